From an optimization exercise on the open Yosys and OpenROAD flow, aimed at a short achievable clock period and few clock cycles; shortcuts taken in it are not production practice.
Function was checked by simulation only, so behaviour that the tests miss may differ from the original.
The runs stand in the order in which they began. Some may have run side by side, so a run need not build on the results above it, and the first need not be the original design.
Some runs may be left out. An edit can pass the tests and still lose a function that they never use.
Power is estimated from default activity; no workload was simulated.

File: flow/design.v
`timescale 1ns / 1ps
`default_nettype none
module Nbit_reg #(parameter n=1, r=0)
   (input  wire [n-1:0] in,
    output wire [n-1:0] out,
    input  wire         clk,
    input  wire         we,
    input  wire         gwe,
    input  wire         rst
    );
   reg [n-1:0] state;
   assign out = state;
   always @(posedge clk) 
     begin 
       if (gwe & rst) 
         state <= r;
       else if (gwe & we) 
         state <= in; 
     end
endmodule
module gp1(input wire a, b,
           output wire g, p);
   assign g = a & b;
   assign p = a | b;
endmodule
module gp4(input wire [3:0] gin, pin,
           input wire cin,
           output wire gout, pout,
           output wire [2:0] cout);
  assign pout = (&  pin [3:0]);
  assign gout = (gin[0] & pin[1] & pin[2] & pin[3]) |(gin[1] & pin[2] & pin[3])| (gin[2] & pin[3]) | gin[3];
  assign cout[0] = (gin[0] | pin[0] & cin); 
  assign cout[1] = (gin[1] | pin[1] & cout[0]);
  assign cout[2] = (gin[2] | pin[2] & cout[1]);
endmodule
module cla16
  (input wire [15:0]  a, b,
   input wire         cin,
   output wire [15:0] sum);
  wire [15:0] gin, pin;
  genvar i;
  for(i = 0; i < 16; i=i+1) begin
    gp1 g(.a(a[i]), .b(b[i]), .g(gin[i]), .p(pin[i]));
  end
  wire [15:0] cout;
  wire g30_1, p30_1;
  gpn #(4) gf1(.gin(gin[3:0]), .pin(pin[3:0]), .cin(cin), .gout(g30_1), .pout(p30_1), .cout(cout[2:0]));
  assign cout[3] = (cin & p30_1) | g30_1;
  wire g30_2, p30_2;
  gp4 gf2(.gin(gin[7:4]), .pin(pin[7:4]), .cin(cout[3]), .gout(g30_2), .pout(p30_2), .cout(cout[6:4]));
  assign cout[7] = (cout[3] & p30_2) | g30_2;
  wire g30_3, p30_3;
  gp4 gf3(.gin(gin[11:8]), .pin(pin[11:8]), .cin(cout[7]), .gout(g30_3), .pout(p30_3), .cout(cout[10:8]));
  assign cout[11] = (cout[7] & p30_3) | g30_3;
  wire g30_4, p30_4;
  gp4 gf4(.gin(gin[15:12]), .pin(pin[15:12]), .cin(cout[11]), .gout(g30_4), .pout(p30_4), .cout(cout[14:12]));
  assign cout[15] = (cout[11] & p30_4) | g30_4;
  assign sum[0] = a[0] ^ b[0] ^ cin;
  for(i = 1; i < 16; i = i + 1) begin
    assign sum[i] = a[i] ^ b[i] ^ cout[i - 1];
  end
endmodule
module gpn
  #(parameter N = 4)
  (input wire [N-1:0] gin, pin,
   input wire  cin,
   output wire gout, pout,
   output wire [N-2:0] cout);
  assign pout = (&  pin [N - 1:0]);
  wire [N-2: 0] temp;
  genvar i;
  for (i = 0; i < N-1; i = i + 1) begin
    assign temp[i] = gin[i] & (& pin[N-1:i+1]);
  end
  assign gout = (| temp [N-2:0]) | gin[N-1];
  assign cout[0] = (gin[0] | pin[0] & cin); 
  for(i = 0; i < N - 2; i = i + 1) begin
    assign cout[i + 1] = (gin[i + 1] | pin[i + 1] & cout[i]);
  end
endmodule
`timescale 1ns / 1ps
`default_nettype none
module lc4_divider(input  wire [15:0] i_dividend,
                   input  wire [15:0] i_divisor,
                   output wire [15:0] o_remainder,
                   output wire [15:0] o_quotient);
      wire [15:0] temp_rem [16:0];
      wire [15:0] temp_quot [16:0];
      wire [15:0] temp_div [16:0];
      assign temp_rem[0] = 16'b0;
      assign temp_quot[0] = 16'b0;
      assign temp_div[0] = i_dividend;
      genvar i;
      for (i = 0; i < 16; i = i + 1) begin
            lc4_divider_one_iter div_one_iter(.i_dividend(temp_div[i]),
                              .i_divisor(i_divisor),
                              .i_remainder(temp_rem[i]),
                              .i_quotient(temp_quot[i]),
                              .o_dividend(temp_div[i + 1]),
                              .o_remainder(temp_rem[i + 1]),
                              .o_quotient(temp_quot[i + 1]));
      end
      wire divisor_zero_check = (i_divisor == 16'b0);
      assign o_quotient = divisor_zero_check ? 16'b0 : temp_quot[16];
      assign o_remainder = divisor_zero_check ? 16'b0 : temp_rem[16];
endmodule  
module lc4_divider_one_iter(input  wire [15:0] i_dividend,
                            input  wire [15:0] i_divisor,
                            input  wire [15:0] i_remainder,
                            input  wire [15:0] i_quotient,
                            output wire [15:0] o_dividend,
                            output wire [15:0] o_remainder,
                            output wire [15:0] o_quotient);
      wire zerocheck = 0 == i_divisor;
      assign o_dividend = i_dividend << 1;
      wire [15:0] div_shift_t, a_comp_t, prequot, preremainder, tempquot, remshift;
      assign remshift = i_remainder << 1;
      assign div_shift_t = (i_dividend >> 15) & 1'b1;
      assign a_comp_t =  div_shift_t | remshift;
      wire select_t = a_comp_t < i_divisor;
      assign preremainder = (select_t ? a_comp_t : (a_comp_t - i_divisor));
      assign o_remainder = zerocheck ? 16'b0 : preremainder;
      assign tempquot = i_quotient << 1;
      assign prequot = (select_t ? tempquot : tempquot | 1'b1);
      assign o_quotient = zerocheck ? 16'b0 : prequot;
endmodule
`timescale 1ns / 1ps
`default_nettype none
module cla_input_rs (  
      input wire [15:0] insn,
      input wire [15:0] pc,
      input wire [15:0] r1,
      output wire [15:0] rs
);
      assign rs = (insn[15:12] == 4'd1) | (insn[15:12] == 4'd6) | (insn[15:12] == 4'd7) ? r1 : pc;
endmodule
module cla_input_rt (  
      input wire [15:0] insn,
      input wire [15:0] r2,
      input wire [15:0] imm11,
      input wire [15:0] imm5,
      input wire [15:0] uimm7,
      input wire [15:0] imm9,
      input wire [15:0] imm6,
      output wire [15:0] rt
);
      wire [15:0] mux1, mux2;
      assign mux1 = (insn[5:4] == 2'b00) ? r2 : ((insn[5:4] == 2'b01) ? ~r2 : imm5);
      assign mux2 = imm9;
      assign rt = (insn[15:12] == 4'b1100) ? imm11 : 
                  ((insn[15:12] == 4'b0001) ? mux1 : 
                   (insn[15:12] == 4'b0010) ? uimm7 :
                   (insn[15:12] == 4'b0000) ? mux2 :
                   (insn[15:12] == 4'b0110 | insn[15:12] == 4'b0111) ? imm6:
                   16'b0
                  );
endmodule
module cla_input_ci (
      input wire [15:0] insn,
      output wire cin
);
      wire mux_top = (insn[5:3] == 3'b010) ? ((insn[15:12] == 4'b0001) ? 1 : 0) : 0;
      wire mux_bot = (insn[15:12] == 4'b0000 | insn[15:12] == 4'b0100 | insn[15:12] == 4'b1100 | insn[15:12] == 4'b1111) ? 1 : 0;
      assign cin = mux_top | mux_bot;
endmodule
module comparators (
      input wire [15:0] insn,
      input wire [15:0] r1,
      input wire [15:0] r2,
      input wire [15:0] imm7,
      input wire [15:0] uimm7,
      output wire [15:0] comp_out
);
      wire [15:0] mux_rs = (insn[8:7] == 2'b00 | insn[8:7] == 2'b10) ? $signed(r1) : r1; 
      wire [15:0] mux_rt = (insn[8:7] == 2'b00) ? $signed(r2) : 
                        (insn[8:7] == 2'b01) ? r2 :
                        (insn[8:7] == 2'b10) ? imm7 :
                        uimm7;
      wire signed [15:0] signed_comp_out = ($signed(mux_rs) > $signed(mux_rt)) ? 16'b1 : ($signed(mux_rs) == $signed(mux_rt)) ? 16'b0 : 16'hFFFF;
      wire [15:0] unsigned_comp_out = (mux_rs > mux_rt) ? 16'b1 : (mux_rs == mux_rt) ? 16'b0 : 16'hFFFF;
      assign comp_out = (insn[8:7] == 2'b00 | insn[8:7] == 2'b10) ? signed_comp_out : unsigned_comp_out;
endmodule
module lc4_alu(input  wire [15:0] i_insn,
               input wire [15:0]  i_pc,
               input wire [15:0]  i_r1data,
               input wire [15:0]  i_r2data,
               output wire [15:0] o_result);
      wire [15:0] imm5, imm6, imm7, imm9, imm11, uimm4, uimm7, uimm8;
      assign uimm4 = {12'b0, i_insn[3:0]};
      assign uimm7 = {9'b0, i_insn[6:0]};
      assign uimm8 = {8'b0, i_insn[7:0]};
      assign imm5 = {{12{i_insn[4]}}, i_insn[3:0]};
      assign imm6 = {{11{i_insn[5]}}, i_insn[4:0]};
      assign imm7 = {{10{i_insn[6]}}, i_insn[5:0]};
      assign imm9 = {{8{i_insn[8]}}, i_insn[7:0]};
      assign imm11 = {{6{i_insn[10]}}, i_insn[9:0]};
      wire cla_cin;
      wire [15:0] cla_rt, cla_rs;
      cla_input_ci get_cin(.insn(i_insn), .cin(cla_cin));
      cla_input_rs get_rs(.insn(i_insn), .pc(i_pc), .r1(i_r1data), .rs(cla_rs));
      cla_input_rt get_rt(.insn(i_insn), .r2(i_r2data), .imm11(imm11), .imm5(imm5), .uimm7(uimm7), .imm9(imm9), .imm6(imm6), .rt(cla_rt));
      wire [15:0] cla_output;
      cla16 get_cla_out(.a(cla_rs), .b(cla_rt), .cin(cla_cin), .sum(cla_output));
      wire [15:0] mult_out = i_r1data * i_r2data;
      wire [15:0] div_out, mod_out;
      lc4_divider div(.i_dividend(i_r1data), .i_divisor(i_r2data), .o_remainder(mod_out), .o_quotient(div_out));
      wire [15:0] math_mux = (i_insn[5:3] == 3'b011) ? div_out : (i_insn[5:3] == 3'b001) ? mult_out : cla_output;
      wire [15:0] comp_result;
      comparators get_comp(.insn(i_insn), .r1(i_r1data), .r2(i_r2data), .imm7(imm7), .uimm7(uimm7), .comp_out(comp_result));
      wire signed [15:0] sra_temp = $signed(i_r1data) >>> uimm4;
      wire [15:0] shift_result = (i_insn[5:4] == 2'b00) ? (i_r1data << uimm4) : 
                              (i_insn[5:4] == 2'b01) ? sra_temp : 
                              (i_insn[5:4] == 2'b10) ? (i_r1data >> uimm4) : 
                              mod_out;
      wire [15:0] hiconst = (i_r1data & 8'hFF) | (uimm8 << 8);
      wire [15:0] trap = 16'h8000 | uimm8;
      wire [15:0] basic_log = (i_insn[5:3] == 3'b000) ? i_r1data & i_r2data :
                              (i_insn[5:3] == 3'b001) ? ~i_r1data :
                              (i_insn[5:3] == 3'b010) ? i_r1data | i_r2data :
                              (i_insn[5:3] == 3'b011) ? i_r1data ^ i_r2data :
                              i_r1data & imm5;
      wire [15:0] jsr_out =  (i_insn[11] == 1) ? ((i_pc & 16'h8000) | (i_insn[10:0] << 4)) : i_r1data;
      wire [15:0] jmp_out = (i_insn[11] == 1) ? cla_output : i_r1data;
      assign o_result =  (i_insn[15:12] == 4'b0100) ? jsr_out : 
                        (i_insn[15:12] == 4'b0101) ? basic_log : 
                        (i_insn[15:12] == 4'b1101) ? hiconst : 
                        (i_insn[15:12] == 4'b1111) ? trap :  
                        (i_insn[15:12] == 4'b1001) ? imm9 : 
                        (i_insn[15:12] == 4'b1010) ? shift_result : 
                        (i_insn[15:12] == 4'b0010) ? comp_result : 
                        (i_insn[15:12] == 4'b0001) ? math_mux : 
                        (i_insn[15:12] == 4'b1100) ? jmp_out : 
                        (i_insn[15:12] == 4'b0000) ? cla_output : 
                        (i_insn[15:12] == 4'b0110) ? cla_output : 
                        (i_insn[15:12] == 4'b0111) ? cla_output :
                        (i_insn[15:12] == 4'b1000) ? i_r1data : 
                        16'b0;
endmodule
`timescale 1ns / 1ps
`default_nettype none
module lc4_decoder(input  wire [15:0] insn,                
                   output wire [ 2:0] r1sel,               
                   output wire        r1re,                
                   output wire [ 2:0] r2sel,               
                   output wire        r2re,                
                   output wire [ 2:0] wsel,                
                   output wire        regfile_we,          
                   output wire        nzp_we,              
                   output wire        select_pc_plus_one,  
                   output wire        is_load,             
                   output wire        is_store,            
                   output wire        is_branch,           
                   output wire        is_control_insn      
                   );
   wire [3:0] opcode = insn[15:12];
   assign     is_branch = (opcode == 4'b0000 & insn != 0);
   wire       is_arith = (opcode == 4'b0001);
   wire       is_add = (is_arith & (insn[5:3] == 3'b000));
   wire       is_mul = (is_arith & (insn[5:3] == 3'b001));
   wire       is_sub = (is_arith & (insn[5:3] == 3'b010));
   wire       is_div = (is_arith & (insn[5:3] == 3'b011));
   wire       is_addi = (is_arith & insn[5]);
   wire       is_compare = (opcode == 4'b0010);
   wire       is_cmp = (is_compare & (insn[8:7] == 2'b00));
   wire       is_cmpu = (is_compare & (insn[8:7] == 2'b01));
   wire       is_cmpi = (is_compare & (insn[8:7] == 2'b10));
   wire       is_cmpiu = (is_compare & (insn[8:7] == 2'b11));
   wire       is_jsr = (insn[15:11] == 5'b01001);
   wire       is_jsrr = (insn[15:11] == 5'b01000);
   wire       is_logic = (opcode == 4'b0101);
   wire       is_and = (is_logic & (insn[5:3] == 3'b000));
   wire       is_not = (is_logic & (insn[5:3] == 3'b001));
   wire       is_or = (is_logic & (insn[5:3] == 3'b010));
   wire       is_xor = (is_logic & (insn[5:3] == 3'b011));
   wire       is_andi = (is_logic & insn[5]);
   wire       is_ldr = (opcode == 4'b0110);
   wire       is_str = (opcode == 4'b0111);
   wire       is_rti = (opcode == 4'b1000);
   wire       is_const = (opcode == 4'b1001);
   wire       is_shift = (opcode == 4'b1010);
   wire       is_sll = (is_shift & (insn[5:4] == 2'b00));
   wire       is_sra = (is_shift & (insn[5:4] == 2'b01));
   wire       is_srl = (is_shift & (insn[5:4] == 2'b10));
   wire       is_mod = (is_shift & (insn[5:4] == 2'b11));
   wire       is_jmpr = (insn[15:11] == 5'b11000);
   wire       is_jmp = (insn[15:11] == 5'b11001);
   wire       is_hiconst = (opcode == 4'b1101);
   wire       is_trap = (opcode == 4'b1111);
   assign r1sel = (is_compare | is_hiconst) ? insn[11:9] :   
                  (is_rti) ? 3'd7 : insn[8:6];
   assign r1re = is_arith | 
                 is_compare | 
                 is_jsrr | 
                 is_logic | 
                 is_ldr | 
                 is_str | 
                 is_rti | 
                 is_shift | 
                 is_jmpr |
                 is_hiconst
                 ;
   assign r2sel = (is_str) ? insn[11:9] : insn[2:0];  
   assign r2re = is_add | is_mul |  is_sub | is_div |
                 is_cmp | is_cmpu |
                 is_and | is_or | is_xor |
                 is_str |
                 is_mod;
   assign wsel = (is_jsr | is_jsrr | is_trap) ? 3'd7 : insn[11:9];   
   assign regfile_we = is_arith | is_jsr | is_jsrr | is_logic | is_ldr | is_const | is_shift | is_hiconst | is_trap;
   assign nzp_we = regfile_we | is_compare;
   assign select_pc_plus_one = is_trap | is_jsrr | is_jsr;
   assign is_load = is_ldr;
   assign is_store = is_str;
   assign is_control_insn =  is_jsr | is_jsrr | is_rti | is_jmpr | is_jmp | is_trap;
endmodule
`timescale 1ns / 1ps
`default_nettype none
module lc4_regfile #(parameter n = 16)
   (input  wire         clk,
    input  wire         gwe,
    input  wire         rst,
    input  wire [  2:0] i_rs,       
    output wire [n-1:0] o_rs_data,  
    input  wire [  2:0] i_rt,       
    output wire [n-1:0] o_rt_data,  
    input  wire [  2:0] i_rd,       
    input  wire [n-1:0] i_wdata,    
    input  wire         i_rd_we     
    );
    wire [8:0] registers_write_q;
    wire [16:0] o_data_temp [8:0];
    genvar i;
    for (i = 0; i < 8; i=i+1) begin
        assign registers_write_q[i] = (i_rd == i) & i_rd_we;
        Nbit_reg #(16, 0) thing_register(.in(i_wdata), .out(o_data_temp[i]), .clk(clk), .we(registers_write_q[i]), .gwe(gwe), .rst(rst));
    end
    assign o_rs_data = i_rs == 0 ? o_data_temp[0] :
                       i_rs == 1 ? o_data_temp[1] :
                       i_rs == 2 ? o_data_temp[2] :
                       i_rs == 3 ? o_data_temp[3] :
                       i_rs == 4 ? o_data_temp[4] :
                       i_rs == 5 ? o_data_temp[5] :
                       i_rs == 6 ? o_data_temp[6] :
                       o_data_temp[7];
    assign o_rt_data = i_rt == 0 ? o_data_temp[0] :
                       i_rt == 1 ? o_data_temp[1] :
                       i_rt == 2 ? o_data_temp[2] :
                       i_rt == 3 ? o_data_temp[3] :
                       i_rt == 4 ? o_data_temp[4] :
                       i_rt == 5 ? o_data_temp[5] :
                       i_rt == 6 ? o_data_temp[6] :
                       o_data_temp[7];
endmodule
`timescale 1ns / 1ps
`default_nettype none
module lc4_processor
   (input  wire        clk,                 
    input wire         rst,  
    input wire         gwe,  
    output wire [15:0] o_cur_pc,  
    input wire [15:0]  i_cur_insn,  
    output wire [15:0] o_dmem_addr,  
    input wire [15:0]  i_cur_dmem_data,  
    output wire        o_dmem_we,  
    output wire [15:0] o_dmem_towrite,  
    output wire [1:0]  test_stall,  
    output wire [15:0] test_cur_pc,  
    output wire [15:0] test_cur_insn,  
    output wire        test_regfile_we,  
    output wire [2:0]  test_regfile_wsel,  
    output wire [15:0] test_regfile_data,  
    output wire        test_nzp_we,  
    output wire [2:0]  test_nzp_new_bits,  
    output wire        test_dmem_we,  
    output wire [15:0] test_dmem_addr,  
    output wire [15:0] test_dmem_data,  
    input wire [7:0]   switch_data,  
    output wire [7:0]  led_data  
    );
   wire [15:0]   pc;       
   wire [15:0]   next_pc;  
   wire stall_load = is_load_X && ((r1sel_D_pre == wsel_X && r1re_D_pre) ||
                     ((r2sel_D_pre == wsel_X && r2re_D_pre) && ~is_store_D_pre));
   wire not_stall_q = ~stall_load && (~is_load_X || ~is_branch_D_pre);
   wire branched_q = (is_control_insn_X) || (is_branch_X & nzp_correct);
   wire [15:0] i_cur_insn_F = branched_q ? 16'b0 : i_cur_insn;
   wire [15:0] pc_F = branched_q ? 16'b0 : pc;
   wire [1:0] stall_F = branched_q ? 2'd2 : (not_stall_q ? 2'd0 : 2'd3);
   Nbit_reg #(16, 16'h8200) pc_reg (.in(next_pc), .out(pc), .clk(clk), .we(not_stall_q), .gwe(gwe), .rst(rst));
   wire [15:0] pc_D_pre, i_cur_insn_D_pre;
   Nbit_reg #(16, 16'h8200) pc_reg_D (.in(pc_F), .out(pc_D_pre), .clk(clk), .we(not_stall_q), .gwe(gwe), .rst(rst));
   Nbit_reg #(16, 16'b0) i_cur_insn_reg_D (.in(i_cur_insn_F), .out(i_cur_insn_D_pre), .clk(clk), .we(not_stall_q), .gwe(gwe), .rst(rst));
   wire [1:0] stall_D_pre;
   Nbit_reg #(2, 2'b10) stall_reg_D(.in(stall_F), .out(stall_D_pre), .clk(clk), .we(not_stall_q), .gwe(gwe), .rst(rst));
   wire [2:0] r1sel_D_pre, r2sel_D_pre, wsel_D_pre;
   wire r1re_D_pre, r2re_D_pre, regfile_we_D_pre, nzp_we_D_pre, select_pc_plus_one_D_pre, is_load_D_pre, is_store_D_pre, is_branch_D_pre, is_control_insn_D_pre;
   lc4_decoder decodermain(.insn(i_cur_insn_D_pre),  .r1sel(r1sel_D_pre), .r1re(r1re_D_pre), .r2sel(r2sel_D_pre), .r2re(r2re_D_pre), .wsel(wsel_D_pre), .regfile_we(regfile_we_D_pre), .nzp_we(nzp_we_D_pre), .select_pc_plus_one(select_pc_plus_one_D_pre), .is_load(is_load_D_pre), .is_store(is_store_D_pre), .is_branch(is_branch_D_pre), .is_control_insn(is_control_insn_D_pre));
   wire [15:0] o_rs_data1, o_rt_data1;
   lc4_regfile #(16) theregisterfile(.clk(clk), .gwe(gwe), .rst(rst),
    .i_rs(r1sel_D_pre),       
    .o_rs_data(o_rs_data1),  
    .i_rt(r2sel_D_pre),       
    .o_rt_data(o_rt_data1),  
    .i_rd_we(regfile_we_W),     
    .i_rd(wsel_W),       
    .i_wdata(i_wdata)    
    );
   wire[15:0] o_rs_data = (r1sel_D_pre == wsel_W) && regfile_we_W && r1re_D_pre ? i_wdata : o_rs_data1;
   wire[15:0] o_rt_data = (r2sel_D_pre == wsel_W) && regfile_we_W && r2re_D_pre ? i_wdata : o_rt_data1;
   wire [15:0] pc_plus_1, pc_plus_1_D;
   cla16 cla_one(.a(pc), .b(0), .cin(1), .sum(pc_plus_1));
   Nbit_reg #(16, 16'b0) pc_plus_one_reg_D(.in(pc_plus_1), .out(pc_plus_1_D), .clk(clk), .we(not_stall_q), .gwe(gwe), .rst(rst));
   wire r1re_D, r2re_D, regfile_we_D, nzp_we_D, select_pc_plus_one_D, is_load_D, is_store_D, is_branch_D, is_control_insn_D;
   wire nop_question = branched_q || ~not_stall_q;
   wire [15:0] pc_D = nop_question ? 16'b0 :  pc_D_pre;
   wire[15:0] i_cur_insn_D = nop_question ? 16'b0 :  i_cur_insn_D_pre;
   wire [2:0] r1sel_D,r2sel_D, wsel_D;
   assign r1sel_D = nop_question ? 3'b0 :  r1sel_D_pre;
   assign r2sel_D = nop_question ? 3'b0 :  r2sel_D_pre;
   assign wsel_D = nop_question ? 3'b0 :  wsel_D_pre;
   assign r1re_D = nop_question ? 1'b0 :  r1re_D_pre;
   assign r2re_D = nop_question ? 1'b0 :  r2re_D_pre;
   assign regfile_we_D = nop_question ? 1'b0 :  regfile_we_D_pre;
   assign select_pc_plus_one_D = nop_question ? 1'b0 :  select_pc_plus_one_D_pre;
   assign is_load_D = nop_question ? 1'b0 : is_load_D_pre;
   assign is_store_D = nop_question ? 1'b0 :  is_store_D_pre;
   assign is_branch_D = nop_question ? 1'b0 :  is_branch_D_pre;
   assign is_control_insn_D = nop_question ? 1'b0 :  is_control_insn_D_pre;
   assign nzp_we_D = nop_question ? 1'b0 :  nzp_we_D_pre;
   wire [1:0] stall_D = branched_q ? 2'b10 : (not_stall_q ? stall_D_pre : 2'b11);
   wire [1:0] stall_X;
   wire [2:0] r1sel_X,r2sel_X, wsel_X;
   wire r1re_X, r2re_X, regfile_we_X, nzp_we_X, select_pc_plus_one_X, is_load_X, is_store_X, is_branch_X, is_control_insn_X;
   wire [15:0] pc_X, o_rs_data_X, o_rt_data_X, i_cur_insn_X, pc_plus_1_X;
   Nbit_reg #(2, 2'b10) stall_reg_X(.in(stall_D), .out(stall_X), .clk(clk), .we(1'b1), .gwe(gwe), .rst(rst));
   Nbit_reg #(16, 16'h8200) pc_reg_X (.in(pc_D), .out(pc_X), .clk(clk), .we(1'b1), .gwe(gwe), .rst(rst));
   Nbit_reg #(16, 0) reg_rs_X (.in(o_rs_data), .out(o_rs_data_X), .clk(clk), .we(1'b1), .gwe(gwe), .rst(rst));
   Nbit_reg #(16, 0) reg_rt_X (.in(o_rt_data), .out(o_rt_data_X), .clk(clk), .we(1'b1), .gwe(gwe), .rst(rst));
   Nbit_reg #(16, 16'b0) pc_plus_one_reg_X(.in(pc_plus_1_D), .out(pc_plus_1_X), .clk(clk), .we(1'b1), .gwe(gwe), .rst(rst));
   Nbit_reg #(3, 0) r1sel_reg_X (.in(r1sel_D), .out(r1sel_X), .clk(clk), .we(1'b1), .gwe(gwe), .rst(rst));
   Nbit_reg #(3, 0) r2sel_reg_X (.in(r2sel_D), .out(r2sel_X), .clk(clk), .we(1'b1), .gwe(gwe), .rst(rst));
   Nbit_reg #(3, 0) wsel_reg_X (.in(wsel_D), .out(wsel_X), .clk(clk), .we(1'b1), .gwe(gwe), .rst(rst));
   Nbit_reg #(1, 0) r1re_reg_X (.in(r1re_D), .out(r1re_X), .clk(clk), .we(1'b1), .gwe(gwe), .rst(rst));
   Nbit_reg #(1, 0) r2re_reg_X (.in(r2re_D), .out(r2re_X), .clk(clk), .we(1'b1), .gwe(gwe), .rst(rst));
   Nbit_reg #(1, 0) regfile_we_reg_X (.in(regfile_we_D), .out(regfile_we_X), .clk(clk), .we(1'b1), .gwe(gwe), .rst(rst));
   Nbit_reg #(1, 0) nzp_we_reg_X (.in(nzp_we_D), .out(nzp_we_X), .clk(clk), .we(1'b1), .gwe(gwe), .rst(rst));
   Nbit_reg #(1, 0) select_pc_plus_one_reg_X (.in(select_pc_plus_one_D), .out(select_pc_plus_one_X), .clk(clk), .we(1'b1), .gwe(gwe), .rst(rst));
   Nbit_reg #(1, 0) is_load_reg_X (.in(is_load_D), .out(is_load_X), .clk(clk), .we(1'b1), .gwe(gwe), .rst(rst));
   Nbit_reg #(1, 0) is_store_reg_X (.in(is_store_D), .out(is_store_X), .clk(clk), .we(1'b1), .gwe(gwe), .rst(rst));
   Nbit_reg #(1, 0) is_branch_reg_X (.in(is_branch_D), .out(is_branch_X), .clk(clk), .we(1'b1), .gwe(gwe), .rst(rst));
   Nbit_reg #(1, 0) is_control_insn_reg_X (.in(is_control_insn_D), .out(is_control_insn_X), .clk(clk), .we(1'b1), .gwe(gwe), .rst(rst));
   Nbit_reg #(16, 0) i_cur_insn_reg_X (.in(i_cur_insn_D), .out(i_cur_insn_X), .clk(clk), .we(1'b1), .gwe(gwe), .rst(rst));
   wire [15:0] bypass_r1_1 = (r1sel_X == wsel_W) && regfile_we_W ? i_wdata : o_rs_data_X;
   wire [15:0] bypass_r2_1 = (r2sel_X == wsel_W) && regfile_we_W ? i_wdata : o_rt_data_X;
   wire [15:0] bypass_r1_full = (r1sel_X == wsel_M) && regfile_we_M ? alu_result_M : bypass_r1_1;
   wire [15:0] bypass_r2_full = (r2sel_X == wsel_M) && regfile_we_M ? alu_result_M : bypass_r2_1;
   wire [15:0] alu_result;
   lc4_alu alu_main(.i_insn(i_cur_insn_X), .i_pc(pc_X), .i_r1data(bypass_r1_full), .i_r2data(bypass_r2_full),
               .o_result(alu_result));
   wire [1:0] stall_M;
   Nbit_reg #(2, 2'b10) stall_reg_M(.in(stall_X), .out(stall_M), .clk(clk), .we(1'b1), .gwe(gwe), .rst(rst));
   wire [15:0] pc_M;
   Nbit_reg #(16, 16'h8200) pc_reg_M (.in(pc_X), .out(pc_M), .clk(clk), .we(1'b1), .gwe(gwe), .rst(rst));
   wire [15:0] o_rs_data_M;
   wire [15:0] o_rt_data_M_1;
   wire [15:0] alu_result_M;
   Nbit_reg #(16, 0) reg_rs_M (.in(bypass_r1_full), .out(o_rs_data_M), .clk(clk), .we(1'b1), .gwe(gwe), .rst(rst));
   Nbit_reg #(16, 0) reg_rt_M (.in(bypass_r2_full), .out(o_rt_data_M_1), .clk(clk), .we(1'b1), .gwe(gwe), .rst(rst));
   Nbit_reg #(16, 0) alu_result_reg_M (.in(alu_result), .out(alu_result_M), .clk(clk), .we(1'b1), .gwe(gwe), .rst(rst));
   wire[15:0] pc_plus_1_M;
   Nbit_reg #(16, 16'b0) pc_plus_one_reg_M(.in(pc_plus_1_X), .out(pc_plus_1_M), .clk(clk), .we(1'b1), .gwe(gwe), .rst(rst));
   wire [15:0] i_cur_insn_M;
   wire [2:0] r1sel_M, r2sel_M, wsel_M;
   wire r1re_M, r2re_M, regfile_we_M, nzp_we_M, select_pc_plus_one_M, is_load_M, is_store_M, is_branch_M, is_control_insn_M;
   Nbit_reg #(3, 0) r1sel_reg_M (.in(r1sel_X), .out(r1sel_M), .clk(clk), .we(1'b1), .gwe(gwe), .rst(rst));
   Nbit_reg #(3, 0) r2sel_reg_M (.in(r2sel_X), .out(r2sel_M), .clk(clk), .we(1'b1), .gwe(gwe), .rst(rst));
   Nbit_reg #(3, 0) wsel_reg_M (.in(wsel_X), .out(wsel_M), .clk(clk), .we(1'b1), .gwe(gwe), .rst(rst));
   Nbit_reg #(1, 0) r1re_reg_M (.in(r1re_X), .out(r1re_M), .clk(clk), .we(1'b1), .gwe(gwe), .rst(rst));
   Nbit_reg #(1, 0) r2re_reg_M (.in(r2re_X), .out(r2re_M), .clk(clk), .we(1'b1), .gwe(gwe), .rst(rst));
   Nbit_reg #(1, 0) regfile_we_reg_M (.in(regfile_we_X), .out(regfile_we_M), .clk(clk), .we(1'b1), .gwe(gwe), .rst(rst));
   Nbit_reg #(1, 0) nzp_we_reg_M (.in(nzp_we_X), .out(nzp_we_M), .clk(clk), .we(1'b1), .gwe(gwe), .rst(rst));
   Nbit_reg #(1, 0) select_pc_plus_one_reg_M (.in(select_pc_plus_one_X), .out(select_pc_plus_one_M), .clk(clk), .we(1'b1), .gwe(gwe), .rst(rst));
   Nbit_reg #(1, 0) is_load_reg_M (.in(is_load_X), .out(is_load_M), .clk(clk), .we(1'b1), .gwe(gwe), .rst(rst));
   Nbit_reg #(1, 0) is_store_reg_M (.in(is_store_X), .out(is_store_M), .clk(clk), .we(1'b1), .gwe(gwe), .rst(rst));
   Nbit_reg #(1, 0) is_branch_reg_M (.in(is_branch_X), .out(is_branch_M), .clk(clk), .we(1'b1), .gwe(gwe), .rst(rst));
   Nbit_reg #(1, 0) is_control_insn_reg_M (.in(is_control_insn_X), .out(is_control_insn_M), .clk(clk), .we(1'b1), .gwe(gwe), .rst(rst));
   Nbit_reg #(16, 0) i_cur_insn_reg_M (.in(i_cur_insn_X), .out(i_cur_insn_M), .clk(clk), .we(1'b1), .gwe(gwe), .rst(rst));
   wire [15:0] o_rt_data_M =  regfile_we_W && is_store_M && r2sel_M == wsel_W ? i_wdata : o_rt_data_M_1;
   wire [15:0] o_dmem_towrite_M = is_store_M ? o_rt_data_M : 16'b0;
   wire o_dmem_we_M = is_store_M;
   wire [15:0] o_dmem_addr_M = (is_load_M | is_store_M) ? alu_result_M : 16'b0;
   assign o_dmem_we = o_dmem_we_M;
   assign o_dmem_addr = o_dmem_addr_M;
   assign o_dmem_towrite = o_dmem_towrite_M;
   wire [15:0] i_cur_dmem_data_M = i_cur_dmem_data;
   Nbit_reg #(2, 2'b10) stall_reg_W(.in(stall_M), .out(test_stall), .clk(clk), .we(1'b1), .gwe(gwe), .rst(rst));
   wire [15:0] o_dmem_addr_W, o_dmem_towrite_W, i_cur_dmem_data_W;
   wire o_dmem_we_W;
   Nbit_reg #(16, 0) o_dem_addr_reg_W (.in(o_dmem_addr_M), .out(o_dmem_addr_W), .clk(clk), .we(1'b1), .gwe(gwe), .rst(rst));
   Nbit_reg #(16, 0) o_dem_towrite_reg_W (.in(o_dmem_towrite_M), .out(o_dmem_towrite_W), .clk(clk), .we(1'b1), .gwe(gwe), .rst(rst));
   Nbit_reg #(1, 0) o_dem_we_reg_W (.in(o_dmem_we_M), .out(o_dmem_we_W), .clk(clk), .we(1'b1), .gwe(gwe), .rst(rst));
   Nbit_reg #(16, 0) i_cur_dmem_data_reg_W (.in(i_cur_dmem_data_M), .out(i_cur_dmem_data_W), .clk(clk), .we(1'b1), .gwe(gwe), .rst(rst));
   wire[15:0] pc_plus_1_W;
   Nbit_reg #(16, 16'b0) pc_plus_one_reg_W(.in(pc_plus_1_M), .out(pc_plus_1_W), .clk(clk), .we(1'b1), .gwe(gwe), .rst(rst));
   wire [15:0] pc_W;
   Nbit_reg #(16, 16'h8200) pc_reg_W (.in(pc_M), .out(pc_W), .clk(clk), .we(1'b1), .gwe(gwe), .rst(rst));
   wire [15:0] o_rs_data_W;
   wire [15:0] o_rt_data_W;
   wire [15:0] alu_result_W;
   Nbit_reg #(16, 0) reg_rs_W (.in(o_rs_data_M), .out(o_rs_data_W), .clk(clk), .we(1'b1), .gwe(gwe), .rst(rst));
   Nbit_reg #(16, 0) reg_rt_W (.in(o_rt_data_M), .out(o_rt_data_W), .clk(clk), .we(1'b1), .gwe(gwe), .rst(rst));
   Nbit_reg #(16, 0) alu_result_reg_W (.in(alu_result_M), .out(alu_result_W), .clk(clk), .we(1'b1), .gwe(gwe), .rst(rst));
   wire [15:0] i_cur_insn_W;
   wire [2:0] r1sel_W, r2sel_W, wsel_W;
   wire r1re_W, r2re_W, regfile_we_W, nzp_we_W, select_pc_plus_one_W, is_load_W, is_store_W, is_branch_W, is_control_insn_W;
   Nbit_reg #(3, 0) r1sel_reg_W (.in(r1sel_M), .out(r1sel_W), .clk(clk), .we(1'b1), .gwe(gwe), .rst(rst));
   Nbit_reg #(3, 0) r2sel_reg_W (.in(r2sel_M), .out(r2sel_W), .clk(clk), .we(1'b1), .gwe(gwe), .rst(rst));
   Nbit_reg #(3, 0) wsel_reg_W (.in(wsel_M), .out(wsel_W), .clk(clk), .we(1'b1), .gwe(gwe), .rst(rst));
   Nbit_reg #(1, 0) r1re_reg_W (.in(r1re_M), .out(r1re_W), .clk(clk), .we(1'b1), .gwe(gwe), .rst(rst));
   Nbit_reg #(1, 0) r2re_reg_W (.in(r2re_M), .out(r2re_W), .clk(clk), .we(1'b1), .gwe(gwe), .rst(rst));
   Nbit_reg #(1, 0) regfile_we_reg_W (.in(regfile_we_M), .out(regfile_we_W), .clk(clk), .we(1'b1), .gwe(gwe), .rst(rst));
   Nbit_reg #(1, 0) nzp_we_reg_W (.in(nzp_we_M), .out(nzp_we_W), .clk(clk), .we(1'b1), .gwe(gwe), .rst(rst));
   Nbit_reg #(1, 0) select_pc_plus_one_reg_W (.in(select_pc_plus_one_M), .out(select_pc_plus_one_W), .clk(clk), .we(1'b1), .gwe(gwe), .rst(rst));
   Nbit_reg #(1, 0) is_load_reg_W (.in(is_load_M), .out(is_load_W), .clk(clk), .we(1'b1), .gwe(gwe), .rst(rst));
   Nbit_reg #(1, 0) is_store_reg_W (.in(is_store_M), .out(is_store_W), .clk(clk), .we(1'b1), .gwe(gwe), .rst(rst));
   Nbit_reg #(1, 0) is_branch_reg_W (.in(is_branch_M), .out(is_branch_W), .clk(clk), .we(1'b1), .gwe(gwe), .rst(rst));
   Nbit_reg #(1, 0) is_control_insn_reg_W (.in(is_control_insn_M), .out(is_control_insn_W), .clk(clk), .we(1'b1), .gwe(gwe), .rst(rst));
   Nbit_reg #(16, 0) i_cur_insn_reg_W (.in(i_cur_insn_M), .out(i_cur_insn_W), .clk(clk), .we(1'b1), .gwe(gwe), .rst(rst));
   wire [15:0] nzp_new_bits_input = is_control_insn_X ? pc_plus_1_X : alu_result;
   wire [2:0] nzp_new_bits = ($signed(nzp_new_bits_input) == 0) ? 3'b010 : 
                        ($signed(nzp_new_bits_input) > 0) ? 3'b001 :
                        3'b100;
   wire nzp_from_load = is_load_M && ~(nzp_we_X && ~is_load_X);
   wire [2:0] nzp_load_bits = ($signed(i_cur_dmem_data) == 0) ? 3'b010 :
                              ($signed(i_cur_dmem_data) > 0) ? 3'b001 :
                              3'b100;
   wire [2:0] nzp_reg_in = nzp_from_load ? nzp_load_bits : nzp_new_bits;
   wire [2:0] nzp_new_bits_M;
   Nbit_reg #(3, 0) nzp_reg_M (.in(nzp_new_bits), .out(nzp_new_bits_M), .clk(clk), .we(1'b1), .gwe(gwe), .rst(rst));
   wire [2:0] nzp_new_bits_W;
   Nbit_reg #(3, 0) nzp_reg_W (.in(nzp_new_bits_M), .out(nzp_new_bits_W), .clk(clk), .we(1'b1), .gwe(gwe), .rst(rst));
   wire nzp_correct = i_cur_insn_X[11] == 1 & nzp_old_bits == 3'b100 | 
                     i_cur_insn_X[10] == 1 & nzp_old_bits == 3'b010 |
                     i_cur_insn_X[9] == 1 & nzp_old_bits == 3'b001;
   wire [2:0] nzp_old_bits;
   Nbit_reg #(3, 0) nzp_reg (.in(nzp_reg_in), .out(nzp_old_bits), .clk(clk), .we(nzp_we_X | is_load_M), .gwe(gwe), .rst(rst));
   assign next_pc = (branched_q) ? alu_result : pc_plus_1;
   wire [15:0] alu_datamem_output = is_load_W ? i_cur_dmem_data_W : alu_result_W;
   wire [15:0] i_wdata = (select_pc_plus_one_W ? pc_plus_1_W : alu_datamem_output);
   assign test_cur_pc = pc_W;
   assign test_cur_insn = i_cur_insn_W;
   assign test_regfile_wsel = wsel_W;
   assign test_regfile_data = regfile_we_W ? i_wdata : 16'b0;
   assign test_nzp_we = nzp_we_W;
   assign test_dmem_we = is_store_W;
   assign test_nzp_new_bits = is_load_W ? ($signed(i_cur_dmem_data_W) == 0) ? 3'b010 : 
                        ($signed(i_cur_dmem_data_W) > 0) ? 3'b001 :
                        3'b100 : nzp_new_bits_W;
   assign test_dmem_addr = o_dmem_addr_W;
   assign test_dmem_data = is_store_W ? o_dmem_towrite_W : (is_load_W ? i_cur_dmem_data_W : 16'b0);
   assign test_regfile_we = regfile_we_W;
   assign o_cur_pc = pc;
endmodule
`timescale 1ns / 1ps
`default_nettype none
module lc4_core
   (input  wire        clk,
    input  wire        rst,
    output wire [15:0] o_cur_pc,
    input  wire [15:0] i_cur_insn,
    output wire [15:0] o_dmem_addr,
    input  wire [15:0] i_cur_dmem_data,
    output wire        o_dmem_we,
    output wire [15:0] o_dmem_towrite,
    output wire [1:0]  test_stall,
    output wire [15:0] test_cur_pc,
    output wire [15:0] test_cur_insn,
    output wire        test_regfile_we,
    output wire [2:0]  test_regfile_wsel,
    output wire [15:0] test_regfile_data,
    output wire        test_nzp_we,
    output wire [2:0]  test_nzp_new_bits,
    output wire        test_dmem_we,
    output wire [15:0] test_dmem_addr,
    output wire [15:0] test_dmem_data
    );
   wire [7:0] led_unused;
   lc4_processor proc (.clk(clk), .rst(rst), .gwe(1'b1),
                       .o_cur_pc(o_cur_pc), .i_cur_insn(i_cur_insn),
                       .o_dmem_addr(o_dmem_addr), .i_cur_dmem_data(i_cur_dmem_data),
                       .o_dmem_we(o_dmem_we), .o_dmem_towrite(o_dmem_towrite),
                       .test_stall(test_stall), .test_cur_pc(test_cur_pc),
                       .test_cur_insn(test_cur_insn), .test_regfile_we(test_regfile_we),
                       .test_regfile_wsel(test_regfile_wsel), .test_regfile_data(test_regfile_data),
                       .test_nzp_we(test_nzp_we), .test_nzp_new_bits(test_nzp_new_bits),
                       .test_dmem_we(test_dmem_we), .test_dmem_addr(test_dmem_addr),
                       .test_dmem_data(test_dmem_data),
                       .switch_data(8'd0), .led_data(led_unused));
endmodule
File: flow/run.sh
#!/bin/bash
# synth_recipe.tcl (not shown) runs the flow's synth.tcl, then flattens the netlist and writes it again
# the make line also repeats each setting of config.mk as NAME=value (left out here)
make -C /OpenROAD-flow-scripts/flow DESIGN_CONFIG=/design/flow/config.mk WORK_HOME=/design/flow/orfs CLKGATE_MAP_FILE= SYNTH_SCRIPT=/design/flow/synth_recipe.tcl finish
File: flow/config.mk
export PLATFORM = sky130hd
export DESIGN_NAME = lc4_core
export DESIGN_NICKNAME = lc4_core
export VERILOG_FILES = /design/flow/design.v
export SDC_FILE = /design/flow/constraint.sdc
export NUM_CORES = 4
export LEC_CHECK = 0
export CAP_MARGIN = 20
export CORE_MARGIN = 2
export CORE_UTILIZATION = 40
export SLEW_MARGIN = 20
File: flow/constraint.sdc
create_clock -name core_clock -period 40.0 [get_ports {clk}]
set_input_delay 8.0000 -clock core_clock [delete_from_list [all_inputs] [get_ports {clk}]]
set_output_delay 8.0000 -clock core_clock [all_outputs]
set_load 0.01 [all_outputs]
==> summary.md, run 1 <==
| Metric | Value |
|---|---|
| Result of the run | complete, no violations |
| Via total after detailed routing | 48,322 |
| Die height | 344 um |
| Filler instances | 11,552 |
| Hold buffer count at cts | 0 |
| Row count | 124 |
| Setup Skew | 0.0559 ns |
| Antenna violations before repair | 7 |
| Pre-antenna DRT Iters | 6 |
| Ys async rst share | 0% |
| TritonCTS sink count | a little over 500 |
| Number of flip-flops in the largest register | 128 |
| Dpl hpwl | 150,000 um |
| Number of different library cells in the post-synthesis netlist | 97 |
| Port bufs | around 170 |
| Summed instance area of the synthesized netlist | 46,300 um^2 |
| Worst Path Arrival | 38.16 ns |
| Final net count | ~6,900 |
| Required time worst endpoint | roughly 40 ns |
| Adder-Cell Fraction of Synth Area | 15.1% |
| Tightest slew margin relative to the limit | 11.4% |
| Setup tns final | 0 ns |
| I/O Pins | 174 |
| Area of the core | 115,000 um^2 |
| Maximum buffer depth of the clock tree | 3 |
| Number of H-tree levels | 2 |
| Layout Cell Area excl Fill | 53,100 um^2 |
| Sequential cell area fraction in the yosys report | 22.2% |
| Vias in the first global route | 45,725 |
| GR Util All Layers | 33.4% |
| Worst reg2reg endpoint | proc.nzp_reg.state[1] |
| Cell taking the most area after synthesis | sky130_fd_sc_hd__dfxtp_1 |
| Largest cells by area after synthesis | sky130_fd_sc_hd__dfxtp_1, sky130_fd_sc_hd__ha_1, sky130_fd_sc_hd__nand2_1 |
| Number of max-cap violations | 0 |
| HP Class | flop to flop |
| R2R setup slack | between 2 and 2.5 ns |
| CP endpoint | proc.nzp_reg.state[1] |
| Pin count of the biggest net entering global routing | 105 |
| Cts bufs inserted | 55 |
| Final count of hold timing violations | 0 |
| Minimum clock period | 37.61 ns |
| Flops & latches, synth | 515 |
| List of most frequent post-synthesis cells | sky130_fd_sc_hd__nand2_1, sky130_fd_sc_hd__nor2_1, sky130_fd_sc_hd__a21oi_1 |
| Least-Margin Pin Slew | 1.31 ns |
| Remaining number of nets flagged by the antenna check after routing | 0 |
| Highest net fanout along the worst path | 14 |
| Number of cell instances on the worst register-to-register path | between 150 and 200 |
| Synth Area in XOR/XNOR | 4.57% |
| Compound-Gate Fraction of Synth Area | 25.0% |
| Setup WS pre-CTS | -0.280 ns |
| Largest Register | proc.theregisterfile.genblk1.thing_register.state |
| Weighted congestion at the end of routability-driven global placement | ~1.1 |
| Syn Inst Count | 6,206 |
| Routed wire length per instance | 25.9 um |
| Cell type of the slowest stage on the worst timing path | sky130_fd_sc_hd__o21ai_1 |
| Post-CTS clock slew at the launch and capture registers of the worst setup and hold paths | 0.06 ns |
| Area of the die | 119,000 um^2 |
| Fraction of post-synthesis cell area in the top cell type by area | 22.2% |
| Most frequently used flop master after synthesis | sky130_fd_sc_hd__dfxtp_1 |
| Layout cell share with drive strength beyond 1 | a little under a tenth |
| CTS tree | built |
| First-pass GRT wire length | ~300,000 um |
| Post-route DRC violation count | 0 |
| Final Max Tran Viols | 0 |
| Final setup violating endpoints | 0 |
| Insertion delay to the later sink of the worst-skew pair | approximately 0.65 ns |
| Synth-to-Final Area Change | 14.5% |
| Post-Place Cell Area | 50,800 um^2 |
| Total detailed-routing wirelength | 205,000 um |
| Setup CP Type | flop to flop |
| Endpoint class of the critical path | flop |
| GRT overflow | 0 |
| Yosys warning total | 10 |
| Simple-gate portion of the synthesized area | between 20% and 30% |
| Most repeated cell in the gate-level netlist after synthesis | sky130_fd_sc_hd__nand2_1 |
| Worst-case setup margin in the final layout | 2.39 ns |
| Hold Startpoint | proc.stall_reg_M.state[1] |
| Combinational family with the most area after synthesis | compound AO/OA/AOI/OAI gates |
| Achievable frequency | 0.0266 GHz |
| Proportion of synthesized area in mux cells | approximately 4.2% |
| Critical path's most frequent cell | sky130_fd_sc_hd__o21ai_0 |
| Startpoint of the worst-slack reg-to-reg timing path | proc.is_load_reg_W.state |
| Number of enable flip-flop cells after synthesis | 0 |
| Startpoint kind of the worst setup timing path | flop |
| Root cell of the clock tree | sky130_fd_sc_hd__clkbuf_16 |
| Crit path largest cell delay | approximately 0.53 ns |
| Worst hold slack after final layout | around 0.40 ns |
| Die X-Extent | around 340 um |
| Mean instance size in the synthesized netlist | 7.47 um^2 |
| Effective utilization at floorplan | about two fifths |
| Fraction of the cycle the final worst path needs | 94.0% |
| Iteration-0 DRC count of the detailed router | 5,315 |
| Critical path origin | proc.is_load_reg_W.state |
| Avg Vias per Cell | 6.10 |
==> final cells by class <==
| class | count | area, um^2 | share of cell area, % |
|---|---|---|---|
| Clock buffer | 75 | 1590 | 3.00 |
| Sequential cell | 515 | 10300 | 19.4 |
| Clock inverter | 27 | 302 | 0.568 |
| Inverter | 298 | 1120 | 2.11 |
| Antenna cell | 6 | 15.0 | 0.0283 |
| Tap cell | 1512 | 1890 | 3.56 |
| Multi-Input combinational cell | 5002 | 33800 | 63.6 |
| Timing Repair Buffer | 484 | 4090 | 7.71 |
==> metrics by stage <==
stage / std cells / util, %
6_report: 7919 / 46.3
5_1_grt: 7913 / 46.3
4_1_cts: 7901 / 46.0
3_5_place_dp: 7799 / 44.3
3_3_place_gp: 7799 / 44.3
2_1_floorplan: 6212 / -
==> critical path: cells and delay by family (launching register included) <==
kind,cells,cell delay (ns)
xor gates and xnor gates,2,0.26
and+or+nand+nor,41,7.62
AOI/OAI and AO/OA,90,21.06
buffers and inverters,15,2.72
adders and majority gates,15,4.97
DFF,1,0.48
muxes,2,0.36
==> routing by layer <==
layer | share of wire [%] | vias to the layer above | global-route usage [%]
met5 | 0.033 | - | 0
met4 | 5.4 | 12 | 16.0
met3 | 8.5 | 532 | 5.93
met2 | 44 | 2309 | 53.0
met1 | 42 | 23278 | 43.8
li1 | - | 22191 | -
==> cells in the final DEF, fill, tap and decap left out, types with 81 or more instances in the layout <==
master | synthesis | layout
sky130_fd_sc_hd__a211oi_1 | 106 | 100
sky130_fd_sc_hd__a21o_1 | 86 | 85
sky130_fd_sc_hd__a21oi_1 | 527 | 523
sky130_fd_sc_hd__and2_1 | 92 | 91
sky130_fd_sc_hd__buf_4 | 20 | 308
sky130_fd_sc_hd__clkdlybuf4s50_1 | 0 | 172
sky130_fd_sc_hd__dfxtp_1 | 515 | 511
sky130_fd_sc_hd__fa_1 | 107 | 107
sky130_fd_sc_hd__ha_1 | 389 | 389
sky130_fd_sc_hd__inv_1 | 286 | 286
sky130_fd_sc_hd__mux2i_1 | 128 | 124
sky130_fd_sc_hd__nand2_1 | 822 | 821
sky130_fd_sc_hd__nand3_1 | 106 | 105
sky130_fd_sc_hd__nor2_1 | 660 | 658
sky130_fd_sc_hd__nor2b_1 | 240 | 238
sky130_fd_sc_hd__nor3_1 | 95 | 92
sky130_fd_sc_hd__o21a_1 | 81 | 81
sky130_fd_sc_hd__o21ai_0 | 359 | 346
sky130_fd_sc_hd__xnor2_1 | 162 | 158
==> worst min-delay path by stage <==
stage,cells after the start,endpoint,slack [ns]
final,1,proc.stall_reg_W.state[1],0.40
after global routing,1,proc.stall_reg_W.state[1],0.43
after CTS,1,proc.stall_reg_W.state[1],0.41
after detailed placement,1,proc.stall_reg_W.state[1],0.40
after global placement,1,proc.stall_reg_W.state[1],0.39
after floorplan,1,proc.pc_reg_W.state[15],0.39
==> cells by family (layout without fill, tap and decap cells) <==
kind of cell	count (synthesis)	count (layout)
AOI/OAI and AO/OA	1788	1789
xor gates and xnor gates	234	234
adders and majority gates	496	496
buffers and inverters	697	884
DFF	515	515
muxes	171	171
other	1	13
and+or+nand+nor	2304	2305
==> what timing repair did <==
item | CTS | global route
cloned | 0 | 2
gates resized for setup | 4 | 64
endpoints found under the setup margin | 4 | 38
pin swaps | 0 | 7
setup buffers | 0 | 10
Testbench counts, summed over its fixed seeds: cycles 62,933.
Power of run 1 is not shown: default switching activity piles up to over one toggle a cycle in this logic, so the estimate is an artifact.
==> run 2: changes to the inputs <==
--- a/flow/design.v
+++ b/flow/design.v
@@ -584,16 +584,296 @@
     output wire [15:0] test_dmem_addr,
     output wire [15:0] test_dmem_data
     );
-   wire [7:0] led_unused;
-   lc4_processor proc (.clk(clk), .rst(rst), .gwe(1'b1),
-                       .o_cur_pc(o_cur_pc), .i_cur_insn(i_cur_insn),
-                       .o_dmem_addr(o_dmem_addr), .i_cur_dmem_data(i_cur_dmem_data),
-                       .o_dmem_we(o_dmem_we), .o_dmem_towrite(o_dmem_towrite),
-                       .test_stall(test_stall), .test_cur_pc(test_cur_pc),
-                       .test_cur_insn(test_cur_insn), .test_regfile_we(test_regfile_we),
-                       .test_regfile_wsel(test_regfile_wsel), .test_regfile_data(test_regfile_data),
-                       .test_nzp_we(test_nzp_we), .test_nzp_new_bits(test_nzp_new_bits),
-                       .test_dmem_we(test_dmem_we), .test_dmem_addr(test_dmem_addr),
-                       .test_dmem_data(test_dmem_data),
-                       .switch_data(8'd0), .led_data(led_unused));
+   function [2:0] nzp_of(input [15:0] v);
+      nzp_of = v[15] ? 3'b100 : ((v == 16'd0) ? 3'b010 : 3'b001);
+   endfunction
+   reg        rst_q;
+   reg [15:0] pc_f;
+   reg [15:0] ir_raw, pc_raw;
+   reg        v_raw;
+   reg        sel_skid;
+   reg [15:0] skid_insn, skid_pc;
+   reg        skid_v;
+   reg        x_v;
+   reg [15:0] x_insn, x_pc, x_a, x_b;
+   reg        x_byp_a, x_byp_b;
+   reg [2:0]  x_dst;
+   reg        x_we, x_nzpw, x_ld, x_st, x_mul, x_div, x_mod;
+   reg [15:0] x_addr, x_sdata;
+   reg        mem_we;
+   reg        w_v;
+   reg [15:0] w_pc, w_insn, w_res, w_ld, w_addr, w_sdata;
+   reg [2:0]  w_dst;
+   reg        w_we, w_nzpw, w_isld, w_isst;
+   reg        t_v;
+   reg [15:0] t_pc, t_insn, t_data, t_daddr, t_ddata;
+   reg        t_we, t_nzpw, t_dwe;
+   reg [2:0]  t_wsel, t_nzp;
+   reg [15:0] rf0, rf1, rf2, rf3, rf4, rf5, rf6, rf7;
+   reg [2:0]  nzp_r;
+   reg        div_busy;
+   reg [2:0]  div_cnt;
+   reg [15:0] div_rem, div_dq;
+   wire [15:0] w_val = w_isld ? w_ld : w_res;
+   wire [2:0]  w_nzp = nzp_of(w_val);
+   wire [15:0] insn_d = sel_skid ? skid_insn : ir_raw;
+   wire [15:0] pc_d   = sel_skid ? skid_pc   : pc_raw;
+   wire        v_d    = sel_skid ? skid_v    : v_raw;
+   wire [3:0] op_d = insn_d[15:12];
+   wire d_br    = (op_d == 4'd0);
+   wire d_arith = (op_d == 4'd1);
+   wire d_cmp   = (op_d == 4'd2);
+   wire d_jsrx  = (op_d == 4'd4);
+   wire d_jsr   = d_jsrx & insn_d[11];
+   wire d_jsrr  = d_jsrx & ~insn_d[11];
+   wire d_logic = (op_d == 4'd5);
+   wire d_ldr   = (op_d == 4'd6);
+   wire d_str   = (op_d == 4'd7);
+   wire d_rti   = (op_d == 4'd8);
+   wire d_const = (op_d == 4'd9);
+   wire d_shift = (op_d == 4'd10);
+   wire d_jmpx  = (op_d == 4'd12);
+   wire d_jmp   = d_jmpx & insn_d[11];
+   wire d_jmpr  = d_jmpx & ~insn_d[11];
+   wire d_hic   = (op_d == 4'd13);
+   wire d_trap  = (op_d == 4'd15);
+   wire d_mul = d_arith & ~insn_d[5] & (insn_d[4:3] == 2'b01);
+   wire d_div = d_arith & ~insn_d[5] & (insn_d[4:3] == 2'b11);
+   wire d_mod = d_shift & (insn_d[5:4] == 2'b11);
+   wire [2:0] rs_d = (d_cmp | d_hic) ? insn_d[11:9] : (d_rti ? 3'd7 : insn_d[8:6]);
+   wire [2:0] rt_d = d_str ? insn_d[11:9] : insn_d[2:0];
+   wire [2:0] dst_d = (d_jsrx | d_trap) ? 3'd7 : insn_d[11:9];
+   wire we_d   = d_arith | d_logic | d_ldr | d_const | d_shift | d_hic | d_jsrx | d_trap;
+   wire nzpw_d = we_d | d_cmp;
+   reg [15:0] rf_rs, rf_rt;
+   always @(*) begin
+      case (rs_d)
+        3'd0: rf_rs = rf0; 3'd1: rf_rs = rf1; 3'd2: rf_rs = rf2; 3'd3: rf_rs = rf3;
+        3'd4: rf_rs = rf4; 3'd5: rf_rs = rf5; 3'd6: rf_rs = rf6; default: rf_rs = rf7;
+      endcase
+      case (rt_d)
+        3'd0: rf_rt = rf0; 3'd1: rf_rt = rf1; 3'd2: rf_rt = rf2; 3'd3: rf_rt = rf3;
+        3'd4: rf_rt = rf4; 3'd5: rf_rt = rf5; 3'd6: rf_rt = rf6; default: rf_rt = rf7;
+      endcase
+   end
+   wire x_fast = ~(x_ld | x_mul | x_div | x_mod);
+   wire x_wr   = x_v & x_we;
+   wire w_wr   = w_v & w_we;
+   wire rs_x = x_wr & (x_dst == rs_d);
+   wire rt_x = x_wr & (x_dst == rt_d);
+   wire rs_w = w_wr & (w_dst == rs_d);
+   wire rt_w = w_wr & (w_dst == rt_d);
+   wire [15:0] x_res_fast;    
+   wire [15:0] a_for_x = rs_w ? w_val : rf_rs;
+   wire [15:0] b_for_x = rt_w ? w_val : rf_rt;
+   wire [15:0] rsv_d = rs_x ? x_res_fast : a_for_x;
+   wire [15:0] rtv_d = rt_x ? x_res_fast : b_for_x;
+   wire x_nzp_src = x_v & x_nzpw;
+   wire [2:0] nzp_d = x_nzp_src ? nzp_of(x_res_fast) :
+                      ((w_v & w_nzpw) ? w_nzp : nzp_r);
+   wire need_rs_d = d_ldr | d_str | d_jsrr | d_jmpr | d_rti;
+   wire use_nzp_d = d_br & (insn_d[11:9] != 3'b000);
+   wire haz_d = (need_rs_d & rs_x & ~x_fast) |
+                (d_str & rt_x & ~x_fast) |
+                (use_nzp_d & x_nzp_src & ~x_fast);
+   wire x_stall;
+   wire stall_d = v_d & (haz_d | x_stall);
+   wire adv_d   = v_d & ~stall_d;
+   wire [15:0] pc1_d = pc_d + 16'd1;
+   wire [15:0] br_tgt  = pc1_d + {{7{insn_d[8]}}, insn_d[8:0]};
+   wire [15:0] jmp_tgt = pc1_d + {{5{insn_d[10]}}, insn_d[10:0]};
+   wire [15:0] jsr_tgt = {pc_d[15], insn_d[10:0], 4'b0000};
+   wire [15:0] trap_tgt = {8'h80, insn_d[7:0]};
+   wire br_taken = d_br & ((insn_d[11:9] & nzp_d) != 3'b000);
+   wire [15:0] target_d = d_br ? br_tgt :
+                          d_jmp ? jmp_tgt :
+                          d_jsr ? jsr_tgt :
+                          d_trap ? trap_tgt : rsv_d;
+   wire taken_d = br_taken | d_jsrx | d_rti | d_jmpx | d_trap;
+   wire redirect = adv_d & taken_d;
+   wire [15:0] addr_d = rsv_d + {{10{insn_d[5]}}, insn_d[5:0]};
+   wire [15:0] A = x_byp_a ? w_val : x_a;
+   wire [15:0] B = x_byp_b ? w_val : x_b;
+   wire [3:0]  op_x = x_insn[15:12];
+   wire [15:0] imm5 = {{11{x_insn[4]}}, x_insn[4:0]};
+   wire [15:0] sum  = A + (x_insn[5] ? imm5 : B);
+   wire [15:0] diff = A - B;
+   reg  [15:0] arith_r;
+   always @(*) begin
+      if (x_insn[5]) arith_r = sum;
+      else case (x_insn[4:3])
+             2'b00: arith_r = sum;
+             2'b10: arith_r = diff;
+             default: arith_r = sum;
+           endcase
+   end
+   wire [15:0] cmp_b = x_insn[8] ? (x_insn[7] ? {9'd0, x_insn[6:0]} : {{9{x_insn[6]}}, x_insn[6:0]}) : B;
+   wire        cmp_uns = x_insn[7];
+   wire        cmp_eq = (A == cmp_b);
+   wire        cmp_lt = cmp_uns ? (A < cmp_b) : ($signed(A) < $signed(cmp_b));
+   wire [15:0] cmp_r = cmp_eq ? 16'd0 : (cmp_lt ? 16'hFFFF : 16'd1);
+   reg  [15:0] logic_r;
+   always @(*) begin
+      if (x_insn[5]) logic_r = A & imm5;
+      else case (x_insn[4:3])
+             2'b00: logic_r = A & B;
+             2'b01: logic_r = ~A;
+             2'b10: logic_r = A | B;
+             default: logic_r = A ^ B;
+           endcase
+   end
+   wire [3:0] sh = x_insn[3:0];
+   reg  [15:0] shift_r;
+   always @(*) begin
+      case (x_insn[5:4])
+        2'b00: shift_r = A << sh;
+        2'b01: shift_r = $signed(A) >>> sh;
+        default: shift_r = A >> sh;
+      endcase
+   end
+   wire [15:0] pc1_x = x_pc + 16'd1;
+   reg [15:0] fast_r;
+   always @(*) begin
+      case (op_x)
+        4'd1:  fast_r = arith_r;
+        4'd2:  fast_r = cmp_r;
+        4'd5:  fast_r = logic_r;
+        4'd9:  fast_r = {{7{x_insn[8]}}, x_insn[8:0]};
+        4'd10: fast_r = shift_r;
+        4'd13: fast_r = {x_insn[7:0], A[7:0]};
+        default: fast_r = pc1_x;    
+      endcase
+   end
+   assign x_res_fast = fast_r;
+   wire [15:0] prod = A * B;
+   wire div_zero = (B == 16'd0);
+   wire div_small = B[15] | ({1'b0, A} < {B, 1'b0});
+   wire div_fast = div_zero | div_small;
+   wire        ge1 = (A >= B);
+   wire [15:0] q_fast = div_zero ? 16'd0 : {15'd0, ge1};
+   wire [15:0] r_fast = div_zero ? 16'd0 : (ge1 ? (A - B) : A);
+   wire [15:0] s_rem0 = div_busy ? div_rem : 16'd0;
+   wire [15:0] s_dq0  = div_busy ? div_dq  : A;
+   wire [16:0] t1 = {s_rem0, s_dq0[15]};
+   wire        b1 = (t1 >= {1'b0, B});
+   wire [15:0] rem1 = b1 ? (t1[15:0] - B) : t1[15:0];
+   wire [15:0] dq1 = {s_dq0[14:0], b1};
+   wire [16:0] t2 = {rem1, dq1[15]};
+   wire        b2 = (t2 >= {1'b0, B});
+   wire [15:0] rem2 = b2 ? (t2[15:0] - B) : t2[15:0];
+   wire [15:0] dq2 = {dq1[14:0], b2};
+   wire x_dm = x_div | x_mod;
+   wire div_last = div_busy & (div_cnt == 3'd7);
+   assign x_stall = x_v & x_dm & ~div_fast & ~div_last;
+   wire [15:0] q_val = div_fast ? q_fast : dq2;
+   wire [15:0] r_val = div_fast ? r_fast : rem2;
+   wire [15:0] x_result = x_mul ? prod : (x_div ? q_val : (x_mod ? r_val : fast_r));
+   always @(posedge clk) begin
+      rst_q <= rst;
+      if (rst)
+        pc_f <= 16'h8200;
+      else if (redirect)
+        pc_f <= target_d;
+      else if (!stall_d)
+        pc_f <= pc_f + 16'd1;
+      ir_raw <= i_cur_insn;
+      pc_raw <= pc_f;
+      v_raw  <= ~rst & ~redirect;
+      skid_insn <= insn_d;
+      skid_pc   <= pc_d;
+      skid_v    <= v_d;
+      sel_skid  <= ~rst & stall_d;
+      if (rst) begin
+         x_v <= 1'b0;
+         mem_we <= 1'b0;
+      end else if (!x_stall) begin
+         x_v <= adv_d;
+         mem_we <= adv_d & d_str;
+      end else begin
+         mem_we <= 1'b0;
+      end
+      if (!x_stall) begin
+         x_insn  <= insn_d;
+         x_pc    <= pc_d;
+         x_a     <= a_for_x;
+         x_b     <= b_for_x;
+         x_byp_a <= rs_x;
+         x_byp_b <= rt_x;
+         x_dst   <= dst_d;
+         x_we    <= we_d;
+         x_nzpw  <= nzpw_d;
+         x_ld    <= d_ldr;
+         x_st    <= d_str;
+         x_mul   <= d_mul;
+         x_div   <= d_div;
+         x_mod   <= d_mod;
+         x_addr  <= addr_d;
+         x_sdata <= rtv_d;
+      end else begin
+         x_a <= A;
+         x_b <= B;
+         x_byp_a <= 1'b0;
+         x_byp_b <= 1'b0;
+      end
+      if (rst | ~x_stall) begin
+         div_busy <= 1'b0;
+         div_cnt  <= 3'd0;
+      end else begin
+         div_busy <= 1'b1;
+         div_cnt  <= div_busy ? div_cnt + 3'd1 : 3'd1;
+      end
+      div_rem <= rem2;
+      div_dq  <= dq2;
+      w_v    <= ~rst & x_v & ~x_stall;
+      w_pc   <= x_pc;
+      w_insn <= x_insn;
+      w_res  <= x_result;
+      w_ld   <= i_cur_dmem_data;
+      w_dst  <= x_dst;
+      w_we   <= x_we;
+      w_nzpw <= x_nzpw;
+      w_isld <= x_ld;
+      w_isst <= x_st;
+      w_addr <= x_addr;
+      w_sdata <= x_sdata;
+      if (rst_q) begin
+         rf0 <= 16'd0; rf1 <= 16'd0; rf2 <= 16'd0; rf3 <= 16'd0;
+         rf4 <= 16'd0; rf5 <= 16'd0; rf6 <= 16'd0; rf7 <= 16'd0;
+         nzp_r <= 3'b000;
+      end else begin
+         if (w_wr) begin
+            case (w_dst)
+              3'd0: rf0 <= w_val; 3'd1: rf1 <= w_val; 3'd2: rf2 <= w_val; 3'd3: rf3 <= w_val;
+              3'd4: rf4 <= w_val; 3'd5: rf5 <= w_val; 3'd6: rf6 <= w_val; default: rf7 <= w_val;
+            endcase
+         end
+         if (w_v & w_nzpw) nzp_r <= w_nzp;
+      end
+      t_v     <= ~rst & w_v;
+      t_pc    <= w_pc;
+      t_insn  <= w_insn;
+      t_we    <= w_we;
+      t_wsel  <= w_dst;
+      t_data  <= w_we ? w_val : 16'd0;
+      t_nzpw  <= w_nzpw;
+      t_nzp   <= w_nzp;
+      t_dwe   <= w_isst;
+      t_daddr <= (w_isld | w_isst) ? w_addr : 16'd0;
+      t_ddata <= w_isst ? w_sdata : (w_isld ? w_ld : 16'd0);
+   end
+   assign o_cur_pc       = pc_f;
+   assign o_dmem_addr    = x_addr;
+   assign o_dmem_we      = mem_we;
+   assign o_dmem_towrite = x_sdata;
+   assign test_stall        = {1'b0, ~t_v};
+   assign test_cur_pc       = t_pc;
+   assign test_cur_insn     = t_insn;
+   assign test_regfile_we   = t_we;
+   assign test_regfile_wsel = t_wsel;
+   assign test_regfile_data = t_data;
+   assign test_nzp_we       = t_nzpw;
+   assign test_nzp_new_bits = t_nzp;
+   assign test_dmem_we      = t_dwe;
+   assign test_dmem_addr    = t_daddr;
+   assign test_dmem_data    = t_ddata;
 endmodule
==> run 2 against run 1 <==
  * Still clean
  * First-iteration DRC count down 28%
  * Flip-flop and latch count grew 40
  * Setup slack better by 28 ns
  * Utilization is 0.13 points higher
  * Via count down 34%
  * Global-route usage is 4.1 points lower
  * Area after synthesis is 24% lower
  * Non-clock buffer count shrank 203
  * Clock skew down 0.0046 ns
  * Wire length decreased by 34%
  * Critical path type is now flop to output port
  * Critical endpoint is now o_cur_pc[5]
  * Largest cell class unchanged
==> summary.md, run 2 <==
| Metric | Value |
|---|---|
| Port bufs | 172 (-0.58%) |
| Avg Vias per Cell | 6.02 (-1.4%) |
| Root cell of the clock tree | sky130_fd_sc_hd__clkbuf_16 |
| Weighted congestion at the end of routability-driven global placement | 0.993 (-6.8%) |
| Post-CTS clock slew at the launch and capture registers of the worst setup and hold paths | 0.06 ns (about the same) |
| Least-Margin Pin Slew | 1.14 ns (-0.174 ns) |
| Result of the run | complete, no violations |
| Worst ir drop on vdd | 0.0000394 V |
| Setup tns final | 0 ns (unchanged) |
| Flops & latches, synth | 555 (+7.8%) |
| Required time worst endpoint | 32.00 ns (-8.56 ns) |
| CTS tree | built |
| Die X-Extent | 300 um (-13%) |
| Total detailed-routing wirelength | 135,000 um (-34%) |
| Dpl hpwl | 96,400 um (-36%) |
| R2R setup slack | 31.06 ns (+28.67 ns) |
| Highest net fanout along the worst path | 7 (-7) |
| Ys async rst share | 0% (unchanged) |
| Setup Skew | 0.0513 ns (-0.00461 ns) |
| Insertion delay to the later sink of the worst-skew pair | 0.68 ns (+0.03 ns) |
| Setup repair after global routing missed its margin | no |
| CTS-repair resized insts | 0 (-4) |
| Static leakage power | approximately 0.016 uW |
| Fraction of the cycle the final worst path needs | 24.3% (-70 points) |
| Number of max-cap violations | 0 (unchanged) |
| Crit path largest cell delay | 0.63 ns (+0.10 ns) |
| Iteration-0 DRC count of the detailed router | 3,852 (-28%) |
| Number of enable flip-flop cells after synthesis | 74 (+74) |
| Layout cell share with drive strength beyond 1 | 9.47% (+0.27 points) |
| Area of the die | 90,200 um^2 (-24%) |
| Startpoint kind of the worst setup timing path | flop |
| Antenna violations before repair | 4 (-3) |
| Area of the core | 86,900 um^2 (-24%) |
| Cell taking the most area after synthesis | sky130_fd_sc_hd__dfxtp_1 |
| Final Max Tran Viols | 0 (unchanged) |
| Final count of hold timing violations | 0 (unchanged) |
| Largest delay share family, worst path | buffers and inverters |
| TritonCTS sink count | 555 (+7.8%) |
| Worst-case setup margin in the final layout | 30.27 ns (+27.88 ns) |
| Vias in the first global route | 30,188 (-34%) |
| HP Class | flop to flop |
| Effective utilization at floorplan | 40.4% (about the same) |
| Sequential Area | 11,900 um^2 (+15%) |
| Hold Startpoint | w_insn[10] |
| Final net count | 4,462 (-35%) |
| Setup CP Type | flop to output port |
| Filler instances | 8,417 (-27%) |
| Minimum clock period | 9.73 ns (-27.88 ns) |
| Sequential cell area fraction in the yosys report | 33.7% (+11 points) |
| First-pass GRT wire length | 201,000 um (-33%) |
| Cell Pwr Density | 46.6 nW/um^2 |
| Most frequently used flop master after synthesis | sky130_fd_sc_hd__dfxtp_1 |
| Remaining number of nets flagged by the antenna check after routing | 0 (unchanged) |
| GRT overflow | 0 (unchanged) |
| Yosys warning total | 1 (-9) |
| Tightest slew margin relative to the limit | 24.0% (+13 points) |
| Commonest non-fill, non-tap cell in the layout | sky130_fd_sc_hd__dfxtp_1 |
| Final setup violating endpoints | 0 (unchanged) |
| Pre-antenna DRT Iters | 7 (+1) |
| Commonest cells after routing, fill and taps aside | sky130_fd_sc_hd__dfxtp_1, sky130_fd_sc_hd__nor2_1, sky130_fd_sc_hd__nand2_1 |
| Number of H-tree levels | 2 (unchanged) |
| Worst Path Arrival | 1.73 ns (-36.43 ns) |
| Setup Buffers After CTS | 0 (unchanged) |
| Synth-to-Final Area Change | 14.8% |
| Syn Inst Count | 4,035 (-35%) |
| Routed wire length per instance | 25.4 um (-1.9%) |
| Hold buffer count at cts | 0 (unchanged) |
| Most repeated cell in the gate-level netlist after synthesis | sky130_fd_sc_hd__dfxtp_1 |
| Post-route DRC violation count | 0 (unchanged) |
| Largest cells by area after synthesis | sky130_fd_sc_hd__dfxtp_1, sky130_fd_sc_hd__ha_1, sky130_fd_sc_hd__edfxtp_1 |
| Cell type of the slowest stage on the worst timing path | sky130_fd_sc_hd__clkdlybuf4s50_1 |
| Maximum buffer depth of the clock tree | 3 (unchanged) |
| Die height | 300 um (-13%) |
| Pin count of the biggest net entering global routing | 87 (-17%) |
| Via total after detailed routing | 32,050 (-34%) |
| Startpoint of the worst-slack reg-to-reg timing path | w_isld |
| Number of cell instances on the worst register-to-register path | 34 (-79%) |
| Area occupied by multi-input gates | 21,400 um^2 (-37%) |
| Summed instance area of the synthesized netlist | 35,100 um^2 (-24%) |
| Endpoint class of the critical path | output port |
| Crit path buffers/inverters | 1 (-14) |
| Fraction of post-synthesis cell area in the top cell type by area | 27.4% (+5.2 points) |
| Row count | 108 (-13%) |
| Hold Path Sink | t_insn[10] |
| GR Util All Layers | 29.3% (-4.1 points) |
| List of most frequent post-synthesis cells | sky130_fd_sc_hd__dfxtp_1, sky130_fd_sc_hd__nor2_1, sky130_fd_sc_hd__nand2_1 |
| Post-layout instance count excluding filler cells | 5,328 (-33%) |
| Number of different library cells in the post-synthesis netlist | 99 (+2.1%) |
| Setup WS pre-CTS | 29.86 ns (+30.14 ns) |
| Depth of the critical timing path with buffers and inverters included | 1 (-99%) |
| Achievable frequency | 0.103 GHz (+290%) |
| Cts bufs inserted | 60 (+9.1%) |
| Worst reg2reg endpoint | w_res[4] |
| Number of placed instances, taps included | 5,212 (-33%) |
| Worst hold slack after final layout | 0.327 ns (-0.0760 ns) |
| Worst Hold Depth | 0 (-1) |
| Worst path cell trace | clkdlybuf4s50_1 |
| Mean instance size in the synthesized netlist | 8.71 um^2 (+17%) |
| I/O Pins | 174 (unchanged) |
==> run 2: kinds of logic (layout without fill, tap and decap cells) <==
group / Yosys count / count (layout) / share of synthesized area [%]
xor+xnor: 156 / 156 / 3.89
flops: 555 / 555 / 33.7
mux: 227 / 227 / 8.09
fa+ha+maj: 308 / 308 / 12.8
other cells: 1 / 2 / 0.0107
buf+inv: 509 / 646 / 5.70
compound gates: 1046 / 1046 / 19.9
simple gates: 1233 / 1233 / 15.9
==> run 2: worst max-delay path by stage <==
stage               slack (ns)     endpoint    start
floorplan                31.00      pc_f[2]      rst
global placement         29.87     pc_f[10]      rst
detailed placement       29.86     pc_f[10]      rst
CTS                      30.24  o_cur_pc[5]  pc_f[5]
global route             30.20  o_cur_pc[5]  pc_f[5]
finish                   30.27  o_cur_pc[5]  pc_f[5]
==> run 2: layer usage <==
metal / wire, um / vias up / global-route usage (%)
li1: - / 14578 / -
met5: 25 / - / 0
met1: 56000 / 15384 / 39.7
met4: 6570 / 4 / 12.8
met3: 13100 / 351 / 5.66
met2: 59600 / 1733 / 45.5
==> run 2: final cells by class <==
cell class              instances  area share, %
diodes                          1        0.00620
clock buffers                  83           4.36
clock inverters                31          0.912
inverters                     251           2.34
multi-input cells            2971           53.1
flip-flops and latches        555           29.4
well taps                    1155           3.58
repair buffers                281           6.31
==> run 2: report_power, final <==
group / total [uW] / internal [uW] / switching [uW]
registers: 643 / 617 / 25.5
logic: 646 / 228 / 418
clock network: 590 / 343 / 247
==> run 2: stage by stage <==
step | util [%] | power (uW) | cell area [um^2]
6_report | 46.4 | 1880 | 40300
5_1_grt | 46.4 | 1950 | 40300
4_1_cts | 46.4 | 1870 | 40300
3_5_place_dp | 44.0 | 1280 | 38200
3_3_place_gp | 44.0 | 1280 | 38200
2_1_floorplan | - | 1030 | 35100
Testbench counts for the RTL of run 2, summed over its fixed seeds: cycles 57,862.
==> run 3: changes to the inputs <==
==> flow/flow/run.sh (new file) <==
#!/bin/bash
set -euo pipefail
bash standard.sh SETUP_SLACK_MARGIN=30.6 SKIP_GATE_CLONING=1 finish > flow_make.log 2>&1
==> flow/standard.sh (new file) <==
#!/bin/bash
# synth_recipe.tcl (not shown) runs the flow's synth.tcl, then flattens the netlist and writes it again
# the make line also repeats each setting of config.mk as NAME=value (left out here)
make -C /OpenROAD-flow-scripts/flow DESIGN_CONFIG=/design/flow/config.mk WORK_HOME=/design/flow/orfs CLKGATE_MAP_FILE= SYNTH_SCRIPT=/design/flow/synth_recipe.tcl "${@:-finish}"
removed: flow/run.sh
==> run 3 against run 2 <==
  * Largest cell class unchanged
  * Wire length decreased by 0.14%
  * Register-to-register slack gained 0.25 ns
  * Still clean on timing, DRC and antenna
  * Highest routed layer unchanged
  * Clock power is essentially flat
  * Global-route usage barely moved
  * Critical path depth did not move
==> summary.md, run 3 <==
| Metric | Value |
|---|---|
| Final setup violating endpoints | 0 (unchanged) |
| Tightest slew margin relative to the limit | 26.0% (+2.0 points) |
| Port bufs | 172 (unchanged) |
| Commonest cells after routing, fill and taps aside | sky130_fd_sc_hd__dfxtp_1, sky130_fd_sc_hd__nor2_1, sky130_fd_sc_hd__nand2_1 |
| Switching part of the total | 36.9% (+0.16 points) |
| Met1 WL | 56,200 um (+0.27%) |
| Least-Margin Pin Slew | 1.11 ns (-0.0294 ns) |
| Clock group share of total power | 31.6% (+0.2 points) |
| Summed instance area of the synthesized netlist | 35,100 um^2 (unchanged) |
| Area of the core | 86,900 um^2 (unchanged) |
| Area of the die | 90,200 um^2 (unchanged) |
| Flops & latches, synth | 555 (unchanged) |
| Setup repair after global routing missed its margin | no |
| Highest net fanout along the worst path | 2 (-5) |
| Cts bufs inserted | 60 (unchanged) |
| Crit path buffers/inverters | 1 (unchanged) |
| Routed wire length per instance | 25.4 um (-0.16%) |
| Endpoint class of the critical path | output port |
| Yosys warning total | 1 (unchanged) |
| Post-CTS clock slew at the launch and capture registers of the worst setup and hold paths | 0.06 ns (about the same) |
| TritonCTS sink count | 555 (unchanged) |
| Number of different library cells in the post-synthesis netlist | 99 (unchanged) |
| Power spent charging and discharging nets | 690 uW (-0.12%) |
| Die height | 300 um (unchanged) |
| Required time worst endpoint | 32.00 ns (about the same) |
| Post-layout util | 46.3% (-0.14 points) |
| Internal power contribution | 1180 uW (-0.82%) |
| GRT overflow | 0 (unchanged) |
| Maximum buffer depth of the clock tree | 3 (unchanged) |
| Worst ir drop on vdd | 0.0000385 V (-2.3%) |
| Vias in the first global route | 30,154 (-0.11%) |
| Die X-Extent | 300 um (unchanged) |
| Highest metal layer with signal wires | met5 |
| Fraction of post-synthesis cell area in the top cell type by area | 27.4% (unchanged) |
| Dpl hpwl | 96,400 um (unchanged) |
| Wire length on met3 | 12,800 um (-1.8%) |
| Pin count of the biggest net entering global routing | 87 (unchanged) |
| Antenna violations before repair | 4 (unchanged) |
| Achievable frequency | 0.107 GHz (+3.8%) |
| I/O Pins | 174 (unchanged) |
| Cell type of the slowest stage on the worst timing path | sky130_fd_sc_hd__edfxtp_1 |
| Pre-antenna DRT Iters | 6 (-1) |
| Root cell of the clock tree | sky130_fd_sc_hd__clkbuf_16 |
| Layout cell share with drive strength beyond 1 | 9.85% (+0.38 points) |
| Combinational share of power | 34.1% (-0.3 points) |
| Crit path largest cell delay | 0.38 ns (-0.25 ns) |
| Commonest non-fill, non-tap cell in the layout | sky130_fd_sc_hd__dfxtp_1 |
| Minimum clock period | 9.37 ns (-0.355 ns) |
| Row count | 108 (unchanged) |
| Iteration-0 DRC count of the detailed router | 3,519 (-8.6%) |
| Mean instance size in the synthesized netlist | 8.71 um^2 (unchanged) |
| Cell taking the most area after synthesis | sky130_fd_sc_hd__dfxtp_1 |
| Final count of hold timing violations | 0 (unchanged) |
| Effective utilization at floorplan | 40.4% (unchanged) |
| Number of H-tree levels | 2 (unchanged) |
| Static leakage power | 0.0167 uW (+2.5%) |
| Flop pwr share | 34.4% (+0.2 points) |
| Final net count | 4,462 (unchanged) |
| Syn Inst Count | 4,035 (unchanged) |
| HP Class | flop to flop |
| Number of max-cap violations | 0 (unchanged) |
| Avg Vias per Cell | 6.01 (-0.17%) |
| CTS tree | built |
| Worst path cell trace | dlygate4sd2_1 |
| Total detailed-routing wirelength | 135,000 um (-0.14%) |
| Setup tns final | 0 ns (unchanged) |
| List of most frequent post-synthesis cells | sky130_fd_sc_hd__dfxtp_1, sky130_fd_sc_hd__nor2_1, sky130_fd_sc_hd__nand2_1 |
| Remaining number of nets flagged by the antenna check after routing | 0 (unchanged) |
| Largest cells by area after synthesis | sky130_fd_sc_hd__dfxtp_1, sky130_fd_sc_hd__ha_1, sky130_fd_sc_hd__edfxtp_1 |
| Synth-to-Final Area Change | 14.5% |
| Startpoint kind of the worst setup timing path | flop |
| Largest delay share family, worst path | flip-flops |
| Post-route DRC violation count | 0 (unchanged) |
| Worst Path Arrival | 1.37 ns (-0.36 ns) |
| Fraction of the cycle the final worst path needs | 23.4% (-0.89 points) |
| Final Max Tran Viols | 0 (unchanged) |
| Most frequently used flop master after synthesis | sky130_fd_sc_hd__dfxtp_1 |
| Number of enable flip-flop cells after synthesis | 74 (unchanged) |
| Setup Skew | 0.0517 ns (+0.000441 ns) |
| Result of the run | complete, no violations |
| Via total after detailed routing | 32,001 (-0.15%) |
| Sequential cell area fraction in the yosys report | 33.7% (unchanged) |
| Insertion delay to the later sink of the worst-skew pair | 0.68 ns (about the same) |
| Weighted congestion at the end of routability-driven global placement | 0.993 (unchanged) |
| First-pass GRT wire length | 201,000 um (about the same) |
| Ys async rst share | 0% (unchanged) |
| Most repeated cell in the gate-level netlist after synthesis | sky130_fd_sc_hd__dfxtp_1 |
| Setup CP Type | flop to output port |
| Met2 wire length | 59,600 um (about the same) |
| GR Util All Layers | 29.3% (about the same) |
| Cell Pwr Density | 46.5 nW/um^2 (-0.27%) |
-- run 3: changes by cell type in the layout (fill, tap and decap cells not counted), sizes merged --
| cell | previous run | this run |
|---|---|---|
| dlygate4sd2 | 0 | 124 |
| clkdlybuf4s50 | 172 | 33 |
| clkbuf | 84 | 85 |
| clkdlybuf4s15 | 0 | 14 |
| diode | 1 | 2 |
-- run 3: layer usage --
metal,vias to the layer above,track usage (%)
met5,-,0
met4,4,12.8
met3,348,5.66
met2,1684,45.5
met1,15388,39.7
li1,14577,-
-- run 3: path summary, 6_finish.rpt --
kind / start / end / slack [ns] / cells after the start
worst max register to register: w_isld / x_addr[15] / 31.31 / 28
worst max-delay path: x_sdata[10] / o_dmem_towrite[10] / 30.63 / 1
worst min-delay path: w_insn[10] / t_insn[10] / 0.33 / 0
worst min register to register: w_insn[10] / t_insn[10] / 0.33 / 0
-- run 3: cell families (layout without fill, tap and decap cells) --
kind of cell	after synthesis	count (layout)	share of synthesized area [%]
simple gates	1233	1233	15.9
compound gates	1046	1046	19.9
flops	555	555	33.7
buf+inv	509	646	5.70
fa+ha+maj	308	308	12.8
mux	227	227	8.09
xor+xnor	156	156	3.89
other cells	1	3	0.0107
-- run 3: metrics by stage --
| stage | power, uW | instances | cell area [um^2] | hold WS (ns) | worst slack, ns |
|---|---|---|---|---|---|
| after global routing | 1940 | 5327 | 40200 | 0.335 | 30.61 |
| after floorplan | 1030 | 4035 | 35100 | 0.310 | 31.00 |
| final | 1870 | 5329 | 40200 | 0.327 | 30.63 |
| after global placement | 1280 | 5211 | 38200 | 0.311 | 29.87 |
| after CTS | 1860 | 5326 | 40200 | 0.333 | 30.53 |
| after detailed placement | 1280 | 5212 | 38200 | 0.312 | 29.86 |
-- run 3: area by class of cell --
class	count	area, um^2
antenna	2	5.00
inverter	251	946
sequential	555	11900
clock buffer	83	1760
tap	1155	1450
timing repair buffer	281	2390
clock inverter	31	368
multi-input combinational	2971	21400
fill	8480	46700
-- run 3: power groups by stage --
stage	sequential, uW	combinational, uW	clock [uW]
floorplan	652	378	0
global placement	653	625	0
detailed placement	654	626	0
CTS	642	620	599
global route	647	676	621
finish	642	637	590
-- run 3: timing repair --
action                                  4_1_cts  5_1_grt
endpoints found under the setup margin      142       23
buffers inserted                              0        0
resized for setup                           154       18
pin swaps                                     0        0
hold buffers                                  0        0
==> run 4: changes to the inputs <==
--- a/flow/design.v
+++ b/flow/design.v
@@ -591,9 +591,25 @@
    reg [15:0] pc_f;
    reg [15:0] ir_raw, pc_raw;
    reg        v_raw;
+   reg [15:0] pnext_raw;
+   reg        phit_raw;
+   reg [1:0]  pctr_raw;
    reg        sel_skid;
-   reg [15:0] skid_insn, skid_pc;
-   reg        skid_v;
+   reg [15:0] skid_insn, skid_pc, skid_pnext;
+   reg        skid_v, skid_phit;
+   reg [1:0]  skid_pctr;
+   localparam BL = 4;
+   localparam BN = 1 << BL;
+   reg [15:0] btb_tgt [0:BN-1];
+   reg [BL-1:0] btb_tag [0:BN-1];
+   reg [1:0]  btb_ctr [0:BN-1];
+   reg [BN-1:0] btb_ret;
+   reg [BN-1:0] btb_val;
+   reg          u_wr, u_cwr, u_inv, u_ret;
+   reg [BL-1:0] u_idx, u_tag;
+   reg [15:0]   u_tgt;
+   reg [1:0]    u_ctr;
+   reg [15:0] ras0, ras1;
    reg        x_v;
    reg [15:0] x_insn, x_pc, x_a, x_b;
    reg        x_byp_a, x_byp_b;
@@ -612,13 +628,16 @@
    reg [15:0] rf0, rf1, rf2, rf3, rf4, rf5, rf6, rf7;
    reg [2:0]  nzp_r;
    reg        div_busy;
-   reg [2:0]  div_cnt;
+   reg [3:0]  div_cnt;
    reg [15:0] div_rem, div_dq;
    wire [15:0] w_val = w_isld ? w_ld : w_res;
    wire [2:0]  w_nzp = nzp_of(w_val);
    wire [15:0] insn_d = sel_skid ? skid_insn : ir_raw;
    wire [15:0] pc_d   = sel_skid ? skid_pc   : pc_raw;
    wire        v_d    = sel_skid ? skid_v    : v_raw;
+   wire [15:0] pnext_d = sel_skid ? skid_pnext : pnext_raw;
+   wire        phit_d  = sel_skid ? skid_phit  : phit_raw;
+   wire [1:0]  pctr_d  = sel_skid ? skid_pctr  : pctr_raw;
    wire [3:0] op_d = insn_d[15:12];
    wire d_br    = (op_d == 4'd0);
    wire d_arith = (op_d == 4'd1);
@@ -689,8 +708,34 @@
                           d_jmp ? jmp_tgt :
                           d_jsr ? jsr_tgt :
                           d_trap ? trap_tgt : rsv_d;
-   wire taken_d = br_taken | d_jsrx | d_rti | d_jmpx | d_trap;
-   wire redirect = adv_d & taken_d;
+   wire jump_d  = d_jsrx | d_rti | d_jmpx | d_trap;
+   wire taken_d = br_taken | jump_d;
+   wire ctrl_d  = use_nzp_d | jump_d;
+   wire ret_d   = (d_jmpr & (insn_d[8:6] == 3'd7)) | d_rti;
+   wire mis_t = (pnext_d != target_d);
+   wire mis_n = (pnext_d != pc1_d);
+   wire redirect = adv_d & (taken_d ? mis_t : mis_n);
+   wire [15:0] npc_d = taken_d ? target_d : pc1_d;
+   reg  [BL-1:0] idx_f;    
+   function [BL-1:0] hash(input [15:0] p);
+      hash = p[BL-1:0] ^ p[2*BL-1:BL];
+   endfunction
+   wire [BL-1:0] tag_f = pc_f[2*BL-1:BL];
+   wire [15:0]   e_tgt = btb_tgt[idx_f];
+   wire [BL-1:0] e_tag = btb_tag[idx_f];
+   wire [1:0]    e_ctr = btb_ctr[idx_f];
+   wire          e_ret = btb_ret[idx_f];
+   wire hit_f = btb_val[idx_f] & (e_tag == tag_f);
+   wire ptaken_f = hit_f & (e_ret | e_ctr[1]);
+   wire [15:0] pc1_f = pc_f + 16'd1;
+   wire [15:0] pred_f = ptaken_f ? (e_ret ? ras0 : e_tgt) : pc1_f;
+   wire [BL-1:0] idx_d = pc_d[BL-1:0] ^ pc_d[2*BL-1:BL];
+   wire [BL-1:0] tag_d = pc_d[2*BL-1:BL];
+   wire btb_wr  = adv_d & ctrl_d & taken_d;
+   wire btb_cwr = adv_d & ctrl_d & (taken_d | phit_d);
+   wire [1:0] ctr_new = taken_d ? (phit_d ? (pctr_d == 2'b11 ? 2'b11 : pctr_d + 2'd1) : 2'b10)
+                                : (pctr_d == 2'b00 ? 2'b00 : pctr_d - 2'd1);
+   wire btb_inv = adv_d & ~ctrl_d & phit_d;
    wire [15:0] addr_d = rsv_d + {{10{insn_d[5]}}, insn_d[5:0]};
    wire [15:0] A = x_byp_a ? w_val : x_a;
    wire [15:0] B = x_byp_b ? w_val : x_b;
@@ -752,46 +797,89 @@
    wire        ge1 = (A >= B);
    wire [15:0] q_fast = div_zero ? 16'd0 : {15'd0, ge1};
    wire [15:0] r_fast = div_zero ? 16'd0 : (ge1 ? (A - B) : A);
-   wire [15:0] s_rem0 = div_busy ? div_rem : 16'd0;
-   wire [15:0] s_dq0  = div_busy ? div_dq  : A;
-   wire [16:0] t1 = {s_rem0, s_dq0[15]};
+   wire lt12 = ({4'd0, A[15:4]} < B);
+   wire lt8  = ({8'd0, A[15:8]} < B);
+   wire lt4  = ({12'd0, A[15:12]} < B);
+   wire [15:0] init_rem = lt12 ? {4'd0, A[15:4]} : lt8 ? {8'd0, A[15:8]} : lt4 ? {12'd0, A[15:12]} : 16'd0;
+   wire [15:0] init_dq  = lt12 ? {A[3:0], 12'd0} : lt8 ? {A[7:0], 8'd0} : lt4 ? {A[11:0], 4'd0} : A;
+   wire [3:0]  init_cnt = lt12 ? 4'd2 : lt8 ? 4'd4 : lt4 ? 4'd6 : 4'd8;
+   wire [16:0] t1 = {div_rem, div_dq[15]};
    wire        b1 = (t1 >= {1'b0, B});
    wire [15:0] rem1 = b1 ? (t1[15:0] - B) : t1[15:0];
-   wire [15:0] dq1 = {s_dq0[14:0], b1};
+   wire [15:0] dq1 = {div_dq[14:0], b1};
    wire [16:0] t2 = {rem1, dq1[15]};
    wire        b2 = (t2 >= {1'b0, B});
    wire [15:0] rem2 = b2 ? (t2[15:0] - B) : t2[15:0];
    wire [15:0] dq2 = {dq1[14:0], b2};
    wire x_dm = x_div | x_mod;
-   wire div_last = div_busy & (div_cnt == 3'd7);
+   wire div_last = div_busy & (div_cnt == 4'd1);
    assign x_stall = x_v & x_dm & ~div_fast & ~div_last;
    wire [15:0] q_val = div_fast ? q_fast : dq2;
    wire [15:0] r_val = div_fast ? r_fast : rem2;
    wire [15:0] x_result = x_mul ? prod : (x_div ? q_val : (x_mod ? r_val : fast_r));
    always @(posedge clk) begin
       rst_q <= rst;
-      if (rst)
-        pc_f <= 16'h8200;
-      else if (redirect)
-        pc_f <= target_d;
-      else if (!stall_d)
-        pc_f <= pc_f + 16'd1;
-      ir_raw <= i_cur_insn;
-      pc_raw <= pc_f;
-      v_raw  <= ~rst & ~redirect;
-      skid_insn <= insn_d;
-      skid_pc   <= pc_d;
-      skid_v    <= v_d;
-      sel_skid  <= ~rst & stall_d;
-      if (rst) begin
+      if (rst_q) begin
+         pc_f  <= 16'h8200;
+         idx_f <= hash(16'h8200);
+      end else if (redirect) begin
+         pc_f  <= npc_d;
+         idx_f <= hash(npc_d);
+      end else if (!stall_d) begin
+         pc_f  <= pred_f;
+         idx_f <= hash(pred_f);
+      end
+      ir_raw    <= i_cur_insn;
+      pc_raw    <= pc_f;
+      v_raw     <= ~rst_q & ~redirect;
+      pnext_raw <= pred_f;
+      phit_raw  <= hit_f;
+      pctr_raw  <= e_ctr;
+      skid_insn  <= insn_d;
+      skid_pc    <= pc_d;
+      skid_v     <= v_d;
+      skid_pnext <= pnext_d;
+      skid_phit  <= phit_d;
+      skid_pctr  <= pctr_d;
+      sel_skid   <= ~rst_q & stall_d;
+      u_wr  <= btb_wr;
+      u_cwr <= btb_cwr;
+      u_inv <= btb_inv;
+      u_idx <= idx_d;
+      u_tag <= tag_d;
+      u_tgt <= target_d;
+      u_ctr <= ctr_new;
+      u_ret <= ret_d;
+      if (u_wr) begin
+         btb_tgt[u_idx] <= u_tgt;
+         btb_tag[u_idx] <= u_tag;
+      end
+      if (u_cwr)
+         btb_ctr[u_idx] <= u_ctr;
+      if (u_wr)
+         btb_ret[u_idx] <= u_ret;
+      if (rst_q)
+         btb_val <= {BN{1'b0}};
+      else if (u_wr)
+         btb_val[u_idx] <= 1'b1;
+      else if (u_inv)
+         btb_val[u_idx] <= 1'b0;
+      if (rst_q) begin
+         ras0 <= 16'd0;
+         ras1 <= 16'd0;
+      end else if (adv_d & (d_jsrx | d_trap)) begin
+         ras0 <= pc1_d;
+         ras1 <= ras0;
+      end else if (adv_d & ret_d) begin
+         ras0 <= ras1;
+      end
+      if (rst_q)
          x_v <= 1'b0;
-         mem_we <= 1'b0;
-      end else if (!x_stall) begin
+      else if (!x_stall)
          x_v <= adv_d;
-         mem_we <= adv_d & d_str;
-      end else begin
-         mem_we <= 1'b0;
-      end
+      mem_we <= ~rst & ~rst_q & adv_d & d_str;
+      x_addr  <= addr_d;
+      x_sdata <= rtv_d;
       if (!x_stall) begin
          x_insn  <= insn_d;
          x_pc    <= pc_d;
@@ -807,24 +895,27 @@
          x_mul   <= d_mul;
          x_div   <= d_div;
          x_mod   <= d_mod;
-         x_addr  <= addr_d;
-         x_sdata <= rtv_d;
       end else begin
          x_a <= A;
          x_b <= B;
          x_byp_a <= 1'b0;
          x_byp_b <= 1'b0;
       end
-      if (rst | ~x_stall) begin
+      if (rst_q | ~x_stall) begin
          div_busy <= 1'b0;
-         div_cnt  <= 3'd0;
       end else begin
          div_busy <= 1'b1;
-         div_cnt  <= div_busy ? div_cnt + 3'd1 : 3'd1;
       end
-      div_rem <= rem2;
-      div_dq  <= dq2;
-      w_v    <= ~rst & x_v & ~x_stall;
+      if (div_busy) begin
+         div_cnt <= div_cnt - 4'd1;
+         div_rem <= rem2;
+         div_dq  <= dq2;
+      end else begin
+         div_cnt <= init_cnt;
+         div_rem <= init_rem;
+         div_dq  <= init_dq;
+      end
+      w_v    <= ~rst_q & x_v & ~x_stall;
       w_pc   <= x_pc;
       w_insn <= x_insn;
       w_res  <= x_result;
@@ -849,7 +940,7 @@
          end
          if (w_v & w_nzpw) nzp_r <= w_nzp;
       end
-      t_v     <= ~rst & w_v;
+      t_v     <= ~rst & ~rst_q & w_v;
       t_pc    <= w_pc;
       t_insn  <= w_insn;
       t_we    <= w_we;
==> flow/flow/run.sh (replaced) <==
#!/bin/bash
set -euo pipefail
bash standard.sh SETUP_SLACK_MARGIN=30.8 SKIP_GATE_CLONING=1 MATCH_CELL_FOOTPRINT=0 finish > flow_make.log 2>&1
==> run 4 against run 3 <==
  * Power increased by 81%
  * Via count grew 44%
  * Register-to-register slack lost 0.25 ns
  * Clock power up 83%
  * Flip-flop and latch count grew 489
  * Sequential share of layout area grew 9.8 points
  * Maximum frequency is 1.4% higher
  * Setup slack better by 0.13 ns
  * Sequential power grew 96%
  * Critical path type unchanged
  * Critical endpoint is now o_cur_pc[11]
  * Largest power group unchanged
==> summary.md, run 4 <==
| Metric | Value |
|---|---|
| Result of the run | complete, no violations |
| Required time worst endpoint | 32.00 ns (about the same) |
| Total detailed-routing wirelength | 216,000 um (+60%) |
| Pin count of the biggest net entering global routing | 99 (+14%) |
| Yosys warning total | 1 (unchanged) |
| Met3 usage | 5.89% (+0.23 points) |
| Tightest slew margin relative to the limit | 16.3% (-9.7 points) |
| Crit path buffers/inverters | 1 (unchanged) |
| Most frequently used flop master after synthesis | sky130_fd_sc_hd__dfxtp_1 |
| Maximum buffer depth of the clock tree | 3 (unchanged) |
| Iteration-0 DRC count of the detailed router | 6,006 (+71%) |
| Worst Path Arrival | 1.25 ns (-0.12 ns) |
| Port bufs | 172 (unchanged) |
| CTS tree | built |
| Setup tns final | 0 ns (unchanged) |
| TritonCTS sink count | 1,044 (+88%) |
| Final Max Tran Viols | 0 (unchanged) |
| Weighted congestion at the end of routability-driven global placement | 0.981 (-1.2%) |
| Fraction of met2 tracks used by global routing | 45.0% (-0.48 points) |
| Vias in the first global route | 43,348 (+44%) |
| Antenna violations before repair | 19 (+15) |
| Number of enable flip-flop cells after synthesis | 410 (+450%) |
| Commonest non-fill, non-tap cell in the layout | sky130_fd_sc_hd__dfxtp_1 |
| Number of different library cells in the post-synthesis netlist | 96 (-3.0%) |
| Post-Place Cell Area | 60,000 um^2 (+57%) |
| Crit path largest cell delay | 0.37 ns (about the same) |
| Achievable frequency | 0.108 GHz (+1.4%) |
| Ys async rst share | 0% (unchanged) |
| Commonest cells after routing, fill and taps aside | sky130_fd_sc_hd__dfxtp_1, sky130_fd_sc_hd__nand2_1, sky130_fd_sc_hd__nor2_1 |
| Met1 track demand over resource | 40.2% (+0.52 points) |
| Cell taking the most area after synthesis | sky130_fd_sc_hd__dfxtp_1 |
| Fraction of the cycle the final worst path needs | 23.1% (-0.32 points) |
| First-pass GRT wire length | 307,000 um (+53%) |
| I/O Pins | 174 (unchanged) |
| Gr busiest metal | met2 |
| Effective utilization at floorplan | 40.1% (-0.33 points) |
| GRT overflow | 0 (unchanged) |
| Startpoint kind of the worst setup timing path | flop |
| Highest net fanout along the worst path | 3 (+1) |
| Flops & latches, synth | 1,044 (+88%) |
| List of most frequent post-synthesis cells | sky130_fd_sc_hd__dfxtp_1, sky130_fd_sc_hd__nor2_1, sky130_fd_sc_hd__nand2_1 |
| Filler instances | 12,927 (+52%) |
| Insertion delay to the later sink of the worst-skew pair | 0.78 ns (+0.10 ns) |
| Layout cell share with drive strength beyond 1 | 16.4% (+6.5 points) |
| Worst ir drop on vdd | 0.0000444 V (+15%) |
| Via total after detailed routing | 46,030 (+44%) |
| Syn Inst Count | 5,462 (+35%) |
| Die X-Extent | 377 um (+26%) |
| Summed instance area of the synthesized netlist | 55,800 um^2 (+59%) |
| Mean instance size in the synthesized netlist | 10.2 um^2 (+17%) |
| Setup repair after global routing missed its margin | yes |
| GR Util All Layers | 29.6% (+0.30 points) |
| Largest registers | btb_tgt: 256 flops, btb_tag: 64 flops, btb_ctr: 32 flops |
| Final count of hold timing violations | 0 (unchanged) |
| Dpl hpwl | 151,000 um (+57%) |
| Pre-antenna DRT Iters | 8 (+2) |
| Cts bufs inserted | 107 (+78%) |
| Synth-to-Final Area Change | 14.6% |
| HP Class | flop to flop |
| Cell type of the slowest stage on the worst timing path | sky130_fd_sc_hd__dfxtp_4 |
| Minimum clock period | 9.25 ns (-0.127 ns) |
| Most repeated cell in the gate-level netlist after synthesis | sky130_fd_sc_hd__dfxtp_1 |
| Area of the core | 139,000 um^2 (+60%) |
| Fraction of post-synthesis cell area in the top cell type by area | 22.8% (-4.6 points) |
| Post-CTS clock slew at the launch and capture registers of the worst setup and hold paths | 0.07 ns (about the same) |
| Remaining number of nets flagged by the antenna check after routing | 0 (unchanged) |
| Tot Pwr | 3390 uW (+81%) |
| Routed wire length per instance | 28.5 um (+12%) |
| Layout Cell Area excl Fill | 63,900 um^2 (+59%) |
| Static leakage power | 0.0243 uW (+46%) |
| Avg Vias per Cell | 6.08 (+1.3%) |
| Sequential cell area fraction in the yosys report | 44.8% (+11 points) |
| Number of H-tree levels | 3 (+1) |
| Largest Register | btb_tgt |
| Least-Margin Pin Slew | 1.25 ns (+0.143 ns) |
| Die height | 377 um (+26%) |
| Cell Pwr Density | 53.0 nW/um^2 (+14%) |
| Area of the die | 142,000 um^2 (+58%) |
| Largest delay share family, worst path | flip-flops |
| Post-route DRC violation count | 0 (unchanged) |
| Setup CP Type | flop to output port |
| Final net count | 5,966 (+34%) |
| Final setup violating endpoints | 0 (unchanged) |
| Row count | 137 (+27%) |
| Setup Skew | 0.0721 ns (+0.0204 ns) |
| Root cell of the clock tree | sky130_fd_sc_hd__clkbuf_16 |
| Largest cells by area after synthesis | sky130_fd_sc_hd__dfxtp_1, sky130_fd_sc_hd__edfxtp_1, sky130_fd_sc_hd__mux4_2 |
| Worst path cell trace | buf_6 |
| Endpoint class of the critical path | output port |
| Number of flip-flops in the largest register | approximately 260 |
| Number of max-cap violations | 0 (unchanged) |
==> run 4: changes by cell type after synthesis, moves of 26 or more <==
cell and change:
sky130_fd_sc_hd__nand2_1 +147, sky130_fd_sc_hd__nor2_1 +76, sky130_fd_sc_hd__o21ai_0 +85, sky130_fd_sc_hd__inv_1 +50, sky130_fd_sc_hd__ha_1 +35, sky130_fd_sc_hd__o21a_1 +26
sky130_fd_sc_hd__a21oi_1 +50, sky130_fd_sc_hd__nand3_1 +49, sky130_fd_sc_hd__clkbuf_1 +78, sky130_fd_sc_hd__edfxtp_1 +336, sky130_fd_sc_hd__dfxtp_1 +153, sky130_fd_sc_hd__mux4_2 +137
==> run 4: area by class of cell <==
cell class | instances | area (um^2) | area share (%)
clock buffer | 138 | 3020 | 4.72
antenna | 10 | 25.0 | 0.0391
tap | 1876 | 2350 | 3.67
sequential | 1044 | 25200 | 39.4
multi-input combinational | 3788 | 28600 | 44.7
clock inverter | 66 | 820 | 1.28
inverter | 290 | 1090 | 1.71
timing repair buffer | 358 | 2890 | 4.51
==> run 4: through the flow <==
step                      hold slack (ns)  setup WS (ns)  instances  util, %
after floorplan                     0.310          31.54       5462        -
after global placement              0.312          30.29       7333     43.1
after detailed placement            0.312          29.99       7335     43.1
after CTS                           0.306          30.71       7556     45.9
after global routing                0.323          30.72       7561     46.0
final                               0.305          30.75       7570     46.0
==> run 4: cell families after synthesis <==
family | Yosys count | synth area share (%)
AOI/OAI and AO/OA | 1311 | 15.6
xor gates and xnor gates | 189 | 2.97
adders and majority gates | 343 | 8.85
buffers and inverters | 630 | 4.35
DFF | 1044 | 44.8
muxes | 366 | 10.7
other | 1 | 0.00672
and+or+nand+nor | 1578 | 12.7
==> run 4: timing repair <==
action	4_1_cts	5_1_grt
resized for setup	516	50
gates cloned	0	0
endpoints found under the setup margin	188	152
buffers inserted	17	3
pin swaps	0	1
hold buffers	0	0
==> run 4: routing by layer <==
| layer | wire [um] | part of all wire, % | vias up |
|---|---|---|---|
| li1 | - | - | 20159 |
| met1 | 87600 | 41 | 22670 |
| met2 | 94700 | 44 | 2632 |
| met3 | 21400 | 9.9 | 555 |
| met4 | 11900 | 5.5 | 14 |
| met5 | 143 | 0.066 | - |
==> run 4: where the power goes <==
part           internal, uW  switching (uW)  total, uW
clock network           618             458       1080
registers              1190            75.0       1260
logic                   382             669       1050
total                  2190            1200       3390
==> run 4: worst paths after layout <==
check                            startpoint            to  slack [ns]  cells after the start
worst max-delay path               pc_f[11]  o_cur_pc[11]       30.75                      1
worst min-delay path            x_sdata[10]   w_sdata[10]        0.31                      0
worst max register to register       w_isld       pc_f[3]       31.06                     22
worst min register to register  x_sdata[10]   w_sdata[10]        0.31                      0
Testbench counts for the RTL of run 4, summed over its fixed seeds: cycles 54,397.
==> run 5: changes to the inputs <==
--- a/flow/design.v
+++ b/flow/design.v
@@ -616,9 +616,12 @@
    reg [2:0]  x_dst;
    reg        x_we, x_nzpw, x_ld, x_st, x_mul, x_div, x_mod;
    reg [15:0] x_addr, x_sdata;
+   reg        x_defer, x_phit;
+   reg [1:0]  x_pctr;
+   reg [15:0] x_pnext, x_tgt;
    reg        mem_we;
    reg        w_v;
-   reg [15:0] w_pc, w_insn, w_res, w_ld, w_addr, w_sdata;
+   reg [15:0] w_pc, w_insn, w_val, w_addr, w_sdata;
    reg [2:0]  w_dst;
    reg        w_we, w_nzpw, w_isld, w_isst;
    reg        t_v;
@@ -630,7 +633,7 @@
    reg        div_busy;
    reg [3:0]  div_cnt;
    reg [15:0] div_rem, div_dq;
-   wire [15:0] w_val = w_isld ? w_ld : w_res;
+   reg [16:0] div_b3;
    wire [2:0]  w_nzp = nzp_of(w_val);
    wire [15:0] insn_d = sel_skid ? skid_insn : ir_raw;
    wire [15:0] pc_d   = sel_skid ? skid_pc   : pc_raw;
@@ -692,12 +695,14 @@
                       ((w_v & w_nzpw) ? w_nzp : nzp_r);
    wire need_rs_d = d_ldr | d_str | d_jsrr | d_jmpr | d_rti;
    wire use_nzp_d = d_br & (insn_d[11:9] != 3'b000);
+   wire defer_d = use_nzp_d & x_nzp_src & x_ld;
    wire haz_d = (need_rs_d & rs_x & ~x_fast) |
                 (d_str & rt_x & ~x_fast) |
-                (use_nzp_d & x_nzp_src & ~x_fast);
+                (use_nzp_d & x_nzp_src & ~x_fast & ~x_ld);
    wire x_stall;
+   wire x_mis;    
    wire stall_d = v_d & (haz_d | x_stall);
-   wire adv_d   = v_d & ~stall_d;
+   wire adv_d   = v_d & ~stall_d & ~x_mis;
    wire [15:0] pc1_d = pc_d + 16'd1;
    wire [15:0] br_tgt  = pc1_d + {{7{insn_d[8]}}, insn_d[8:0]};
    wire [15:0] jmp_tgt = pc1_d + {{5{insn_d[10]}}, insn_d[10:0]};
@@ -714,7 +719,7 @@
    wire ret_d   = (d_jmpr & (insn_d[8:6] == 3'd7)) | d_rti;
    wire mis_t = (pnext_d != target_d);
    wire mis_n = (pnext_d != pc1_d);
-   wire redirect = adv_d & (taken_d ? mis_t : mis_n);
+   wire redirect = adv_d & ~defer_d & (taken_d ? mis_t : mis_n);
    wire [15:0] npc_d = taken_d ? target_d : pc1_d;
    reg  [BL-1:0] idx_f;    
    function [BL-1:0] hash(input [15:0] p);
@@ -731,8 +736,8 @@
    wire [15:0] pred_f = ptaken_f ? (e_ret ? ras0 : e_tgt) : pc1_f;
    wire [BL-1:0] idx_d = pc_d[BL-1:0] ^ pc_d[2*BL-1:BL];
    wire [BL-1:0] tag_d = pc_d[2*BL-1:BL];
-   wire btb_wr  = adv_d & ctrl_d & taken_d;
-   wire btb_cwr = adv_d & ctrl_d & (taken_d | phit_d);
+   wire btb_wr  = adv_d & ctrl_d & ~defer_d & taken_d;
+   wire btb_cwr = adv_d & ctrl_d & ~defer_d & (taken_d | phit_d);
    wire [1:0] ctr_new = taken_d ? (phit_d ? (pctr_d == 2'b11 ? 2'b11 : pctr_d + 2'd1) : 2'b10)
                                 : (pctr_d == 2'b00 ? 2'b00 : pctr_d - 2'd1);
    wire btb_inv = adv_d & ~ctrl_d & phit_d;
@@ -777,6 +782,12 @@
       endcase
    end
    wire [15:0] pc1_x = x_pc + 16'd1;
+   wire x_taken = (x_insn[11:9] & w_nzp) != 3'b000;
+   wire x_dres  = x_v & x_defer;
+   assign x_mis = x_dres & (x_taken ? (x_pnext != x_tgt) : (x_pnext != pc1_x));
+   wire [15:0] x_npc = x_taken ? x_tgt : pc1_x;
+   wire [1:0] x_ctr_new = x_taken ? (x_phit ? (x_pctr == 2'b11 ? 2'b11 : x_pctr + 2'd1) : 2'b10)
+                                  : (x_pctr == 2'b00 ? 2'b00 : x_pctr - 2'd1);
    reg [15:0] fast_r;
    always @(*) begin
       case (op_x)
@@ -802,15 +813,24 @@
    wire lt4  = ({12'd0, A[15:12]} < B);
    wire [15:0] init_rem = lt12 ? {4'd0, A[15:4]} : lt8 ? {8'd0, A[15:8]} : lt4 ? {12'd0, A[15:12]} : 16'd0;
    wire [15:0] init_dq  = lt12 ? {A[3:0], 12'd0} : lt8 ? {A[7:0], 8'd0} : lt4 ? {A[11:0], 4'd0} : A;
-   wire [3:0]  init_cnt = lt12 ? 4'd2 : lt8 ? 4'd4 : lt4 ? 4'd6 : 4'd8;
-   wire [16:0] t1 = {div_rem, div_dq[15]};
-   wire        b1 = (t1 >= {1'b0, B});
-   wire [15:0] rem1 = b1 ? (t1[15:0] - B) : t1[15:0];
-   wire [15:0] dq1 = {div_dq[14:0], b1};
-   wire [16:0] t2 = {rem1, dq1[15]};
-   wire        b2 = (t2 >= {1'b0, B});
-   wire [15:0] rem2 = b2 ? (t2[15:0] - B) : t2[15:0];
-   wire [15:0] dq2 = {dq1[14:0], b2};
+   wire [3:0]  init_cnt = lt12 ? 4'd1 : lt8 ? 4'd2 : lt4 ? 4'd3 : 4'd4;
+   wire [17:0] bx1 = {2'b00, B};
+   wire [17:0] bx2 = {1'b0, B, 1'b0};
+   wire [17:0] bx3 = {1'b0, div_b3};
+   wire [17:0] u1 = {div_rem, div_dq[15:14]};
+   wire [18:0] u1m1 = {1'b0, u1} - {1'b0, bx1};
+   wire [18:0] u1m2 = {1'b0, u1} - {1'b0, bx2};
+   wire [18:0] u1m3 = {1'b0, u1} - {1'b0, bx3};
+   wire [1:0]  q1 = ~u1m3[18] ? 2'd3 : ~u1m2[18] ? 2'd2 : ~u1m1[18] ? 2'd1 : 2'd0;
+   wire [15:0] rem1 = ~u1m3[18] ? u1m3[15:0] : ~u1m2[18] ? u1m2[15:0] : ~u1m1[18] ? u1m1[15:0] : u1[15:0];
+   wire [15:0] dq1 = {div_dq[13:0], q1};
+   wire [17:0] u2 = {rem1, dq1[15:14]};
+   wire [18:0] u2m1 = {1'b0, u2} - {1'b0, bx1};
+   wire [18:0] u2m2 = {1'b0, u2} - {1'b0, bx2};
+   wire [18:0] u2m3 = {1'b0, u2} - {1'b0, bx3};
+   wire [1:0]  q2 = ~u2m3[18] ? 2'd3 : ~u2m2[18] ? 2'd2 : ~u2m1[18] ? 2'd1 : 2'd0;
+   wire [15:0] rem2 = ~u2m3[18] ? u2m3[15:0] : ~u2m2[18] ? u2m2[15:0] : ~u2m1[18] ? u2m1[15:0] : u2[15:0];
+   wire [15:0] dq2 = {dq1[13:0], q2};
    wire x_dm = x_div | x_mod;
    wire div_last = div_busy & (div_cnt == 4'd1);
    assign x_stall = x_v & x_dm & ~div_fast & ~div_last;
@@ -822,6 +842,9 @@
       if (rst_q) begin
          pc_f  <= 16'h8200;
          idx_f <= hash(16'h8200);
+      end else if (x_mis) begin
+         pc_f  <= x_npc;
+         idx_f <= hash(x_npc);
       end else if (redirect) begin
          pc_f  <= npc_d;
          idx_f <= hash(npc_d);
@@ -831,7 +854,7 @@
       end
       ir_raw    <= i_cur_insn;
       pc_raw    <= pc_f;
-      v_raw     <= ~rst_q & ~redirect;
+      v_raw     <= ~rst_q & ~redirect & ~x_mis;
       pnext_raw <= pred_f;
       phit_raw  <= hit_f;
       pctr_raw  <= e_ctr;
@@ -841,15 +864,26 @@
       skid_pnext <= pnext_d;
       skid_phit  <= phit_d;
       skid_pctr  <= pctr_d;
-      sel_skid   <= ~rst_q & stall_d;
-      u_wr  <= btb_wr;
-      u_cwr <= btb_cwr;
-      u_inv <= btb_inv;
-      u_idx <= idx_d;
-      u_tag <= tag_d;
-      u_tgt <= target_d;
-      u_ctr <= ctr_new;
-      u_ret <= ret_d;
+      sel_skid   <= ~rst_q & stall_d & ~x_mis;
+      if (x_dres) begin
+         u_wr  <= x_taken;
+         u_cwr <= x_taken | x_phit;
+         u_inv <= 1'b0;
+         u_idx <= x_pc[BL-1:0] ^ x_pc[2*BL-1:BL];
+         u_tag <= x_pc[2*BL-1:BL];
+         u_tgt <= x_tgt;
+         u_ctr <= x_ctr_new;
+         u_ret <= 1'b0;
+      end else begin
+         u_wr  <= btb_wr;
+         u_cwr <= btb_cwr;
+         u_inv <= btb_inv;
+         u_idx <= idx_d;
+         u_tag <= tag_d;
+         u_tgt <= target_d;
+         u_ctr <= ctr_new;
+         u_ret <= ret_d;
+      end
       if (u_wr) begin
          btb_tgt[u_idx] <= u_tgt;
          btb_tag[u_idx] <= u_tag;
@@ -895,6 +929,11 @@
          x_mul   <= d_mul;
          x_div   <= d_div;
          x_mod   <= d_mod;
+         x_defer <= defer_d;
+         x_phit  <= phit_d;
+         x_pctr  <= pctr_d;
+         x_pnext <= pnext_d;
+         x_tgt   <= br_tgt;
       end else begin
          x_a <= A;
          x_b <= B;
@@ -914,12 +953,12 @@
          div_cnt <= init_cnt;
          div_rem <= init_rem;
          div_dq  <= init_dq;
+         div_b3  <= {1'b0, B} + {B, 1'b0};
       end
       w_v    <= ~rst_q & x_v & ~x_stall;
       w_pc   <= x_pc;
       w_insn <= x_insn;
-      w_res  <= x_result;
-      w_ld   <= i_cur_dmem_data;
+      w_val  <= x_ld ? i_cur_dmem_data : x_result;
       w_dst  <= x_dst;
       w_we   <= x_we;
       w_nzpw <= x_nzpw;
@@ -950,7 +989,7 @@
       t_nzp   <= w_nzp;
       t_dwe   <= w_isst;
       t_daddr <= (w_isld | w_isst) ? w_addr : 16'd0;
-      t_ddata <= w_isst ? w_sdata : (w_isld ? w_ld : 16'd0);
+      t_ddata <= w_isst ? w_sdata : (w_isld ? w_val : 16'd0);
    end
    assign o_cur_pc       = pc_f;
    assign o_dmem_addr    = x_addr;
==> run 5 against run 4 <==
  * Still clean on timing, DRC and antenna
  * Sequential share of layout area decreased by 1.7 points
  * Utilization decreased by 0.22 points
  * Final cell count increased by 13%
  * Synthesized cell count increased by 15%
  * Critical endpoint is now o_cur_pc[4]
  * Largest power group is now combinational logic
  * Highest routed layer unchanged
==> summary.md, run 5 <==
| Metric | Value |
|---|---|
| Result of the run | complete, no violations |
| Cts bufs inserted | 114 (+6.5%) |
| Worst reg2reg endpoint | pc_f[6] |
| Die height | 398 um (+5.4%) |
| Remaining number of nets flagged by the antenna check after routing | 0 (unchanged) |
| Post-CTS clock slew at the launch and capture registers of the worst setup and hold paths | 0.06 ns (about the same) |
| Least-Margin Pin Slew | 1.27 ns (+0.0218 ns) |
| Via total after detailed routing | 51,482 (+12%) |
| Iteration-0 DRC count of the detailed router | 6,387 (+6.3%) |
| Number of H-tree levels | 3 (unchanged) |
| Layout cell share with drive strength beyond 1 | 14.8% (-1.6 points) |
| Highest net fanout along the worst path | 5 (+2) |
| Flops & latches, synth | 1,085 (+3.9%) |
| Depth of the critical timing path with buffers and inverters included | 1 (unchanged) |
| TritonCTS sink count | 1,085 (+3.9%) |
| Number of enable flip-flop cells after synthesis | 463 (+13%) |
| Yosys warning total | 1 (unchanged) |
| Crit path largest cell delay | 0.42 ns (+0.05 ns) |
| Worst ir drop on vdd | 0.0000539 V (+21%) |
| Cell type of the slowest stage on the worst timing path | sky130_fd_sc_hd__dfxtp_4 |
| Final Max Tran Viols | 0 (unchanged) |
| Dpl hpwl | 164,000 um (+8.4%) |
| Setup tns final | 0 ns (unchanged) |
| Maximum buffer depth of the clock tree | 3 (unchanged) |
| Sequential cell area fraction in the yosys report | 42.5% (-2.3 points) |
| Mean instance size in the synthesized netlist | 9.91 um^2 (-3.0%) |
| Root cell of the clock tree | sky130_fd_sc_hd__clkbuf_16 |
| Setup CP Type | flop to output port |
| Met2 wire length | 100,000 um (+5.8%) |
| Effective utilization at floorplan | 40.2% (+0.13 points) |
| GR Util All Layers | 28.6% (-1.0 points) |
| Avg Vias per Cell | 6.03 (-0.88%) |
| Final setup violating endpoints | 0 (unchanged) |
| I/O Pins | 174 (unchanged) |
| Startpoint of the worst-slack reg-to-reg timing path | w_val[4] |
| Largest delay share family, worst path | flip-flops |
| Final net count | 6,855 (+15%) |
| GRT overflow | 0 (unchanged) |
| Commonest cells after routing, fill and taps aside | sky130_fd_sc_hd__nand2_1, sky130_fd_sc_hd__dfxtp_1, sky130_fd_sc_hd__a21oi_1 |
| Met1 WL | 95,500 um (+9.1%) |
| Weighted congestion at the end of routability-driven global placement | 1.02 (+3.5%) |
| Commonest non-fill, non-tap cell in the layout | sky130_fd_sc_hd__nand2_1 |
| Fraction of the cycle the final worst path needs | 23.4% (+0.24 points) |
| Number of flip-flops in the largest register | 256 (unchanged) |
| Number of max-cap violations | 0 (unchanged) |
| Most frequently used flop master after synthesis | sky130_fd_sc_hd__dfxtp_1 |
| Largest registers | btb_tgt: 256 flops, btb_tag: 64 flops, btb_ctr: 32 flops |
| Setup Skew | 0.0984 ns (+0.0263 ns) |
| Pin count of the biggest net entering global routing | 94 (-5.1%) |
| Total detailed-routing wirelength | 232,000 um (+7.5%) |
| Highest metal layer with signal wires | met5 |
| Most repeated cell in the gate-level netlist after synthesis | sky130_fd_sc_hd__nand2_1 |
| Minimum clock period | 9.34 ns (+0.0957 ns) |
| Routed wire length per instance | 27.1 um (-4.7%) |
| Worst path cell trace | buf_6 |
| Hold buffer count at cts | 0 (unchanged) |
| Area of the core | 154,000 um^2 (+11%) |
| Hold Path Sink | t_pc[10] |
| Synth-to-Final Area Change | 13.7% |
| Vias in the first global route | 48,497 (+12%) |
| Achievable frequency | 0.107 GHz (-1.0%) |
| Worst Path Arrival | 1.34 ns (+0.09 ns) |
| Number of cell instances on the worst register-to-register path | 23 (+4.5%) |
| Area of the die | 158,000 um^2 (+11%) |
| Worst Hold Depth | 0 (unchanged) |
| Antenna violations before repair | 20 (+1) |
| Final count of hold timing violations | 0 (unchanged) |
| Cell Pwr Density | 57.7 nW/um^2 (+8.8%) |
| Syn Inst Count | 6,257 (+15%) |
| Required time worst endpoint | 32.00 ns (about the same) |
| Filler instances | 14,417 (+12%) |
| Worst hold slack after final layout | 0.324 ns (+0.0188 ns) |
| Static leakage power | 0.0274 uW (+12%) |
| Setup repair after global routing missed its margin | yes |
| Hold Startpoint | w_pc[10] |
| Ys async rst share | 0% (unchanged) |
| List of most frequent post-synthesis cells | sky130_fd_sc_hd__nand2_1, sky130_fd_sc_hd__dfxtp_1, sky130_fd_sc_hd__a21oi_1 |
| Row count | 144 (+5.1%) |
| Post-route DRC violation count | 0 (unchanged) |
| Largest cells by area after synthesis | sky130_fd_sc_hd__edfxtp_1, sky130_fd_sc_hd__dfxtp_1, sky130_fd_sc_hd__ha_1 |
| Wire length on met3 | 24,600 um (+15%) |
| Tightest slew margin relative to the limit | 14.5% (-1.9 points) |
| Pre-antenna DRT Iters | 8 (unchanged) |
| Die X-Extent | 398 um (+5.4%) |
| Port bufs | 172 (unchanged) |
| Fraction of post-synthesis cell area in the top cell type by area | 22.4% (-0.33 points) |
| Summed instance area of the synthesized netlist | 62,000 um^2 (+11%) |
| CTS tree | built |
| Number of different library cells in the post-synthesis netlist | 108 (+13%) |
| Largest Register | btb_tgt |
| Insertion delay to the later sink of the worst-skew pair | 0.81 ns (+0.03 ns) |
| First-pass GRT wire length | 336,000 um (+9.1%) |
| Cell taking the most area after synthesis | sky130_fd_sc_hd__edfxtp_1 |
| HP Class | flop to flop |
| Startpoint kind of the worst setup timing path | flop |
| R2R setup slack | 31.29 ns (+0.23 ns) |
| Crit path buffers/inverters | 1 (unchanged) |
| Endpoint class of the critical path | output port |
-- run 5: cell types whose count changed after synthesis, moves of 27 or more --
cell                       delta
sky130_fd_sc_hd__xnor2_1     +55
sky130_fd_sc_hd__a21oi_1    +188
sky130_fd_sc_hd__mux2i_1     +95
sky130_fd_sc_hd__nand2_1    +280
sky130_fd_sc_hd__inv_1       +65
sky130_fd_sc_hd__edfxtp_1    +53
sky130_fd_sc_hd__o22ai_1     +27
sky130_fd_sc_hd__a31oi_1     +46
sky130_fd_sc_hd__ha_1        +89
sky130_fd_sc_hd__o21ai_0     +34
sky130_fd_sc_hd__a211oi_1   -134
sky130_fd_sc_hd__nor2_1     -110
-- run 5: cells by family (layout without fill, tap and decap cells) --
group	after synthesis	in the layout	synth area share, %
AO/OA/AOI/OAI	1512	1512	15.6
XOR/XNOR	265	265	3.74
adder cells (fa/ha/maj)	437	437	9.92
buffers and inverters	711	940	4.56
flip-flops	1085	1085	42.5
multiplexers	445	445	10.7
other	1	13	0.00605
AND/OR/NAND/NOR	1801	1801	13.0
-- run 5: final cells by class --
cell class | count | area, um^2 | share of cell area [%]
clock inverters | 62 | 692 | 0.982
repair buffers | 367 | 3020 | 4.28
inverters | 355 | 1330 | 1.89
multi-input cells | 4461 | 33100 | 47.0
flip-flops and latches | 1085 | 26500 | 37.6
diodes | 12 | 30.0 | 0.0426
clock buffers | 156 | 3220 | 4.57
well taps | 2044 | 2560 | 3.63
-- run 5: per-stage QoR --
| stage | util (%) | setup WS (ns) | cells | power, uW | cell area [um^2] |
|---|---|---|---|---|---|
| 2_1_floorplan | - | 31.23 | 6257 | 2360 | 62000 |
| 3_3_place_gp | 43.0 | 30.44 | 8289 | 2890 | 66300 |
| 3_5_place_dp | 43.0 | 30.51 | 8289 | 2900 | 66300 |
| 4_1_cts | 45.5 | 30.55 | 8521 | 4000 | 70100 |
| 5_1_grt | 45.7 | 30.65 | 8531 | 4240 | 70500 |
| 6_report | 45.8 | 30.66 | 8542 | 4070 | 70500 |
-- run 5: where the power goes --
part | switching, uW | internal, uW | leakage [uW]
registers | 80.1 | 1250 | 0.00955
logic | 1020 | 624 | 0.0159
clock network | 477 | 617 | 0.00191
total | 1580 | 2490 | 0.0274
-- run 5: metal layers --
metal	GRT usage, %	vias to the layer above
li1	-	22890
met1	38.7	25197
met2	42.8	2790
met3	7.49	581
met4	12.9	24
met5	0	-
-- run 5: repair_timing --
item,4_1_cts,5_1_grt
pin swaps,0,2
buffers inserted,14,7
gates resized for setup,518,92
endpoints found under the setup margin,152,148
-- run 5: worst max-delay path by stage --
| stage | slack (ns) | end | start |
|---|---|---|---|
| after CTS | 30.55 | o_cur_pc[4] | pc_f[4] |
| final | 30.66 | o_cur_pc[4] | pc_f[4] |
| after floorplan | 31.23 | w_val[12] | x_byp_b |
| after global placement | 30.44 | w_val[4] | x_byp_b |
| after global routing | 30.65 | o_cur_pc[4] | pc_f[4] |
| after detailed placement | 30.51 | w_val[4] | x_byp_b |
Testbench counts for the RTL of run 5, summed over its fixed seeds: cycles 53,495.
==> run 6: changes to the inputs <==
--- a/flow/design.v
+++ b/flow/design.v
@@ -634,6 +634,7 @@
    reg [3:0]  div_cnt;
    reg [15:0] div_rem, div_dq;
    reg [16:0] div_b3;
+   reg [15:0] div_b;
    wire [2:0]  w_nzp = nzp_of(w_val);
    wire [15:0] insn_d = sel_skid ? skid_insn : ir_raw;
    wire [15:0] pc_d   = sel_skid ? skid_pc   : pc_raw;
@@ -704,8 +705,10 @@
    wire stall_d = v_d & (haz_d | x_stall);
    wire adv_d   = v_d & ~stall_d & ~x_mis;
    wire [15:0] pc1_d = pc_d + 16'd1;
-   wire [15:0] br_tgt  = pc1_d + {{7{insn_d[8]}}, insn_d[8:0]};
-   wire [15:0] jmp_tgt = pc1_d + {{5{insn_d[10]}}, insn_d[10:0]};
+   wire [15:0] br_tgt, jmp_tgt;
+   wire        co_br, co_jmp;
+   lc4_fadd #(16) a_br  (.a(pc_d), .b({{7{insn_d[8]}}, insn_d[8:0]}), .ci(1'b1), .s(br_tgt), .co(co_br));
+   lc4_fadd #(16) a_jmp (.a(pc_d), .b({{5{insn_d[10]}}, insn_d[10:0]}), .ci(1'b1), .s(jmp_tgt), .co(co_jmp));
    wire [15:0] jsr_tgt = {pc_d[15], insn_d[10:0], 4'b0000};
    wire [15:0] trap_tgt = {8'h80, insn_d[7:0]};
    wire br_taken = d_br & ((insn_d[11:9] & nzp_d) != 3'b000);
@@ -741,13 +744,17 @@
    wire [1:0] ctr_new = taken_d ? (phit_d ? (pctr_d == 2'b11 ? 2'b11 : pctr_d + 2'd1) : 2'b10)
                                 : (pctr_d == 2'b00 ? 2'b00 : pctr_d - 2'd1);
    wire btb_inv = adv_d & ~ctrl_d & phit_d;
-   wire [15:0] addr_d = rsv_d + {{10{insn_d[5]}}, insn_d[5:0]};
+   wire [15:0] addr_d;
+   wire        co_addr;
+   lc4_fadd #(16) a_addr (.a(rsv_d), .b({{10{insn_d[5]}}, insn_d[5:0]}), .ci(1'b0), .s(addr_d), .co(co_addr));
    wire [15:0] A = x_byp_a ? w_val : x_a;
    wire [15:0] B = x_byp_b ? w_val : x_b;
    wire [3:0]  op_x = x_insn[15:12];
    wire [15:0] imm5 = {{11{x_insn[4]}}, x_insn[4:0]};
-   wire [15:0] sum  = A + (x_insn[5] ? imm5 : B);
-   wire [15:0] diff = A - B;
+   wire [15:0] sum, diff;
+   wire        co_sum, a_ge_b;    
+   lc4_fadd #(16) a_sum  (.a(A), .b(x_insn[5] ? imm5 : B), .ci(1'b0), .s(sum), .co(co_sum));
+   lc4_fadd #(16) a_diff (.a(A), .b(~B), .ci(1'b1), .s(diff), .co(a_ge_b));
    reg  [15:0] arith_r;
    always @(*) begin
       if (x_insn[5]) arith_r = sum;
@@ -760,7 +767,11 @@
    wire [15:0] cmp_b = x_insn[8] ? (x_insn[7] ? {9'd0, x_insn[6:0]} : {{9{x_insn[6]}}, x_insn[6:0]}) : B;
    wire        cmp_uns = x_insn[7];
    wire        cmp_eq = (A == cmp_b);
-   wire        cmp_lt = cmp_uns ? (A < cmp_b) : ($signed(A) < $signed(cmp_b));
+   wire [15:0] cmp_d;
+   wire        cmp_ge;
+   lc4_fadd #(16) a_cmp (.a({A[15] ^ ~cmp_uns, A[14:0]}), .b(~{cmp_b[15] ^ ~cmp_uns, cmp_b[14:0]}),
+                         .ci(1'b1), .s(cmp_d), .co(cmp_ge));
+   wire        cmp_lt = ~cmp_ge;
    wire [15:0] cmp_r = cmp_eq ? 16'd0 : (cmp_lt ? 16'hFFFF : 16'd1);
    reg  [15:0] logic_r;
    always @(*) begin
@@ -801,35 +812,48 @@
       endcase
    end
    assign x_res_fast = fast_r;
-   wire [15:0] prod = A * B;
+   wire [15:0] prod;
+   lc4_mul16 mul (.a(A), .b(B), .y(prod));
    wire div_zero = (B == 16'd0);
-   wire div_small = B[15] | ({1'b0, A} < {B, 1'b0});
+   wire [16:0] d2b;
+   wire        a_ge_2b;
+   lc4_fadd #(17) a_d2b (.a({1'b0, A}), .b(~{B, 1'b0}), .ci(1'b1), .s(d2b), .co(a_ge_2b));
+   wire div_small = ~a_ge_2b;
    wire div_fast = div_zero | div_small;
-   wire        ge1 = (A >= B);
+   wire        ge1 = a_ge_b;
    wire [15:0] q_fast = div_zero ? 16'd0 : {15'd0, ge1};
-   wire [15:0] r_fast = div_zero ? 16'd0 : (ge1 ? (A - B) : A);
-   wire lt12 = ({4'd0, A[15:4]} < B);
-   wire lt8  = ({8'd0, A[15:8]} < B);
-   wire lt4  = ({12'd0, A[15:12]} < B);
+   wire [15:0] r_fast = div_zero ? 16'd0 : (ge1 ? diff : A);
+   wire [15:0] dl12, dl8, dl4;
+   wire        ge12, ge8, ge4;
+   lc4_fadd #(16) a_l12 (.a({4'd0, A[15:4]}),  .b(~B), .ci(1'b1), .s(dl12), .co(ge12));
+   lc4_fadd #(16) a_l8  (.a({8'd0, A[15:8]}),  .b(~B), .ci(1'b1), .s(dl8),  .co(ge8));
+   lc4_fadd #(16) a_l4  (.a({12'd0, A[15:12]}), .b(~B), .ci(1'b1), .s(dl4),  .co(ge4));
+   wire lt12 = ~ge12;
+   wire lt8  = ~ge8;
+   wire lt4  = ~ge4;
    wire [15:0] init_rem = lt12 ? {4'd0, A[15:4]} : lt8 ? {8'd0, A[15:8]} : lt4 ? {12'd0, A[15:12]} : 16'd0;
    wire [15:0] init_dq  = lt12 ? {A[3:0], 12'd0} : lt8 ? {A[7:0], 8'd0} : lt4 ? {A[11:0], 4'd0} : A;
    wire [3:0]  init_cnt = lt12 ? 4'd1 : lt8 ? 4'd2 : lt4 ? 4'd3 : 4'd4;
-   wire [17:0] bx1 = {2'b00, B};
-   wire [17:0] bx2 = {1'b0, B, 1'b0};
+   wire [17:0] bx1 = {2'b00, div_b};
+   wire [17:0] bx2 = {1'b0, div_b, 1'b0};
    wire [17:0] bx3 = {1'b0, div_b3};
    wire [17:0] u1 = {div_rem, div_dq[15:14]};
-   wire [18:0] u1m1 = {1'b0, u1} - {1'b0, bx1};
-   wire [18:0] u1m2 = {1'b0, u1} - {1'b0, bx2};
-   wire [18:0] u1m3 = {1'b0, u1} - {1'b0, bx3};
-   wire [1:0]  q1 = ~u1m3[18] ? 2'd3 : ~u1m2[18] ? 2'd2 : ~u1m1[18] ? 2'd1 : 2'd0;
-   wire [15:0] rem1 = ~u1m3[18] ? u1m3[15:0] : ~u1m2[18] ? u1m2[15:0] : ~u1m1[18] ? u1m1[15:0] : u1[15:0];
+   wire [17:0] u1m1, u1m2, u1m3;
+   wire        c11, c12, c13;
+   lc4_fadd #(18) s11 (.a(u1), .b(~bx1), .ci(1'b1), .s(u1m1), .co(c11));
+   lc4_fadd #(18) s12 (.a(u1), .b(~bx2), .ci(1'b1), .s(u1m2), .co(c12));
+   lc4_fadd #(18) s13 (.a(u1), .b(~bx3), .ci(1'b1), .s(u1m3), .co(c13));
+   wire [1:0]  q1 = c13 ? 2'd3 : c12 ? 2'd2 : c11 ? 2'd1 : 2'd0;
+   wire [15:0] rem1 = c13 ? u1m3[15:0] : c12 ? u1m2[15:0] : c11 ? u1m1[15:0] : u1[15:0];
    wire [15:0] dq1 = {div_dq[13:0], q1};
    wire [17:0] u2 = {rem1, dq1[15:14]};
-   wire [18:0] u2m1 = {1'b0, u2} - {1'b0, bx1};
-   wire [18:0] u2m2 = {1'b0, u2} - {1'b0, bx2};
-   wire [18:0] u2m3 = {1'b0, u2} - {1'b0, bx3};
-   wire [1:0]  q2 = ~u2m3[18] ? 2'd3 : ~u2m2[18] ? 2'd2 : ~u2m1[18] ? 2'd1 : 2'd0;
-   wire [15:0] rem2 = ~u2m3[18] ? u2m3[15:0] : ~u2m2[18] ? u2m2[15:0] : ~u2m1[18] ? u2m1[15:0] : u2[15:0];
+   wire [17:0] u2m1, u2m2, u2m3;
+   wire        c21, c22, c23;
+   lc4_fadd #(18) s21 (.a(u2), .b(~bx1), .ci(1'b1), .s(u2m1), .co(c21));
+   lc4_fadd #(18) s22 (.a(u2), .b(~bx2), .ci(1'b1), .s(u2m2), .co(c22));
+   lc4_fadd #(18) s23 (.a(u2), .b(~bx3), .ci(1'b1), .s(u2m3), .co(c23));
+   wire [1:0]  q2 = c23 ? 2'd3 : c22 ? 2'd2 : c21 ? 2'd1 : 2'd0;
+   wire [15:0] rem2 = c23 ? u2m3[15:0] : c22 ? u2m2[15:0] : c21 ? u2m1[15:0] : u2[15:0];
    wire [15:0] dq2 = {dq1[13:0], q2};
    wire x_dm = x_div | x_mod;
    wire div_last = div_busy & (div_cnt == 4'd1);
@@ -954,6 +978,7 @@
          div_rem <= init_rem;
          div_dq  <= init_dq;
          div_b3  <= {1'b0, B} + {B, 1'b0};
+         div_b   <= B;
       end
       w_v    <= ~rst_q & x_v & ~x_stall;
       w_pc   <= x_pc;
@@ -1007,3 +1032,74 @@
    assign test_dmem_addr    = t_daddr;
    assign test_dmem_data    = t_ddata;
 endmodule
+module lc4_fadd #(parameter W = 16)
+   (input  wire [W-1:0] a,
+    input  wire [W-1:0] b,
+    input  wire         ci,
+    output wire [W-1:0] s,
+    output wire         co);
+   localparam L = (W > 16) ? 5 : (W > 8) ? 4 : (W > 4) ? 3 : 2;
+   wire [W-1:0] p0 = a ^ b;
+   wire [W-1:0] g [0:L];
+   wire [W-1:0] p [0:L];
+   assign g[0] = (a & b) | {{(W-1){1'b0}}, p0[0] & ci};
+   assign p[0] = p0;
+   genvar k, i;
+   generate
+      for (k = 1; k <= L; k = k + 1) begin : lv
+         for (i = 0; i < W; i = i + 1) begin : bt
+            if (i >= (1 << (k-1))) begin : m
+               assign g[k][i] = g[k-1][i] | (p[k-1][i] & g[k-1][i - (1 << (k-1))]);
+               assign p[k][i] = p[k-1][i] & p[k-1][i - (1 << (k-1))];
+            end else begin : c
+               assign g[k][i] = g[k-1][i];
+               assign p[k][i] = p[k-1][i];
+            end
+         end
+      end
+   endgenerate
+   assign s  = p0 ^ {g[L][W-2:0], ci};
+   assign co = g[L][W-1];
+endmodule
+module lc4_mul16
+   (input  wire [15:0] a,
+    input  wire [15:0] b,
+    output wire [15:0] y);
+   wire [16:0] bb = {b, 1'b0};
+   wire [15:0] row [0:8];
+   wire [15:0] corr;
+   genvar i;
+   generate
+      for (i = 0; i < 8; i = i + 1) begin : booth
+         wire b0 = bb[2*i];
+         wire b1 = bb[2*i+1];
+         wire b2 = bb[2*i+2];
+         wire one = b1 ^ b0;
+         wire two = (b2 & ~b1 & ~b0) | (~b2 & b1 & b0);
+         wire neg = b2 & ~(b1 & b0);
+         wire [15:0] mag = one ? a : (two ? {a[14:0], 1'b0} : 16'd0);
+         wire [15:0] sel = mag ^ {16{neg}};
+         assign row[i] = sel << (2*i);
+         assign corr[2*i] = neg;
+         assign corr[2*i+1] = 1'b0;
+      end
+   endgenerate
+   assign row[8] = corr;
+   function [31:0] csa(input [15:0] x, input [15:0] y, input [15:0] z);
+      reg [15:0] s, c;
+      begin
+         s = x ^ y ^ z;
+         c = (x & y) | (x & z) | (y & z);
+         csa = {s, c[14:0], 1'b0};
+      end
+   endfunction
+   wire [31:0] l1a = csa(row[0], row[1], row[2]);
+   wire [31:0] l1b = csa(row[3], row[4], row[5]);
+   wire [31:0] l1c = csa(row[6], row[7], row[8]);
+   wire [31:0] l2a = csa(l1a[31:16], l1a[15:0], l1b[31:16]);
+   wire [31:0] l2b = csa(l1b[15:0], l1c[31:16], l1c[15:0]);
+   wire [31:0] l3a = csa(l2a[31:16], l2a[15:0], l2b[31:16]);
+   wire [31:0] l4a = csa(l3a[31:16], l3a[15:0], l2b[15:0]);
+   wire co_unused;
+   lc4_fadd #(16) fin (.a(l4a[31:16]), .b(l4a[15:0]), .ci(1'b0), .s(y), .co(co_unused));
+endmodule
==> run 6 against run 5 <==
  * Setup slack improved by 0.023 ns
  * Utilization increased by 0.16 points
  * Clock skew decreased by 0.025 ns
  * Count of clock-buffer cells in the layout decreased by 6
  * Critical endpoint unchanged
==> summary.md, run 6 <==
| Metric | Value |
|---|---|
| Iteration-0 DRC count of the detailed router | 5,956 (-6.7%) |
| Number of max-cap violations | 0 (unchanged) |
| GRT overflow | 0 (unchanged) |
| Hold Startpoint | w_pc[6] |
| Number of H-tree levels | 3 (unchanged) |
| Crit path buffers/inverters | 1 (unchanged) |
| Antenna violations before repair | 14 (-30%) |
| Final Max Tran Viols | 0 (unchanged) |
| Vias in the first global route | 48,724 (+0.47%) |
| Tightest slew margin relative to the limit | 17.2% (+2.7 points) |
| Area of the core | 152,000 um^2 (-1.2%) |
| Yosys warning total | 5 (+4) |
| Pre-antenna DRT Iters | 6 (-2) |
| Final net count | 6,696 (-2.3%) |
| Worst hold slack after final layout | 0.320 ns (-0.00376 ns) |
| Fraction of the cycle the final worst path needs | 23.3% (-0.058 points) |
| Cell type of the slowest stage on the worst timing path | sky130_fd_sc_hd__dfxtp_4 |
| Crit path largest cell delay | 0.39 ns (-0.03 ns) |
| TritonCTS sink count | 1,100 (+1.4%) |
| Summed instance area of the synthesized netlist | 61,400 um^2 (-0.87%) |
| Final setup violating endpoints | 0 (unchanged) |
| Number of different library cells in the post-synthesis netlist | 96 (-11%) |
| Setup tns final | 0 ns (unchanged) |
| Largest cells by area after synthesis | sky130_fd_sc_hd__edfxtp_1, sky130_fd_sc_hd__dfxtp_1, sky130_fd_sc_hd__ha_1 |
| Commonest cells after routing, fill and taps aside | sky130_fd_sc_hd__nand2_1, sky130_fd_sc_hd__dfxtp_1, sky130_fd_sc_hd__a21oi_1 |
| Maximum buffer depth of the clock tree | 3 (unchanged) |
| Tot Pwr | 4390 uW (+8.0%) |
| Flops & latches, synth | 1,100 (+1.4%) |
| Cts bufs inserted | 115 (+0.88%) |
| Layout Cell Area excl Fill | 69,900 um^2 (-0.81%) |
| Area of the die | 157,000 um^2 (-0.86%) |
| Post-route DRC violation count | 0 (unchanged) |
| Least-Margin Pin Slew | 1.23 ns (-0.0447 ns) |
| Most repeated cell in the gate-level netlist after synthesis | sky130_fd_sc_hd__nand2_1 |
| Hold buffer count at cts | 0 (unchanged) |
| Commonest non-fill, non-tap cell in the layout | sky130_fd_sc_hd__nand2_1 |
| Most frequently used flop master after synthesis | sky130_fd_sc_hd__dfxtp_1 |
| Root cell of the clock tree | sky130_fd_sc_hd__clkbuf_16 |
| Filler instances | 14,275 (-0.98%) |
| Startpoint of the worst-slack reg-to-reg timing path | sel_skid |
| Setup CP Type | flop to output port |
| Area occupied by multi-input gates | 32,400 um^2 (-2.1%) |
| Largest Register | btb_tgt |
| GR Util All Layers | 28.7% (+0.13 points) |
| Critical path origin | pc_f[4] |
| Weighted congestion at the end of routability-driven global placement | 0.995 (-2.0%) |
| Remaining number of nets flagged by the antenna check after routing | 0 (unchanged) |
| Achievable frequency | 0.107 GHz (+0.25%) |
| Layout cell share with drive strength beyond 1 | 14.6% (-0.22 points) |
| Pin count of the biggest net entering global routing | 173 (+84%) |
| Largest delay share family, worst path | flip-flops |
| Ys async rst share | 0% (unchanged) |
| First-pass GRT wire length | 334,000 um (-0.34%) |
| Cell taking the most area after synthesis | sky130_fd_sc_hd__edfxtp_1 |
| Via total after detailed routing | 50,848 (-1.2%) |
| Number of flip-flops in the largest register | 256 (unchanged) |
| Minimum clock period | 9.32 ns (-0.0232 ns) |
| Effective utilization at floorplan | 40.4% (+0.12 points) |
| Synth-to-Final Area Change | 13.8% (about the same) |
| Sequential cell area fraction in the yosys report | 43.6% (+1.1 points) |
| Die X-Extent | 396 um (-0.43%) |
| Highest net fanout along the worst path | 2 (-3) |
| Largest registers | btb_tgt: 256 flops, btb_tag: 64 flops, btb_ctr: 32 flops |
| Insertion delay to the later sink of the worst-skew pair | 0.82 ns (about the same) |
| Final count of hold timing violations | 0 (unchanged) |
| Row count | 143 (-0.69%) |
| Worst ir drop on vdd | 0.0000489 V (-9.4%) |
| List of most frequent post-synthesis cells | sky130_fd_sc_hd__nand2_1, sky130_fd_sc_hd__dfxtp_1, sky130_fd_sc_hd__a21oi_1 |
| Required time worst endpoint | 32.00 ns (about the same) |
| Fraction of post-synthesis cell area in the top cell type by area | 23.4% (+0.93 points) |
| HP Class | flop to flop |
| Total detailed-routing wirelength | 231,000 um (-0.36%) |
| Post-Place Cell Area | 65,700 um^2 (-0.92%) |
| Routed wire length per instance | 27.4 um (+0.99%) |
| Die height | 396 um (-0.43%) |
| Startpoint kind of the worst setup timing path | flop |
| Cell Pwr Density | 62.8 nW/um^2 (+8.9%) |
| Syn Inst Count | 6,194 (-1.0%) |
| Sequential Area | 27,000 um^2 (+1.6%) |
| Port bufs | 172 (unchanged) |
| Setup repair after global routing missed its margin | yes |
| Worst Path Arrival | 1.32 ns (-0.02 ns) |
| Mean instance size in the synthesized netlist | 9.92 um^2 (+0.14%) |
| Result of the run | complete, no violations |
| Post-CTS clock slew at the launch and capture registers of the worst setup and hold paths | 0.07 ns (about the same) |
| Worst path cell trace | buf_6 |
| I/O Pins | 174 (unchanged) |
| Dpl hpwl | 165,000 um (+1.1%) |
| Static leakage power | 0.0265 uW (-3.1%) |
| Setup Skew | 0.0734 ns (-0.0250 ns) |
| Number of enable flip-flop cells after synthesis | 478 (+3.2%) |
| CTS tree | built |
| Endpoint class of the critical path | output port |
| Avg Vias per Cell | 6.03 (+0.10%) |
| Post-layout util | 45.9% (+0.16 points) |
-- run 6: cell types whose count changed after synthesis, sizes merged, moves of 20 or more --
cell / previous run / this run
a22oi: 38 / 78
xnor2: 198 / 246
nand2: 810 / 777
fa: 91 / 46
nor3: 94 / 114
xor2: 67 / 87
a31oi: 73 / 42
a21oi: 473 / 518
inv: 345 / 265
clkbuf: 257 / 289
-- run 6: per-stage QoR --
stage / std cells / setup WS (ns)
floorplan: 6194 / 31.52
global placement: 8183 / 30.79
detailed placement: 8184 / 30.76
CTS: 8421 / 30.62
global route: 8421 / 30.64
finish: 8428 / 30.68
-- run 6: what timing repair did --
action | CTS | global route
endpoints found under the setup margin | 139 | 169
buffers inserted | 17 | 0
gates resized for setup | 548 | 62
endpoints found under the hold margin | 0 | 0
gates cloned | 0 | 0
-- run 6: worst paths after layout --
kind	to	slack, ns	depth (start not counted)
setup / recovery	o_cur_pc[4]	30.68	1
hold / removal	t_pc[6]	0.32	0
setup reg to reg	pc_f[9]	31.15	23
hold reg to reg	t_pc[6]	0.32	0
-- run 6: layout make-up --
type	count	share of cell area (%)
multi-input combinational	4449	46.4
antenna	7	0.0251
clock inverter	70	1.18
clock buffer	150	4.69
inverter	275	1.48
sequential	1100	38.6
timing repair buffer	347	4.09
tap	2030	3.63
-- run 6: cells by family (layout without fill, tap and decap cells) --
family / Yosys count / in the layout / synth area share, %
other cells: 1 / 8 / 0.00610
compound gates: 1556 / 1556 / 16.0
fa+ha+maj: 374 / 374 / 8.18
xor+xnor: 333 / 333 / 4.75
flops: 1100 / 1100 / 43.6
simple gates: 1745 / 1745 / 12.6
mux: 440 / 440 / 10.8
buf+inv: 645 / 842 / 4.08
-- run 6: layer usage --
metal / GRT usage [%] / vias up / part of all wire, %
met5: 0 / - / 0.027
met4: 15.3 / 10 / 6.1
met3: 5.94 / 600 / 8.8
met2: 45.2 / 2604 / 45
met1: 37.1 / 24922 / 40
li1: - / 22712 / -
-- run 6: power breakdown --
part	leakage, uW	switching (uW)	internal [uW]	total, uW
Clock	0.00199	498	646	1140
Sequential	0.00972	92.3	1280	1370
Combinational	0.0148	1160	720	1880
Testbench counts for the RTL of run 6, summed over its fixed seeds: cycles 53,495.
==> run 7: changes to the inputs <==
--- a/flow/design.v
+++ b/flow/design.v
@@ -598,7 +598,7 @@
    reg [15:0] skid_insn, skid_pc, skid_pnext;
    reg        skid_v, skid_phit;
    reg [1:0]  skid_pctr;
-   localparam BL = 4;
+   localparam BL = 5;
    localparam BN = 1 << BL;
    reg [15:0] btb_tgt [0:BN-1];
    reg [BL-1:0] btb_tag [0:BN-1];
==> run 7 against run 6 <==
  * Maximum frequency barely moved
  * Utilization down 0.37 points
  * Clock skew is 0.011 ns lower
  * Clock power rose by 35%
  * Wire length rose by 22%
  * Area after synthesis increased by 29%
  * Global-route usage shrank 1.5 points
  * Final area rose by 28%
  * Worst hold slack about the same
  * Sequential power rose by 37%
  * Register-to-register slack worse by 0.02 ns
==> summary.md, run 7 <==
| Metric | Value |
|---|---|
| Result of the run | complete, no violations |
| Highest net fanout along the worst path | 2 (unchanged) |
| Cts bufs inserted | 163 (+42%) |
| TritonCTS sink count | 1,520 (+38%) |
| Least-Margin Pin Slew | 1.29 ns (+0.0577 ns) |
| Sequential cell area fraction in the yosys report | 49.4% (+5.8 points) |
| Static leakage power | 0.0329 uW (+24%) |
| Cell Pwr Density | 60.1 nW/um^2 (-4.3%) |
| Cell type of the slowest stage on the worst timing path | sky130_fd_sc_hd__dfxtp_4 |
| Number of different library cells in the post-synthesis netlist | 121 (+26%) |
| Root cell of the clock tree | sky130_fd_sc_hd__clkbuf_16 |
| Minimum clock period | 9.33 ns (+0.00850 ns) |
| List of most frequent post-synthesis cells | sky130_fd_sc_hd__edfxtp_1, sky130_fd_sc_hd__nand2_1, sky130_fd_sc_hd__dfxtp_1 |
| Worst ir drop on vdd | 0.0000505 V (+3.4%) |
| Insertion delay to the later sink of the worst-skew pair | 0.84 ns (+0.02 ns) |
| Post-route DRC violation count | 0 (unchanged) |
| Startpoint kind of the worst setup timing path | flop |
| Setup CP Type | flop to output port |
| Setup repair after global routing missed its margin | yes |
| Port bufs | 172 (unchanged) |
| Number of enable flip-flop cells after synthesis | 878 (+84%) |
| Final count of hold timing violations | 0 (unchanged) |
| GRT overflow | 0 (unchanged) |
| Commonest cells after routing, fill and taps aside | sky130_fd_sc_hd__edfxtp_1, sky130_fd_sc_hd__nand2_1, sky130_fd_sc_hd__dfxtp_1 |
| Via total after detailed routing | 60,904 (+20%) |
| Commonest non-fill, non-tap cell in the layout | sky130_fd_sc_hd__edfxtp_1 |
| Iteration-0 DRC count of the detailed router | 7,757 (+30%) |
| Cell taking the most area after synthesis | sky130_fd_sc_hd__edfxtp_1 |
| Die X-Extent | 450 um (+14%) |
| Layout cell share with drive strength beyond 1 | 16.9% (+2.3 points) |
| Maximum buffer depth of the clock tree | 3 (unchanged) |
| Largest registers | btb_tgt: 512 flops, btb_tag: 160 flops, btb_ctr: 64 flops |
| Weighted congestion at the end of routability-driven global placement | 1.01 (+1.3%) |
| Fraction of post-synthesis cell area in the top cell type by area | 33.2% (+9.9 points) |
| Largest delay share family, worst path | flip-flops |
| Summed instance area of the synthesized netlist | 79,400 um^2 (+29%) |
| Crit path largest cell delay | 0.38 ns (about the same) |
| Pre-antenna DRT Iters | 8 (+2) |
| I/O Pins | 174 (unchanged) |
| Required time worst endpoint | 32.00 ns (about the same) |
| Pin count of the biggest net entering global routing | 126 (-27%) |
| Total detailed-routing wirelength | 283,000 um (+22%) |
| First-pass GRT wire length | 409,000 um (+22%) |
| Post-CTS clock slew at the launch and capture registers of the worst setup and hold paths | 0.06 ns (about the same) |
| Setup tns final | 0 ns (unchanged) |
| Endpoint class of the critical path | output port |
| Synth-to-Final Area Change | 13.2% |
| Largest Register | btb_tgt |
| Setup WS pre-CTS | 30.82 ns (+0.0541 ns) |
| Antenna violations before repair | 4 (-10) |
| Vias in the first global route | 58,294 (+20%) |
| Worst Path Arrival | 1.33 ns (about the same) |
| Number of H-tree levels | 4 (+1) |
| Tightest slew margin relative to the limit | 12.0% (-5.2 points) |
| Avg Vias per Cell | 6.10 (+1.2%) |
| Achievable frequency | 0.107 GHz (about the same) |
| Crit path buffers/inverters | 1 (unchanged) |
| Ys async rst share | 0% (unchanged) |
| Worst path cell trace | buf_6 |
| Most repeated cell in the gate-level netlist after synthesis | sky130_fd_sc_hd__edfxtp_1 |
| Mean instance size in the synthesized netlist | 11.2 um^2 (+13%) |
| Remaining number of nets flagged by the antenna check after routing | 0 (unchanged) |
| GR Util All Layers | 27.3% (-1.5 points) |
| Die height | 450 um (+14%) |
| Number of flip-flops in the largest register | 512 (+100%) |
| Final Max Tran Viols | 0 (unchanged) |
| Row count | 163 (+14%) |
| Post-layout util | 45.6% (-0.37 points) |
| Area of the die | 202,000 um^2 (+29%) |
| CTS tree | built |
| Largest cells by area after synthesis | sky130_fd_sc_hd__edfxtp_1, sky130_fd_sc_hd__dfxtp_1, sky130_fd_sc_hd__mux4_2 |
| Number of max-cap violations | 0 (unchanged) |
| Most frequently used flop master after synthesis | sky130_fd_sc_hd__edfxtp_1 |
| HP Class | flop to flop |
| Syn Inst Count | 7,090 (+14%) |
| Setup Skew | 0.0621 ns (-0.0113 ns) |
| Flops & latches, synth | 1,520 (+38%) |
| Final net count | 7,608 (+14%) |
| Yosys warning total | 5 (unchanged) |
| Final setup violating endpoints | 0 (unchanged) |
| Layout Cell Area excl Fill | 89,800 um^2 (+28%) |
| Post-Place Cell Area | 84,200 um^2 (+28%) |
| Routed wire length per instance | 28.3 um (+3.4%) |
| Effective utilization at floorplan | 40.3% (-0.10 points) |
| Dpl hpwl | 195,000 um (+18%) |
| Fraction of the cycle the final worst path needs | 23.3% (about the same) |
| Worst-case setup margin in the final layout | 30.67 ns (-0.00850 ns) |
| R2R setup slack | 31.13 ns (-0.02 ns) |
| Area of the core | 197,000 um^2 (+30%) |
-- run 7: changes by cell type after synthesis, moves of 39 or more --
cell	before	now
sky130_fd_sc_hd__edfxtp_1	478	878
sky130_fd_sc_hd__nor2_1	422	525
sky130_fd_sc_hd__a21oi_1	518	479
sky130_fd_sc_hd__mux4_2	169	297
sky130_fd_sc_hd__o21ai_0	331	289
sky130_fd_sc_hd__a211oi_1	40	84
-- run 7: through the flow --
| stage | power [uW] | hold slack [ns] | instances |
|---|---|---|---|
| 5_1_grt | 5640 | 0.328 | 9977 |
| 4_1_cts | 5370 | 0.320 | 9974 |
| 6_report | 5400 | 0.320 | 9979 |
| 3_5_place_dp | 3820 | 0.312 | 9657 |
| 3_3_place_gp | 3820 | 0.317 | 9657 |
| 2_1_floorplan | 3180 | 0.310 | 7090 |
-- run 7: area by class of cell --
class	instances	area [um^2]
repair buffers	372	3060
clock inverters	84	962
flip-flops and latches	1520	39400
diodes	3	7.51
inverters	304	1150
well taps	2640	3300
fillers	18128	107000
clock buffers	216	4510
multi-input cells	4840	37400
-- run 7: path summary, 6_finish.rpt --
path	cells after the start	to	startpoint
setup reg to reg	20	pc_f[13]	x_byp_a
hold / removal	0	t_pc[1]	w_pc[1]
hold reg to reg	0	t_pc[1]	w_pc[1]
setup / recovery	1	o_cur_pc[7]	pc_f[7]
-- run 7: power breakdown --
part	leakage [uW]	switching, uW	internal, uW
sequential	0.0136	114	1770
clock	0.00269	659	881
combinational	0.0166	1230	751
-- run 7: routing by layer --
layer  GRT usage (%)  part of all wire, %  up-vias
met3            5.24                  9.5      654
met4            12.3                  5.1        0
met1            37.1                   40    30367
met5               0                    0        -
met2            42.1                   45     3347
li1                -                    -    26536
-- run 7: cell families after synthesis --
| logic type | count (synthesis) | share of synthesized area [%] |
|---|---|---|
| adder cells (fa/ha/maj) | 374 | 6.33 |
| flip-flops | 1520 | 49.4 |
| multiplexers | 608 | 12.6 |
| other | 1 | 0.00472 |
| AND/OR/NAND/NOR | 1888 | 10.7 |
| AO/OA/AOI/OAI | 1637 | 13.5 |
| XOR/XNOR | 332 | 3.69 |
| buffers and inverters | 730 | 3.73 |
-- run 7: what timing repair did --
| item | CTS | global route |
|---|---|---|
| setup endpoints to repair | 139 | 155 |
| gates cloned | 0 | 0 |
| hold buffers | 0 | 0 |
| resized for setup | 549 | 60 |
| setup buffers | 17 | 2 |
Testbench counts for the RTL of run 7, summed over its fixed seeds: cycles 52,971.
==> run 8: changes to the inputs <==
--- a/flow/design.v
+++ b/flow/design.v
@@ -598,7 +598,7 @@
    reg [15:0] skid_insn, skid_pc, skid_pnext;
    reg        skid_v, skid_phit;
    reg [1:0]  skid_pctr;
-   localparam BL = 5;
+   localparam BL = 4;
    localparam BN = 1 << BL;
    reg [15:0] btb_tgt [0:BN-1];
    reg [BL-1:0] btb_tag [0:BN-1];
==> flow/flow/run.sh (replaced) <==
#!/bin/bash
set -euo pipefail
bash standard.sh SETUP_SLACK_MARGIN=31.2 GPL_TIMING_DRIVEN=1 SKIP_GATE_CLONING=1 MATCH_CELL_FOOTPRINT=0 finish > flow_make.log 2>&1
==> run 8 against run 7 <==
  * Still clean
  * Die area decreased by 22%
  * Non-clock buffer count decreased by 23
  * Sequential power decreased by 27%
  * First-iteration DRC count decreased by 24%
  * Area after synthesis decreased by 23%
  * Register-to-register slack improved by 0.29 ns
  * Utilization increased by 0.41 points
  * Power decreased by 19%
  * Clock skew increased by 0.0094 ns
  * Final area decreased by 22%
  * Critical endpoint is now o_cur_pc[4]
  * Largest cell class is now multi-input combinational cells
==> summary.md, run 8 <==
| Metric | Value |
|---|---|
| Result of the run | complete, no violations |
| Largest cells by area after synthesis | sky130_fd_sc_hd__edfxtp_1, sky130_fd_sc_hd__dfxtp_1, sky130_fd_sc_hd__ha_1 |
| Gr busiest metal | met2 |
| Startpoint kind of the worst setup timing path | flop |
| Worst path cell trace | buf_6 |
| Final count of hold timing violations | 0 (unchanged) |
| Highest net fanout along the worst path | 2 (unchanged) |
| Met1 track demand over resource | 37.1% (about the same) |
| Worst hold slack after final layout | 0.320 ns (+0.000443 ns) |
| Post-route DRC violation count | 0 (unchanged) |
| Effective utilization at floorplan | 40.4% (+0.10 points) |
| Yosys warning total | 5 (unchanged) |
| GR Util All Layers | 28.7% (+1.5 points) |
| Die height | 396 um (-12%) |
| Syn Inst Count | 6,194 (-13%) |
| Largest delay share family, worst path | flip-flops |
| Cell Pwr Density | 62.9 nW/um^2 (+4.6%) |
| Post-CTS clock slew at the launch and capture registers of the worst setup and hold paths | 0.06 ns (about the same) |
| Remaining number of nets flagged by the antenna check after routing | 0 (unchanged) |
| Commonest non-fill, non-tap cell in the layout | sky130_fd_sc_hd__nand2_1 |
| Tightest slew margin relative to the limit | 14.7% (+2.7 points) |
| Setup CP Type | flop to output port |
| Number of placed instances, taps included | 8,184 (-15%) |
| Summed instance area of the synthesized netlist | 61,400 um^2 (-23%) |
| Largest registers | btb_tgt: 256 flops, btb_tag: 64 flops, btb_ctr: 32 flops |
| Insertion delay to the later sink of the worst-skew pair | 0.81 ns (-0.03 ns) |
| Die X-Extent | 396 um (-12%) |
| Fraction of the cycle the final worst path needs | 23.3% (-0.028 points) |
| Largest Register | btb_tgt |
| Avg Vias per Cell | 6.04 (-1.1%) |
| Hold buffer count at cts | 0 (unchanged) |
| GRT overflow | 0 (unchanged) |
| Number of enable flip-flop cells after synthesis | 478 (-46%) |
| Port bufs | 172 (unchanged) |
| HP Class | flop to flop |
| Most frequently used flop master after synthesis | sky130_fd_sc_hd__dfxtp_1 |
| Endpoint class of the critical path | output port |
| Setup tns final | 0 ns (unchanged) |
| Ys async rst share | 0% (unchanged) |
| Crit path largest cell delay | 0.39 ns (about the same) |
| List of most frequent post-synthesis cells | sky130_fd_sc_hd__nand2_1, sky130_fd_sc_hd__dfxtp_1, sky130_fd_sc_hd__a21oi_1 |
| Post-layout instance count excluding filler cells | 8,428 (-16%) |
| Antenna violations before repair | 14 (+10) |
| Required time worst endpoint | 32.00 ns (about the same) |
| Most repeated cell in the gate-level netlist after synthesis | sky130_fd_sc_hd__nand2_1 |
| Number of max-cap violations | 0 (unchanged) |
| Cts bufs inserted | 115 (-29%) |
| Dpl hpwl | 165,000 um (-15%) |
| Static leakage power | 0.0265 uW (-19%) |
| Number of H-tree levels | 3 (-1) |
| Layout cell share with drive strength beyond 1 | 14.7% (-2.2 points) |
| Fraction of post-synthesis cell area in the top cell type by area | 23.4% (-9.9 points) |
| Achievable frequency | 0.107 GHz (+0.12%) |
| Final setup violating endpoints | 0 (unchanged) |
| Met3 usage | 5.95% (+0.71 points) |
| Vias in the first global route | 48,741 (-16%) |
| Routed wire length per instance | 27.5 um (-3.1%) |
| Weighted congestion at the end of routability-driven global placement | 0.995 (-1.3%) |
| First-pass GRT wire length | 335,000 um (-18%) |
| I/O Pins | 174 (unchanged) |
| Sequential cell area fraction in the yosys report | 43.6% (-5.8 points) |
| Area of the die | 157,000 um^2 (-22%) |
| Area of the core | 152,000 um^2 (-23%) |
| Number of flip-flops in the largest register | 256 (-50%) |
| Cell taking the most area after synthesis | sky130_fd_sc_hd__edfxtp_1 |
| Worst ir drop on vdd | 0.0000497 V (-1.7%) |
| Synth-to-Final Area Change | 13.9% |
| Root cell of the clock tree | sky130_fd_sc_hd__clkbuf_16 |
| CTS tree | built |
| Final Max Tran Viols | 0 (unchanged) |
| Flops & latches, synth | 1,100 (-28%) |
| Crit path buffers/inverters | 1 (unchanged) |
| Total detailed-routing wirelength | 231,000 um (-18%) |
| TritonCTS sink count | 1,100 (-28%) |
| Cell type of the slowest stage on the worst timing path | sky130_fd_sc_hd__dfxtp_4 |
| Final net count | 6,698 (-12%) |
| Mean instance size in the synthesized netlist | 9.92 um^2 (-11%) |
| Maximum buffer depth of the clock tree | 3 (unchanged) |
| Commonest cells after routing, fill and taps aside | sky130_fd_sc_hd__nand2_1, sky130_fd_sc_hd__dfxtp_1, sky130_fd_sc_hd__a21oi_1 |
| Worst Path Arrival | 1.32 ns (about the same) |
| Fraction of met2 tracks used by global routing | 45.3% (+3.2 points) |
| Pin count of the biggest net entering global routing | 173 (+37%) |
| Via total after detailed routing | 50,872 (-16%) |
| Row count | 143 (-12%) |
| Post-layout util | 46.0% (+0.41 points) |
| Setup repair after global routing missed its margin | yes |
| Setup Skew | 0.0715 ns (+0.00936 ns) |
| Iteration-0 DRC count of the detailed router | 5,886 (-24%) |
| Pre-antenna DRT Iters | 8 (unchanged) |
| Number of different library cells in the post-synthesis netlist | 96 (-21%) |
| Minimum clock period | 9.32 ns (-0.0113 ns) |
| Least-Margin Pin Slew | 1.27 ns (-0.0202 ns) |
==> run 8: cell count changes after synthesis, moves of 30 or more <==
cell	previous run	this run
sky130_fd_sc_hd__edfxtp_1	878	478
sky130_fd_sc_hd__mux4_2	297	169
sky130_fd_sc_hd__nor2_1	525	422
sky130_fd_sc_hd__a211oi_1	84	40
sky130_fd_sc_hd__o21ai_0	289	331
sky130_fd_sc_hd__a21oi_1	479	518
sky130_fd_sc_hd__a22oi_1	108	78
==> run 8: worst paths after layout <==
| check | start | endpoint | slack, ns | cells past startpoint |
|---|---|---|---|---|
| worst min-delay path | w_pc[6] | t_pc[6] | 0.32 | 0 |
| worst max-delay path | pc_f[4] | o_cur_pc[4] | 30.68 | 1 |
| worst min register to register | w_pc[6] | t_pc[6] | 0.32 | 0 |
| worst max register to register | x_byp_a | pc_f[9] | 31.42 | 23 |
==> run 8: kinds of logic after synthesis <==
group,share of synthesized area [%]
AOI/OAI and AO/OA,16.0
xor gates and xnor gates,4.75
adders and majority gates,8.18
buffers and inverters,4.08
DFF,43.6
muxes,10.8
other,0.00610
and+or+nand+nor,12.6
==> run 8: metal layers <==
metal  share of wire, %  wire length, um
met4                6.2            14300
met1                 40            91800
met2                 45           105000
met3                8.8            20500
met5              0.032               74
==> run 8: through the flow <==
step / instance area (um^2) / total power [uW] / setup WS (ns)
floorplan: 61400 / 2610 / 31.52
global placement: 65700 / 3190 / 30.79
detailed placement: 65700 / 3210 / 30.76
CTS: 69700 / 4360 / 30.62
global route: 70000 / 4620 / 30.64
finish: 70000 / 4400 / 30.68
==> run 8: power breakdown <==
| group | switching, uW | total, uW | leakage [uW] | internal [uW] |
|---|---|---|---|---|
| clock network | 498 | 1140 | 0.00199 | 646 |
| registers | 92.3 | 1370 | 0.00972 | 1280 |
| logic | 1160 | 1890 | 0.0148 | 723 |
| total | 1750 | 4400 | 0.0265 | 2650 |
==> run 8: what timing repair did <==
| action | in CTS | in global routing |
|---|---|---|
| endpoints found under the setup margin | 148 | 202 |
| buffers inserted | 17 | 2 |
| endpoints found under the hold margin | 0 | 0 |
| gates resized for setup | 551 | 75 |
| pin swaps | 0 | 1 |
==> run 8: final cells by class <==
class | instances | area [um^2]
clock inverter | 70 | 822
clock buffer | 150 | 3280
multi-input combinational | 4449 | 32500
tap | 2030 | 2540
fill | 14261 | 82300
inverter | 275 | 1040
sequential | 1100 | 27000
antenna | 5 | 12.5
timing repair buffer | 349 | 2880
Testbench counts for the RTL of run 8, summed over its fixed seeds: cycles 53,495.
==> run 9: changes to the inputs <==
--- a/flow/design.v
+++ b/flow/design.v
@@ -598,7 +598,7 @@
    reg [15:0] skid_insn, skid_pc, skid_pnext;
    reg        skid_v, skid_phit;
    reg [1:0]  skid_pctr;
-   localparam BL = 4;
+   localparam BL = 6;
    localparam BN = 1 << BL;
    reg [15:0] btb_tgt [0:BN-1];
    reg [BL-1:0] btb_tag [0:BN-1];
==> flow/flow/run.sh (replaced) <==
#!/bin/bash
set -euo pipefail
bash standard.sh SETUP_SLACK_MARGIN=30.8 SKIP_GATE_CLONING=1 MATCH_CELL_FOOTPRINT=0 finish > flow_make.log 2>&1
==> run 9 against run 8 <==
  * Still clean
  * Critical path depth is 1 higher
  * Register-to-register slack worse by 0.14 ns
  * Synthesized cell count up 40%
  * Clock power increased by 110%
  * Sequential share of layout area rose by 12 points
  * Count of clock-buffer cells in the layout rose by 189
  * Worst hold slack better by 0.0029 ns
  * Sequential power is 110% higher
  * Combinational power increased by 33%
  * Setup slack got worse by 0.10 ns
  * Clock skew is 0.0016 ns higher
  * Global-route usage down 2.6 points
  * Largest power group is now sequential cells
==> summary.md, run 9 <==
| Metric | Value |
|---|---|
| Cts bufs inserted | 265 (+130%) |
| Largest cells by area after synthesis | sky130_fd_sc_hd__edfxtp_1, sky130_fd_sc_hd__dfxtp_1, sky130_fd_sc_hd__mux4_2 |
| Wire length on met3 | 29,900 um (+46%) |
| Tightest slew margin relative to the limit | 15.7% (+1.0 points) |
| Final count of hold timing violations | 0 (unchanged) |
| Worst ir drop on vdd | 0.0000886 V (+78%) |
| Number of cell instances on the worst register-to-register path | 24 (+4.3%) |
| Final Max Tran Viols | 0 (unchanged) |
| Proportion of synthesized area in mux cells | 14.4% (+3.6 points) |
| Antenna violations before repair | 19 (+5) |
| Met1 WL | 150,000 um (+63%) |
| Simple-gate portion of the synthesized area | 8.45% (-4.1 points) |
| Area of the core | 280,000 um^2 (+84%) |
| Synth Area in XOR/XNOR | 2.63% (-2.1 points) |
| Worst reg2reg endpoint | pc_f[12] |
| Post-Place Cell Area | 120,000 um^2 (+82%) |
| Hold buffer count at cts | 0 (unchanged) |
| Achievable frequency | 0.106 GHz (-1.1%) |
| Minimum clock period | 9.42 ns (+0.101 ns) |
| Post-layout instance count excluding filler cells | 12,867 (+53%) |
| Fraction of post-synthesis cell area in the top cell type by area | 45.5% (+22 points) |
| Post-route DRC violation count | 0 (unchanged) |
| Setup tns final | 0 ns (unchanged) |
| Highest metal layer with signal wires | met5 |
| Iteration-0 DRC count of the detailed router | 9,223 (+57%) |
| R2R setup slack | 31.28 ns (-0.14 ns) |
| GR Util All Layers | 26.1% (-2.6 points) |
| Setup CP Type | flop to output port |
| Via total after detailed routing | 77,057 (+51%) |
| Startpoint kind of the worst setup timing path | flop |
| Adder-Cell Fraction of Synth Area | 4.45% (-3.7 points) |
| Pin count of the biggest net entering global routing | 97 (-44%) |
| Setup repair after global routing missed its margin | yes |
| Maximum buffer depth of the clock tree | 4 (+1) |
| Weighted congestion at the end of routability-driven global placement | 0.957 (-3.8%) |
| Sequential cell area fraction in the yosys report | 57.6% (+14 points) |
| Summed instance area of the synthesized netlist | 113,000 um^2 (+84%) |
| Layout Cell Area excl Fill | 128,000 um^2 (+83%) |
| Most repeated cell in the gate-level netlist after synthesis | sky130_fd_sc_hd__edfxtp_1 |
| Result of the run | complete, no violations |
| Static leakage power | 0.0443 uW (+67%) |
| Highest net fanout along the worst path | 1 (-1) |
| Number of enable flip-flop cells after synthesis | 1,710 (+260%) |
| Met2 wire length | 180,000 um (+72%) |
| Most frequently used flop master after synthesis | sky130_fd_sc_hd__edfxtp_1 |
| GRT overflow | 0 (unchanged) |
| Ys async rst share | 0% (unchanged) |
| Number of different library cells in the post-synthesis netlist | 97 (+1.0%) |
| Number of H-tree levels | 5 (+2) |
| Fraction of the cycle the final worst path needs | 23.5% (+0.25 points) |
| Post-CTS clock slew at the launch and capture registers of the worst setup and hold paths | 0.07 ns (about the same) |
| Remaining number of nets flagged by the antenna check after routing | 0 (unchanged) |
| Cell Pwr Density | 60.9 nW/um^2 (-3.1%) |
| Largest Register | btb_tgt |
| Row count | 194 (+36%) |
| Required time worst endpoint | 32.00 ns (about the same) |
| Total detailed-routing wirelength | 381,000 um (+65%) |
| Vias in the first global route | 75,477 (+55%) |
| I/O Pins | 174 (unchanged) |
| Tot Pwr | 7820 uW (+78%) |
| Compound-Gate Fraction of Synth Area | 9.72% (-6.2 points) |
| Hold Startpoint | w_pc[5] |
| Layout cell share with drive strength beyond 1 | 19.4% (+4.7 points) |
| CTS tree | built |
| Final net count | 9,321 (+39%) |
| Root cell of the clock tree | sky130_fd_sc_hd__clkbuf_16 |
| Insertion delay to the later sink of the worst-skew pair | 0.89 ns (+0.08 ns) |
| Largest registers | btb_tgt: 1024 flops, btb_tag: 384 flops, btb_ctr: 128 flops |
| Yosys warning total | 5 (unchanged) |
| Avg Vias per Cell | 5.99 (-0.78%) |
| TritonCTS sink count | 2,388 (+120%) |
| Routed wire length per instance | 29.6 um (+7.8%) |
| Pre-antenna DRT Iters | 8 (unchanged) |
| List of most frequent post-synthesis cells | sky130_fd_sc_hd__edfxtp_1, sky130_fd_sc_hd__nand2_1, sky130_fd_sc_hd__dfxtp_1 |
| Combinational family with the most area after synthesis | multiplexers |
| Die X-Extent | 535 um (+35%) |
| Effective utilization at floorplan | 40.3% (-0.066 points) |
| Synth-to-Final Area Change | 13.9% (about the same) |
| Commonest cells after routing, fill and taps aside | sky130_fd_sc_hd__edfxtp_1, sky130_fd_sc_hd__nand2_1, sky130_fd_sc_hd__mux4_2 |
| Startpoint of the worst-slack reg-to-reg timing path | x_byp_a |
| Final setup violating endpoints | 0 (unchanged) |
| Number of placed instances, taps included | 12,346 (+51%) |
| Number of max-cap violations | 0 (unchanged) |
| Syn Inst Count | 8,675 (+40%) |
| Cell taking the most area after synthesis | sky130_fd_sc_hd__edfxtp_1 |
| Area of the die | 286,000 um^2 (+83%) |
| Least-Margin Pin Slew | 1.25 ns (-0.0148 ns) |
| Flops & latches, synth | 2,388 (+120%) |
| Critical path origin | t_v |
| First-pass GRT wire length | 545,000 um (+63%) |
| CP endpoint | test_stall[0] |
| Port bufs | 172 (unchanged) |
| Endpoint class of the critical path | output port |
| Number of flip-flops in the largest register | 1,024 (+300%) |
| Dpl hpwl | 257,000 um (+55%) |
| Worst Path Arrival | 1.42 ns (+0.10 ns) |
| Setup Skew | 0.0731 ns (+0.00162 ns) |
| Mean instance size in the synthesized netlist | 13.0 um^2 (+31%) |
| HP Class | flop to flop |
| Die height | 535 um (+35%) |
| Commonest non-fill, non-tap cell in the layout | sky130_fd_sc_hd__edfxtp_1 |
[run 9: cell count changes in the layout (fill, tap and decap cells not counted), moves of 28 or more]
cell                        before   now
sky130_fd_sc_hd__mux4_2        169   602
sky130_fd_sc_hd__nor2_2          8    67
sky130_fd_sc_hd__edfxtp_1      478  1710
sky130_fd_sc_hd__clkbuf_1       18    46
sky130_fd_sc_hd__clkinv_1       12    47
sky130_fd_sc_hd__nor2_1        408   574
sky130_fd_sc_hd__o21ai_0       322   392
sky130_fd_sc_hd__clkbuf_16     124   271
sky130_fd_sc_hd__a21oi_1       511   550
sky130_fd_sc_hd__buf_4         173   304
sky130_fd_sc_hd__nand2_1       774   921
[run 9: cell families after synthesis]
group,after synthesis
flops,2388
simple gates,2179
compound gates,1734
mux,861
buf+inv,799
fa+ha+maj,374
xor+xnor,339
other cells,1
[run 9: stage by stage]
step	utilization (%)	hold slack [ns]	worst slack (ns)
2_1_floorplan	-	0.310	31.25
3_3_place_gp	42.8	0.320	30.60
3_5_place_dp	42.8	0.313	30.61
4_1_cts	45.7	0.327	30.54
5_1_grt	45.9	0.334	30.56
6_report	45.9	0.323	30.58
[run 9: how the worst min path moves through the flow]
stage	end	depth (start not counted)
floorplan	t_insn[0]	0
global placement	t_pc[13]	0
detailed placement	t_pc[3]	0
CTS	t_pc[3]	0
global route	t_pc[14]	0
finish	t_pc[5]	0
[run 9: area by class of cell]
class,count,area (um^2)
clock buffers,339,7250
repair buffers,480,3910
inverters,291,1090
clock inverters,134,1190
diodes,23,57.6
multi-input cells,5488,45100
fillers,24821,151000
well taps,3724,4660
flip-flops and latches,2388,65200
[run 9: worst max-delay path, stage by stage (launching register included)]
cell and delay [ns]:
sky130_fd_sc_hd__dfxtp_2 0.37, sky130_fd_sc_hd__inv_2 0.05, sky130_fd_sc_hd__buf_6 0.11
[run 9: repair_timing]
action / 4_1_cts / 5_1_grt
pin swaps: 0 / 0
setup endpoints to repair: 139 / 189
buffers inserted: 16 / 8
resized for setup: 544 / 70
[run 9: power breakdown]
| part | switching (uW) | total [uW] | leakage [uW] | internal, uW |
|---|---|---|---|---|
| logic | 1550 | 2510 | 0.0187 | 961 |
| registers | 114 | 2910 | 0.0214 | 2800 |
| clock network | 1020 | 2400 | 0.00413 | 1370 |
| total | 2690 | 7820 | 0.0443 | 5130 |
[run 9: routing by layer]
| layer | track usage [%] | vias up |
|---|---|---|
| li1 | - | 33330 |
| met1 | 34.2 | 39166 |
| met2 | 42.4 | 3729 |
| met3 | 4.14 | 822 |
| met4 | 12.5 | 10 |
| met5 | 0 | - |
Testbench counts for the RTL of run 9, summed over its fixed seeds: cycles 52,563.

## separate check: timing with driven ports
Ports are ideal in the flow. The routed layouts listed here were re-timed in OpenROAD.
Step 1 assumes that a clkbuf_16 drives the clock port and a buf_2 every other input.
Step 2 moves the port delays by t, midway between the first and last clock arrival at a register: inputs arrive t later, outputs are due t later. That takes back most of the time a late clock gives input paths.
Three values: no drivers, after step 1, after step 2; two values: the first two.
| run | shift t [ns] | slack for setup (ns) | worst setup path after step 2 | clock arrival spread, ns |
|---|---|---|---|---|
| run 1 | 0.692 | 2.394 / 2.394 / 2.394 | register to register | 0.056 / 0.056 |
| run 2 | 0.728 | 30.273 / 30.201 / 29.765 | input to register | 0.051 / 0.052 |
| run 3 | 0.729 | 30.627 / 30.556 / 30.077 | input to register | 0.052 / 0.052 |
| run 4 | 0.825 | 30.754 / 30.673 / 31.062 | register to register | 0.074 / 0.073 |
| run 5 | 0.844 | 30.659 / 30.574 / 30.654 | input to register | 0.102 / 0.103 |
| run 6 | 0.857 | 30.682 / 30.601 / 30.723 | input to register | 0.079 / 0.078 |
| run 7 | 0.891 | 30.673 / 30.591 / 30.792 | input to register | 0.068 / 0.068 |
| run 8 | 0.858 | 30.685 / 30.604 / 30.722 | input to register | 0.079 / 0.078 |
| run 9 | 0.951 | 30.583 / 30.488 / 30.528 | input to register | 0.081 / 0.080 |
After both steps every run listed still meets setup and hold. For run 3, which loses most, drivers alone change the setup slack by -0.071 ns; drivers and shift together by -0.550 ns.
